Context: an optimization exercise on an open-source flow, tuned for small area and a short achievable clock period. The choices shown serve that exercise and are no tape-out recipe. Only simulation tests tie the RTL to the original design; equivalence was not proved. Order is by start time. A run may have started before the one above it ended, and the first run may already hold edits. Some runs may be left out. An edit can pass the tests and still lose a function that they never use.

## flow/run.sh

```bash
#!/bin/bash
# synth_recipe.tcl (not shown) runs the flow's synth.tcl, then flattens the netlist and writes it again
# the make line also repeats each setting of config.mk as NAME=value (left out here)
make -C /OpenROAD-flow-scripts/flow DESIGN_CONFIG=/design/flow/config.mk WORK_HOME=/design/flow/orfs CLKGATE_MAP_FILE= SYNTH_SCRIPT=/design/flow/synth_recipe.tcl finish
```

## flow/config.mk

```make
export PLATFORM = sky130hd
export DESIGN_NAME = ex_stage
export DESIGN_NICKNAME = ex_stage
export VERILOG_FILES = /design/flow/design.v
export SDC_FILE = /design/flow/constraint.sdc
export NUM_CORES = 4
export LEC_CHECK = 0
export CAP_MARGIN = 20
export CORE_MARGIN = 2
export CORE_UTILIZATION = 50
export CTS_CLUSTER_DIAMETER = 50
export CTS_CLUSTER_SIZE = 10
export SLEW_MARGIN = 20
```

## flow/constraint.sdc

```tcl
create_clock -name core_clock -period 600.0 [get_ports {clk}]
set_input_delay 120.0000 -clock core_clock [delete_from_list [all_inputs] [get_ports {clk}]]
set_output_delay 120.0000 -clock core_clock [all_outputs]
set_load 0.01 [all_outputs]
```

## flow/design.v

```verilog
module alucontrol(
	input wire [5:0] funct,
	input wire [5:0] opcode,
	input wire aluop_in,
	output reg [4:0] aluop_out
);
localparam [4:0] ALUOP_NONE = 5'h1f;
always @* begin
	aluop_out = ALUOP_NONE;
	if (aluop_in) begin
		case (opcode)
			6'h8: aluop_out = 5'h2;
			6'hc: aluop_out = 5'h0;
			6'hd:  aluop_out = 5'h1;
			6'he: aluop_out = 5'ha;
			6'ha: aluop_out = 5'h7;
			6'h5:  aluop_out = 5'hc;
			6'h4:  aluop_out = 5'hb;
			6'h20:   aluop_out = 5'h2;
			6'h23:   aluop_out = 5'h2;
			6'h28:   aluop_out = 5'h2;
			6'h2b:   aluop_out = 5'h2;
			6'hf:  aluop_out = 5'hd;
			6'h10: aluop_out = 5'h10;
			6'h11: aluop_out = 5'h10;
			default:  aluop_out = ALUOP_NONE;
		endcase
	end else begin
		case (funct)
			6'h0: aluop_out = 5'h4;
			6'h2: aluop_out = 5'h8;
			6'h3: aluop_out = 5'h9;
			6'h20: aluop_out = 5'h2;
			6'h22: aluop_out = 5'h6;
			6'h24: aluop_out = 5'h0;
			6'h25:  aluop_out = 5'h1;
			6'h26: aluop_out = 5'ha;
			6'h27: aluop_out = 5'h3;
			6'h2a: aluop_out = 5'h7;
			6'h18: aluop_out = 5'he;
			6'h1a: aluop_out = 5'hf;
			default: aluop_out = ALUOP_NONE;
		endcase
	end
end
endmodule
module alu(
	input wire [4:0] aluop,
	input wire [N-1:0] s,
	input wire [N-1:0] t,
	input wire [4:0] shamt,
	output reg zero,
	output reg overflow,
	output reg [N-1:0] out
);
parameter N = 32;
reg [63:0] tmp;
always @* begin
	zero = 1'b0;
	overflow = 1'b0;
	out = {N{1'b0}};
	tmp = 64'd0;
	case (aluop)
		5'h4: begin
			out = s << shamt;
		end
		5'h8: begin
			out = s >> shamt;
		end
		5'h9: begin
			out = $signed(s) >>> shamt;
		end
		5'h2: begin
			out = s + t;
			if((s[31] == t[31]) && (out[31] != s[31])) overflow = 1;
		end
		5'h6: begin
			out = s - t;
			if((s[31] != t[31]) && (out[31] != s[31])) overflow = 1;
		end
		5'h0: begin
			out = s & t;
		end
		5'h1:  begin
			out = s | t;
		end
		5'ha: begin
			out = s ^ t;
		end
		5'h3: begin
			out = ~(s | t);
		end
		5'h7: begin
			out = (s[31] != t[31]) ? (s[31] > t[31]) : (s < t);
		end
		5'hb: begin
			if((s - t) == 0) zero = 1;
		end
		5'hc: begin
			if((s - t) != 0) zero = 1;
		end
		5'hd: begin
			out = {t[15:0], 16'h0000};
		end
		5'he: begin
			tmp = s * t;
			out = tmp[31:0];
			if({32{out[31]}} != tmp[63:32]) overflow = 1;
		end
		5'hf: begin
			if(t == 0)  begin
				overflow = 1;
			end else begin
				tmp = s / t;
				out = tmp[31:0];
			end
		end
		5'h10: begin
			out = s;
		end
		default: begin
			out = {N{1'b0}};
		end
	endcase
end
endmodule
module ex_stage (
	input wire clk,
	input wire reset,
	input wire we,
	output wire [4:0] reg_probe,
	output wire [31:0] data_probe,
	output wire write_probe,
	input wire alu_s,
	input wire alu_t,
	input wire alu_op,
	input wire dst_reg,
	input wire is_link,
	input wire is_jump,
	input wire dst_jump,
	input wire [31:0] pc_jump,
	input wire [31:0] pc_next,
	input wire [31:0] data_s,
	input wire [31:0] data_t,
	input wire [31:0] data_c0,
	input wire [5:0] opcode,
	input wire [5:0] funct,
	input wire [4:0] reg_s,
	input wire [4:0] reg_t,
	input wire [4:0] reg_d,
	input wire is_branch,
	input wire mem_read,
	input wire mem_write,
	input wire mem_type,
	input wire mem_to_reg,
	input wire reg_write,
	input wire [31:0] immediate,
	output reg is_branch_out,
	output reg [31:0] pc_branch,
	output reg is_jump_out,
	output reg [31:0] pc_jump_out,
	output reg alu_zero,
	output reg mem_read_out,
	output reg mem_write_out,
	output reg mem_type_out,
	output reg mem_to_reg_out,
	output reg [31:0] alu_out,
	output reg [31:0] data_t_out,
	output reg [4:0] reg_addr,
	output reg reg_write_out
);
wire aluz;
wire [4:0] aluop_out;
wire [31:0] alu_result;
reg [4:0] dst_regid;
reg [4:0] wreg;
reg [31:0] exout;
reg [31:0] data_s_alu;
reg [31:0] data_t_alu;
reg [31:0] expc_branch;
reg [31:0] exdst_jump;
assign reg_probe   = wreg;
assign data_probe  = exout;
assign write_probe = reg_write & ~mem_to_reg;
alucontrol alucontrol(
	.funct(funct),
	.opcode(opcode),
	.aluop_in(alu_op),
	.aluop_out(aluop_out)
);
alu alu(
	.aluop(aluop_out),
	.s(data_s_alu),
	.t(data_t_alu),
	.shamt(immediate[10:6]),
	.zero(aluz),
	.out(alu_result)
);
always @(*) begin
	data_s_alu  = alu_s    ? data_c0   : data_s;
	data_t_alu  = alu_t    ? immediate : data_t;
	exout       = is_link  ? pc_next   : alu_result;
	dst_regid   = dst_reg  ? reg_d     : reg_t;
	wreg        = is_link  ? 5'd31     : dst_regid;
	exdst_jump  = dst_jump ? data_s   : pc_jump;
	expc_branch = pc_next + (immediate << 2);
end
always @(posedge clk) begin
	if (reset) begin
		is_branch_out  <= 0;
		pc_branch      <= 0;
		alu_zero       <= 0;
		mem_read_out   <= 0;
		mem_write_out  <= 0;
		mem_type_out   <= 0;
		mem_to_reg_out <= 0;
		alu_out        <= 0;
		data_t_out     <= 0;
		reg_addr       <= 0;
		reg_write_out  <= 0;
		is_jump_out    <= 0;
		pc_jump_out    <= 0;
	end else if (we) begin
		is_branch_out  <= is_branch;
		pc_branch      <= expc_branch;
		alu_zero       <= aluz;
		mem_read_out   <= mem_read;
		mem_write_out  <= mem_write;
		mem_type_out   <= mem_type;
		mem_to_reg_out <= mem_to_reg;
		alu_out        <= exout;
		data_t_out     <= data_t;
		reg_addr       <= wreg;
		reg_write_out  <= reg_write;
		is_jump_out    <= is_jump;
		pc_jump_out    <= exdst_jump;
	end
end
endmodule
```

==> impl_results.md, run 1 <==
- Critical path type: input pin to primary output
- CTS Buffer Depth: 3
- Setup crit start kind: input pin
- Syn avg cell area: 7.18 µm²
- Largest net degree at the start of global routing: 100
- Worst setup EP type: primary output
- Total clock buffers created by CTS: 25
- CP Depth: 1143
- Pins over their slew limit: 0
- CTS tree: yes
- Via count: around 130k
- Syn Std Cell Area: 125000 µm²
- HP Start: reg_addr[1]
- Initial Util: between 50% and 60%
- DR iter-0 viols: 12700
- Area Growth Syn to Fin: 7.32%
- Setup TNS: 0 ns
- Yosys reg bits: 141
- Worst skew pair latency: 0.63 ns
- Outcome: finished clean
- Clock skew: 0 ns
- Post-CTS Setup Inserts: 0
- Final critical-path required period: 568.82 ns
- # nets final: 20000
- CTS root buf: clkbuf_16
- Post-synth top flop: dfxtp_1
- GPL Wtd Cong: about 1.1
- Final WL: 518000 µm
- Synth top area share: 18.1%
- Launch point of the critical path: alu_t
- Final Hold Fails: 0
- Fmax: between 1.5 and 2 MHz
- Most frequent cells in the layout: nor2_1, ha_1, nand2_1, a21oi_1, inv_1
- Worst Hold End: reg_addr[1]
- Clk slew on worst S/H paths: 0.05 ns
- Die area: roughly 250000 µm²
- Cell family with most CP delay: compound AO/OA/AOI/OAI gates
- R2r setup slk: between 500 and 600 ns
- Port Buffers: 408
- CTS sink cnt: 141
- Worst reg2reg endpoint: pc_branch[16]
- Sequential fraction of the synthesis area: 2.26%
- Cells on worst reg2reg path: 2
- Vias per cell: 6.34
- Required @ worst endpoint: 480.00 ns
- Commonest non-fill, non-tap cell in the layout: nor2_1
- Cts repair resizes: 0
- Drt pass-1 iters: 6
- Synth area leaders: ha_1, fa_1, nor2_1
- Number of global-route vias before repair: 121000
- DIE HEIGHT: between 500 and 600 µm
- Antenna-violating nets left: 0
- DP HPWL: 425000 µm
- Drt wl/cell: about 25 µm
- Die Width: 503 µm
- Final worst-path cycle share: ~95%
- Rows: approximately 180
- Hold path depth: 2
- # setup viols final: 0
- Max cap viols: 0
- Initial antenna violation count: 45
- CP Capture Point: data_probe[0]
- Dpl ws: around 36 ns
- Critical path's most frequent cell: o21a_1
- Slowest stage cell on the critical path: o311ai_0
- First-pass GRT wire length: a little under 800000 µm
- Post-synth ARST share: 0%
- Worst-path fanout max: between 60 and 70
- Slew headroom: 9.98%
- Worst-Margin Slew: 1.33 ns
- Post-CTS Hold Buffers: 0
- Synth warn: 3
- Number of fill cells: roughly 25000
- Final WS setup: 31.18 ns
- Congestion Overflow GR: 0
- Hold Path Class: register to register
- # DRC: 0
- # IOs: approximately 410
- Mapped Cells: between 15000 and 20000
- Distinct cells, synth: 202
- Post-synth EDFFs: 0
- RSZ-0062 raised after global routing: false
- Core Box Area: ~250000 µm²
- CP Buf/Inv Count: about 160
- CTS H-tree depth: 4
- Total GRT Usage: 39.5%
- WP data arrival: 448.82 ns
- Worst r2r src: pc_branch[16]
- Largest area contributor in the netlist: ha_1
- Share of layout cells above drive strength 1: roughly a tenth
- Largest stage delay, worst path: 0.96 ns
per-stage QoR:
stage                     hold slack [ns]  cell area [µm²]  instances  utilization [%]
final                               0.466           134000      20900             53.9
after global placement              0.456           133000      20800             53.6
after CTS                           0.465           134000      20900             53.9
after global routing                0.491           134000      20900             53.9
after detailed placement            0.457           133000      20800             53.6
after floorplan                     0.486           125000      17400                -
cell usage after synthesis, types with 141 or more instances:
cell type and number:
nor2_1 2020, ha_1 1807, nand2_1 1586, a21oi_1 1413, inv_1 999, nor3_1 868, o21a_1 764, o21ai_0 691
xnor2_1 595, xor2_1 497, fa_1 411, clkbuf_1 397, o31ai_1 376, mux2i_1 317, mux2_2 305, or2_2 280
nand3_1 279, a21o_1 266, a211oi_1 176, nor2b_1 164, nand4_1 153, dfxtp_1 141
sequential cells by signal (all words and copies together) (netlist names):
register and count:
data_t_out 32, pc_branch 32, pc_jump_out 32, mem_to_reg_out 1, reg_write_out 1, mem_read_out 1, reg_addr 5, is_branch_out 1
is_jump_out 1, alu_zero 1, mem_type_out 1, alu_out 32, mem_write_out 1
layout make-up:
cell class | count | area [µm²] | area share (%)
Antenna cell | 31 | 77.6 | 0.0580
Clock buffer | 31 | 698 | 0.522
Clock inverter | 2 | 12.5 | 0.00935
Inverter | 1023 | 3850 | 2.88
Multi-Input combinational cell | 15600 | 116000 | 86.4
Sequential cell | 141 | 2820 | 2.11
Tap cell | 3330 | 4170 | 3.11
Timing Repair Buffer | 740 | 6610 | 4.94
per-layer routing:
| layer | routed length (µm) | track usage (%) |
|---|---|---|
| met4 | 39300 | 25.7 |
| met3 | 44600 | 6.66 |
| met2 | 218000 | 60.1 |
| met5 | 335 | 0 |
| met1 | 217000 | 51.4 |
kinds of logic (layout without fill, tap and decap cells):
family          Yosys count  in the layout  share of synthesized area [%]
buf+inv                1660           1796                           5.69
flops                   141            141                           2.26
other cells               1             63                        0.00301
fa+ha+maj              2223           2223                           24.8
xor+xnor               1102           1102                           7.81
compound gates         5075           5075                           27.7
simple gates           6498           6498                           25.7
mux                     667            667                           5.95
Power of run 1 is not shown: the default activity estimate is doubtful for this run.
## Run 2: large edit since run 1, in outline
flow/design.v: 239 -> 2697 lines; modules unchanged: 0
  alucontrol: edited, 46 -> 41 lines
  mdarr: new, 2505 lines, shown in part
  alu: edited, 80 -> 33 lines
  ex_stage: edited, 113 -> 118 lines
==> module alucontrol as of run 2 <==
module alucontrol(
	input wire [5:0] funct,
	input wire [5:0] opcode,
	input wire aluop_in,
	output wire op_add,    
	output wire op_sub,    
	output wire op_slt,    
	output wire op_and,
	output wire op_or,
	output wire op_xor,
	output wire op_nor,
	output wire op_sll,
	output wire op_srl,
	output wire op_sra,
	output wire op_lui,
	output wire op_mov,
	output wire op_mul,
	output wire op_div,
	output wire op_beq,
	output wire op_bne
);
wire i = aluop_in;
wire r = ~aluop_in;
assign op_add = (i & (opcode == 6'h8 || opcode == 6'h20 || opcode == 6'h23 ||
                      opcode == 6'h28 || opcode == 6'h2b)) | (r & funct == 6'h20);
assign op_sub = r & (funct == 6'h22);
assign op_slt = (i & opcode == 6'ha) | (r & funct == 6'h2a);
assign op_and = (i & opcode == 6'hc) | (r & funct == 6'h24);
assign op_or  = (i & opcode == 6'hd)  | (r & funct == 6'h25);
assign op_xor = (i & opcode == 6'he) | (r & funct == 6'h26);
assign op_nor = r & (funct == 6'h27);
assign op_sll = r & (funct == 6'h0);
assign op_srl = r & (funct == 6'h2);
assign op_sra = r & (funct == 6'h3);
assign op_lui = i & (opcode == 6'hf);
assign op_mov = i & (opcode == 6'h10 || opcode == 6'h11);
assign op_mul = r & (funct == 6'h18);
assign op_div = r & (funct == 6'h1a);
assign op_beq = i & (opcode == 6'h4);
assign op_bne = i & (opcode == 6'h5);
endmodule
==> module mdarr as of run 2, first 46 of 2505 lines <==
module mdarr(input wire [31:0] s, input wire [31:0] t, input wire div,
             output wire [31:0] prod, output wire [31:0] quot);
wire [31:0] bv = t ^ {32{div}};
wire [32:1] thigh;
assign thigh[32] = 1'b0;
assign thigh[31] = thigh[32] | t[31];
assign thigh[30] = thigh[31] | t[30];
assign thigh[29] = thigh[30] | t[29];
assign thigh[28] = thigh[29] | t[28];
assign thigh[27] = thigh[28] | t[27];
assign thigh[26] = thigh[27] | t[26];
assign thigh[25] = thigh[26] | t[25];
assign thigh[24] = thigh[25] | t[24];
assign thigh[23] = thigh[24] | t[23];
assign thigh[22] = thigh[23] | t[22];
assign thigh[21] = thigh[22] | t[21];
assign thigh[20] = thigh[21] | t[20];
assign thigh[19] = thigh[20] | t[19];
assign thigh[18] = thigh[19] | t[18];
assign thigh[17] = thigh[18] | t[17];
assign thigh[16] = thigh[17] | t[16];
assign thigh[15] = thigh[16] | t[15];
assign thigh[14] = thigh[15] | t[14];
assign thigh[13] = thigh[14] | t[13];
assign thigh[12] = thigh[13] | t[12];
assign thigh[11] = thigh[12] | t[11];
assign thigh[10] = thigh[11] | t[10];
assign thigh[9] = thigh[10] | t[9];
assign thigh[8] = thigh[9] | t[8];
assign thigh[7] = thigh[8] | t[7];
assign thigh[6] = thigh[7] | t[6];
assign thigh[5] = thigh[6] | t[5];
assign thigh[4] = thigh[5] | t[4];
assign thigh[3] = thigh[4] | t[3];
assign thigh[2] = thigh[3] | t[2];
assign thigh[1] = thigh[2] | t[1];
wire [31:0] q;
wire [0:0] s31_a = s[31] & div;
wire [1:0] s31_g0, s31_p0;
assign s31_g0[0] = div; assign s31_p0[0] = 1'b0;
assign s31_g0[1] = s31_a[0] & bv[0]; assign s31_p0[1] = s31_a[0] ^ bv[0];
wire s31_G1 = s31_g0[1] | (s31_p0[1] & s31_g0[0]); wire s31_P1 = s31_p0[1] & s31_p0[0];
wire [0:0] s31_x;
assign s31_x[0] = s31_p0[1] ^ s31_g0[0];
wire s31_co = s31_G1;
wire s31_cond = div ? (s31_co & ~thigh[1]) : s[31];
==> module alu as of run 2 <==
module alu(
	input wire op_add, op_sub, op_slt, op_and, op_or, op_xor, op_nor,
	input wire op_sll, op_srl, op_sra, op_lui, op_mov, op_mul, op_div,
	input wire op_beq, op_bne,
	input wire [31:0] s,
	input wire [31:0] t,
	input wire [4:0] shamt,
	output wire zero,
	output wire [31:0] out
);
wire sub = op_sub | op_slt;
wire [32:0] sum = {1'b0, s} + {1'b0, t ^ {32{sub}}} + {32'd0, sub};
wire ltu = ~sum[32];
wire lts = (s[31] ^ t[31]) ? s[31] : ltu;
wire eq = (s == t);
assign zero = (op_beq & eq) | (op_bne & ~eq);
wire [31:0] shl = s << shamt;
wire [31:0] shr = $signed({op_sra & s[31], s}) >>> shamt;
wire [31:0] prod, quot;
mdarr md(.s(s), .t(t), .div(op_div), .prod(prod), .quot(quot));
assign out = ({32{op_add | op_sub}} & sum[31:0])
           | ({32{op_slt}} & {31'd0, lts})
           | ({32{op_and}} & (s & t))
           | ({32{op_or}}  & (s | t))
           | ({32{op_xor}} & (s ^ t))
           | ({32{op_nor}} & ~(s | t))
           | ({32{op_sll}} & shl)
           | ({32{op_srl | op_sra}} & shr)
           | ({32{op_lui}} & {t[15:0], 16'h0000})
           | ({32{op_mov}} & s)
           | ({32{op_mul}} & prod)
           | ({32{op_div}} & quot);
endmodule
==> module ex_stage, changes in run 2 <==
@@ -44,8 +44,9 @@
 	output reg reg_write_out
 );
 wire aluz;
-wire [4:0] aluop_out;
 wire [31:0] alu_result;
+wire op_add, op_sub, op_slt, op_and, op_or, op_xor, op_nor;
+wire op_sll, op_srl, op_sra, op_lui, op_mov, op_mul, op_div, op_beq, op_bne;
 reg [4:0] dst_regid;
 reg [4:0] wreg;
 reg [31:0] exout;
@@ -57,13 +58,17 @@
 assign data_probe  = exout;
 assign write_probe = reg_write & ~mem_to_reg;
 alucontrol alucontrol(
-	.funct(funct),
-	.opcode(opcode),
-	.aluop_in(alu_op),
-	.aluop_out(aluop_out)
+	.funct(funct), .opcode(opcode), .aluop_in(alu_op),
+	.op_add(op_add), .op_sub(op_sub), .op_slt(op_slt), .op_and(op_and),
+	.op_or(op_or), .op_xor(op_xor), .op_nor(op_nor), .op_sll(op_sll),
+	.op_srl(op_srl), .op_sra(op_sra), .op_lui(op_lui), .op_mov(op_mov),
+	.op_mul(op_mul), .op_div(op_div), .op_beq(op_beq), .op_bne(op_bne)
 );
 alu alu(
-	.aluop(aluop_out),
+	.op_add(op_add), .op_sub(op_sub), .op_slt(op_slt), .op_and(op_and),
+	.op_or(op_or), .op_xor(op_xor), .op_nor(op_nor), .op_sll(op_sll),
+	.op_srl(op_srl), .op_sra(op_sra), .op_lui(op_lui), .op_mov(op_mov),
+	.op_mul(op_mul), .op_div(op_div), .op_beq(op_beq), .op_bne(op_bne),
 	.s(data_s_alu),
 	.t(data_t_alu),
 	.shamt(immediate[10:6]),
--- a/flow/config.mk
+++ b/flow/config.mk
@@ -5,6 +5,7 @@
 export SDC_FILE = /design/flow/constraint.sdc
 export NUM_CORES = 4
 export LEC_CHECK = 0
+export ABC_AREA = 1
 export CAP_MARGIN = 20
 export CORE_MARGIN = 2
 export CORE_UTILIZATION = 50
==> impl_results.md, run 2 <==
- Slowest stage cell on the critical path: clkinv_1
- Fin util: 57.2% (+3.3 points)
- Worst r2r src: pc_branch[22]
- Syn avg cell area: 6.38 µm² (-11%)
- Worst-Margin Slew: 1.11 ns (-0.226 ns)
- Synth area leaders: ha_1, nand2_1, inv_1
- # IOs: 414 (unchanged)
- Total clock buffers created by CTS: 17 (-32%)
- # setup viols final: 0 (unchanged)
- WP data arrival: 231.64 ns (-217.18 ns)
- Largest stage delay, worst path: 0.75 ns (-0.21 ns)
- CP Capture Point: data_probe[22]
- Count leader, synth: nand2_1
- CTS sink cnt: 141 (unchanged)
- Post-synth ARST share: 0% (unchanged)
- DIE HEIGHT: 294 µm (-42%)
- Number of fill cells: 8424 (-67%)
- CTS H-tree depth: 4 (unchanged)
- HP Start: alu_zero
- Area of the multi-input gates: 34700 µm² (-70%)
- Post-CTS Hold Buffers: 0 (unchanged)
- Syn Std Cell Area: 42100 µm² (-66%)
- Synth top area share: 18.3% (+0.13 points)
- Core Box Area: 83600 µm² (-66%)
- Yosys reg bits: 141 (unchanged)
- Post-synth top flop: dfxtp_1
- Via count: 46100 (-65%)
- Initial antenna violation count: 7 (-84%)
- Synth warn: 1 (-2)
- Worst reg2reg endpoint: pc_branch[22]
- Final worst-path cycle share: 58.6% (-36 points)
- Required @ worst endpoint: 480.00 ns (about the same)
- Pins over their slew limit: 0 (unchanged)
- Sequential Area: 2820 µm² (unchanged)
- Commonest non-fill, non-tap cell in the layout: nand2_1
- Clk slew on worst S/H paths: 0.07 ns (+0.02 ns)
- Die Width: 294 µm (-42%)
- Die area: 86600 µm² (-66%)
- DR iter-0 viols: 3767 (-70%)
- CP Buf/Inv Count: 83 (-49%)
- Max cap viols: 0 (unchanged)
- Vias per cell: 5.75 (-9.3%)
- CTS root buf: clkbuf_16
- Outcome: finished clean
- Final Hold Fails: 0 (unchanged)
- Initial Util: 50.4% (+0.19 points)
- Area Growth Syn to Fin: 13.4%
- Hold Path Class: register to register
- Share of layout cells above drive strength 1: 11.3% (+1.9 points)
- Final critical-path required period: 351.65 ns (-217.18 ns)
- Final WL: 178000 µm (-66%)
- Launch point of the critical path: alu_t
- Setup TNS: 0 ns (unchanged)
- Post-synth EDFFs: 0 (unchanged)
- Critical path type: input pin to primary output
- Slew headroom: 24.3% (+14 points)
- First-pass GRT wire length: 266000 µm (-65%)
- # nets final: 7873 (-61%)
- Cells on worst reg2reg path: 4 (+2)
- Clock skew: 0 ns (unchanged)
- Number of global-route vias before repair: 43300 (-64%)
- Worst Hold End: alu_zero
- Port Buffers: 408 (unchanged)
- Worst-path fanout max: 43 (-35%)
- Hold path depth: 2 (unchanged)
- R2r setup slk: 599.22 ns (+0.34 ns)
- Largest net degree at the start of global routing: 78 (-22%)
- Fmax: 2.84 MHz (+62%)
- DP HPWL: 146000 µm (-66%)
- CP Depth: 1144 (+0.087%)
- Cts repair resizes: 0 (unchanged)
- Setup crit start kind: input pin
- Distinct cells, synth: 83 (-59%)
- Largest area contributor in the netlist: ha_1
- Sequential fraction of the synthesis area: 6.70% (+4.4 points)
- # DRC: 0 (unchanged)
- Post-CTS Setup Inserts: 0 (unchanged)
- Worst skew pair latency: 0.45 ns (-0.18 ns)
- Total GRT Usage: 40.4% (+0.92 points)
- GPL Wtd Cong: 1.08 (+2.7%)
- Cell family with most CP delay: simple AND/OR/NAND/NOR gates
- Rows: 106 (-42%)
- Synth cell count leaders: nand2_1, inv_1, ha_1
- Worst setup EP type: primary output
- Congestion Overflow GR: 0 (unchanged)
- Mapped Cells: 6604 (-62%)
- Drt wl/cell: 22.3 µm (-10%)
- Antenna-violating nets left: 0 (unchanged)
- Most frequent cells in the layout: nand2_1, inv_1, ha_1, nand3_1, clkdlybuf4s50_1
- Critical path's most frequent cell: nand2_1
- CTS Buffer Depth: 2 (-1)
- CTS tree: yes
- RSZ-0062 raised after global routing: false
- Drt pass-1 iters: 6 (unchanged)
-- run 2: per-layer routing --
metal	up-vias	wire (µm)	global-route usage (%)
li1	22400	-	-
met1	21300	73500	51.1
met2	1962	78200	64.5
met3	440	13800	6.00
met4	2	12800	25.4
met5	-	13	0
-- run 2: layout make-up --
type / instances / area share, %
multi-input combinational: 5375 / 72.7
antenna: 4 / 0.0210
clock inverter: 14 / 0.259
inverter: 829 / 6.55
timing repair buffer: 554 / 10.8
tap: 1080 / 2.83
clock buffer: 18 / 0.899
sequential: 141 / 5.91
-- run 2: cells by family (layout without fill, tap and decap cells) --
group | count (synthesis) | count (layout) | synth area share [%]
adders and majority gates | 720 | 720 | 23.3
DFF | 141 | 141 | 6.70
other | 0 | 4 | 0
AOI/OAI and AO/OA | 1250 | 1250 | 18.3
buffers and inverters | 1088 | 1415 | 11.6
xor gates and xnor gates | 373 | 373 | 7.78
muxes | 20 | 20 | 0.475
and+or+nand+nor | 3012 | 3012 | 31.9
-- run 2: per-stage QoR --
step	hold WS (ns)	cells	cell area, µm²	setup WS [ns]
after detailed placement	0.463	7976	47100	250.39
final	0.475	8015	47800	248.36
after CTS	0.479	8008	47700	249.88
after global placement	0.457	7975	47100	252.06
after global routing	0.505	8014	47800	236.05
after floorplan	0.490	6604	42100	272.94
Power of run 2 is not shown: the default activity estimate is doubtful for this run.
==> inputs of run 3 (changes only) <==
--- a/flow/design.v
+++ b/flow/design.v
@@ -2544,6 +2544,24 @@
 assign prod = s0_o;
 assign quot = (thigh[1] | t[0]) ? q : 32'd0;
 endmodule
+module rca #(parameter N = 32) (
+	input wire [N-1:0] a,
+	input wire [N-1:0] b,
+	input wire ci,
+	output wire [N-1:0] y,
+	output wire co
+);
+wire [N:0] c;
+assign c[0] = ci;
+genvar j;
+generate
+	for (j = 0; j < N; j = j + 1) begin : fa
+		assign y[j] = a[j] ^ b[j] ^ c[j];
+		assign c[j+1] = (a[j] & b[j]) | (a[j] & c[j]) | (b[j] & c[j]);
+	end
+endgenerate
+assign co = c[N];
+endmodule
 module alu(
 	input wire op_add, op_sub, op_slt, op_and, op_or, op_xor, op_nor,
 	input wire op_sll, op_srl, op_sra, op_lui, op_mov, op_mul, op_div,
@@ -2554,28 +2572,33 @@
 	output wire zero,
 	output wire [31:0] out
 );
-wire sub = op_sub | op_slt;
-wire [32:0] sum = {1'b0, s} + {1'b0, t ^ {32{sub}}} + {32'd0, sub};
-wire ltu = ~sum[32];
-wire lts = (s[31] ^ t[31]) ? s[31] : ltu;
-wire eq = (s == t);
+wire sub = op_sub | op_slt | op_beq | op_bne;
+wire [31:0] sum;
+wire co;
+rca #(32) add(.a(s), .b(t ^ {32{sub}}), .ci(sub), .y(sum), .co(co));
+wire lts = (s[31] ^ t[31]) ? s[31] : ~co;
+wire eq = ~|sum;
 assign zero = (op_beq & eq) | (op_bne & ~eq);
-wire [31:0] shl = s << shamt;
-wire [31:0] shr = $signed({op_sra & s[31], s}) >>> shamt;
+wire shft = op_sll | op_srl | op_sra;
+wire neg = op_sra & s[31];
+wire [31:0] md_t = shft ? (32'd1 << shamt) : t;
+wire [31:0] md_s = s ^ {32{neg}};
+wire md_div = op_div | op_srl | op_sra;
 wire [31:0] prod, quot;
-mdarr md(.s(s), .t(t), .div(op_div), .prod(prod), .quot(quot));
-assign out = ({32{op_add | op_sub}} & sum[31:0])
-           | ({32{op_slt}} & {31'd0, lts})
-           | ({32{op_and}} & (s & t))
-           | ({32{op_or}}  & (s | t))
-           | ({32{op_xor}} & (s ^ t))
-           | ({32{op_nor}} & ~(s | t))
-           | ({32{op_sll}} & shl)
-           | ({32{op_srl | op_sra}} & shr)
+mdarr md(.s(md_s), .t(md_t), .div(md_div), .prod(prod), .quot(quot));
+wire c11 = op_and | op_or | op_mov;
+wire c10 = op_or | op_xor | op_mov;
+wire c01 = op_or | op_xor;
+wire c00 = op_nor;
+wire [31:0] lg = (s & t & {32{c11}}) | (s & ~t & {32{c10}}) | (~s & t & {32{c01}}) | (~s & ~t & {32{c00}});
+wire sel_q = op_div | op_srl | (op_sra & ~s[31]);
+assign out = ({32{op_add | op_sub}} & sum)
+           | {31'd0, op_slt & lts}
+           | lg
            | ({32{op_lui}} & {t[15:0], 16'h0000})
-           | ({32{op_mov}} & s)
-           | ({32{op_mul}} & prod)
-           | ({32{op_div}} & quot);
+           | ({32{op_mul | op_sll}} & prod)
+           | ({32{sel_q}} & quot)
+           | ({32{neg}} & ~quot);
 endmodule
 module ex_stage (
 	input wire clk,
@@ -2654,15 +2677,17 @@
 	.zero(aluz),
 	.out(alu_result)
 );
+wire [29:0] pcb_hi;
+rca #(30) pcadd(.a(pc_next[31:2]), .b(immediate[29:0]), .ci(1'b0), .y(pcb_hi), .co());
 always @(*) begin
+	expc_branch = {pcb_hi, pc_next[1:0]};
 	data_s_alu  = alu_s    ? data_c0   : data_s;
 	data_t_alu  = alu_t    ? immediate : data_t;
 	exout       = is_link  ? pc_next   : alu_result;
 	dst_regid   = dst_reg  ? reg_d     : reg_t;
 	wreg        = is_link  ? 5'd31     : dst_regid;
 	exdst_jump  = dst_jump ? data_s   : pc_jump;
-	expc_branch = pc_next + (immediate << 2);
-end
+	end
 always @(posedge clk) begin
 	if (reset) begin
 		is_branch_out  <= 0;
==> impl_results.md, run 3 <==
- Outcome: finished clean
- DR iter-0 viols: 2651 (-30%)
- Cts repair resizes: 0 (unchanged)
- Number of global-route vias before repair: 35600 (-18%)
- GPL Wtd Cong: 1.00 (-7.2%)
- Setup crit start kind: input pin
- Clock skew: 0 ns (unchanged)
- Synth warn: 1 (unchanged)
- Final critical-path required period: 351.83 ns (+0.185 ns)
- First-pass GRT wire length: 209000 µm (-21%)
- Congestion Overflow GR: 0 (unchanged)
- Post-CTS Hold Buffers: 0 (unchanged)
- Area of the multi-input gates: 31700 µm² (-8.7%)
- Final WL: 136000 µm (-24%)
- DP HPWL: 111000 µm (-24%)
- Largest net degree at the start of global routing: 129 (+65%)
- Port Buffers: 408 (unchanged)
- R2r setup slk: 599.25 ns (+0.03 ns)
- Launch point of the critical path: alu_t
- Critical path's most frequent cell: nand2_1
- Drt pass-1 iters: 6 (unchanged)
- Distinct cells, synth: 80 (-3.6%)
- Max cap viols: 0 (unchanged)
- Met1 WL: 59900 µm (-19%)
- Sequential Area: 2820 µm² (unchanged)
- Commonest non-fill, non-tap cell in the layout: nand2_1
- Worst r2r src: alu_out[4]
- Worst setup EP type: primary output
- Drt wl/cell: 19.4 µm (-13%)
- Final worst-path cycle share: 58.6% (about the same)
- Final WS setup: 248.17 ns (-0.185 ns)
- CTS sink cnt: 141 (unchanged)
- Worst-Margin Slew: 1.23 ns (+0.127 ns)
- Largest area contributor in the netlist: ha_1
- Clk slew on worst S/H paths: 0.06 ns (about the same)
- Pins over their slew limit: 0 (unchanged)
- Slowest stage cell on the critical path: o21ai_0
- Die area: 79900 µm² (-7.7%)
- RSZ-0062 raised after global routing: false
- Yosys reg bits: 141 (unchanged)
- Number of fill cells: 7737 (-8.2%)
- Synth cell count leaders: nand2_1, inv_1, ha_1
- Worst Hold End: alu_zero
- # DRC: 0 (unchanged)
- Post-synth top flop: dfxtp_1
- Initial antenna violation count: 5 (-2)
- CP Depth: 1146 (+0.17%)
- WP data arrival: 231.83 ns (+0.19 ns)
- DIE HEIGHT: 283 µm (-3.9%)
- Largest stage delay, worst path: 0.90 ns (+0.15 ns)
- Antenna-violating nets left: 0 (unchanged)
- Worst-path fanout max: 64 (+49%)
- # nets final: 6845 (-13%)
- # IOs: 414 (unchanged)
- Cells on worst reg2reg path: 4 (unchanged)
- Hold path depth: 2 (unchanged)
- Most frequent cells in the layout: nand2_1, inv_1, ha_1, clkdlybuf4s50_1, nand3_1
- Mapped Cells: 5655 (-14%)
- Rows: 102 (-3.8%)
- Vias per cell: 5.42 (-5.7%)
- Post-CTS Setup Inserts: 0 (unchanged)
- HP Start: alu_zero
- Area Growth Syn to Fin: 13.1%
- Initial Util: 50.3% (-0.11 points)
- Required @ worst endpoint: 480.00 ns (about the same)
- Sequential fraction of the synthesis area: 7.27% (+0.57 points)
- CP Buf/Inv Count: 88 (+6.0%)
- Final Hold Fails: 0 (unchanged)
- Cell family with most CP delay: compound AO/OA/AOI/OAI gates
- Post-synth ARST share: 0% (unchanged)
- Worst skew pair latency: 0.45 ns (about the same)
- CTS Buffer Depth: 2 (unchanged)
- Synth top area share: 16.0% (-2.3 points)
- Setup TNS: 0 ns (unchanged)
- # setup viols final: 0 (unchanged)
- Fmax: 2.84 MHz (about the same)
- Syn Std Cell Area: 38800 µm² (-7.8%)
- Share of layout cells above drive strength 1: 16.0% (+4.7 points)
- Top layer in use: met5
- CTS tree: yes
- Critical path type: input pin to primary output
- Met3 wire length: 8280 µm (-40%)
- Slew headroom: 17.0% (-7.3 points)
- Worst reg2reg endpoint: alu_out[4]
- CTS H-tree depth: 4 (unchanged)
- Via count: 38000 (-18%)
- Total clock buffers created by CTS: 17 (unchanged)
- Die Width: 283 µm (-3.9%)
- Post-synth EDFFs: 0 (unchanged)
- Dpl ws: 248.26 ns (-2.14 ns)
- Met2 routed WL: 61400 µm (-21%)
- Total GRT Usage: 33.9% (-6.6 points)
- Hold Path Class: register to register
- Count leader, synth: nand2_1
- Synth area leaders: ha_1, nand2_1, fa_1
- Core Box Area: 77200 µm² (-7.6%)
- CP Capture Point: data_probe[13]
- CTS root buf: clkbuf_16
- Syn avg cell area: 6.87 µm² (+7.7%)
run 3: cell types whose count changed in the layout (fill, tap and decap cells not counted), moves of 33 or more:
cell,before,now
buf_4,142,85
a21oi_1,331,245
a21o_1,46,94
nand2_2,92,221
ha_1,615,496
inv_1,766,651
fa_1,105,162
nand2_1,1734,1259
o21ai_2,107,216
o2111ai_1,40,7
nor2_1,352,273
o211ai_1,76,43
o21ai_0,377,262
nand3_1,443,368
run 3: layer usage:
metal  vias to the layer above  track usage, %
met3                       215            5.07
met2                      1003            55.3
li1                      19200               -
met5                         -               0
met4                         6            14.2
met1                     17600            44.5
run 3: final cells by class:
class                      count  area share (%)
multi-input combinational   4581            72.2
timing repair buffer         494            10.8
sequential                   141            6.43
inverter                     717            6.22
tap                         1040            2.96
clock buffer                  18           0.977
clock inverter                14           0.399
antenna                        2          0.0114
run 3: through the flow:
step	cell area [µm²]	instances	util (%)	hold slack [ns]
CTS	43900	7005	56.9	0.472
finish	43900	7007	56.9	0.471
global placement	43300	6972	56.0	0.461
global route	43900	7005	56.9	0.488
detailed placement	43300	6973	56.1	0.462
floorplan	38800	5655	-	0.485
run 3: cells by family (layout without fill, tap and decap cells):
kind of cell	Yosys count	in the layout	synth area share [%]
flip-flops	141	141	7.27
adder cells (fa/ha/maj)	658	658	24.3
buffers and inverters	933	1243	11.9
other	0	2	0
XOR/XNOR	361	361	8.22
AO/OA/AOI/OAI	1103	1103	19.0
AND/OR/NAND/NOR	2458	2458	29.3
multiplexers	1	1	0.0258
Power of run 3 is not shown: the default activity estimate is doubtful for this run.
==> inputs of run 4 (changes only) <==
--- a/flow/design.v
+++ b/flow/design.v
@@ -2569,6 +2569,8 @@
 	input wire [31:0] s,
 	input wire [31:0] t,
 	input wire [4:0] shamt,
+	input wire link,
+	input wire [31:0] pc_next,
 	output wire zero,
 	output wire [31:0] out
 );
@@ -2580,25 +2582,26 @@
 wire eq = ~|sum;
 assign zero = (op_beq & eq) | (op_bne & ~eq);
 wire shft = op_sll | op_srl | op_sra;
-wire neg = op_sra & s[31];
 wire [31:0] md_t = shft ? (32'd1 << shamt) : t;
-wire [31:0] md_s = s ^ {32{neg}};
 wire md_div = op_div | op_srl | op_sra;
 wire [31:0] prod, quot;
-mdarr md(.s(md_s), .t(md_t), .div(md_div), .prod(prod), .quot(quot));
+mdarr md(.s(s), .t(md_t), .div(md_div), .prod(prod), .quot(quot));
+wire neg = op_sra & s[31];
+wire [31:0] sra_fill = ~(32'hffffffff >> shamt);
 wire c11 = op_and | op_or | op_mov;
 wire c10 = op_or | op_xor | op_mov;
 wire c01 = op_or | op_xor;
 wire c00 = op_nor;
 wire [31:0] lg = (s & t & {32{c11}}) | (s & ~t & {32{c10}}) | (~s & t & {32{c01}}) | (~s & ~t & {32{c00}});
-wire sel_q = op_div | op_srl | (op_sra & ~s[31]);
-assign out = ({32{op_add | op_sub}} & sum)
-           | {31'd0, op_slt & lts}
-           | lg
-           | ({32{op_lui}} & {t[15:0], 16'h0000})
-           | ({32{op_mul | op_sll}} & prod)
-           | ({32{sel_q}} & quot)
-           | ({32{neg}} & ~quot);
+wire nl = ~link;
+assign out = ({32{(op_add | op_sub) & nl}} & sum)
+           | {31'd0, op_slt & nl & lts}
+           | ({32{nl}} & lg)
+           | ({32{op_lui & nl}} & {t[15:0], 16'h0000})
+           | ({32{(op_mul | op_sll) & nl}} & prod)
+           | ({32{md_div & nl}} & quot)
+           | ({32{neg & nl}} & sra_fill)
+           | ({32{link}} & pc_next);
 endmodule
 module ex_stage (
 	input wire clk,
@@ -2674,6 +2677,8 @@
 	.s(data_s_alu),
 	.t(data_t_alu),
 	.shamt(immediate[10:6]),
+	.link(is_link),
+	.pc_next(pc_next),
 	.zero(aluz),
 	.out(alu_result)
 );
@@ -2683,7 +2688,7 @@
 	expc_branch = {pcb_hi, pc_next[1:0]};
 	data_s_alu  = alu_s    ? data_c0   : data_s;
 	data_t_alu  = alu_t    ? immediate : data_t;
-	exout       = is_link  ? pc_next   : alu_result;
+	exout       = alu_result;
 	dst_regid   = dst_reg  ? reg_d     : reg_t;
 	wreg        = is_link  ? 5'd31     : dst_regid;
 	exdst_jump  = dst_jump ? data_s   : pc_jump;
--- a/flow/config.mk
+++ b/flow/config.mk
@@ -8,7 +8,8 @@
 export ABC_AREA = 1
 export CAP_MARGIN = 20
 export CORE_MARGIN = 2
-export CORE_UTILIZATION = 50
+export CORE_UTILIZATION = 70
 export CTS_CLUSTER_DIAMETER = 50
 export CTS_CLUSTER_SIZE = 10
+export PLACE_DENSITY = 0.8
 export SLEW_MARGIN = 20
==> impl_results.md, run 4 <==
- Worst-Margin Slew: 1.19 ns (-0.0471 ns)
- Post-CTS Setup Inserts: 0 (unchanged)
- Post-synth EDFFs: 0 (unchanged)
- Largest net degree at the start of global routing: 102 (-21%)
- # setup viols final: 0 (unchanged)
- Cell total after placement: 6466 (-7.3%)
- Worst Hold End: pc_jump_out[30]
- WP data arrival: 235.13 ns (+3.30 ns)
- RSZ-0062 raised after global routing: false
- Post-synth top flop: dfxtp_1
- Drt pass-1 iters: 8 (+2)
- Synth cell count leaders: nand2_1, inv_1, ha_1
- Synth Area in XOR/XNOR: 7.74% (-0.48 points)
- GRT met2 Usage: 71.6% (+16 points)
- Non-filler instance count after layout: 6501 (-7.2%)
- Cells on worst reg2reg path: 2 (-2)
- Syn Std Cell Area: 38600 µm² (-0.63%)
- DIE HEIGHT: 239 µm (-16%)
- Share of layout cells above drive strength 1: 17.3% (+1.3 points)
- Outcome: finished clean
- Worst r2r src: data_t_out[9]
- CP Depth: 1145 (-0.087%)
- Cts repair resizes: 0 (unchanged)
- Synth warn: 1 (unchanged)
- Via count: 39400 (+3.7%)
- Area Growth Syn to Fin: 11.5%
- Syn avg cell area: 7.03 µm² (+2.4%)
- Met1 Use GR: 54.4% (+9.8 points)
- GPL Wtd Cong: 1.07 (+6.4%)
- Total clock buffers created by CTS: 17 (unchanged)
- Largest stage delay, worst path: 0.80 ns (-0.10 ns)
- Number of fill cells: 4143 (-46%)
- Hold Path Class: register to register
- Pins over their slew limit: 0 (unchanged)
- Max cap viols: 0 (unchanged)
- Slowest stage cell on the critical path: o21ai_4
- Critical path type: input pin to primary output
- Worst-path fanout max: 61 (-4.7%)
- Most frequent cells in the layout: nand2_1, inv_1, ha_1, clkdlybuf4s50_1, nand3_1
- Fmax: 2.82 MHz (-0.93%)
- Core Box Area: 54800 µm² (-29%)
- Cell family with most CP delay: compound AO/OA/AOI/OAI gates
- Number of global-route vias before repair: 37500 (+5.1%)
- Antenna-violating nets left: 0 (unchanged)
- Setup TNS: 0 ns (unchanged)
- CTS root buf: clkbuf_16
- Worst setup EP type: primary output
- Sequential fraction of the synthesis area: 7.32% (+0.046 points)
- CTS H-tree depth: 4 (unchanged)
- Hold path depth: 2 (unchanged)
- Synth area leaders: ha_1, nand2_1, fa_1
- Final critical-path required period: 355.13 ns (+3.30 ns)
- DP HPWL: 102000 µm (-8.0%)
- Congestion Overflow GR: 0 (unchanged)
- DR iter-0 viols: 3728 (+41%)
- Worst reg2reg endpoint: data_t_out[9]
- Distinct cells, synth: 80 (unchanged)
- Die Width: 239 µm (-16%)
- Initial antenna violation count: 7 (+2)
- Worst skew pair latency: 0.47 ns (+0.02 ns)
- Clock skew: 0 ns (unchanged)
- Synth Area in Adders: 24.5% (+0.15 points)
- Initial Util: 70.5% (+20 points)
- First-pass GRT wire length: 201000 µm (-4.2%)
- CTS Buffer Depth: 2 (unchanged)
- Post-CTS Hold Buffers: 0 (unchanged)
- Post-synthesis compound-gate area fraction: 21.1% (+2.1 points)
- Drt wl/cell: 19.8 µm (+2.3%)
- Vias per cell: 6.06 (+12%)
- Final Hold Fails: 0 (unchanged)
- R2r setup slk: 599.22 ns (-0.03 ns)
- CTS sink cnt: 141 (unchanged)
- Clk slew on worst S/H paths: 0.07 ns (about the same)
- Critical path's most frequent cell: nand2_1
- Sequential Area: 2820 µm² (unchanged)
- Post-synth ARST share: 0% (unchanged)
- Synth top area share: 16.1% (+0.10 points)
- Most Crowded Layer GR: met2
- CP Buf/Inv Count: 76 (-14%)
- GR Util met3: 11.0% (+6.0 points)
- Total GRT Usage: 44.8% (+11 points)
- Setup crit start kind: input pin
- CTS tree: yes
- Final WL: 129000 µm (-5.0%)
- Commonest non-fill, non-tap cell in the layout: nand2_1
- Largest family of logic cells by synthesized area: simple AND/OR/NAND/NOR gates
- Slew headroom: 20.0% (+3.1 points)
- Die area: 57000 µm² (-29%)
- Area of the multi-input gates: 31600 µm² (-0.49%)
- Yosys reg bits: 141 (unchanged)
- Count leader, synth: nand2_1
- Mapped Cells: 5486 (-3.0%)
- Largest area contributor in the netlist: ha_1
- Launch point of the critical path: alu_op
- Required @ worst endpoint: 480.00 ns (about the same)
- Rows: 86 (-16%)
- Final worst-path cycle share: 59.2% (+0.55 points)
- # IOs: 414 (unchanged)
- # nets final: 6675 (-2.5%)
- Post-synthesis simple-gate area fraction: 27.5% (-1.7 points)
- Port Buffers: 408 (unchanged)
- Post-synthesis mux area share: 0.269% (+0.24 points)
- HP Start: pc_jump_out[30]
- CP Capture Point: data_probe[12]
- # DRC: 0 (unchanged)
## run 4: changes by cell type after synthesis, sizes merged, moves of 15 or more
cell,delta
a221oi,+15
a21o,+18
nand3,-41
o211ai,+27
o21ai,+32
buf,-31
a211oi,+15
nor2,+51
xnor2,+17
inv,-84
xor2,-37
clkbuf,+31
a21oi,-28
nand2,-128
## run 4: cell type report
class / count / share of cell area, %
Antenna cell: 2 / 0.0116
Clock buffer: 18 / 1.02
Clock inverter: 14 / 0.416
Inverter: 643 / 5.74
Multi-Input combinational cell: 4489 / 73.3
Sequential cell: 141 / 6.56
Tap cell: 704 / 2.05
Timing Repair Buffer: 490 / 10.9
## run 4: cell families (layout without fill, tap and decap cells)
| family | count (synthesis) | count (layout) |
|---|---|---|
| AND/OR/NAND/NOR | 2309 | 2309 |
| AO/OA/AOI/OAI | 1171 | 1171 |
| buffers and inverters | 856 | 1165 |
| adder cells (fa/ha/maj) | 658 | 658 |
| XOR/XNOR | 341 | 341 |
| flip-flops | 141 | 141 |
| multiplexers | 10 | 10 |
| other | 0 | 2 |
## run 4: per-layer routing
layer	share of wire, %	vias up
met5	0.043	-
met4	7.2	8
met3	10	530
met2	44	1919
met1	38	18200
li1	-	18800
## run 4: metrics by stage
stage                     area (µm²)  util (%)  hold slack, ns  setup WS, ns
after CTS                      43000      78.5           0.490        246.60
after floorplan                38600         -           0.490        268.56
after detailed placement       42400      77.4           0.467        247.15
after global routing           43000      78.6           0.519        235.35
after global placement         42400      77.4           0.457        249.67
final                          43000      78.6           0.487        244.87
Power of run 4 is not shown: the default activity estimate is doubtful for this run.
==> inputs of run 5 (changes only) <==
==> flow/flow/run.sh (new file) <==
#!/bin/bash
# Standard ORFS layout, but the port buffers that global placement inserts use the
# smallest plain buffer (buf_1) instead of the default choice (a delay-cell buffer).
set -euo pipefail
bash standard.sh 'BUFFER_PORTS_ARGS=-buffer_cell sky130_fd_sc_hd__buf_1' finish > flow_make.log 2>&1
==> flow/standard.sh (new file) <==
#!/bin/bash
# synth_recipe.tcl (not shown) runs the flow's synth.tcl, then flattens the netlist and writes it again
# the make line also repeats each setting of config.mk as NAME=value (left out here)
make -C /OpenROAD-flow-scripts/flow DESIGN_CONFIG=/design/flow/config.mk WORK_HOME=/design/flow/orfs CLKGATE_MAP_FILE= SYNTH_SCRIPT=/design/flow/synth_recipe.tcl "${@:-finish}"
removed: flow/run.sh
==> impl_results.md, run 5 <==
- Outcome: finished clean
- Worst Hold End: alu_zero
- Count leader, synth: nand2_1
- Sequential fraction of the synthesis area: 7.32% (unchanged)
- Area Growth Syn to Fin: 5.01%
- CTS tree: yes
- Die Width: 239 µm (unchanged)
- Congestion Overflow GR: 0 (unchanged)
- Drt pass-1 iters: 8 (unchanged)
- Worst-Margin Slew: 1.24 ns (+0.0551 ns)
- Sequential Area: 2820 µm² (unchanged)
- Met3 wire length: 12500 µm (-6.3%)
- Initial Util: 70.5% (unchanged)
- Initial antenna violation count: 9 (+2)
- Largest net degree at the start of global routing: 103 (+0.98%)
- Port Buffers: 408 (unchanged)
- Share of layout cells above drive strength 1: 17.3% (about the same)
- Fin util: 74.0% (-4.6 points)
- HP Start: alu_zero
- Final critical-path required period: 354.30 ns (-0.835 ns)
- Number of fill cells: 4659 (+12%)
- CP Capture Point: data_probe[14]
- Setup crit start kind: input pin
- CTS root buf: clkbuf_16
- Distinct cells, synth: 80 (unchanged)
- # DRC: 0 (unchanged)
- Post-synth EDFFs: 0 (unchanged)
- Critical path type: input pin to primary output
- Largest stage delay, worst path: 0.96 ns (+0.16 ns)
- Mapped Cells: 5486 (unchanged)
- Core Box Area: 54800 µm² (unchanged)
- Synth area leaders: ha_1, nand2_1, fa_1
- CTS H-tree depth: 4 (unchanged)
- Synth cell count leaders: nand2_1, inv_1, ha_1
- Final worst-path cycle share: 59.0% (-0.14 points)
- Launch point of the critical path: alu_t
- Rows: 86 (unchanged)
- Max cap viols: 0 (unchanged)
- Clk slew on worst S/H paths: 0.07 ns (about the same)
- Clock skew: 0 ns (unchanged)
- Hold path depth: 2 (unchanged)
- Number of global-route vias before repair: 37000 (-1.3%)
- First-pass GRT wire length: 197000 µm (-1.8%)
- R2r setup slk: 599.22 ns (about the same)
- CTS Buffer Depth: 2 (unchanged)
- DR iter-0 viols: 3509 (-5.9%)
- Worst reg2reg endpoint: alu_out[1]
- Via count: 39200 (-0.55%)
- Slew headroom: 16.3% (-3.7 points)
- Slowest stage cell on the critical path: o21ai_0
- Area of the multi-input gates: 31500 µm² (about the same)
- Cell total after placement: 6469 (+0.046%)
- Total GRT Usage: 43.9% (-0.89 points)
- Top layer in use: met5
- Largest area contributor in the netlist: ha_1
- Met1 WL: 49700 µm (+0.14%)
- Required @ worst endpoint: 480.00 ns (about the same)
- RSZ-0062 raised after global routing: false
- DIE HEIGHT: 239 µm (unchanged)
- Met2 routed WL: 55600 µm (-2.1%)
- CP Buf/Inv Count: 79 (+3.9%)
- Cells on worst reg2reg path: 4 (+2)
- Setup TNS: 0 ns (unchanged)
- Synth top area share: 16.1% (unchanged)
- CP Depth: 1145 (unchanged)
- Post-synth ARST share: 0% (unchanged)
- Post-CTS Hold Buffers: 0 (unchanged)
- Final Hold Fails: 0 (unchanged)
- Hold Slack: 0.487 ns (-0.000405 ns)
- # IOs: 414 (unchanged)
- Worst-path fanout max: 58 (-4.9%)
- Post-synth top flop: dfxtp_1
- Most frequent cells in the layout: nand2_1, inv_1, ha_1, buf_1, nand3_1
- Non-filler instance count after layout: 6506 (+0.077%)
- DP HPWL: 100000 µm (-1.7%)
- Final WL: 126000 µm (-2.1%)
- # nets final: 6677 (+0.030%)
- Antenna-violating nets left: 0 (unchanged)
- Die area: 57000 µm² (unchanged)
- Post-CTS Setup Inserts: 0 (unchanged)
- Worst r2r src: alu_out[1]
- Total clock buffers created by CTS: 17 (unchanged)
- CTS sink cnt: 141 (unchanged)
- # setup viols final: 0 (unchanged)
- Critical path's most frequent cell: nand2_1
- Fmax: 2.82 MHz (+0.24%)
- Commonest non-fill, non-tap cell in the layout: nand2_1
- Worst setup EP type: primary output
- Syn Std Cell Area: 38600 µm² (unchanged)
- Worst skew pair latency: 0.47 ns (about the same)
- Synth warn: 1 (unchanged)
- GPL Wtd Cong: 1.05 (-0.99%)
- Cts repair resizes: 0 (unchanged)
- Hold Path Class: register to register
- Pins over their slew limit: 0 (unchanged)
- WP data arrival: 234.30 ns (-0.83 ns)
- Drt wl/cell: 19.4 µm (-2.2%)
- Yosys reg bits: 141 (unchanged)
- Cell family with most CP delay: compound AO/OA/AOI/OAI gates
- Vias per cell: 6.02 (-0.63%)
- Syn avg cell area: 7.03 µm² (unchanged)
-- run 5: cell count changes in the layout (fill, tap and decap cells not counted), sizes merged --
cell / previous run / this run
clkinvlp: 3 / 0
diode: 2 / 5
clkinv: 17 / 15
buf: 86 / 487
clkbuf: 18 / 23
clkdlybuf4s50: 404 / 0
inv: 634 / 639
-- run 5: final cells by class --
type	count	share of cell area [%]
clock buffer	18	1.08
multi-input combinational	4489	77.8
timing repair buffer	492	5.36
inverter	643	6.09
clock inverter	14	0.463
sequential	141	6.97
tap	704	2.17
antenna	5	0.0309
-- run 5: metal layers --
layer / up-vias / track usage [%]
met2: 1805 / 70.0
li1: 18800 / -
met1: 18100 / 54.0
met4: 8 / 25.6
met5: - / 0
met3: 510 / 10.7
-- run 5: kinds of logic after synthesis --
kind of cell               count (synthesis)  share of synthesized area [%]
and+or+nand+nor                         2309                           27.5
AOI/OAI and AO/OA                       1171                           21.1
buffers and inverters                    856                           11.5
adders and majority gates                658                           24.5
xor gates and xnor gates                 341                           7.74
DFF                                      141                           7.32
muxes                                     10                          0.269
-- run 5: metrics by stage --
step           setup WS (ns)  cell area (µm²)
2_1_floorplan         268.56            38600
3_3_place_gp          249.72            39900
3_5_place_dp          247.56            39900
4_1_cts               247.02            40500
5_1_grt               235.81            40500
6_report              245.70            40500
Power of run 5 is not shown: the default activity estimate is doubtful for this run.
==> inputs of run 6 (changes only) <==
--- a/flow/design.v
+++ b/flow/design.v
@@ -71,37 +71,53 @@
 assign thigh[7] = thigh[8] | t[7];
 assign thigh[6] = thigh[7] | t[6];
 assign thigh[5] = thigh[6] | t[5];
-assign thigh[4] = thigh[5] | t[4];
+wire th4_tree = |t[31:4];
+assign thigh[4] = th4_tree;
 assign thigh[3] = thigh[4] | t[3];
 assign thigh[2] = thigh[3] | t[2];
 assign thigh[1] = thigh[2] | t[1];
 wire [31:0] q;
-wire [0:0] s31_a = s[31] & div;
+wire [15:0] g31_o;
+mdgrp31 ug31(.bv(bv), .thigh(thigh), .div(div), .sb(s[31:16]), .gq(q[31:16]), .g_out(g31_o));
+wire [31:0] g15_o;
+mdgrp15 ug15(.g_in(g31_o), .bv(bv), .thigh(thigh), .div(div), .sb(s[15:0]), .gq(q[15:0]), .g_out(g15_o));
+assign prod = g15_o;
+assign quot = (thigh[1] | t[0]) ? q : 32'd0;
+endmodule
+module mdgrp31(input wire [31:0] bv, input wire [32:1] thigh, input wire div, input wire [31:16] sb, output wire [31:16] gq, output wire [15:0] g_out);
+wire [0:0] s31_a = sb[31] & div;
 wire [1:0] s31_g0, s31_p0;
 assign s31_g0[0] = div; assign s31_p0[0] = 1'b0;
 assign s31_g0[1] = s31_a[0] & bv[0]; assign s31_p0[1] = s31_a[0] ^ bv[0];
 wire s31_G1 = s31_g0[1] | (s31_p0[1] & s31_g0[0]); wire s31_P1 = s31_p0[1] & s31_p0[0];
+wire [1:0] s31_c;
+assign s31_c[0] = s31_g0[0];
+assign s31_c[1] = s31_G1;
 wire [0:0] s31_x;
 assign s31_x[0] = s31_p0[1] ^ s31_g0[0];
 wire s31_co = s31_G1;
-wire s31_cond = div ? (s31_co & ~thigh[1]) : s[31];
-assign q[31] = s31_co & ~thigh[1];
+wire s31_cond = div ? (s31_co & ~thigh[1]) : sb[31];
+assign gq[31] = s31_co & ~thigh[1];
 wire [0:0] s31_o = s31_cond ? s31_x : s31_a;
-wire [1:0] s30_a = {s31_o[0:0], s[30] & div};
+wire [1:0] s30_a = {s31_o[0:0], sb[30] & div};
 wire [2:0] s30_g0, s30_p0;
 assign s30_g0[0] = div; assign s30_p0[0] = 1'b0;
 assign s30_g0[1] = s30_a[0] & bv[0]; assign s30_p0[1] = s30_a[0] ^ bv[0];
 assign s30_g0[2] = s30_a[1] & bv[1]; assign s30_p0[2] = s30_a[1] ^ bv[1];
 wire s30_G1 = s30_g0[1] | (s30_p0[1] & s30_g0[0]); wire s30_P1 = s30_p0[1] & s30_p0[0];
 wire s30_G2 = s30_g0[2] | (s30_p0[2] & s30_G1); wire s30_P2 = s30_p0[2] & s30_P1;
+wire [2:0] s30_c;
+assign s30_c[0] = s30_g0[0];
+assign s30_c[1] = s30_G1;
+assign s30_c[2] = s30_G2;
 wire [1:0] s30_x;
 assign s30_x[0] = s30_p0[1] ^ s30_g0[0];
 assign s30_x[1] = s30_p0[2] ^ s30_G1;
 wire s30_co = s30_G2;
-wire s30_cond = div ? (s30_co & ~thigh[2]) : s[30];
-assign q[30] = s30_co & ~thigh[2];
+wire s30_cond = div ? (s30_co & ~thigh[2]) : sb[30];
+assign gq[30] = s30_co & ~thigh[2];
 wire [1:0] s30_o = s30_cond ? s30_x : s30_a;
-wire [2:0] s29_a = {s30_o[1:0], s[29] & div};
+wire [2:0] s29_a = {s30_o[1:0], sb[29] & div};
 wire [3:0] s29_g0, s29_p0;
 assign s29_g0[0] = div; assign s29_p0[0] = 1'b0;
 assign s29_g0[1] = s29_a[0] & bv[0]; assign s29_p0[1] = s29_a[0] ^ bv[0];
@@ -111,15 +127,20 @@
 wire s29_G2 = s29_g0[3] | (s29_p0[3] & s29_g0[2]); wire s29_P2 = s29_p0[3] & s29_p0[2];
 wire s29_G3 = s29_g0[2] | (s29_p0[2] & s29_G1); wire s29_P3 = s29_p0[2] & s29_P1;
 wire s29_G4 = s29_G2 | (s29_P2 & s29_G1); wire s29_P4 = s29_P2 & s29_P1;
+wire [3:0] s29_c;
+assign s29_c[0] = s29_g0[0];
+assign s29_c[1] = s29_G1;
+assign s29_c[2] = s29_G3;
+assign s29_c[3] = s29_G4;
 wire [2:0] s29_x;
 assign s29_x[0] = s29_p0[1] ^ s29_g0[0];
 assign s29_x[1] = s29_p0[2] ^ s29_G1;
 assign s29_x[2] = s29_p0[3] ^ s29_G3;
 wire s29_co = s29_G4;
-wire s29_cond = div ? (s29_co & ~thigh[3]) : s[29];
-assign q[29] = s29_co & ~thigh[3];
+wire s29_cond = div ? (s29_co & ~thigh[3]) : sb[29];
+assign gq[29] = s29_co & ~thigh[3];
 wire [2:0] s29_o = s29_cond ? s29_x : s29_a;
-wire [3:0] s28_a = {s29_o[2:0], s[28] & div};
+wire [3:0] s28_a = {s29_o[2:0], sb[28] & div};
 wire [4:0] s28_g0, s28_p0;
 assign s28_g0[0] = div; assign s28_p0[0] = 1'b0;
 assign s28_g0[1] = s28_a[0] & bv[0]; assign s28_p0[1] = s28_a[0] ^ bv[0];
@@ -131,16 +152,22 @@
 wire s28_G3 = s28_g0[2] | (s28_p0[2] & s28_G1); wire s28_P3 = s28_p0[2] & s28_P1;
 wire s28_G4 = s28_G2 | (s28_P2 & s28_G1); wire s28_P4 = s28_P2 & s28_P1;
 wire s28_G5 = s28_g0[4] | (s28_p0[4] & s28_G4); wire s28_P5 = s28_p0[4] & s28_P4;
+wire [4:0] s28_c;
+assign s28_c[0] = s28_g0[0];
+assign s28_c[1] = s28_G1;
+assign s28_c[2] = s28_G3;
+assign s28_c[3] = s28_G4;
+assign s28_c[4] = s28_G5;
 wire [3:0] s28_x;
 assign s28_x[0] = s28_p0[1] ^ s28_g0[0];
 assign s28_x[1] = s28_p0[2] ^ s28_G1;
 assign s28_x[2] = s28_p0[3] ^ s28_G3;
 assign s28_x[3] = s28_p0[4] ^ s28_G4;
 wire s28_co = s28_G5;
-wire s28_cond = div ? (s28_co & ~thigh[4]) : s[28];
-assign q[28] = s28_co & ~thigh[4];
+wire s28_cond = div ? (s28_co & ~thigh[4]) : sb[28];
+assign gq[28] = s28_co & ~thigh[4];
 wire [3:0] s28_o = s28_cond ? s28_x : s28_a;
-wire [4:0] s27_a = {s28_o[3:0], s[27] & div};
+wire [4:0] s27_a = {s28_o[3:0], sb[27] & div};
 wire [5:0] s27_g0, s27_p0;
 assign s27_g0[0] = div; assign s27_p0[0] = 1'b0;
 assign s27_g0[1] = s27_a[0] & bv[0]; assign s27_p0[1] = s27_a[0] ^ bv[0];
@@ -155,6 +182,13 @@
 wire s27_G5 = s27_G2 | (s27_P2 & s27_G1); wire s27_P5 = s27_P2 & s27_P1;
 wire s27_G6 = s27_g0[4] | (s27_p0[4] & s27_G5); wire s27_P6 = s27_p0[4] & s27_P5;
 wire s27_G7 = s27_G3 | (s27_P3 & s27_G5); wire s27_P7 = s27_P3 & s27_P5;
+wire [5:0] s27_c;
+assign s27_c[0] = s27_g0[0];
+assign s27_c[1] = s27_G1;
+assign s27_c[2] = s27_G4;
+assign s27_c[3] = s27_G5;
+assign s27_c[4] = s27_G6;
+assign s27_c[5] = s27_G7;
 wire [4:0] s27_x;
 assign s27_x[0] = s27_p0[1] ^ s27_g0[0];
 assign s27_x[1] = s27_p0[2] ^ s27_G1;
@@ -162,10 +196,10 @@
 assign s27_x[3] = s27_p0[4] ^ s27_G5;
 assign s27_x[4] = s27_p0[5] ^ s27_G6;
 wire s27_co = s27_G7;
-wire s27_cond = div ? (s27_co & ~thigh[5]) : s[27];
-assign q[27] = s27_co & ~thigh[5];
+wire s27_cond = div ? (s27_co & ~thigh[5]) : sb[27];
+assign gq[27] = s27_co & ~thigh[5];
 wire [4:0] s27_o = s27_cond ? s27_x : s27_a;
-wire [5:0] s26_a = {s27_o[4:0], s[26] & div};
+wire [5:0] s26_a = {s27_o[4:0], sb[26] & div};
 wire [6:0] s26_g0, s26_p0;
 assign s26_g0[0] = div; assign s26_p0[0] = 1'b0;
 assign s26_g0[1] = s26_a[0] & bv[0]; assign s26_p0[1] = s26_a[0] ^ bv[0];
@@ -183,6 +217,14 @@
 wire s26_G7 = s26_g0[4] | (s26_p0[4] & s26_G5); wire s26_P7 = s26_p0[4] & s26_P5;
 wire s26_G8 = s26_G3 | (s26_P3 & s26_G5); wire s26_P8 = s26_P3 & s26_P5;
 wire s26_G9 = s26_G6 | (s26_P6 & s26_G5); wire s26_P9 = s26_P6 & s26_P5;
+wire [6:0] s26_c;
+assign s26_c[0] = s26_g0[0];
+assign s26_c[1] = s26_G1;
+assign s26_c[2] = s26_G4;
+assign s26_c[3] = s26_G5;
+assign s26_c[4] = s26_G7;
+assign s26_c[5] = s26_G8;
+assign s26_c[6] = s26_G9;
 wire [5:0] s26_x;
 assign s26_x[0] = s26_p0[1] ^ s26_g0[0];
 assign s26_x[1] = s26_p0[2] ^ s26_G1;
@@ -191,10 +233,10 @@
 assign s26_x[4] = s26_p0[5] ^ s26_G7;
 assign s26_x[5] = s26_p0[6] ^ s26_G8;
 wire s26_co = s26_G9;
-wire s26_cond = div ? (s26_co & ~thigh[6]) : s[26];
-assign q[26] = s26_co & ~thigh[6];
+wire s26_cond = div ? (s26_co & ~thigh[6]) : sb[26];
+assign gq[26] = s26_co & ~thigh[6];
 wire [5:0] s26_o = s26_cond ? s26_x : s26_a;
-wire [6:0] s25_a = {s26_o[5:0], s[25] & div};
+wire [6:0] s25_a = {s26_o[5:0], sb[25] & div};
 wire [7:0] s25_g0, s25_p0;
 assign s25_g0[0] = div; assign s25_p0[0] = 1'b0;
 assign s25_g0[1] = s25_a[0] & bv[0]; assign s25_p0[1] = s25_a[0] ^ bv[0];
@@ -216,6 +258,15 @@
 wire s25_G10 = s25_G3 | (s25_P3 & s25_G6); wire s25_P10 = s25_P3 & s25_P6;
 wire s25_G11 = s25_G7 | (s25_P7 & s25_G6); wire s25_P11 = s25_P7 & s25_P6;
 wire s25_G12 = s25_G8 | (s25_P8 & s25_G6); wire s25_P12 = s25_P8 & s25_P6;
+wire [7:0] s25_c;
+assign s25_c[0] = s25_g0[0];
+assign s25_c[1] = s25_G1;
+assign s25_c[2] = s25_G5;
+assign s25_c[3] = s25_G6;
+assign s25_c[4] = s25_G9;
+assign s25_c[5] = s25_G10;
+assign s25_c[6] = s25_G11;
+assign s25_c[7] = s25_G12;
 wire [6:0] s25_x;
 assign s25_x[0] = s25_p0[1] ^ s25_g0[0];
 assign s25_x[1] = s25_p0[2] ^ s25_G1;
@@ -225,10 +276,10 @@
 assign s25_x[5] = s25_p0[6] ^ s25_G10;
 assign s25_x[6] = s25_p0[7] ^ s25_G11;
 wire s25_co = s25_G12;
-wire s25_cond = div ? (s25_co & ~thigh[7]) : s[25];
-assign q[25] = s25_co & ~thigh[7];
+wire s25_cond = div ? (s25_co & ~thigh[7]) : sb[25];
+assign gq[25] = s25_co & ~thigh[7];
 wire [6:0] s25_o = s25_cond ? s25_x : s25_a;
-wire [7:0] s24_a = {s25_o[6:0], s[24] & div};
+wire [7:0] s24_a = {s25_o[6:0], sb[24] & div};
 wire [8:0] s24_g0, s24_p0;
 assign s24_g0[0] = div; assign s24_p0[0] = 1'b0;
 assign s24_g0[1] = s24_a[0] & bv[0]; assign s24_p0[1] = s24_a[0] ^ bv[0];
@@ -252,6 +303,16 @@
 wire s24_G11 = s24_G7 | (s24_P7 & s24_G6); wire s24_P11 = s24_P7 & s24_P6;
 wire s24_G12 = s24_G8 | (s24_P8 & s24_G6); wire s24_P12 = s24_P8 & s24_P6;
 wire s24_G13 = s24_g0[8] | (s24_p0[8] & s24_G12); wire s24_P13 = s24_p0[8] & s24_P12;
+wire [8:0] s24_c;
+assign s24_c[0] = s24_g0[0];
+assign s24_c[1] = s24_G1;
+assign s24_c[2] = s24_G5;
+assign s24_c[3] = s24_G6;
+assign s24_c[4] = s24_G9;
+assign s24_c[5] = s24_G10;
+assign s24_c[6] = s24_G11;
+assign s24_c[7] = s24_G12;
+assign s24_c[8] = s24_G13;
 wire [7:0] s24_x;
 assign s24_x[0] = s24_p0[1] ^ s24_g0[0];
 assign s24_x[1] = s24_p0[2] ^ s24_G1;
@@ -262,10 +323,10 @@
 assign s24_x[6] = s24_p0[7] ^ s24_G11;
 assign s24_x[7] = s24_p0[8] ^ s24_G12;
 wire s24_co = s24_G13;
-wire s24_cond = div ? (s24_co & ~thigh[8]) : s[24];
-assign q[24] = s24_co & ~thigh[8];
+wire s24_cond = div ? (s24_co & ~thigh[8]) : sb[24];
+assign gq[24] = s24_co & ~thigh[8];
 wire [7:0] s24_o = s24_cond ? s24_x : s24_a;
-wire [8:0] s23_a = {s24_o[7:0], s[23] & div};
+wire [8:0] s23_a = {s24_o[7:0], sb[23] & div};
 wire [9:0] s23_g0, s23_p0;
 assign s23_g0[0] = div; assign s23_p0[0] = 1'b0;
 assign s23_g0[1] = s23_a[0] & bv[0]; assign s23_p0[1] = s23_a[0] ^ bv[0];
@@ -292,6 +353,17 @@
 wire s23_G13 = s23_G9 | (s23_P9 & s23_G7); wire s23_P13 = s23_P9 & s23_P7;
 wire s23_G14 = s23_g0[8] | (s23_p0[8] & s23_G13); wire s23_P14 = s23_p0[8] & s23_P13;
 wire s23_G15 = s23_G5 | (s23_P5 & s23_G13); wire s23_P15 = s23_P5 & s23_P13;
+wire [9:0] s23_c;
+assign s23_c[0] = s23_g0[0];
+assign s23_c[1] = s23_G1;
+assign s23_c[2] = s23_G6;
+assign s23_c[3] = s23_G7;
+assign s23_c[4] = s23_G10;
+assign s23_c[5] = s23_G11;
+assign s23_c[6] = s23_G12;
+assign s23_c[7] = s23_G13;
+assign s23_c[8] = s23_G14;
+assign s23_c[9] = s23_G15;
 wire [8:0] s23_x;
 assign s23_x[0] = s23_p0[1] ^ s23_g0[0];
 assign s23_x[1] = s23_p0[2] ^ s23_G1;
@@ -303,10 +375,10 @@
 assign s23_x[7] = s23_p0[8] ^ s23_G13;
 assign s23_x[8] = s23_p0[9] ^ s23_G14;
 wire s23_co = s23_G15;
-wire s23_cond = div ? (s23_co & ~thigh[9]) : s[23];
-assign q[23] = s23_co & ~thigh[9];
+wire s23_cond = div ? (s23_co & ~thigh[9]) : sb[23];
+assign gq[23] = s23_co & ~thigh[9];
 wire [8:0] s23_o = s23_cond ? s23_x : s23_a;
-wire [9:0] s22_a = {s23_o[8:0], s[22] & div};
+wire [9:0] s22_a = {s23_o[8:0], sb[22] & div};
 wire [10:0] s22_g0, s22_p0;
 assign s22_g0[0] = div; assign s22_p0[0] = 1'b0;
 assign s22_g0[1] = s22_a[0] & bv[0]; assign s22_p0[1] = s22_a[0] ^ bv[0];
@@ -336,6 +408,18 @@
 wire s22_G15 = s22_g0[8] | (s22_p0[8] & s22_G14); wire s22_P15 = s22_p0[8] & s22_P14;
 wire s22_G16 = s22_G5 | (s22_P5 & s22_G14); wire s22_P16 = s22_P5 & s22_P14;
 wire s22_G17 = s22_G10 | (s22_P10 & s22_G14); wire s22_P17 = s22_P10 & s22_P14;
+wire [10:0] s22_c;
+assign s22_c[0] = s22_g0[0];
+assign s22_c[1] = s22_G1;
+assign s22_c[2] = s22_G6;
+assign s22_c[3] = s22_G7;
+assign s22_c[4] = s22_G11;
+assign s22_c[5] = s22_G12;
+assign s22_c[6] = s22_G13;
+assign s22_c[7] = s22_G14;
+assign s22_c[8] = s22_G15;
+assign s22_c[9] = s22_G16;
+assign s22_c[10] = s22_G17;
 wire [9:0] s22_x;
 assign s22_x[0] = s22_p0[1] ^ s22_g0[0];
 assign s22_x[1] = s22_p0[2] ^ s22_G1;
@@ -348,10 +432,10 @@
 assign s22_x[8] = s22_p0[9] ^ s22_G15;
 assign s22_x[9] = s22_p0[10] ^ s22_G16;
 wire s22_co = s22_G17;
-wire s22_cond = div ? (s22_co & ~thigh[10]) : s[22];
-assign q[22] = s22_co & ~thigh[10];
+wire s22_cond = div ? (s22_co & ~thigh[10]) : sb[22];
+assign gq[22] = s22_co & ~thigh[10];
 wire [9:0] s22_o = s22_cond ? s22_x : s22_a;
-wire [10:0] s21_a = {s22_o[9:0], s[21] & div};
+wire [10:0] s21_a = {s22_o[9:0], sb[21] & div};
 wire [11:0] s21_g0, s21_p0;
 assign s21_g0[0] = div; assign s21_p0[0] = 1'b0;
 assign s21_g0[1] = s21_a[0] & bv[0]; assign s21_p0[1] = s21_a[0] ^ bv[0];
@@ -385,6 +469,19 @@
 wire s21_G18 = s21_G5 | (s21_P5 & s21_G16); wire s21_P18 = s21_P5 & s21_P16;
 wire s21_G19 = s21_G11 | (s21_P11 & s21_G16); wire s21_P19 = s21_P11 & s21_P16;
 wire s21_G20 = s21_G12 | (s21_P12 & s21_G16); wire s21_P20 = s21_P12 & s21_P16;
+wire [11:0] s21_c;
+assign s21_c[0] = s21_g0[0];
+assign s21_c[1] = s21_G1;
+assign s21_c[2] = s21_G7;
+assign s21_c[3] = s21_G8;
+assign s21_c[4] = s21_G13;
+assign s21_c[5] = s21_G14;
+assign s21_c[6] = s21_G15;
+assign s21_c[7] = s21_G16;
+assign s21_c[8] = s21_G17;
+assign s21_c[9] = s21_G18;
+assign s21_c[10] = s21_G19;
+assign s21_c[11] = s21_G20;
 wire [10:0] s21_x;
 assign s21_x[0] = s21_p0[1] ^ s21_g0[0];
 assign s21_x[1] = s21_p0[2] ^ s21_G1;
@@ -398,10 +495,10 @@
 assign s21_x[9] = s21_p0[10] ^ s21_G18;
 assign s21_x[10] = s21_p0[11] ^ s21_G19;
 wire s21_co = s21_G20;
-wire s21_cond = div ? (s21_co & ~thigh[11]) : s[21];
-assign q[21] = s21_co & ~thigh[11];
+wire s21_cond = div ? (s21_co & ~thigh[11]) : sb[21];
+assign gq[21] = s21_co & ~thigh[11];
 wire [10:0] s21_o = s21_cond ? s21_x : s21_a;
-wire [11:0] s20_a = {s21_o[10:0], s[20] & div};
+wire [11:0] s20_a = {s21_o[10:0], sb[20] & div};
 wire [12:0] s20_g0, s20_p0;
 assign s20_g0[0] = div; assign s20_p0[0] = 1'b0;
 assign s20_g0[1] = s20_a[0] & bv[0]; assign s20_p0[1] = s20_a[0] ^ bv[0];
@@ -438,6 +535,20 @@
 wire s20_G20 = s20_G11 | (s20_P11 & s20_G16); wire s20_P20 = s20_P11 & s20_P16;
 wire s20_G21 = s20_G12 | (s20_P12 & s20_G16); wire s20_P21 = s20_P12 & s20_P16;
 wire s20_G22 = s20_G17 | (s20_P17 & s20_G16); wire s20_P22 = s20_P17 & s20_P16;
+wire [12:0] s20_c;
+assign s20_c[0] = s20_g0[0];
+assign s20_c[1] = s20_G1;
+assign s20_c[2] = s20_G7;
+assign s20_c[3] = s20_G8;
+assign s20_c[4] = s20_G13;
+assign s20_c[5] = s20_G14;
+assign s20_c[6] = s20_G15;
+assign s20_c[7] = s20_G16;
+assign s20_c[8] = s20_G18;
+assign s20_c[9] = s20_G19;
+assign s20_c[10] = s20_G20;
+assign s20_c[11] = s20_G21;
+assign s20_c[12] = s20_G22;
 wire [11:0] s20_x;
 assign s20_x[0] = s20_p0[1] ^ s20_g0[0];
 assign s20_x[1] = s20_p0[2] ^ s20_G1;
@@ -452,10 +563,10 @@
 assign s20_x[10] = s20_p0[11] ^ s20_G20;
 assign s20_x[11] = s20_p0[12] ^ s20_G21;
 wire s20_co = s20_G22;
-wire s20_cond = div ? (s20_co & ~thigh[12]) : s[20];
-assign q[20] = s20_co & ~thigh[12];
+wire s20_cond = div ? (s20_co & ~thigh[12]) : sb[20];
+assign gq[20] = s20_co & ~thigh[12];
 wire [11:0] s20_o = s20_cond ? s20_x : s20_a;
-wire [12:0] s19_a = {s20_o[11:0], s[19] & div};
+wire [12:0] s19_a = {s20_o[11:0], sb[19] & div};
 wire [13:0] s19_g0, s19_p0;
 assign s19_g0[0] = div; assign s19_p0[0] = 1'b0;
 assign s19_g0[1] = s19_a[0] & bv[0]; assign s19_p0[1] = s19_a[0] ^ bv[0];
@@ -496,6 +607,21 @@
 wire s19_G23 = s19_G13 | (s19_P13 & s19_G17); wire s19_P23 = s19_P13 & s19_P17;
 wire s19_G24 = s19_G18 | (s19_P18 & s19_G17); wire s19_P24 = s19_P18 & s19_P17;
 wire s19_G25 = s19_G19 | (s19_P19 & s19_G17); wire s19_P25 = s19_P19 & s19_P17;
+wire [13:0] s19_c;
+assign s19_c[0] = s19_g0[0];
+assign s19_c[1] = s19_G1;
+assign s19_c[2] = s19_G8;
+assign s19_c[3] = s19_G9;
+assign s19_c[4] = s19_G14;
+assign s19_c[5] = s19_G15;
+assign s19_c[6] = s19_G16;
+assign s19_c[7] = s19_G17;
+assign s19_c[8] = s19_G20;
+assign s19_c[9] = s19_G21;
+assign s19_c[10] = s19_G22;
+assign s19_c[11] = s19_G23;
+assign s19_c[12] = s19_G24;
+assign s19_c[13] = s19_G25;
 wire [12:0] s19_x;
 assign s19_x[0] = s19_p0[1] ^ s19_g0[0];
 assign s19_x[1] = s19_p0[2] ^ s19_G1;
@@ -511,10 +637,10 @@
 assign s19_x[11] = s19_p0[12] ^ s19_G23;
 assign s19_x[12] = s19_p0[13] ^ s19_G24;
 wire s19_co = s19_G25;
-wire s19_cond = div ? (s19_co & ~thigh[13]) : s[19];
-assign q[19] = s19_co & ~thigh[13];
+wire s19_cond = div ? (s19_co & ~thigh[13]) : sb[19];
+assign gq[19] = s19_co & ~thigh[13];
 wire [12:0] s19_o = s19_cond ? s19_x : s19_a;
-wire [13:0] s18_a = {s19_o[12:0], s[18] & div};
+wire [13:0] s18_a = {s19_o[12:0], sb[18] & div};
 wire [14:0] s18_g0, s18_p0;
 assign s18_g0[0] = div; assign s18_p0[0] = 1'b0;
 assign s18_g0[1] = s18_a[0] & bv[0]; assign s18_p0[1] = s18_a[0] ^ bv[0];
@@ -559,6 +685,22 @@
 wire s18_G26 = s18_G19 | (s18_P19 & s18_G18); wire s18_P26 = s18_P19 & s18_P18;
 wire s18_G27 = s18_G20 | (s18_P20 & s18_G18); wire s18_P27 = s18_P20 & s18_P18;
 wire s18_G28 = s18_G21 | (s18_P21 & s18_G18); wire s18_P28 = s18_P21 & s18_P18;
+wire [14:0] s18_c;
+assign s18_c[0] = s18_g0[0];
+assign s18_c[1] = s18_G1;
+assign s18_c[2] = s18_G8;
+assign s18_c[3] = s18_G9;
+assign s18_c[4] = s18_G15;
+assign s18_c[5] = s18_G16;
+assign s18_c[6] = s18_G17;
+assign s18_c[7] = s18_G18;
+assign s18_c[8] = s18_G22;
+assign s18_c[9] = s18_G23;
+assign s18_c[10] = s18_G24;
+assign s18_c[11] = s18_G25;
+assign s18_c[12] = s18_G26;
+assign s18_c[13] = s18_G27;
+assign s18_c[14] = s18_G28;
 wire [13:0] s18_x;
 assign s18_x[0] = s18_p0[1] ^ s18_g0[0];
 assign s18_x[1] = s18_p0[2] ^ s18_G1;
@@ -575,10 +717,10 @@
 assign s18_x[12] = s18_p0[13] ^ s18_G26;
 assign s18_x[13] = s18_p0[14] ^ s18_G27;
 wire s18_co = s18_G28;
-wire s18_cond = div ? (s18_co & ~thigh[14]) : s[18];
-assign q[18] = s18_co & ~thigh[14];
+wire s18_cond = div ? (s18_co & ~thigh[14]) : sb[18];
+assign gq[18] = s18_co & ~thigh[14];
 wire [13:0] s18_o = s18_cond ? s18_x : s18_a;
-wire [14:0] s17_a = {s18_o[13:0], s[17] & div};
+wire [14:0] s17_a = {s18_o[13:0], sb[17] & div};
 wire [15:0] s17_g0, s17_p0;
 assign s17_g0[0] = div; assign s17_p0[0] = 1'b0;
 assign s17_g0[1] = s17_a[0] & bv[0]; assign s17_p0[1] = s17_a[0] ^ bv[0];
@@ -628,6 +770,23 @@
 wire s17_G30 = s17_G22 | (s17_P22 & s17_G20); wire s17_P30 = s17_P22 & s17_P20;
 wire s17_G31 = s17_G23 | (s17_P23 & s17_G20); wire s17_P31 = s17_P23 & s17_P20;
 wire s17_G32 = s17_G24 | (s17_P24 & s17_G20); wire s17_P32 = s17_P24 & s17_P20;
+wire [15:0] s17_c;
+assign s17_c[0] = s17_g0[0];
+assign s17_c[1] = s17_G1;
+assign s17_c[2] = s17_G9;
+assign s17_c[3] = s17_G10;
+assign s17_c[4] = s17_G17;
+assign s17_c[5] = s17_G18;
+assign s17_c[6] = s17_G19;
+assign s17_c[7] = s17_G20;
+assign s17_c[8] = s17_G25;
+assign s17_c[9] = s17_G26;
+assign s17_c[10] = s17_G27;
+assign s17_c[11] = s17_G28;
+assign s17_c[12] = s17_G29;
+assign s17_c[13] = s17_G30;
+assign s17_c[14] = s17_G31;
+assign s17_c[15] = s17_G32;
 wire [14:0] s17_x;
 assign s17_x[0] = s17_p0[1] ^ s17_g0[0];
 assign s17_x[1] = s17_p0[2] ^ s17_G1;
@@ -645,10 +804,10 @@
 assign s17_x[13] = s17_p0[14] ^ s17_G30;
 assign s17_x[14] = s17_p0[15] ^ s17_G31;
 wire s17_co = s17_G32;
-wire s17_cond = div ? (s17_co & ~thigh[15]) : s[17];
-assign q[17] = s17_co & ~thigh[15];
+wire s17_cond = div ? (s17_co & ~thigh[15]) : sb[17];
+assign gq[17] = s17_co & ~thigh[15];
 wire [14:0] s17_o = s17_cond ? s17_x : s17_a;
-wire [15:0] s16_a = {s17_o[14:0], s[16] & div};
+wire [15:0] s16_a = {s17_o[14:0], sb[16] & div};
 wire [16:0] s16_g0, s16_p0;
 assign s16_g0[0] = div; assign s16_p0[0] = 1'b0;
 assign s16_g0[1] = s16_a[0] & bv[0]; assign s16_p0[1] = s16_a[0] ^ bv[0];
@@ -700,6 +859,24 @@
 wire s16_G31 = s16_G23 | (s16_P23 & s16_G20); wire s16_P31 = s16_P23 & s16_P20;
 wire s16_G32 = s16_G24 | (s16_P24 & s16_G20); wire s16_P32 = s16_P24 & s16_P20;
 wire s16_G33 = s16_g0[16] | (s16_p0[16] & s16_G32); wire s16_P33 = s16_p0[16] & s16_P32;
+wire [16:0] s16_c;
+assign s16_c[0] = s16_g0[0];
+assign s16_c[1] = s16_G1;
+assign s16_c[2] = s16_G9;
+assign s16_c[3] = s16_G10;
+assign s16_c[4] = s16_G17;
+assign s16_c[5] = s16_G18;
+assign s16_c[6] = s16_G19;
+assign s16_c[7] = s16_G20;
+assign s16_c[8] = s16_G25;
+assign s16_c[9] = s16_G26;
+assign s16_c[10] = s16_G27;
+assign s16_c[11] = s16_G28;
+assign s16_c[12] = s16_G29;
+assign s16_c[13] = s16_G30;
+assign s16_c[14] = s16_G31;
+assign s16_c[15] = s16_G32;
+assign s16_c[16] = s16_G33;
 wire [15:0] s16_x;
 assign s16_x[0] = s16_p0[1] ^ s16_g0[0];
 assign s16_x[1] = s16_p0[2] ^ s16_G1;
@@ -718,10 +895,13 @@
 assign s16_x[14] = s16_p0[15] ^ s16_G31;
 assign s16_x[15] = s16_p0[16] ^ s16_G32;
 wire s16_co = s16_G33;
-wire s16_cond = div ? (s16_co & ~thigh[16]) : s[16];
-assign q[16] = s16_co & ~thigh[16];
+wire s16_cond = div ? (s16_co & ~thigh[16]) : sb[16];
+assign gq[16] = s16_co & ~thigh[16];
 wire [15:0] s16_o = s16_cond ? s16_x : s16_a;
-wire [16:0] s15_a = {s16_o[15:0], s[15] & div};
+assign g_out = s16_o;
+endmodule
+module mdgrp15(input wire [15:0] g_in, input wire [31:0] bv, input wire [32:1] thigh, input wire div, input wire [15:0] sb, output wire [15:0] gq, output wire [31:0] g_out);
+wire [16:0] s15_a = {g_in[15:0], sb[15] & div};
 wire [17:0] s15_g0, s15_p0;
 assign s15_g0[0] = div; assign s15_p0[0] = 1'b0;
 assign s15_g0[1] = s15_a[0] & bv[0]; assign s15_p0[1] = s15_a[0] ^ bv[0];
@@ -776,6 +956,25 @@
 wire s15_G33 = s15_G25 | (s15_P25 & s15_G21); wire s15_P33 = s15_P25 & s15_P21;
 wire s15_G34 = s15_g0[16] | (s15_p0[16] & s15_G33); wire s15_P34 = s15_p0[16] & s15_P33;
 wire s15_G35 = s15_G9 | (s15_P9 & s15_G33); wire s15_P35 = s15_P9 & s15_P33;
+wire [17:0] s15_c;
+assign s15_c[0] = s15_g0[0];
+assign s15_c[1] = s15_G1;
+assign s15_c[2] = s15_G10;
+assign s15_c[3] = s15_G11;
+assign s15_c[4] = s15_G18;
+assign s15_c[5] = s15_G19;
+assign s15_c[6] = s15_G20;
+assign s15_c[7] = s15_G21;
+assign s15_c[8] = s15_G26;
+assign s15_c[9] = s15_G27;
+assign s15_c[10] = s15_G28;
+assign s15_c[11] = s15_G29;
+assign s15_c[12] = s15_G30;
+assign s15_c[13] = s15_G31;
+assign s15_c[14] = s15_G32;
+assign s15_c[15] = s15_G33;
+assign s15_c[16] = s15_G34;
+assign s15_c[17] = s15_G35;
 wire [16:0] s15_x;
 assign s15_x[0] = s15_p0[1] ^ s15_g0[0];
 assign s15_x[1] = s15_p0[2] ^ s15_G1;
@@ -795,10 +994,10 @@
 assign s15_x[15] = s15_p0[16] ^ s15_G33;
 assign s15_x[16] = s15_p0[17] ^ s15_G34;
 wire s15_co = s15_G35;
-wire s15_cond = div ? (s15_co & ~thigh[17]) : s[15];
-assign q[15] = s15_co & ~thigh[17];
+wire s15_cond = div ? (s15_co & ~thigh[17]) : sb[15];
+assign gq[15] = s15_co & ~thigh[17];
 wire [16:0] s15_o = s15_cond ? s15_x : s15_a;
-wire [17:0] s14_a = {s15_o[16:0], s[14] & div};
+wire [17:0] s14_a = {s15_o[16:0], sb[14] & div};
 wire [18:0] s14_g0, s14_p0;
 assign s14_g0[0] = div; assign s14_p0[0] = 1'b0;
 assign s14_g0[1] = s14_a[0] & bv[0]; assign s14_p0[1] = s14_a[0] ^ bv[0];
@@ -856,6 +1055,26 @@
 wire s14_G35 = s14_g0[16] | (s14_p0[16] & s14_G34); wire s14_P35 = s14_p0[16] & s14_P34;
 wire s14_G36 = s14_G9 | (s14_P9 & s14_G34); wire s14_P36 = s14_P9 & s14_P34;
 wire s14_G37 = s14_G18 | (s14_P18 & s14_G34); wire s14_P37 = s14_P18 & s14_P34;
+wire [18:0] s14_c;
+assign s14_c[0] = s14_g0[0];
+assign s14_c[1] = s14_G1;
+assign s14_c[2] = s14_G10;
+assign s14_c[3] = s14_G11;
+assign s14_c[4] = s14_G19;
+assign s14_c[5] = s14_G20;
+assign s14_c[6] = s14_G21;
+assign s14_c[7] = s14_G22;
+assign s14_c[8] = s14_G27;
+assign s14_c[9] = s14_G28;
+assign s14_c[10] = s14_G29;
+assign s14_c[11] = s14_G30;
+assign s14_c[12] = s14_G31;
+assign s14_c[13] = s14_G32;
+assign s14_c[14] = s14_G33;
+assign s14_c[15] = s14_G34;
+assign s14_c[16] = s14_G35;
+assign s14_c[17] = s14_G36;
+assign s14_c[18] = s14_G37;
 wire [17:0] s14_x;
 assign s14_x[0] = s14_p0[1] ^ s14_g0[0];
 assign s14_x[1] = s14_p0[2] ^ s14_G1;
@@ -876,10 +1095,10 @@
 assign s14_x[16] = s14_p0[17] ^ s14_G35;
 assign s14_x[17] = s14_p0[18] ^ s14_G36;
 wire s14_co = s14_G37;
-wire s14_cond = div ? (s14_co & ~thigh[18]) : s[14];
-assign q[14] = s14_co & ~thigh[18];
+wire s14_cond = div ? (s14_co & ~thigh[18]) : sb[14];
+assign gq[14] = s14_co & ~thigh[18];
 wire [17:0] s14_o = s14_cond ? s14_x : s14_a;
-wire [18:0] s13_a = {s14_o[17:0], s[13] & div};
+wire [18:0] s13_a = {s14_o[17:0], sb[13] & div};
 wire [19:0] s13_g0, s13_p0;
 assign s13_g0[0] = div; assign s13_p0[0] = 1'b0;
 assign s13_g0[1] = s13_a[0] & bv[0]; assign s13_p0[1] = s13_a[0] ^ bv[0];
@@ -941,6 +1160,27 @@
 wire s13_G38 = s13_G9 | (s13_P9 & s13_G36); wire s13_P38 = s13_P9 & s13_P36;
 wire s13_G39 = s13_G19 | (s13_P19 & s13_G36); wire s13_P39 = s13_P19 & s13_P36;
 wire s13_G40 = s13_G20 | (s13_P20 & s13_G36); wire s13_P40 = s13_P20 & s13_P36;
+wire [19:0] s13_c;
+assign s13_c[0] = s13_g0[0];
+assign s13_c[1] = s13_G1;
+assign s13_c[2] = s13_G11;
+assign s13_c[3] = s13_G12;
+assign s13_c[4] = s13_G21;
+assign s13_c[5] = s13_G22;
+assign s13_c[6] = s13_G23;
+assign s13_c[7] = s13_G24;
+assign s13_c[8] = s13_G29;
+assign s13_c[9] = s13_G30;
+assign s13_c[10] = s13_G31;
+assign s13_c[11] = s13_G32;
+assign s13_c[12] = s13_G33;
+assign s13_c[13] = s13_G34;
+assign s13_c[14] = s13_G35;
+assign s13_c[15] = s13_G36;
+assign s13_c[16] = s13_G37;
+assign s13_c[17] = s13_G38;
+assign s13_c[18] = s13_G39;
+assign s13_c[19] = s13_G40;
 wire [18:0] s13_x;
 assign s13_x[0] = s13_p0[1] ^ s13_g0[0];
 assign s13_x[1] = s13_p0[2] ^ s13_G1;
@@ -962,10 +1202,10 @@
 assign s13_x[17] = s13_p0[18] ^ s13_G38;
 assign s13_x[18] = s13_p0[19] ^ s13_G39;
 wire s13_co = s13_G40;
-wire s13_cond = div ? (s13_co & ~thigh[19]) : s[13];
-assign q[13] = s13_co & ~thigh[19];
+wire s13_cond = div ? (s13_co & ~thigh[19]) : sb[13];
+assign gq[13] = s13_co & ~thigh[19];
 wire [18:0] s13_o = s13_cond ? s13_x : s13_a;
-wire [19:0] s12_a = {s13_o[18:0], s[12] & div};
+wire [19:0] s12_a = {s13_o[18:0], sb[12] & div};
 wire [20:0] s12_g0, s12_p0;
 assign s12_g0[0] = div; assign s12_p0[0] = 1'b0;
 assign s12_g0[1] = s12_a[0] & bv[0]; assign s12_p0[1] = s12_a[0] ^ bv[0];
@@ -1030,6 +1270,28 @@
 wire s12_G40 = s12_G19 | (s12_P19 & s12_G37); wire s12_P40 = s12_P19 & s12_P37;
 wire s12_G41 = s12_G20 | (s12_P20 & s12_G37); wire s12_P41 = s12_P20 & s12_P37;
 wire s12_G42 = s12_G29 | (s12_P29 & s12_G37); wire s12_P42 = s12_P29 & s12_P37;
+wire [20:0] s12_c;
+assign s12_c[0] = s12_g0[0];
+assign s12_c[1] = s12_G1;
+assign s12_c[2] = s12_G11;
+assign s12_c[3] = s12_G12;
+assign s12_c[4] = s12_G21;
+assign s12_c[5] = s12_G22;
+assign s12_c[6] = s12_G23;
+assign s12_c[7] = s12_G24;
+assign s12_c[8] = s12_G30;
+assign s12_c[9] = s12_G31;
+assign s12_c[10] = s12_G32;
+assign s12_c[11] = s12_G33;
+assign s12_c[12] = s12_G34;
+assign s12_c[13] = s12_G35;
+assign s12_c[14] = s12_G36;
+assign s12_c[15] = s12_G37;
+assign s12_c[16] = s12_G38;
+assign s12_c[17] = s12_G39;
+assign s12_c[18] = s12_G40;
+assign s12_c[19] = s12_G41;
+assign s12_c[20] = s12_G42;
 wire [19:0] s12_x;
 assign s12_x[0] = s12_p0[1] ^ s12_g0[0];
 assign s12_x[1] = s12_p0[2] ^ s12_G1;
@@ -1052,10 +1314,10 @@
 assign s12_x[18] = s12_p0[19] ^ s12_G40;
 assign s12_x[19] = s12_p0[20] ^ s12_G41;
 wire s12_co = s12_G42;
-wire s12_cond = div ? (s12_co & ~thigh[20]) : s[12];
-assign q[12] = s12_co & ~thigh[20];
+wire s12_cond = div ? (s12_co & ~thigh[20]) : sb[12];
+assign gq[12] = s12_co & ~thigh[20];
 wire [19:0] s12_o = s12_cond ? s12_x : s12_a;
-wire [20:0] s11_a = {s12_o[19:0], s[11] & div};
+wire [20:0] s11_a = {s12_o[19:0], sb[11] & div};
 wire [21:0] s11_g0, s11_p0;
 assign s11_g0[0] = div; assign s11_p0[0] = 1'b0;
 assign s11_g0[1] = s11_a[0] & bv[0]; assign s11_p0[1] = s11_a[0] ^ bv[0];
@@ -1124,6 +1386,29 @@
 wire s11_G43 = s11_G21 | (s11_P21 & s11_G39); wire s11_P43 = s11_P21 & s11_P39;
 wire s11_G44 = s11_G30 | (s11_P30 & s11_G39); wire s11_P44 = s11_P30 & s11_P39;
 wire s11_G45 = s11_G31 | (s11_P31 & s11_G39); wire s11_P45 = s11_P31 & s11_P39;
+wire [21:0] s11_c;
+assign s11_c[0] = s11_g0[0];
+assign s11_c[1] = s11_G1;
+assign s11_c[2] = s11_G12;
+assign s11_c[3] = s11_G13;
+assign s11_c[4] = s11_G22;
+assign s11_c[5] = s11_G23;
+assign s11_c[6] = s11_G24;
+assign s11_c[7] = s11_G25;
+assign s11_c[8] = s11_G32;
+assign s11_c[9] = s11_G33;
+assign s11_c[10] = s11_G34;
+assign s11_c[11] = s11_G35;
+assign s11_c[12] = s11_G36;
+assign s11_c[13] = s11_G37;
+assign s11_c[14] = s11_G38;
+assign s11_c[15] = s11_G39;
+assign s11_c[16] = s11_G40;
+assign s11_c[17] = s11_G41;
+assign s11_c[18] = s11_G42;
+assign s11_c[19] = s11_G43;
+assign s11_c[20] = s11_G44;
+assign s11_c[21] = s11_G45;
 wire [20:0] s11_x;
 assign s11_x[0] = s11_p0[1] ^ s11_g0[0];
 assign s11_x[1] = s11_p0[2] ^ s11_G1;
@@ -1147,10 +1432,10 @@
 assign s11_x[19] = s11_p0[20] ^ s11_G43;
 assign s11_x[20] = s11_p0[21] ^ s11_G44;
 wire s11_co = s11_G45;
-wire s11_cond = div ? (s11_co & ~thigh[21]) : s[11];
-assign q[11] = s11_co & ~thigh[21];
+wire s11_cond = div ? (s11_co & ~thigh[21]) : sb[11];
+assign gq[11] = s11_co & ~thigh[21];
 wire [20:0] s11_o = s11_cond ? s11_x : s11_a;
-wire [21:0] s10_a = {s11_o[20:0], s[10] & div};
+wire [21:0] s10_a = {s11_o[20:0], sb[10] & div};
 wire [22:0] s10_g0, s10_p0;
 assign s10_g0[0] = div; assign s10_p0[0] = 1'b0;
 assign s10_g0[1] = s10_a[0] & bv[0]; assign s10_p0[1] = s10_a[0] ^ bv[0];
@@ -1223,6 +1508,30 @@
 wire s10_G46 = s10_G31 | (s10_P31 & s10_G41); wire s10_P46 = s10_P31 & s10_P41;
 wire s10_G47 = s10_G32 | (s10_P32 & s10_G41); wire s10_P47 = s10_P32 & s10_P41;
 wire s10_G48 = s10_G33 | (s10_P33 & s10_G41); wire s10_P48 = s10_P33 & s10_P41;
+wire [22:0] s10_c;
+assign s10_c[0] = s10_g0[0];
+assign s10_c[1] = s10_G1;
+assign s10_c[2] = s10_G12;
+assign s10_c[3] = s10_G13;
+assign s10_c[4] = s10_G23;
+assign s10_c[5] = s10_G24;
+assign s10_c[6] = s10_G25;
+assign s10_c[7] = s10_G26;
+assign s10_c[8] = s10_G34;
+assign s10_c[9] = s10_G35;
+assign s10_c[10] = s10_G36;
+assign s10_c[11] = s10_G37;
+assign s10_c[12] = s10_G38;
+assign s10_c[13] = s10_G39;
+assign s10_c[14] = s10_G40;
+assign s10_c[15] = s10_G41;
+assign s10_c[16] = s10_G42;
+assign s10_c[17] = s10_G43;
+assign s10_c[18] = s10_G44;
+assign s10_c[19] = s10_G45;
+assign s10_c[20] = s10_G46;
+assign s10_c[21] = s10_G47;
+assign s10_c[22] = s10_G48;
 wire [21:0] s10_x;
 assign s10_x[0] = s10_p0[1] ^ s10_g0[0];
 assign s10_x[1] = s10_p0[2] ^ s10_G1;
@@ -1247,10 +1556,10 @@
 assign s10_x[20] = s10_p0[21] ^ s10_G46;
 assign s10_x[21] = s10_p0[22] ^ s10_G47;
 wire s10_co = s10_G48;
-wire s10_cond = div ? (s10_co & ~thigh[22]) : s[10];
-assign q[10] = s10_co & ~thigh[22];
+wire s10_cond = div ? (s10_co & ~thigh[22]) : sb[10];
+assign gq[10] = s10_co & ~thigh[22];
 wire [21:0] s10_o = s10_cond ? s10_x : s10_a;
-wire [22:0] s9_a = {s10_o[21:0], s[9] & div};
+wire [22:0] s9_a = {s10_o[21:0], sb[9] & div};
 wire [23:0] s9_g0, s9_p0;
 assign s9_g0[0] = div; assign s9_p0[0] = 1'b0;
 assign s9_g0[1] = s9_a[0] & bv[0]; assign s9_p0[1] = s9_a[0] ^ bv[0];
@@ -1328,6 +1637,31 @@
 wire s9_G50 = s9_G34 | (s9_P34 & s9_G44); wire s9_P50 = s9_P34 & s9_P44;
 wire s9_G51 = s9_G35 | (s9_P35 & s9_G44); wire s9_P51 = s9_P35 & s9_P44;
 wire s9_G52 = s9_G36 | (s9_P36 & s9_G44); wire s9_P52 = s9_P36 & s9_P44;
+wire [23:0] s9_c;
+assign s9_c[0] = s9_g0[0];
+assign s9_c[1] = s9_G1;
+assign s9_c[2] = s9_G13;
+assign s9_c[3] = s9_G14;
+assign s9_c[4] = s9_G25;
+assign s9_c[5] = s9_G26;
+assign s9_c[6] = s9_G27;
+assign s9_c[7] = s9_G28;
+assign s9_c[8] = s9_G37;
+assign s9_c[9] = s9_G38;
+assign s9_c[10] = s9_G39;
+assign s9_c[11] = s9_G40;
+assign s9_c[12] = s9_G41;
+assign s9_c[13] = s9_G42;
+assign s9_c[14] = s9_G43;
+assign s9_c[15] = s9_G44;
+assign s9_c[16] = s9_G45;
+assign s9_c[17] = s9_G46;
+assign s9_c[18] = s9_G47;
+assign s9_c[19] = s9_G48;
+assign s9_c[20] = s9_G49;
+assign s9_c[21] = s9_G50;
+assign s9_c[22] = s9_G51;
+assign s9_c[23] = s9_G52;
 wire [22:0] s9_x;
 assign s9_x[0] = s9_p0[1] ^ s9_g0[0];
 assign s9_x[1] = s9_p0[2] ^ s9_G1;
@@ -1353,10 +1687,10 @@
 assign s9_x[21] = s9_p0[22] ^ s9_G50;
 assign s9_x[22] = s9_p0[23] ^ s9_G51;
 wire s9_co = s9_G52;
-wire s9_cond = div ? (s9_co & ~thigh[23]) : s[9];
-assign q[9] = s9_co & ~thigh[23];
+wire s9_cond = div ? (s9_co & ~thigh[23]) : sb[9];
+assign gq[9] = s9_co & ~thigh[23];
 wire [22:0] s9_o = s9_cond ? s9_x : s9_a;
-wire [23:0] s8_a = {s9_o[22:0], s[8] & div};
+wire [23:0] s8_a = {s9_o[22:0], sb[8] & div};
 wire [24:0] s8_g0, s8_p0;
 assign s8_g0[0] = div; assign s8_p0[0] = 1'b0;
 assign s8_g0[1] = s8_a[0] & bv[0]; assign s8_p0[1] = s8_a[0] ^ bv[0];
@@ -1437,6 +1771,32 @@
 wire s8_G52 = s8_G35 | (s8_P35 & s8_G44); wire s8_P52 = s8_P35 & s8_P44;
 wire s8_G53 = s8_G36 | (s8_P36 & s8_G44); wire s8_P53 = s8_P36 & s8_P44;
 wire s8_G54 = s8_G45 | (s8_P45 & s8_G44); wire s8_P54 = s8_P45 & s8_P44;
+wire [24:0] s8_c;
+assign s8_c[0] = s8_g0[0];
+assign s8_c[1] = s8_G1;
+assign s8_c[2] = s8_G13;
+assign s8_c[3] = s8_G14;
+assign s8_c[4] = s8_G25;
+assign s8_c[5] = s8_G26;
+assign s8_c[6] = s8_G27;
+assign s8_c[7] = s8_G28;
+assign s8_c[8] = s8_G37;
+assign s8_c[9] = s8_G38;
+assign s8_c[10] = s8_G39;
+assign s8_c[11] = s8_G40;
+assign s8_c[12] = s8_G41;
+assign s8_c[13] = s8_G42;
+assign s8_c[14] = s8_G43;
+assign s8_c[15] = s8_G44;
+assign s8_c[16] = s8_G46;
+assign s8_c[17] = s8_G47;
+assign s8_c[18] = s8_G48;
+assign s8_c[19] = s8_G49;
+assign s8_c[20] = s8_G50;
+assign s8_c[21] = s8_G51;
+assign s8_c[22] = s8_G52;
+assign s8_c[23] = s8_G53;
+assign s8_c[24] = s8_G54;
 wire [23:0] s8_x;
 assign s8_x[0] = s8_p0[1] ^ s8_g0[0];
 assign s8_x[1] = s8_p0[2] ^ s8_G1;
@@ -1463,10 +1823,10 @@
 assign s8_x[22] = s8_p0[23] ^ s8_G52;
 assign s8_x[23] = s8_p0[24] ^ s8_G53;
 wire s8_co = s8_G54;
-wire s8_cond = div ? (s8_co & ~thigh[24]) : s[8];
-assign q[8] = s8_co & ~thigh[24];
+wire s8_cond = div ? (s8_co & ~thigh[24]) : sb[8];
+assign gq[8] = s8_co & ~thigh[24];
 wire [23:0] s8_o = s8_cond ? s8_x : s8_a;
-wire [24:0] s7_a = {s8_o[23:0], s[7] & div};
+wire [24:0] s7_a = {s8_o[23:0], sb[7] & div};
 wire [25:0] s7_g0, s7_p0;
 assign s7_g0[0] = div; assign s7_p0[0] = 1'b0;
 assign s7_g0[1] = s7_a[0] & bv[0]; assign s7_p0[1] = s7_a[0] ^ bv[0];
@@ -1551,6 +1911,33 @@
 wire s7_G55 = s7_G37 | (s7_P37 & s7_G45); wire s7_P55 = s7_P37 & s7_P45;
 wire s7_G56 = s7_G46 | (s7_P46 & s7_G45); wire s7_P56 = s7_P46 & s7_P45;
 wire s7_G57 = s7_G47 | (s7_P47 & s7_G45); wire s7_P57 = s7_P47 & s7_P45;
+wire [25:0] s7_c;
+assign s7_c[0] = s7_g0[0];
+assign s7_c[1] = s7_G1;
+assign s7_c[2] = s7_G14;
+assign s7_c[3] = s7_G15;
+assign s7_c[4] = s7_G26;
+assign s7_c[5] = s7_G27;
+assign s7_c[6] = s7_G28;
+assign s7_c[7] = s7_G29;
+assign s7_c[8] = s7_G38;
+assign s7_c[9] = s7_G39;
+assign s7_c[10] = s7_G40;
+assign s7_c[11] = s7_G41;
+assign s7_c[12] = s7_G42;
+assign s7_c[13] = s7_G43;
+assign s7_c[14] = s7_G44;
+assign s7_c[15] = s7_G45;
+assign s7_c[16] = s7_G48;
+assign s7_c[17] = s7_G49;
+assign s7_c[18] = s7_G50;
+assign s7_c[19] = s7_G51;
+assign s7_c[20] = s7_G52;
+assign s7_c[21] = s7_G53;
+assign s7_c[22] = s7_G54;
+assign s7_c[23] = s7_G55;
+assign s7_c[24] = s7_G56;
+assign s7_c[25] = s7_G57;
 wire [24:0] s7_x;
 assign s7_x[0] = s7_p0[1] ^ s7_g0[0];
 assign s7_x[1] = s7_p0[2] ^ s7_G1;
@@ -1578,10 +1965,10 @@
 assign s7_x[23] = s7_p0[24] ^ s7_G55;
 assign s7_x[24] = s7_p0[25] ^ s7_G56;
 wire s7_co = s7_G57;
-wire s7_cond = div ? (s7_co & ~thigh[25]) : s[7];
-assign q[7] = s7_co & ~thigh[25];
+wire s7_cond = div ? (s7_co & ~thigh[25]) : sb[7];
+assign gq[7] = s7_co & ~thigh[25];
 wire [24:0] s7_o = s7_cond ? s7_x : s7_a;
-wire [25:0] s6_a = {s7_o[24:0], s[6] & div};
+wire [25:0] s6_a = {s7_o[24:0], sb[6] & div};
 wire [26:0] s6_g0, s6_p0;
 assign s6_g0[0] = div; assign s6_p0[0] = 1'b0;
 assign s6_g0[1] = s6_a[0] & bv[0]; assign s6_p0[1] = s6_a[0] ^ bv[0];
@@ -1670,6 +2057,34 @@
 wire s6_G58 = s6_G47 | (s6_P47 & s6_G46); wire s6_P58 = s6_P47 & s6_P46;
 wire s6_G59 = s6_G48 | (s6_P48 & s6_G46); wire s6_P59 = s6_P48 & s6_P46;
 wire s6_G60 = s6_G49 | (s6_P49 & s6_G46); wire s6_P60 = s6_P49 & s6_P46;
+wire [26:0] s6_c;
+assign s6_c[0] = s6_g0[0];
+assign s6_c[1] = s6_G1;
+assign s6_c[2] = s6_G14;
+assign s6_c[3] = s6_G15;
+assign s6_c[4] = s6_G27;
+assign s6_c[5] = s6_G28;
+assign s6_c[6] = s6_G29;
+assign s6_c[7] = s6_G30;
+assign s6_c[8] = s6_G39;
+assign s6_c[9] = s6_G40;
+assign s6_c[10] = s6_G41;
+assign s6_c[11] = s6_G42;
+assign s6_c[12] = s6_G43;
+assign s6_c[13] = s6_G44;
+assign s6_c[14] = s6_G45;
+assign s6_c[15] = s6_G46;
+assign s6_c[16] = s6_G50;
+assign s6_c[17] = s6_G51;
+assign s6_c[18] = s6_G52;
+assign s6_c[19] = s6_G53;
+assign s6_c[20] = s6_G54;
+assign s6_c[21] = s6_G55;
+assign s6_c[22] = s6_G56;
+assign s6_c[23] = s6_G57;
+assign s6_c[24] = s6_G58;
+assign s6_c[25] = s6_G59;
+assign s6_c[26] = s6_G60;
 wire [25:0] s6_x;
 assign s6_x[0] = s6_p0[1] ^ s6_g0[0];
 assign s6_x[1] = s6_p0[2] ^ s6_G1;
@@ -1698,10 +2113,10 @@
 assign s6_x[24] = s6_p0[25] ^ s6_G58;
 assign s6_x[25] = s6_p0[26] ^ s6_G59;
 wire s6_co = s6_G60;
-wire s6_cond = div ? (s6_co & ~thigh[26]) : s[6];
-assign q[6] = s6_co & ~thigh[26];
+wire s6_cond = div ? (s6_co & ~thigh[26]) : sb[6];
+assign gq[6] = s6_co & ~thigh[26];
 wire [25:0] s6_o = s6_cond ? s6_x : s6_a;
-wire [26:0] s5_a = {s6_o[25:0], s[5] & div};
+wire [26:0] s5_a = {s6_o[25:0], sb[5] & div};
 wire [27:0] s5_g0, s5_p0;
 assign s5_g0[0] = div; assign s5_p0[0] = 1'b0;
 assign s5_g0[1] = s5_a[0] & bv[0]; assign s5_p0[1] = s5_a[0] ^ bv[0];
@@ -1795,6 +2210,35 @@
 wire s5_G62 = s5_G50 | (s5_P50 & s5_G48); wire s5_P62 = s5_P50 & s5_P48;
 wire s5_G63 = s5_G51 | (s5_P51 & s5_G48); wire s5_P63 = s5_P51 & s5_P48;
 wire s5_G64 = s5_G52 | (s5_P52 & s5_G48); wire s5_P64 = s5_P52 & s5_P48;
+wire [27:0] s5_c;
+assign s5_c[0] = s5_g0[0];
+assign s5_c[1] = s5_G1;
+assign s5_c[2] = s5_G15;
+assign s5_c[3] = s5_G16;
+assign s5_c[4] = s5_G29;
+assign s5_c[5] = s5_G30;
+assign s5_c[6] = s5_G31;
+assign s5_c[7] = s5_G32;
+assign s5_c[8] = s5_G41;
+assign s5_c[9] = s5_G42;
+assign s5_c[10] = s5_G43;
+assign s5_c[11] = s5_G44;
+assign s5_c[12] = s5_G45;
+assign s5_c[13] = s5_G46;
+assign s5_c[14] = s5_G47;
+assign s5_c[15] = s5_G48;
+assign s5_c[16] = s5_G53;
+assign s5_c[17] = s5_G54;
+assign s5_c[18] = s5_G55;
+assign s5_c[19] = s5_G56;
+assign s5_c[20] = s5_G57;
+assign s5_c[21] = s5_G58;
+assign s5_c[22] = s5_G59;
+assign s5_c[23] = s5_G60;
+assign s5_c[24] = s5_G61;
+assign s5_c[25] = s5_G62;
+assign s5_c[26] = s5_G63;
+assign s5_c[27] = s5_G64;
 wire [26:0] s5_x;
 assign s5_x[0] = s5_p0[1] ^ s5_g0[0];
 assign s5_x[1] = s5_p0[2] ^ s5_G1;
@@ -1824,10 +2268,10 @@
 assign s5_x[25] = s5_p0[26] ^ s5_G62;
 assign s5_x[26] = s5_p0[27] ^ s5_G63;
 wire s5_co = s5_G64;
-wire s5_cond = div ? (s5_co & ~thigh[27]) : s[5];
-assign q[5] = s5_co & ~thigh[27];
+wire s5_cond = div ? (s5_co & ~thigh[27]) : sb[5];
+assign gq[5] = s5_co & ~thigh[27];
 wire [26:0] s5_o = s5_cond ? s5_x : s5_a;
-wire [27:0] s4_a = {s5_o[26:0], s[4] & div};
+wire [27:0] s4_a = {s5_o[26:0], sb[4] & div};
 wire [28:0] s4_g0, s4_p0;
 assign s4_g0[0] = div; assign s4_p0[0] = 1'b0;
 assign s4_g0[1] = s4_a[0] & bv[0]; assign s4_p0[1] = s4_a[0] ^ bv[0];
@@ -1925,6 +2369,36 @@
 wire s4_G65 = s4_G52 | (s4_P52 & s4_G49); wire s4_P65 = s4_P52 & s4_P49;
 wire s4_G66 = s4_G53 | (s4_P53 & s4_G49); wire s4_P66 = s4_P53 & s4_P49;
 wire s4_G67 = s4_G54 | (s4_P54 & s4_G49); wire s4_P67 = s4_P54 & s4_P49;
+wire [28:0] s4_c;
+assign s4_c[0] = s4_g0[0];
+assign s4_c[1] = s4_G1;
+assign s4_c[2] = s4_G15;
+assign s4_c[3] = s4_G16;
+assign s4_c[4] = s4_G29;
+assign s4_c[5] = s4_G30;
+assign s4_c[6] = s4_G31;
+assign s4_c[7] = s4_G32;
+assign s4_c[8] = s4_G42;
+assign s4_c[9] = s4_G43;
+assign s4_c[10] = s4_G44;
+assign s4_c[11] = s4_G45;
+assign s4_c[12] = s4_G46;
+assign s4_c[13] = s4_G47;
+assign s4_c[14] = s4_G48;
+assign s4_c[15] = s4_G49;
+assign s4_c[16] = s4_G55;
+assign s4_c[17] = s4_G56;
+assign s4_c[18] = s4_G57;
+assign s4_c[19] = s4_G58;
+assign s4_c[20] = s4_G59;
+assign s4_c[21] = s4_G60;
+assign s4_c[22] = s4_G61;
+assign s4_c[23] = s4_G62;
+assign s4_c[24] = s4_G63;
+assign s4_c[25] = s4_G64;
+assign s4_c[26] = s4_G65;
+assign s4_c[27] = s4_G66;
+assign s4_c[28] = s4_G67;
 wire [27:0] s4_x;
 assign s4_x[0] = s4_p0[1] ^ s4_g0[0];
 assign s4_x[1] = s4_p0[2] ^ s4_G1;
@@ -1955,10 +2429,10 @@
 assign s4_x[26] = s4_p0[27] ^ s4_G65;
 assign s4_x[27] = s4_p0[28] ^ s4_G66;
 wire s4_co = s4_G67;
-wire s4_cond = div ? (s4_co & ~thigh[28]) : s[4];
-assign q[4] = s4_co & ~thigh[28];
+wire s4_cond = div ? (s4_co & ~thigh[28]) : sb[4];
+assign gq[4] = s4_co & ~thigh[28];
 wire [27:0] s4_o = s4_cond ? s4_x : s4_a;
-wire [28:0] s3_a = {s4_o[27:0], s[3] & div};
+wire [28:0] s3_a = {s4_o[27:0], sb[3] & div};
 wire [29:0] s3_g0, s3_p0;
 assign s3_g0[0] = div; assign s3_p0[0] = 1'b0;
 assign s3_g0[1] = s3_a[0] & bv[0]; assign s3_p0[1] = s3_a[0] ^ bv[0];
@@ -2061,6 +2535,37 @@
 wire s3_G69 = s3_G55 | (s3_P55 & s3_G51); wire s3_P69 = s3_P55 & s3_P51;
 wire s3_G70 = s3_G56 | (s3_P56 & s3_G51); wire s3_P70 = s3_P56 & s3_P51;
 wire s3_G71 = s3_G57 | (s3_P57 & s3_G51); wire s3_P71 = s3_P57 & s3_P51;
+wire [29:0] s3_c;
+assign s3_c[0] = s3_g0[0];
+assign s3_c[1] = s3_G1;
+assign s3_c[2] = s3_G16;
+assign s3_c[3] = s3_G17;
+assign s3_c[4] = s3_G30;
+assign s3_c[5] = s3_G31;
+assign s3_c[6] = s3_G32;
+assign s3_c[7] = s3_G33;
+assign s3_c[8] = s3_G44;
+assign s3_c[9] = s3_G45;
+assign s3_c[10] = s3_G46;
+assign s3_c[11] = s3_G47;
+assign s3_c[12] = s3_G48;
+assign s3_c[13] = s3_G49;
+assign s3_c[14] = s3_G50;
+assign s3_c[15] = s3_G51;
+assign s3_c[16] = s3_G58;
+assign s3_c[17] = s3_G59;
+assign s3_c[18] = s3_G60;
+assign s3_c[19] = s3_G61;
+assign s3_c[20] = s3_G62;
+assign s3_c[21] = s3_G63;
+assign s3_c[22] = s3_G64;
+assign s3_c[23] = s3_G65;
+assign s3_c[24] = s3_G66;
+assign s3_c[25] = s3_G67;
+assign s3_c[26] = s3_G68;
+assign s3_c[27] = s3_G69;
+assign s3_c[28] = s3_G70;
+assign s3_c[29] = s3_G71;
 wire [28:0] s3_x;
 assign s3_x[0] = s3_p0[1] ^ s3_g0[0];
 assign s3_x[1] = s3_p0[2] ^ s3_G1;
@@ -2092,10 +2597,10 @@
 assign s3_x[27] = s3_p0[28] ^ s3_G69;
 assign s3_x[28] = s3_p0[29] ^ s3_G70;
 wire s3_co = s3_G71;
-wire s3_cond = div ? (s3_co & ~thigh[29]) : s[3];
-assign q[3] = s3_co & ~thigh[29];
+wire s3_cond = div ? (s3_co & ~thigh[29]) : sb[3];
+assign gq[3] = s3_co & ~thigh[29];
 wire [28:0] s3_o = s3_cond ? s3_x : s3_a;
-wire [29:0] s2_a = {s3_o[28:0], s[2] & div};
+wire [29:0] s2_a = {s3_o[28:0], sb[2] & div};
 wire [30:0] s2_g0, s2_p0;
 assign s2_g0[0] = div; assign s2_p0[0] = 1'b0;
 assign s2_g0[1] = s2_a[0] & bv[0]; assign s2_p0[1] = s2_a[0] ^ bv[0];
@@ -2203,6 +2708,38 @@
 wire s2_G73 = s2_G58 | (s2_P58 & s2_G53); wire s2_P73 = s2_P58 & s2_P53;
 wire s2_G74 = s2_G59 | (s2_P59 & s2_G53); wire s2_P74 = s2_P59 & s2_P53;
 wire s2_G75 = s2_G60 | (s2_P60 & s2_G53); wire s2_P75 = s2_P60 & s2_P53;
+wire [30:0] s2_c;
+assign s2_c[0] = s2_g0[0];
+assign s2_c[1] = s2_G1;
+assign s2_c[2] = s2_G16;
+assign s2_c[3] = s2_G17;
+assign s2_c[4] = s2_G31;
+assign s2_c[5] = s2_G32;
+assign s2_c[6] = s2_G33;
+assign s2_c[7] = s2_G34;
+assign s2_c[8] = s2_G46;
+assign s2_c[9] = s2_G47;
+assign s2_c[10] = s2_G48;
+assign s2_c[11] = s2_G49;
+assign s2_c[12] = s2_G50;
+assign s2_c[13] = s2_G51;
+assign s2_c[14] = s2_G52;
+assign s2_c[15] = s2_G53;
+assign s2_c[16] = s2_G61;
+assign s2_c[17] = s2_G62;
+assign s2_c[18] = s2_G63;
+assign s2_c[19] = s2_G64;
+assign s2_c[20] = s2_G65;
+assign s2_c[21] = s2_G66;
+assign s2_c[22] = s2_G67;
+assign s2_c[23] = s2_G68;
+assign s2_c[24] = s2_G69;
+assign s2_c[25] = s2_G70;
+assign s2_c[26] = s2_G71;
+assign s2_c[27] = s2_G72;
+assign s2_c[28] = s2_G73;
+assign s2_c[29] = s2_G74;
+assign s2_c[30] = s2_G75;
 wire [29:0] s2_x;
 assign s2_x[0] = s2_p0[1] ^ s2_g0[0];
 assign s2_x[1] = s2_p0[2] ^ s2_G1;
@@ -2235,10 +2772,10 @@
 assign s2_x[28] = s2_p0[29] ^ s2_G73;
 assign s2_x[29] = s2_p0[30] ^ s2_G74;
 wire s2_co = s2_G75;
-wire s2_cond = div ? (s2_co & ~thigh[30]) : s[2];
-assign q[2] = s2_co & ~thigh[30];
+wire s2_cond = div ? (s2_co & ~thigh[30]) : sb[2];
+assign gq[2] = s2_co & ~thigh[30];
 wire [29:0] s2_o = s2_cond ? s2_x : s2_a;
-wire [30:0] s1_a = {s2_o[29:0], s[1] & div};
+wire [30:0] s1_a = {s2_o[29:0], sb[1] & div};
 wire [31:0] s1_g0, s1_p0;
 assign s1_g0[0] = div; assign s1_p0[0] = 1'b0;
 assign s1_g0[1] = s1_a[0] & bv[0]; assign s1_p0[1] = s1_a[0] ^ bv[0];
@@ -2352,6 +2889,39 @@
 wire s1_G78 = s1_G62 | (s1_P62 & s1_G56); wire s1_P78 = s1_P62 & s1_P56;
 wire s1_G79 = s1_G63 | (s1_P63 & s1_G56); wire s1_P79 = s1_P63 & s1_P56;
 wire s1_G80 = s1_G64 | (s1_P64 & s1_G56); wire s1_P80 = s1_P64 & s1_P56;
+wire [31:0] s1_c;
+assign s1_c[0] = s1_g0[0];
+assign s1_c[1] = s1_G1;
+assign s1_c[2] = s1_G17;
+assign s1_c[3] = s1_G18;
+assign s1_c[4] = s1_G33;
+assign s1_c[5] = s1_G34;
+assign s1_c[6] = s1_G35;
+assign s1_c[7] = s1_G36;
+assign s1_c[8] = s1_G49;
+assign s1_c[9] = s1_G50;
+assign s1_c[10] = s1_G51;
+assign s1_c[11] = s1_G52;
+assign s1_c[12] = s1_G53;
+assign s1_c[13] = s1_G54;
+assign s1_c[14] = s1_G55;
+assign s1_c[15] = s1_G56;
+assign s1_c[16] = s1_G65;
+assign s1_c[17] = s1_G66;
+assign s1_c[18] = s1_G67;
+assign s1_c[19] = s1_G68;
+assign s1_c[20] = s1_G69;
+assign s1_c[21] = s1_G70;
+assign s1_c[22] = s1_G71;
+assign s1_c[23] = s1_G72;
+assign s1_c[24] = s1_G73;
+assign s1_c[25] = s1_G74;
+assign s1_c[26] = s1_G75;
+assign s1_c[27] = s1_G76;
+assign s1_c[28] = s1_G77;
+assign s1_c[29] = s1_G78;
+assign s1_c[30] = s1_G79;
+assign s1_c[31] = s1_G80;
 wire [30:0] s1_x;
 assign s1_x[0] = s1_p0[1] ^ s1_g0[0];
 assign s1_x[1] = s1_p0[2] ^ s1_G1;
@@ -2385,10 +2955,10 @@
 assign s1_x[29] = s1_p0[30] ^ s1_G78;
 assign s1_x[30] = s1_p0[31] ^ s1_G79;
 wire s1_co = s1_G80;
-wire s1_cond = div ? (s1_co & ~thigh[31]) : s[1];
-assign q[1] = s1_co & ~thigh[31];
+wire s1_cond = div ? (s1_co & ~thigh[31]) : sb[1];
+assign gq[1] = s1_co & ~thigh[31];
 wire [30:0] s1_o = s1_cond ? s1_x : s1_a;
-wire [31:0] s0_a = {s1_o[30:0], s[0] & div};
+wire [31:0] s0_a = {s1_o[30:0], sb[0] & div};
 wire [32:0] s0_g0, s0_p0;
 assign s0_g0[0] = div; assign s0_p0[0] = 1'b0;
 assign s0_g0[1] = s0_a[0] & bv[0]; assign s0_p0[1] = s0_a[0] ^ bv[0];
@@ -2504,6 +3074,40 @@
 wire s0_G79 = s0_G63 | (s0_P63 & s0_G56); wire s0_P79 = s0_P63 & s0_P56;
 wire s0_G80 = s0_G64 | (s0_P64 & s0_G56); wire s0_P80 = s0_P64 & s0_P56;
 wire s0_G81 = s0_g0[32] | (s0_p0[32] & s0_G80); wire s0_P81 = s0_p0[32] & s0_P80;
+wire [32:0] s0_c;
+assign s0_c[0] = s0_g0[0];
+assign s0_c[1] = s0_G1;
+assign s0_c[2] = s0_G17;
+assign s0_c[3] = s0_G18;
+assign s0_c[4] = s0_G33;
+assign s0_c[5] = s0_G34;
+assign s0_c[6] = s0_G35;
+assign s0_c[7] = s0_G36;
+assign s0_c[8] = s0_G49;
+assign s0_c[9] = s0_G50;
+assign s0_c[10] = s0_G51;
+assign s0_c[11] = s0_G52;
+assign s0_c[12] = s0_G53;
+assign s0_c[13] = s0_G54;
+assign s0_c[14] = s0_G55;
+assign s0_c[15] = s0_G56;
+assign s0_c[16] = s0_G65;
+assign s0_c[17] = s0_G66;
+assign s0_c[18] = s0_G67;
+assign s0_c[19] = s0_G68;
+assign s0_c[20] = s0_G69;
+assign s0_c[21] = s0_G70;
+assign s0_c[22] = s0_G71;
+assign s0_c[23] = s0_G72;
+assign s0_c[24] = s0_G73;
+assign s0_c[25] = s0_G74;
+assign s0_c[26] = s0_G75;
+assign s0_c[27] = s0_G76;
+assign s0_c[28] = s0_G77;
+assign s0_c[29] = s0_G78;
+assign s0_c[30] = s0_G79;
+assign s0_c[31] = s0_G80;
+assign s0_c[32] = s0_G81;
 wire [31:0] s0_x;
 assign s0_x[0] = s0_p0[1] ^ s0_g0[0];
 assign s0_x[1] = s0_p0[2] ^ s0_G1;
@@ -2538,11 +3142,10 @@
 assign s0_x[30] = s0_p0[31] ^ s0_G79;
 assign s0_x[31] = s0_p0[32] ^ s0_G80;
 wire s0_co = s0_G81;
-wire s0_cond = div ? (s0_co & ~1'b0) : s[0];
-assign q[0] = s0_co & ~1'b0;
+wire s0_cond = div ? (s0_co & ~1'b0) : sb[0];
+assign gq[0] = s0_co & ~1'b0;
 wire [31:0] s0_o = s0_cond ? s0_x : s0_a;
-assign prod = s0_o;
-assign quot = (thigh[1] | t[0]) ? q : 32'd0;
+assign g_out = s0_o;
 endmodule
 module rca #(parameter N = 32) (
 	input wire [N-1:0] a,
--- a/flow/config.mk
+++ b/flow/config.mk
@@ -13,3 +13,5 @@
 export CTS_CLUSTER_SIZE = 10
 export PLACE_DENSITY = 0.8
 export SLEW_MARGIN = 20
+export SYNTH_HIERARCHICAL = 1
+export SYNTH_MINIMUM_KEEP_SIZE = 0
==> impl_results.md, run 6 <==
- Critical path's most frequent cell: nand2_1
- Total GRT Usage: 46.9% (+3.0 points)
- Pins over their slew limit: 0 (unchanged)
- RSZ-0062 raised after global routing: false
- Outcome: finished clean
- Setup crit start kind: input pin
- Hold Slack: 0.461 ns (-0.0260 ns)
- Drt pass-1 iters: 7 (-1)
- Initial antenna violation count: 8 (-1)
- Cell total after placement: 7819 (+21%)
- Final Hold Fails: 0 (unchanged)
- Slowest stage cell on the critical path: o21ai_0
- Syn avg cell area: 6.28 µm² (-11%)
- Vias per cell: 5.95 (-1.2%)
- Worst-Margin Slew: 1.09 ns (-0.154 ns)
- Slew headroom: 26.7% (+10 points)
- # nets final: 7984 (+20%)
- DP HPWL: 122000 µm (+21%)
- DR iter-0 viols: 4752 (+35%)
- CTS H-tree depth: 4 (unchanged)
- Synth warn: 7 (+6)
- Total clock buffers created by CTS: 17 (unchanged)
- # setup viols final: 0 (unchanged)
- Die Width: 250 µm (+4.9%)
- Fmax: 3.11 MHz (+10%)
- Via count: 46700 (+19%)
- Drt wl/cell: 19.2 µm (-1.1%)
- First-pass GRT wire length: 231000 µm (+17%)
- Port Buffers: 408 (unchanged)
- Most frequent cells in the layout: nand2_1, inv_1, nand3_1, ha_1, nor2_1
- Die area: 62700 µm² (+10%)
- Post-CTS Hold Buffers: 0 (unchanged)
- Setup TNS: 0 ns (unchanged)
- Worst skew pair latency: 0.47 ns (about the same)
- Final critical-path required period: 321.68 ns (-32.62 ns)
- Core Box Area: 60100 µm² (+9.8%)
- Mapped Cells: 6762 (+23%)
- Post-CTS Setup Inserts: 0 (unchanged)
- Rows: 90 (+4.7%)
- # DRC: 0 (unchanged)
- R2r setup slk: 599.23 ns (about the same)
- Largest net degree at the start of global routing: 78 (-24%)
- Clk slew on worst S/H paths: 0.07 ns (about the same)
- Share of layout cells above drive strength 1: 9.17% (-8.1 points)
- Antenna-violating nets left: 0 (unchanged)
- Cts repair resizes: 0 (unchanged)
- Congestion Overflow GR: 0 (unchanged)
- Non-filler instance count after layout: 7859 (+21%)
- CTS sink cnt: 141 (unchanged)
- Clock skew: 0 ns (unchanged)
- Commonest non-fill, non-tap cell in the layout: nand2_1
- DIE HEIGHT: 250 µm (+4.9%)
- Syn Std Cell Area: 42500 µm² (+10%)
- Max cap viols: 0 (unchanged)
- Final WL: 151000 µm (+20%)
- Area Growth Syn to Fin: 5.65%
- Number of global-route vias before repair: 42600 (+15%)
- CTS Buffer Depth: 2 (unchanged)
- Worst-path fanout max: 35 (-40%)
- Initial Util: 70.7% (+0.22 points)
- Largest stage delay, worst path: 0.88 ns (-0.08 ns)
- GPL Wtd Cong: 1.06 (+0.68%)
- Hold Path Class: register to register
- Required @ worst endpoint: 480.00 ns (about the same)
- # IOs: 414 (unchanged)
- WP data arrival: 201.68 ns (-32.62 ns)
- Critical path type: input pin to primary output
- Worst setup EP type: primary output
- CTS tree: yes
- Final worst-path cycle share: 53.6% (-5.4 points)
- CTS root buf: clkbuf_16
-- run 6: metal layers --
metal	vias up	wire length [µm]	global-route usage, %
li1	22400	-	-
met5	-	51	0
met4	6	12300	32.2
met1	21300	57700	58.7
met2	2483	63300	71.7
met3	600	17600	11.0
-- run 6: worst paths after layout --
kind,from,end,depth (start not counted)
worst max register to register,pc_jump_out[23],pc_jump_out[23],4
worst max-delay path,funct[4],data_probe[23],563
worst min-delay path,alu_out[31],alu_out[31],2
worst min register to register,alu_out[31],alu_out[31],2
-- run 6: layout make-up --
cell class	count	area (µm²)
antenna	7	17.5
sequential	141	2820
clock buffer	17	425
multi-input combinational	5526	35000
clock inverter	15	176
timing repair buffer	481	2100
fill	5119	15200
tap	782	978
inverter	890	3360
-- run 6: worst max-delay path: cells and delay by family --
kind,cells,cell delay [ns]
buf+inv,54,10.72
xor+xnor,1,0.20
fa+ha+maj,36,11.10
simple gates,372,40.13
compound gates,100,18.87
-- run 6: metrics by stage --
stage / utilization [%] / setup WS, ns / area (µm²)
2_1_floorplan: - / 297.28 / 42500
3_3_place_gp: 73.6 / 282.21 / 44300
6_report: 74.7 / 278.32 / 44900
3_5_place_dp: 73.6 / 280.30 / 44300
5_1_grt: 74.6 / 270.98 / 44900
4_1_cts: 74.6 / 280.04 / 44900
Power of run 6 is not shown: the default activity estimate is doubtful for this run.
==> inputs of run 7 (changes only) <==
--- a/flow/design.v
+++ b/flow/design.v
@@ -39,9 +39,10 @@
 assign op_beq = i & (opcode == 6'h4);
 assign op_bne = i & (opcode == 6'h5);
 endmodule
-module mdarr(input wire [31:0] s, input wire [31:0] t, input wire div,
-             output wire [31:0] prod, output wire [31:0] quot);
-wire [31:0] bv = t ^ {32{div}};
+module mdarr(input wire [31:0] s, input wire [31:0] t, input wire div, input wire sub, input wire add,
+             output wire [31:0] prod, output wire [31:0] quot, output wire cout);
+wire [31:0] bv = t ^ {32{sub}};
+wire cin = sub;
 wire [32:1] thigh;
 assign thigh[32] = 1'b0;
 assign thigh[31] = thigh[32] | t[31];
@@ -77,17 +78,9 @@
 assign thigh[2] = thigh[3] | t[2];
 assign thigh[1] = thigh[2] | t[1];
 wire [31:0] q;
-wire [15:0] g31_o;
-mdgrp31 ug31(.bv(bv), .thigh(thigh), .div(div), .sb(s[31:16]), .gq(q[31:16]), .g_out(g31_o));
-wire [31:0] g15_o;
-mdgrp15 ug15(.g_in(g31_o), .bv(bv), .thigh(thigh), .div(div), .sb(s[15:0]), .gq(q[15:0]), .g_out(g15_o));
-assign prod = g15_o;
-assign quot = (thigh[1] | t[0]) ? q : 32'd0;
-endmodule
-module mdgrp31(input wire [31:0] bv, input wire [32:1] thigh, input wire div, input wire [31:16] sb, output wire [31:16] gq, output wire [15:0] g_out);
-wire [0:0] s31_a = sb[31] & div;
+wire [0:0] s31_a = s[31] & div;
 wire [1:0] s31_g0, s31_p0;
-assign s31_g0[0] = div; assign s31_p0[0] = 1'b0;
+assign s31_g0[0] = cin; assign s31_p0[0] = 1'b0;
 assign s31_g0[1] = s31_a[0] & bv[0]; assign s31_p0[1] = s31_a[0] ^ bv[0];
 wire s31_G1 = s31_g0[1] | (s31_p0[1] & s31_g0[0]); wire s31_P1 = s31_p0[1] & s31_p0[0];
 wire [1:0] s31_c;
@@ -96,12 +89,12 @@
 wire [0:0] s31_x;
 assign s31_x[0] = s31_p0[1] ^ s31_g0[0];
 wire s31_co = s31_G1;
-wire s31_cond = div ? (s31_co & ~thigh[1]) : sb[31];
-assign gq[31] = s31_co & ~thigh[1];
+wire s31_cond = div ? (s31_co & ~thigh[1]) : s[31];
+assign q[31] = s31_co & ~thigh[1];
 wire [0:0] s31_o = s31_cond ? s31_x : s31_a;
-wire [1:0] s30_a = {s31_o[0:0], sb[30] & div};
+wire [1:0] s30_a = {s31_o[0:0], s[30] & div};
 wire [2:0] s30_g0, s30_p0;
-assign s30_g0[0] = div; assign s30_p0[0] = 1'b0;
+assign s30_g0[0] = cin; assign s30_p0[0] = 1'b0;
 assign s30_g0[1] = s30_a[0] & bv[0]; assign s30_p0[1] = s30_a[0] ^ bv[0];
 assign s30_g0[2] = s30_a[1] & bv[1]; assign s30_p0[2] = s30_a[1] ^ bv[1];
 wire s30_G1 = s30_g0[1] | (s30_p0[1] & s30_g0[0]); wire s30_P1 = s30_p0[1] & s30_p0[0];
@@ -114,12 +107,12 @@
 assign s30_x[0] = s30_p0[1] ^ s30_g0[0];
 assign s30_x[1] = s30_p0[2] ^ s30_G1;
 wire s30_co = s30_G2;
-wire s30_cond = div ? (s30_co & ~thigh[2]) : sb[30];
-assign gq[30] = s30_co & ~thigh[2];
+wire s30_cond = div ? (s30_co & ~thigh[2]) : s[30];
+assign q[30] = s30_co & ~thigh[2];
 wire [1:0] s30_o = s30_cond ? s30_x : s30_a;
-wire [2:0] s29_a = {s30_o[1:0], sb[29] & div};
+wire [2:0] s29_a = {s30_o[1:0], s[29] & div};
 wire [3:0] s29_g0, s29_p0;
-assign s29_g0[0] = div; assign s29_p0[0] = 1'b0;
+assign s29_g0[0] = cin; assign s29_p0[0] = 1'b0;
 assign s29_g0[1] = s29_a[0] & bv[0]; assign s29_p0[1] = s29_a[0] ^ bv[0];
 assign s29_g0[2] = s29_a[1] & bv[1]; assign s29_p0[2] = s29_a[1] ^ bv[1];
 assign s29_g0[3] = s29_a[2] & bv[2]; assign s29_p0[3] = s29_a[2] ^ bv[2];
@@ -137,12 +130,12 @@
 assign s29_x[1] = s29_p0[2] ^ s29_G1;
 assign s29_x[2] = s29_p0[3] ^ s29_G3;
 wire s29_co = s29_G4;
-wire s29_cond = div ? (s29_co & ~thigh[3]) : sb[29];
-assign gq[29] = s29_co & ~thigh[3];
+wire s29_cond = div ? (s29_co & ~thigh[3]) : s[29];
+assign q[29] = s29_co & ~thigh[3];
 wire [2:0] s29_o = s29_cond ? s29_x : s29_a;
-wire [3:0] s28_a = {s29_o[2:0], sb[28] & div};
+wire [3:0] s28_a = {s29_o[2:0], s[28] & div};
 wire [4:0] s28_g0, s28_p0;
-assign s28_g0[0] = div; assign s28_p0[0] = 1'b0;
+assign s28_g0[0] = cin; assign s28_p0[0] = 1'b0;
 assign s28_g0[1] = s28_a[0] & bv[0]; assign s28_p0[1] = s28_a[0] ^ bv[0];
 assign s28_g0[2] = s28_a[1] & bv[1]; assign s28_p0[2] = s28_a[1] ^ bv[1];
 assign s28_g0[3] = s28_a[2] & bv[2]; assign s28_p0[3] = s28_a[2] ^ bv[2];
@@ -164,12 +157,12 @@
 assign s28_x[2] = s28_p0[3] ^ s28_G3;
 assign s28_x[3] = s28_p0[4] ^ s28_G4;
 wire s28_co = s28_G5;
-wire s28_cond = div ? (s28_co & ~thigh[4]) : sb[28];
-assign gq[28] = s28_co & ~thigh[4];
+wire s28_cond = div ? (s28_co & ~thigh[4]) : s[28];
+assign q[28] = s28_co & ~thigh[4];
 wire [3:0] s28_o = s28_cond ? s28_x : s28_a;
-wire [4:0] s27_a = {s28_o[3:0], sb[27] & div};
+wire [4:0] s27_a = {s28_o[3:0], s[27] & div};
 wire [5:0] s27_g0, s27_p0;
-assign s27_g0[0] = div; assign s27_p0[0] = 1'b0;
+assign s27_g0[0] = cin; assign s27_p0[0] = 1'b0;
 assign s27_g0[1] = s27_a[0] & bv[0]; assign s27_p0[1] = s27_a[0] ^ bv[0];
 assign s27_g0[2] = s27_a[1] & bv[1]; assign s27_p0[2] = s27_a[1] ^ bv[1];
 assign s27_g0[3] = s27_a[2] & bv[2]; assign s27_p0[3] = s27_a[2] ^ bv[2];
@@ -196,12 +189,12 @@
 assign s27_x[3] = s27_p0[4] ^ s27_G5;
 assign s27_x[4] = s27_p0[5] ^ s27_G6;
 wire s27_co = s27_G7;
-wire s27_cond = div ? (s27_co & ~thigh[5]) : sb[27];
-assign gq[27] = s27_co & ~thigh[5];
+wire s27_cond = div ? (s27_co & ~thigh[5]) : s[27];
+assign q[27] = s27_co & ~thigh[5];
 wire [4:0] s27_o = s27_cond ? s27_x : s27_a;
-wire [5:0] s26_a = {s27_o[4:0], sb[26] & div};
+wire [5:0] s26_a = {s27_o[4:0], s[26] & div};
 wire [6:0] s26_g0, s26_p0;
-assign s26_g0[0] = div; assign s26_p0[0] = 1'b0;
+assign s26_g0[0] = cin; assign s26_p0[0] = 1'b0;
 assign s26_g0[1] = s26_a[0] & bv[0]; assign s26_p0[1] = s26_a[0] ^ bv[0];
 assign s26_g0[2] = s26_a[1] & bv[1]; assign s26_p0[2] = s26_a[1] ^ bv[1];
 assign s26_g0[3] = s26_a[2] & bv[2]; assign s26_p0[3] = s26_a[2] ^ bv[2];
@@ -233,12 +226,12 @@
 assign s26_x[4] = s26_p0[5] ^ s26_G7;
 assign s26_x[5] = s26_p0[6] ^ s26_G8;
 wire s26_co = s26_G9;
-wire s26_cond = div ? (s26_co & ~thigh[6]) : sb[26];
-assign gq[26] = s26_co & ~thigh[6];
+wire s26_cond = div ? (s26_co & ~thigh[6]) : s[26];
+assign q[26] = s26_co & ~thigh[6];
 wire [5:0] s26_o = s26_cond ? s26_x : s26_a;
-wire [6:0] s25_a = {s26_o[5:0], sb[25] & div};
+wire [6:0] s25_a = {s26_o[5:0], s[25] & div};
 wire [7:0] s25_g0, s25_p0;
-assign s25_g0[0] = div; assign s25_p0[0] = 1'b0;
+assign s25_g0[0] = cin; assign s25_p0[0] = 1'b0;
 assign s25_g0[1] = s25_a[0] & bv[0]; assign s25_p0[1] = s25_a[0] ^ bv[0];
 assign s25_g0[2] = s25_a[1] & bv[1]; assign s25_p0[2] = s25_a[1] ^ bv[1];
 assign s25_g0[3] = s25_a[2] & bv[2]; assign s25_p0[3] = s25_a[2] ^ bv[2];
@@ -276,12 +269,12 @@
 assign s25_x[5] = s25_p0[6] ^ s25_G10;
 assign s25_x[6] = s25_p0[7] ^ s25_G11;
 wire s25_co = s25_G12;
-wire s25_cond = div ? (s25_co & ~thigh[7]) : sb[25];
-assign gq[25] = s25_co & ~thigh[7];
+wire s25_cond = div ? (s25_co & ~thigh[7]) : s[25];
+assign q[25] = s25_co & ~thigh[7];
 wire [6:0] s25_o = s25_cond ? s25_x : s25_a;
-wire [7:0] s24_a = {s25_o[6:0], sb[24] & div};
+wire [7:0] s24_a = {s25_o[6:0], s[24] & div};
 wire [8:0] s24_g0, s24_p0;
-assign s24_g0[0] = div; assign s24_p0[0] = 1'b0;
+assign s24_g0[0] = cin; assign s24_p0[0] = 1'b0;
 assign s24_g0[1] = s24_a[0] & bv[0]; assign s24_p0[1] = s24_a[0] ^ bv[0];
 assign s24_g0[2] = s24_a[1] & bv[1]; assign s24_p0[2] = s24_a[1] ^ bv[1];
 assign s24_g0[3] = s24_a[2] & bv[2]; assign s24_p0[3] = s24_a[2] ^ bv[2];
@@ -323,12 +316,12 @@
 assign s24_x[6] = s24_p0[7] ^ s24_G11;
 assign s24_x[7] = s24_p0[8] ^ s24_G12;
 wire s24_co = s24_G13;
-wire s24_cond = div ? (s24_co & ~thigh[8]) : sb[24];
-assign gq[24] = s24_co & ~thigh[8];
+wire s24_cond = div ? (s24_co & ~thigh[8]) : s[24];
+assign q[24] = s24_co & ~thigh[8];
 wire [7:0] s24_o = s24_cond ? s24_x : s24_a;
-wire [8:0] s23_a = {s24_o[7:0], sb[23] & div};
+wire [8:0] s23_a = {s24_o[7:0], s[23] & div};
 wire [9:0] s23_g0, s23_p0;
-assign s23_g0[0] = div; assign s23_p0[0] = 1'b0;
+assign s23_g0[0] = cin; assign s23_p0[0] = 1'b0;
 assign s23_g0[1] = s23_a[0] & bv[0]; assign s23_p0[1] = s23_a[0] ^ bv[0];
 assign s23_g0[2] = s23_a[1] & bv[1]; assign s23_p0[2] = s23_a[1] ^ bv[1];
 assign s23_g0[3] = s23_a[2] & bv[2]; assign s23_p0[3] = s23_a[2] ^ bv[2];
@@ -375,12 +368,12 @@
 assign s23_x[7] = s23_p0[8] ^ s23_G13;
 assign s23_x[8] = s23_p0[9] ^ s23_G14;
 wire s23_co = s23_G15;
-wire s23_cond = div ? (s23_co & ~thigh[9]) : sb[23];
-assign gq[23] = s23_co & ~thigh[9];
+wire s23_cond = div ? (s23_co & ~thigh[9]) : s[23];
+assign q[23] = s23_co & ~thigh[9];
 wire [8:0] s23_o = s23_cond ? s23_x : s23_a;
-wire [9:0] s22_a = {s23_o[8:0], sb[22] & div};
+wire [9:0] s22_a = {s23_o[8:0], s[22] & div};
 wire [10:0] s22_g0, s22_p0;
-assign s22_g0[0] = div; assign s22_p0[0] = 1'b0;
+assign s22_g0[0] = cin; assign s22_p0[0] = 1'b0;
 assign s22_g0[1] = s22_a[0] & bv[0]; assign s22_p0[1] = s22_a[0] ^ bv[0];
 assign s22_g0[2] = s22_a[1] & bv[1]; assign s22_p0[2] = s22_a[1] ^ bv[1];
 assign s22_g0[3] = s22_a[2] & bv[2]; assign s22_p0[3] = s22_a[2] ^ bv[2];
@@ -432,12 +425,12 @@
 assign s22_x[8] = s22_p0[9] ^ s22_G15;
 assign s22_x[9] = s22_p0[10] ^ s22_G16;
 wire s22_co = s22_G17;
-wire s22_cond = div ? (s22_co & ~thigh[10]) : sb[22];
-assign gq[22] = s22_co & ~thigh[10];
+wire s22_cond = div ? (s22_co & ~thigh[10]) : s[22];
+assign q[22] = s22_co & ~thigh[10];
 wire [9:0] s22_o = s22_cond ? s22_x : s22_a;
-wire [10:0] s21_a = {s22_o[9:0], sb[21] & div};
+wire [10:0] s21_a = {s22_o[9:0], s[21] & div};
 wire [11:0] s21_g0, s21_p0;
-assign s21_g0[0] = div; assign s21_p0[0] = 1'b0;
+assign s21_g0[0] = cin; assign s21_p0[0] = 1'b0;
 assign s21_g0[1] = s21_a[0] & bv[0]; assign s21_p0[1] = s21_a[0] ^ bv[0];
 assign s21_g0[2] = s21_a[1] & bv[1]; assign s21_p0[2] = s21_a[1] ^ bv[1];
 assign s21_g0[3] = s21_a[2] & bv[2]; assign s21_p0[3] = s21_a[2] ^ bv[2];
@@ -495,12 +488,12 @@
 assign s21_x[9] = s21_p0[10] ^ s21_G18;
 assign s21_x[10] = s21_p0[11] ^ s21_G19;
 wire s21_co = s21_G20;
-wire s21_cond = div ? (s21_co & ~thigh[11]) : sb[21];
-assign gq[21] = s21_co & ~thigh[11];
+wire s21_cond = div ? (s21_co & ~thigh[11]) : s[21];
+assign q[21] = s21_co & ~thigh[11];
 wire [10:0] s21_o = s21_cond ? s21_x : s21_a;
-wire [11:0] s20_a = {s21_o[10:0], sb[20] & div};
+wire [11:0] s20_a = {s21_o[10:0], s[20] & div};
 wire [12:0] s20_g0, s20_p0;
-assign s20_g0[0] = div; assign s20_p0[0] = 1'b0;
+assign s20_g0[0] = cin; assign s20_p0[0] = 1'b0;
 assign s20_g0[1] = s20_a[0] & bv[0]; assign s20_p0[1] = s20_a[0] ^ bv[0];
 assign s20_g0[2] = s20_a[1] & bv[1]; assign s20_p0[2] = s20_a[1] ^ bv[1];
 assign s20_g0[3] = s20_a[2] & bv[2]; assign s20_p0[3] = s20_a[2] ^ bv[2];
@@ -563,12 +556,12 @@
 assign s20_x[10] = s20_p0[11] ^ s20_G20;
 assign s20_x[11] = s20_p0[12] ^ s20_G21;
 wire s20_co = s20_G22;
-wire s20_cond = div ? (s20_co & ~thigh[12]) : sb[20];
-assign gq[20] = s20_co & ~thigh[12];
+wire s20_cond = div ? (s20_co & ~thigh[12]) : s[20];
+assign q[20] = s20_co & ~thigh[12];
 wire [11:0] s20_o = s20_cond ? s20_x : s20_a;
-wire [12:0] s19_a = {s20_o[11:0], sb[19] & div};
+wire [12:0] s19_a = {s20_o[11:0], s[19] & div};
 wire [13:0] s19_g0, s19_p0;
-assign s19_g0[0] = div; assign s19_p0[0] = 1'b0;
+assign s19_g0[0] = cin; assign s19_p0[0] = 1'b0;
 assign s19_g0[1] = s19_a[0] & bv[0]; assign s19_p0[1] = s19_a[0] ^ bv[0];
 assign s19_g0[2] = s19_a[1] & bv[1]; assign s19_p0[2] = s19_a[1] ^ bv[1];
 assign s19_g0[3] = s19_a[2] & bv[2]; assign s19_p0[3] = s19_a[2] ^ bv[2];
@@ -637,12 +630,12 @@
 assign s19_x[11] = s19_p0[12] ^ s19_G23;
 assign s19_x[12] = s19_p0[13] ^ s19_G24;
 wire s19_co = s19_G25;
-wire s19_cond = div ? (s19_co & ~thigh[13]) : sb[19];
-assign gq[19] = s19_co & ~thigh[13];
+wire s19_cond = div ? (s19_co & ~thigh[13]) : s[19];
+assign q[19] = s19_co & ~thigh[13];
 wire [12:0] s19_o = s19_cond ? s19_x : s19_a;
-wire [13:0] s18_a = {s19_o[12:0], sb[18] & div};
+wire [13:0] s18_a = {s19_o[12:0], s[18] & div};
 wire [14:0] s18_g0, s18_p0;
-assign s18_g0[0] = div; assign s18_p0[0] = 1'b0;
+assign s18_g0[0] = cin; assign s18_p0[0] = 1'b0;
 assign s18_g0[1] = s18_a[0] & bv[0]; assign s18_p0[1] = s18_a[0] ^ bv[0];
 assign s18_g0[2] = s18_a[1] & bv[1]; assign s18_p0[2] = s18_a[1] ^ bv[1];
 assign s18_g0[3] = s18_a[2] & bv[2]; assign s18_p0[3] = s18_a[2] ^ bv[2];
@@ -717,12 +710,12 @@
 assign s18_x[12] = s18_p0[13] ^ s18_G26;
 assign s18_x[13] = s18_p0[14] ^ s18_G27;
 wire s18_co = s18_G28;
-wire s18_cond = div ? (s18_co & ~thigh[14]) : sb[18];
-assign gq[18] = s18_co & ~thigh[14];
+wire s18_cond = div ? (s18_co & ~thigh[14]) : s[18];
+assign q[18] = s18_co & ~thigh[14];
 wire [13:0] s18_o = s18_cond ? s18_x : s18_a;
-wire [14:0] s17_a = {s18_o[13:0], sb[17] & div};
+wire [14:0] s17_a = {s18_o[13:0], s[17] & div};
 wire [15:0] s17_g0, s17_p0;
-assign s17_g0[0] = div; assign s17_p0[0] = 1'b0;
+assign s17_g0[0] = cin; assign s17_p0[0] = 1'b0;
 assign s17_g0[1] = s17_a[0] & bv[0]; assign s17_p0[1] = s17_a[0] ^ bv[0];
 assign s17_g0[2] = s17_a[1] & bv[1]; assign s17_p0[2] = s17_a[1] ^ bv[1];
 assign s17_g0[3] = s17_a[2] & bv[2]; assign s17_p0[3] = s17_a[2] ^ bv[2];
@@ -804,12 +797,12 @@
 assign s17_x[13] = s17_p0[14] ^ s17_G30;
 assign s17_x[14] = s17_p0[15] ^ s17_G31;
 wire s17_co = s17_G32;
-wire s17_cond = div ? (s17_co & ~thigh[15]) : sb[17];
-assign gq[17] = s17_co & ~thigh[15];
+wire s17_cond = div ? (s17_co & ~thigh[15]) : s[17];
+assign q[17] = s17_co & ~thigh[15];
 wire [14:0] s17_o = s17_cond ? s17_x : s17_a;
-wire [15:0] s16_a = {s17_o[14:0], sb[16] & div};
+wire [15:0] s16_a = {s17_o[14:0], s[16] & div};
 wire [16:0] s16_g0, s16_p0;
-assign s16_g0[0] = div; assign s16_p0[0] = 1'b0;
+assign s16_g0[0] = cin; assign s16_p0[0] = 1'b0;
 assign s16_g0[1] = s16_a[0] & bv[0]; assign s16_p0[1] = s16_a[0] ^ bv[0];
 assign s16_g0[2] = s16_a[1] & bv[1]; assign s16_p0[2] = s16_a[1] ^ bv[1];
 assign s16_g0[3] = s16_a[2] & bv[2]; assign s16_p0[3] = s16_a[2] ^ bv[2];
@@ -895,15 +888,12 @@
 assign s16_x[14] = s16_p0[15] ^ s16_G31;
 assign s16_x[15] = s16_p0[16] ^ s16_G32;
 wire s16_co = s16_G33;
-wire s16_cond = div ? (s16_co & ~thigh[16]) : sb[16];
-assign gq[16] = s16_co & ~thigh[16];
+wire s16_cond = div ? (s16_co & ~thigh[16]) : s[16];
+assign q[16] = s16_co & ~thigh[16];
 wire [15:0] s16_o = s16_cond ? s16_x : s16_a;
-assign g_out = s16_o;
-endmodule
-module mdgrp15(input wire [15:0] g_in, input wire [31:0] bv, input wire [32:1] thigh, input wire div, input wire [15:0] sb, output wire [15:0] gq, output wire [31:0] g_out);
-wire [16:0] s15_a = {g_in[15:0], sb[15] & div};
+wire [16:0] s15_a = {s16_o[15:0], s[15] & div};
 wire [17:0] s15_g0, s15_p0;
-assign s15_g0[0] = div; assign s15_p0[0] = 1'b0;
+assign s15_g0[0] = cin; assign s15_p0[0] = 1'b0;
 assign s15_g0[1] = s15_a[0] & bv[0]; assign s15_p0[1] = s15_a[0] ^ bv[0];
 assign s15_g0[2] = s15_a[1] & bv[1]; assign s15_p0[2] = s15_a[1] ^ bv[1];
 assign s15_g0[3] = s15_a[2] & bv[2]; assign s15_p0[3] = s15_a[2] ^ bv[2];
@@ -994,12 +984,12 @@
 assign s15_x[15] = s15_p0[16] ^ s15_G33;
 assign s15_x[16] = s15_p0[17] ^ s15_G34;
 wire s15_co = s15_G35;
-wire s15_cond = div ? (s15_co & ~thigh[17]) : sb[15];
-assign gq[15] = s15_co & ~thigh[17];
+wire s15_cond = div ? (s15_co & ~thigh[17]) : s[15];
+assign q[15] = s15_co & ~thigh[17];
 wire [16:0] s15_o = s15_cond ? s15_x : s15_a;
-wire [17:0] s14_a = {s15_o[16:0], sb[14] & div};
+wire [17:0] s14_a = {s15_o[16:0], s[14] & div};
 wire [18:0] s14_g0, s14_p0;
-assign s14_g0[0] = div; assign s14_p0[0] = 1'b0;
+assign s14_g0[0] = cin; assign s14_p0[0] = 1'b0;
 assign s14_g0[1] = s14_a[0] & bv[0]; assign s14_p0[1] = s14_a[0] ^ bv[0];
 assign s14_g0[2] = s14_a[1] & bv[1]; assign s14_p0[2] = s14_a[1] ^ bv[1];
 assign s14_g0[3] = s14_a[2] & bv[2]; assign s14_p0[3] = s14_a[2] ^ bv[2];
@@ -1095,12 +1085,12 @@
 assign s14_x[16] = s14_p0[17] ^ s14_G35;
 assign s14_x[17] = s14_p0[18] ^ s14_G36;
 wire s14_co = s14_G37;
-wire s14_cond = div ? (s14_co & ~thigh[18]) : sb[14];
-assign gq[14] = s14_co & ~thigh[18];
+wire s14_cond = div ? (s14_co & ~thigh[18]) : s[14];
+assign q[14] = s14_co & ~thigh[18];
 wire [17:0] s14_o = s14_cond ? s14_x : s14_a;
-wire [18:0] s13_a = {s14_o[17:0], sb[13] & div};
+wire [18:0] s13_a = {s14_o[17:0], s[13] & div};
 wire [19:0] s13_g0, s13_p0;
-assign s13_g0[0] = div; assign s13_p0[0] = 1'b0;
+assign s13_g0[0] = cin; assign s13_p0[0] = 1'b0;
 assign s13_g0[1] = s13_a[0] & bv[0]; assign s13_p0[1] = s13_a[0] ^ bv[0];
 assign s13_g0[2] = s13_a[1] & bv[1]; assign s13_p0[2] = s13_a[1] ^ bv[1];
 assign s13_g0[3] = s13_a[2] & bv[2]; assign s13_p0[3] = s13_a[2] ^ bv[2];
@@ -1202,12 +1192,12 @@
 assign s13_x[17] = s13_p0[18] ^ s13_G38;
 assign s13_x[18] = s13_p0[19] ^ s13_G39;
 wire s13_co = s13_G40;
-wire s13_cond = div ? (s13_co & ~thigh[19]) : sb[13];
-assign gq[13] = s13_co & ~thigh[19];
+wire s13_cond = div ? (s13_co & ~thigh[19]) : s[13];
+assign q[13] = s13_co & ~thigh[19];
 wire [18:0] s13_o = s13_cond ? s13_x : s13_a;
-wire [19:0] s12_a = {s13_o[18:0], sb[12] & div};
+wire [19:0] s12_a = {s13_o[18:0], s[12] & div};
 wire [20:0] s12_g0, s12_p0;
-assign s12_g0[0] = div; assign s12_p0[0] = 1'b0;
+assign s12_g0[0] = cin; assign s12_p0[0] = 1'b0;
 assign s12_g0[1] = s12_a[0] & bv[0]; assign s12_p0[1] = s12_a[0] ^ bv[0];
 assign s12_g0[2] = s12_a[1] & bv[1]; assign s12_p0[2] = s12_a[1] ^ bv[1];
 assign s12_g0[3] = s12_a[2] & bv[2]; assign s12_p0[3] = s12_a[2] ^ bv[2];
@@ -1314,12 +1304,12 @@
 assign s12_x[18] = s12_p0[19] ^ s12_G40;
 assign s12_x[19] = s12_p0[20] ^ s12_G41;
 wire s12_co = s12_G42;
-wire s12_cond = div ? (s12_co & ~thigh[20]) : sb[12];
-assign gq[12] = s12_co & ~thigh[20];
+wire s12_cond = div ? (s12_co & ~thigh[20]) : s[12];
+assign q[12] = s12_co & ~thigh[20];
 wire [19:0] s12_o = s12_cond ? s12_x : s12_a;
-wire [20:0] s11_a = {s12_o[19:0], sb[11] & div};
+wire [20:0] s11_a = {s12_o[19:0], s[11] & div};
 wire [21:0] s11_g0, s11_p0;
-assign s11_g0[0] = div; assign s11_p0[0] = 1'b0;
+assign s11_g0[0] = cin; assign s11_p0[0] = 1'b0;
 assign s11_g0[1] = s11_a[0] & bv[0]; assign s11_p0[1] = s11_a[0] ^ bv[0];
 assign s11_g0[2] = s11_a[1] & bv[1]; assign s11_p0[2] = s11_a[1] ^ bv[1];
 assign s11_g0[3] = s11_a[2] & bv[2]; assign s11_p0[3] = s11_a[2] ^ bv[2];
@@ -1432,12 +1422,12 @@
 assign s11_x[19] = s11_p0[20] ^ s11_G43;
 assign s11_x[20] = s11_p0[21] ^ s11_G44;
 wire s11_co = s11_G45;
-wire s11_cond = div ? (s11_co & ~thigh[21]) : sb[11];
-assign gq[11] = s11_co & ~thigh[21];
+wire s11_cond = div ? (s11_co & ~thigh[21]) : s[11];
+assign q[11] = s11_co & ~thigh[21];
 wire [20:0] s11_o = s11_cond ? s11_x : s11_a;
-wire [21:0] s10_a = {s11_o[20:0], sb[10] & div};
+wire [21:0] s10_a = {s11_o[20:0], s[10] & div};
 wire [22:0] s10_g0, s10_p0;
-assign s10_g0[0] = div; assign s10_p0[0] = 1'b0;
+assign s10_g0[0] = cin; assign s10_p0[0] = 1'b0;
 assign s10_g0[1] = s10_a[0] & bv[0]; assign s10_p0[1] = s10_a[0] ^ bv[0];
 assign s10_g0[2] = s10_a[1] & bv[1]; assign s10_p0[2] = s10_a[1] ^ bv[1];
 assign s10_g0[3] = s10_a[2] & bv[2]; assign s10_p0[3] = s10_a[2] ^ bv[2];
@@ -1556,12 +1546,12 @@
 assign s10_x[20] = s10_p0[21] ^ s10_G46;
 assign s10_x[21] = s10_p0[22] ^ s10_G47;
 wire s10_co = s10_G48;
-wire s10_cond = div ? (s10_co & ~thigh[22]) : sb[10];
-assign gq[10] = s10_co & ~thigh[22];
+wire s10_cond = div ? (s10_co & ~thigh[22]) : s[10];
+assign q[10] = s10_co & ~thigh[22];
 wire [21:0] s10_o = s10_cond ? s10_x : s10_a;
-wire [22:0] s9_a = {s10_o[21:0], sb[9] & div};
+wire [22:0] s9_a = {s10_o[21:0], s[9] & div};
 wire [23:0] s9_g0, s9_p0;
-assign s9_g0[0] = div; assign s9_p0[0] = 1'b0;
+assign s9_g0[0] = cin; assign s9_p0[0] = 1'b0;
 assign s9_g0[1] = s9_a[0] & bv[0]; assign s9_p0[1] = s9_a[0] ^ bv[0];
 assign s9_g0[2] = s9_a[1] & bv[1]; assign s9_p0[2] = s9_a[1] ^ bv[1];
 assign s9_g0[3] = s9_a[2] & bv[2]; assign s9_p0[3] = s9_a[2] ^ bv[2];
@@ -1687,12 +1677,12 @@
 assign s9_x[21] = s9_p0[22] ^ s9_G50;
 assign s9_x[22] = s9_p0[23] ^ s9_G51;
 wire s9_co = s9_G52;
-wire s9_cond = div ? (s9_co & ~thigh[23]) : sb[9];
-assign gq[9] = s9_co & ~thigh[23];
+wire s9_cond = div ? (s9_co & ~thigh[23]) : s[9];
+assign q[9] = s9_co & ~thigh[23];
 wire [22:0] s9_o = s9_cond ? s9_x : s9_a;
-wire [23:0] s8_a = {s9_o[22:0], sb[8] & div};
+wire [23:0] s8_a = {s9_o[22:0], s[8] & div};
 wire [24:0] s8_g0, s8_p0;
-assign s8_g0[0] = div; assign s8_p0[0] = 1'b0;
+assign s8_g0[0] = cin; assign s8_p0[0] = 1'b0;
 assign s8_g0[1] = s8_a[0] & bv[0]; assign s8_p0[1] = s8_a[0] ^ bv[0];
 assign s8_g0[2] = s8_a[1] & bv[1]; assign s8_p0[2] = s8_a[1] ^ bv[1];
 assign s8_g0[3] = s8_a[2] & bv[2]; assign s8_p0[3] = s8_a[2] ^ bv[2];
@@ -1823,12 +1813,12 @@
 assign s8_x[22] = s8_p0[23] ^ s8_G52;
 assign s8_x[23] = s8_p0[24] ^ s8_G53;
 wire s8_co = s8_G54;
-wire s8_cond = div ? (s8_co & ~thigh[24]) : sb[8];
-assign gq[8] = s8_co & ~thigh[24];
+wire s8_cond = div ? (s8_co & ~thigh[24]) : s[8];
+assign q[8] = s8_co & ~thigh[24];
 wire [23:0] s8_o = s8_cond ? s8_x : s8_a;
-wire [24:0] s7_a = {s8_o[23:0], sb[7] & div};
+wire [24:0] s7_a = {s8_o[23:0], s[7] & div};
 wire [25:0] s7_g0, s7_p0;
-assign s7_g0[0] = div; assign s7_p0[0] = 1'b0;
+assign s7_g0[0] = cin; assign s7_p0[0] = 1'b0;
 assign s7_g0[1] = s7_a[0] & bv[0]; assign s7_p0[1] = s7_a[0] ^ bv[0];
 assign s7_g0[2] = s7_a[1] & bv[1]; assign s7_p0[2] = s7_a[1] ^ bv[1];
 assign s7_g0[3] = s7_a[2] & bv[2]; assign s7_p0[3] = s7_a[2] ^ bv[2];
@@ -1965,12 +1955,12 @@
 assign s7_x[23] = s7_p0[24] ^ s7_G55;
 assign s7_x[24] = s7_p0[25] ^ s7_G56;
 wire s7_co = s7_G57;
-wire s7_cond = div ? (s7_co & ~thigh[25]) : sb[7];
-assign gq[7] = s7_co & ~thigh[25];
+wire s7_cond = div ? (s7_co & ~thigh[25]) : s[7];
+assign q[7] = s7_co & ~thigh[25];
 wire [24:0] s7_o = s7_cond ? s7_x : s7_a;
-wire [25:0] s6_a = {s7_o[24:0], sb[6] & div};
+wire [25:0] s6_a = {s7_o[24:0], s[6] & div};
 wire [26:0] s6_g0, s6_p0;
-assign s6_g0[0] = div; assign s6_p0[0] = 1'b0;
+assign s6_g0[0] = cin; assign s6_p0[0] = 1'b0;
 assign s6_g0[1] = s6_a[0] & bv[0]; assign s6_p0[1] = s6_a[0] ^ bv[0];
 assign s6_g0[2] = s6_a[1] & bv[1]; assign s6_p0[2] = s6_a[1] ^ bv[1];
 assign s6_g0[3] = s6_a[2] & bv[2]; assign s6_p0[3] = s6_a[2] ^ bv[2];
@@ -2113,12 +2103,12 @@
 assign s6_x[24] = s6_p0[25] ^ s6_G58;
 assign s6_x[25] = s6_p0[26] ^ s6_G59;
 wire s6_co = s6_G60;
-wire s6_cond = div ? (s6_co & ~thigh[26]) : sb[6];
-assign gq[6] = s6_co & ~thigh[26];
+wire s6_cond = div ? (s6_co & ~thigh[26]) : s[6];
+assign q[6] = s6_co & ~thigh[26];
 wire [25:0] s6_o = s6_cond ? s6_x : s6_a;
-wire [26:0] s5_a = {s6_o[25:0], sb[5] & div};
+wire [26:0] s5_a = {s6_o[25:0], s[5] & div};
 wire [27:0] s5_g0, s5_p0;
-assign s5_g0[0] = div; assign s5_p0[0] = 1'b0;
+assign s5_g0[0] = cin; assign s5_p0[0] = 1'b0;
 assign s5_g0[1] = s5_a[0] & bv[0]; assign s5_p0[1] = s5_a[0] ^ bv[0];
 assign s5_g0[2] = s5_a[1] & bv[1]; assign s5_p0[2] = s5_a[1] ^ bv[1];
 assign s5_g0[3] = s5_a[2] & bv[2]; assign s5_p0[3] = s5_a[2] ^ bv[2];
@@ -2268,12 +2258,12 @@
 assign s5_x[25] = s5_p0[26] ^ s5_G62;
 assign s5_x[26] = s5_p0[27] ^ s5_G63;
 wire s5_co = s5_G64;
-wire s5_cond = div ? (s5_co & ~thigh[27]) : sb[5];
-assign gq[5] = s5_co & ~thigh[27];
+wire s5_cond = div ? (s5_co & ~thigh[27]) : s[5];
+assign q[5] = s5_co & ~thigh[27];
 wire [26:0] s5_o = s5_cond ? s5_x : s5_a;
-wire [27:0] s4_a = {s5_o[26:0], sb[4] & div};
+wire [27:0] s4_a = {s5_o[26:0], s[4] & div};
 wire [28:0] s4_g0, s4_p0;
-assign s4_g0[0] = div; assign s4_p0[0] = 1'b0;
+assign s4_g0[0] = cin; assign s4_p0[0] = 1'b0;
 assign s4_g0[1] = s4_a[0] & bv[0]; assign s4_p0[1] = s4_a[0] ^ bv[0];
 assign s4_g0[2] = s4_a[1] & bv[1]; assign s4_p0[2] = s4_a[1] ^ bv[1];
 assign s4_g0[3] = s4_a[2] & bv[2]; assign s4_p0[3] = s4_a[2] ^ bv[2];
@@ -2429,12 +2419,12 @@
 assign s4_x[26] = s4_p0[27] ^ s4_G65;
 assign s4_x[27] = s4_p0[28] ^ s4_G66;
 wire s4_co = s4_G67;
-wire s4_cond = div ? (s4_co & ~thigh[28]) : sb[4];
-assign gq[4] = s4_co & ~thigh[28];
+wire s4_cond = div ? (s4_co & ~thigh[28]) : s[4];
+assign q[4] = s4_co & ~thigh[28];
 wire [27:0] s4_o = s4_cond ? s4_x : s4_a;
-wire [28:0] s3_a = {s4_o[27:0], sb[3] & div};
+wire [28:0] s3_a = {s4_o[27:0], s[3] & div};
 wire [29:0] s3_g0, s3_p0;
-assign s3_g0[0] = div; assign s3_p0[0] = 1'b0;
+assign s3_g0[0] = cin; assign s3_p0[0] = 1'b0;
 assign s3_g0[1] = s3_a[0] & bv[0]; assign s3_p0[1] = s3_a[0] ^ bv[0];
 assign s3_g0[2] = s3_a[1] & bv[1]; assign s3_p0[2] = s3_a[1] ^ bv[1];
 assign s3_g0[3] = s3_a[2] & bv[2]; assign s3_p0[3] = s3_a[2] ^ bv[2];
@@ -2597,12 +2587,12 @@
 assign s3_x[27] = s3_p0[28] ^ s3_G69;
 assign s3_x[28] = s3_p0[29] ^ s3_G70;
 wire s3_co = s3_G71;
-wire s3_cond = div ? (s3_co & ~thigh[29]) : sb[3];
-assign gq[3] = s3_co & ~thigh[29];
+wire s3_cond = div ? (s3_co & ~thigh[29]) : s[3];
+assign q[3] = s3_co & ~thigh[29];
 wire [28:0] s3_o = s3_cond ? s3_x : s3_a;
-wire [29:0] s2_a = {s3_o[28:0], sb[2] & div};
+wire [29:0] s2_a = {s3_o[28:0], s[2] & div};
 wire [30:0] s2_g0, s2_p0;
-assign s2_g0[0] = div; assign s2_p0[0] = 1'b0;
+assign s2_g0[0] = cin; assign s2_p0[0] = 1'b0;
 assign s2_g0[1] = s2_a[0] & bv[0]; assign s2_p0[1] = s2_a[0] ^ bv[0];
 assign s2_g0[2] = s2_a[1] & bv[1]; assign s2_p0[2] = s2_a[1] ^ bv[1];
 assign s2_g0[3] = s2_a[2] & bv[2]; assign s2_p0[3] = s2_a[2] ^ bv[2];
@@ -2772,12 +2762,12 @@
 assign s2_x[28] = s2_p0[29] ^ s2_G73;
 assign s2_x[29] = s2_p0[30] ^ s2_G74;
 wire s2_co = s2_G75;
-wire s2_cond = div ? (s2_co & ~thigh[30]) : sb[2];
-assign gq[2] = s2_co & ~thigh[30];
+wire s2_cond = div ? (s2_co & ~thigh[30]) : s[2];
+assign q[2] = s2_co & ~thigh[30];
 wire [29:0] s2_o = s2_cond ? s2_x : s2_a;
-wire [30:0] s1_a = {s2_o[29:0], sb[1] & div};
+wire [30:0] s1_a = {s2_o[29:0], s[1] & div};
 wire [31:0] s1_g0, s1_p0;
-assign s1_g0[0] = div; assign s1_p0[0] = 1'b0;
+assign s1_g0[0] = cin; assign s1_p0[0] = 1'b0;
 assign s1_g0[1] = s1_a[0] & bv[0]; assign s1_p0[1] = s1_a[0] ^ bv[0];
 assign s1_g0[2] = s1_a[1] & bv[1]; assign s1_p0[2] = s1_a[1] ^ bv[1];
 assign s1_g0[3] = s1_a[2] & bv[2]; assign s1_p0[3] = s1_a[2] ^ bv[2];
@@ -2955,12 +2945,12 @@
 assign s1_x[29] = s1_p0[30] ^ s1_G78;
 assign s1_x[30] = s1_p0[31] ^ s1_G79;
 wire s1_co = s1_G80;
-wire s1_cond = div ? (s1_co & ~thigh[31]) : sb[1];
-assign gq[1] = s1_co & ~thigh[31];
+wire s1_cond = div ? (s1_co & ~thigh[31]) : s[1];
+assign q[1] = s1_co & ~thigh[31];
 wire [30:0] s1_o = s1_cond ? s1_x : s1_a;
-wire [31:0] s0_a = {s1_o[30:0], sb[0] & div};
+wire [31:0] s0_a = add ? s : {s1_o[30:0], s[0] & div};
 wire [32:0] s0_g0, s0_p0;
-assign s0_g0[0] = div; assign s0_p0[0] = 1'b0;
+assign s0_g0[0] = cin; assign s0_p0[0] = 1'b0;
 assign s0_g0[1] = s0_a[0] & bv[0]; assign s0_p0[1] = s0_a[0] ^ bv[0];
 assign s0_g0[2] = s0_a[1] & bv[1]; assign s0_p0[2] = s0_a[1] ^ bv[1];
 assign s0_g0[3] = s0_a[2] & bv[2]; assign s0_p0[3] = s0_a[2] ^ bv[2];
@@ -3142,10 +3132,12 @@
 assign s0_x[30] = s0_p0[31] ^ s0_G79;
 assign s0_x[31] = s0_p0[32] ^ s0_G80;
 wire s0_co = s0_G81;
-wire s0_cond = div ? (s0_co & ~1'b0) : sb[0];
-assign gq[0] = s0_co & ~1'b0;
+wire s0_cond = add | (div ? s0_co : s[0]);
+assign cout = s0_co;
+assign q[0] = s0_co & ~1'b0;
 wire [31:0] s0_o = s0_cond ? s0_x : s0_a;
-assign g_out = s0_o;
+assign prod = s0_o;
+assign quot = (thigh[1] | t[0]) ? q : 32'd0;
 endmodule
 module rca #(parameter N = 32) (
 	input wire [N-1:0] a,
@@ -3177,18 +3169,19 @@
 	output wire zero,
 	output wire [31:0] out
 );
-wire sub = op_sub | op_slt | op_beq | op_bne;
-wire [31:0] sum;
-wire co;
-rca #(32) add(.a(s), .b(t ^ {32{sub}}), .ci(sub), .y(sum), .co(co));
-wire lts = (s[31] ^ t[31]) ? s[31] : ~co;
-wire eq = ~|sum;
-assign zero = (op_beq & eq) | (op_bne & ~eq);
 wire shft = op_sll | op_srl | op_sra;
 wire [31:0] md_t = shft ? (32'd1 << shamt) : t;
 wire md_div = op_div | op_srl | op_sra;
+wire cmp = op_slt | op_beq | op_bne;
+wire md_add = op_add | op_sub | cmp;
+wire md_sub = op_sub | cmp | md_div;
 wire [31:0] prod, quot;
-mdarr md(.s(s), .t(md_t), .div(md_div), .prod(prod), .quot(quot));
+wire co;
+mdarr md(.s(s), .t(md_t), .div(md_div), .sub(md_sub), .add(md_add),
+         .prod(prod), .quot(quot), .cout(co));
+wire lts = (s[31] ^ t[31]) ? s[31] : ~co;
+wire eq = ~|prod;
+assign zero = (op_beq & eq) | (op_bne & ~eq);
 wire neg = op_sra & s[31];
 wire [31:0] sra_fill = ~(32'hffffffff >> shamt);
 wire c11 = op_and | op_or | op_mov;
@@ -3197,11 +3190,10 @@
 wire c00 = op_nor;
 wire [31:0] lg = (s & t & {32{c11}}) | (s & ~t & {32{c10}}) | (~s & t & {32{c01}}) | (~s & ~t & {32{c00}});
 wire nl = ~link;
-assign out = ({32{(op_add | op_sub) & nl}} & sum)
+assign out = ({32{(op_add | op_sub | op_mul | op_sll) & nl}} & prod)
            | {31'd0, op_slt & nl & lts}
            | ({32{nl}} & lg)
            | ({32{op_lui & nl}} & {t[15:0], 16'h0000})
-           | ({32{(op_mul | op_sll) & nl}} & prod)
            | ({32{md_div & nl}} & quot)
            | ({32{neg & nl}} & sra_fill)
            | ({32{link}} & pc_next);
==> flow/flow/run.sh (replaced) <==
#!/bin/bash
# Standard ORFS layout with two changes:
#  - synthesis is the standard flow's own script (synth_recipe.tcl), but ABC maps the logic with
#    flow/abc.script, which gives ABC a delay target so that it recovers area instead
#    of sizing every path for minimum delay;
#  - the port buffers that global placement inserts use buf_1 instead of a delay-cell buffer.
set -euo pipefail
W=$PWD
cat > "$W/flow_synth.tcl" <<EOT
proc abc {args} {
  set i [lsearch -exact \$args -script]
  if {\$i >= 0} { lset args [expr {\$i+1}] {$W/flow/abc.script} }
  yosys abc {*}\$args
}
source {$W/synth_recipe.tcl}
EOT
sed "s#SYNTH_SCRIPT=[^ ]*#SYNTH_SCRIPT=$W/flow_synth.tcl#" standard.sh > standard_abc.sh
grep -q "SYNTH_SCRIPT=$W/flow_synth.tcl" standard_abc.sh
bash standard_abc.sh 'BUFFER_PORTS_ARGS=-buffer_cell sky130_fd_sc_hd__buf_1' finish > flow_make.log 2>&1
==> flow/flow/abc.script (new file) <==
strash
dch
map -D 10000
topo
stime -c
buffer -c
upsize -c -D 10000
dnsize -c -D 10000
--- a/flow/config.mk
+++ b/flow/config.mk
@@ -9,9 +9,8 @@
 export CAP_MARGIN = 20
 export CORE_MARGIN = 2
 export CORE_UTILIZATION = 70
+export CTS_BUF_LIST = sky130_fd_sc_hd__clkbuf_8
 export CTS_CLUSTER_DIAMETER = 50
 export CTS_CLUSTER_SIZE = 10
 export PLACE_DENSITY = 0.8
 export SLEW_MARGIN = 20
-export SYNTH_HIERARCHICAL = 1
-export SYNTH_MINIMUM_KEEP_SIZE = 0
==> impl_results.md, run 7 <==
- Syn avg cell area: 6.45 µm² (+2.6%)
- Clk slew on worst S/H paths: 0.09 ns (+0.02 ns)
- Synth area leaders: ha_1, nand2_1, o21ai_0
- Die area: 49000 µm² (-22%)
- Post-synth EDFFs: 0
- DIE HEIGHT: 221 µm (-12%)
- DR iter-0 viols: 3805 (-20%)
- Worst setup EP type: primary output
- Setup crit start kind: input pin
- Worst reg2reg endpoint: pc_jump_out[27]
- RSZ-0062 raised after global routing: false
- Share of layout cells above drive strength 1: 4.29% (-4.9 points)
- Cell family with most CP delay: compound AO/OA/AOI/OAI gates
- R2r setup slk: 599.06 ns (-0.17 ns)
- Fin util: 77.3% (+2.6 points)
- Required @ worst endpoint: 480.00 ns (about the same)
- Outcome: finished clean
- Final worst-path cycle share: 60.8% (+7.2 points)
- CTS tree: yes
- Critical path type: input pin to primary output
- # setup viols final: 0 (unchanged)
- # nets final: 6306 (-21%)
- CP Buf/Inv Count: 213 (+290%)
- Total clock buffers created by CTS: 17 (unchanged)
- Syn Std Cell Area: 33000 µm² (-22%)
- Distinct cells, synth: 51
- Area Growth Syn to Fin: 8.94%
- Slowest stage cell on the critical path: o21ai_2
- Count leader, synth: nand2_1
- Via count: 37900 (-19%)
- Mapped Cells: 5124 (-24%)
- CP Depth: 1148 (+100%)
- Clock skew: 0 ns (unchanged)
- Most frequent cells in the layout: nand2_1, o21ai_0, nor2_1, inv_1, ha_1
- Post-CTS Setup Inserts: 0 (unchanged)
- Die Width: 221 µm (-12%)
- GPL Wtd Cong: 1.12 (+5.8%)
- HP Start: alu_zero
- Initial Util: 71.0% (+0.30 points)
- CTS root buf: clkbuf_8
- Drt pass-1 iters: 8 (+1)
- Total GRT Usage: 48.7% (+1.8 points)
- Final Hold Fails: 0 (unchanged)
- Slew headroom: 15.8% (-11 points)
- CP Capture Point: data_probe[25]
- Synth cell count leaders: nand2_1, o21ai_0, nor2_1
- Rows: 79 (-12%)
- Synth top area share: 18.8%
- Port Buffers: 408 (unchanged)
- CTS H-tree depth: 4 (unchanged)
- Core Box Area: 46600 µm² (-23%)
- First-pass GRT wire length: 189000 µm (-18%)
- Antenna-violating nets left: 0 (unchanged)
- Post-CTS Hold Buffers: 0 (unchanged)
- WP data arrival: 245.07 ns (+43.39 ns)
- CTS Buffer Depth: 2 (unchanged)
- Yosys reg bits: approximately 140
- Post-synth ARST share: 0%
- Cts repair resizes: 0 (unchanged)
- # IOs: 414 (unchanged)
- Post-synth top flop: dfxtp_1
- Critical path's most frequent cell: nand2_1
- Sequential fraction of the synthesis area: 8.54%
- DP HPWL: 97400 µm (-20%)
- Worst-Margin Slew: 1.25 ns (+0.167 ns)
- Final WL: 123000 µm (-18%)
- Worst skew pair latency: 0.54 ns (+0.07 ns)
- Largest stage delay, worst path: 0.79 ns (-0.09 ns)
- # DRC: 0 (unchanged)
- Max cap viols: 0 (unchanged)
- Cells on worst reg2reg path: 2 (-2)
- Hold Path Class: register to register
- Fmax: 2.74 MHz (-12%)
- Synth warn: 1 (-6)
- Final critical-path required period: 365.07 ns (+43.38 ns)
- Largest area contributor in the netlist: ha_1
- Worst r2r src: pc_jump_out[27]
- Drt wl/cell: 20.3 µm (+5.8%)
- Worst Hold End: alu_zero
- Hold path depth: 2 (unchanged)
- Launch point of the critical path: immediate[8]
- Worst-path fanout max: 45 (+29%)
- Vias per cell: 6.25 (+5.0%)
- Initial antenna violation count: 12 (+4)
- Number of global-route vias before repair: 35400 (-17%)
- Congestion Overflow GR: 0 (unchanged)
- Pins over their slew limit: 0 (unchanged)
- Commonest non-fill, non-tap cell in the layout: nand2_1
- Largest net degree at the start of global routing: 93 (+19%)
- Setup TNS: 0 ns (unchanged)
- CTS sink cnt: 141 (unchanged)
## run 7: cell types whose count changed in the layout (fill, tap and decap cells not counted), moves of 66 or more
cell,change
a31oi_1,+66
and2_1,-95
fa_1,-66
inv_1,-333
nand2_1,-1020
nand2_2,-129
nand3_1,-666
nand3_2,-82
nor2_1,+176
o21ai_0,+492
## run 7: per-stage QoR
stage / hold slack (ns) / cells / area [µm²] / setup slack, ns
3_3_place_gp: 0.456 / 6031 / 35600 / 241.17
5_1_grt: 0.516 / 6069 / 36000 / 223.20
3_5_place_dp: 0.463 / 6031 / 35600 / 237.98
4_1_cts: 0.482 / 6062 / 35900 / 237.58
6_report: 0.491 / 6073 / 36000 / 234.94
2_1_floorplan: 0.484 / 5124 / 33000 / 258.78
## run 7: kinds of logic after synthesis
| kind of cell | after synthesis | share of synthesized area, % |
|---|---|---|
| compound gates | 1486 | 25.3 |
| xor+xnor | 334 | 8.85 |
| fa+ha+maj | 627 | 26.7 |
| buf+inv | 737 | 8.38 |
| flops | 141 | 8.54 |
| mux | 25 | 0.765 |
| simple gates | 1774 | 21.4 |
## run 7: area by class of cell
cell class | count | area, µm²
tap | 607 | 759
clock buffer | 17 | 234
timing repair buffer | 508 | 2290
sequential | 141 | 2820
inverter | 530 | 1990
fill | 3737 | 10600
antenna | 10 | 25.0
clock inverter | 14 | 128
multi-input combinational | 4246 | 27700
## run 7: per-layer routing
layer  track usage [%]  vias up  part of all wire (%)
li1                  -    18000                     -
met1              57.9    17300                    38
met2              73.8     2082                    42
met3              16.8      587                    12
met4              33.4       12                   8.1
met5                 0        -                 0.080
Power of run 7 is not shown: the default activity estimate is doubtful for this run.
==> inputs of run 8 (changes only) <==
==> flow/flow/run.sh (replaced) <==
#!/bin/bash
# Standard ORFS layout (standard.sh, unchanged synthesis) with two changes:
#  - after synthesis, every combinational cell is swapped to the smallest-area cell of
#    its own family (same function and pins, e.g. nand2_4 -> nand2_1); the placer's
#    repair_design still sizes up what slew or load limits need;
#  - the port buffers that global placement inserts use buf_1 instead of a delay-cell buffer.
set -euo pipefail
W=$PWD
R=$W/orfs/results/$FLOW_PLATFORM/ex_stage/base
bash standard.sh synth > flow_synth.log 2>&1
cat > "$W/downsize_run.tcl" <<EOT
read_db $R/1_synth.odb
source $W/flow/downsize.tcl
downsize_all
write_db $R/1_synth.odb
EOT
openroad -no_init -exit "$W/downsize_run.tcl" > downsize.log 2>&1
bash standard.sh 'BUFFER_PORTS_ARGS=-buffer_cell sky130_fd_sc_hd__buf_1' finish > flow_make.log 2>&1
==> flow/flow/downsize.tcl (new file) <==
# Swap every combinational cell to the smallest-area cell of the same family (same function,
# same pins): sky130_fd_sc_hd__<base>_<N> -> the <base>_<M> with least area. Flip-flops stay.
proc downsize_all {} {
  set db [ord::get_db]
  set masters {}
  foreach lib [$db getLibs] {
    foreach m [$lib getMasters] { lappend masters $m }
  }
  array set best {}
  foreach m $masters {
    set n [$m getName]
    if {![regexp {^(sky130_fd_sc_hd__[a-z0-9]+)_([0-9]+)$} $n -> base sz]} { continue }
    set a [expr {[$m getWidth] * [$m getHeight]}]
    if {![info exists best($base)] || $a < [lindex $best($base) 1]} { set best($base) [list $m $a] }
  }
  set n 0
  foreach inst [[ord::get_db_block] getInsts] {
    set m [$inst getMaster]
    set name [$m getName]
    if {![regexp {^(sky130_fd_sc_hd__[a-z0-9]+)_([0-9]+)$} $name -> base sz]} { continue }
    if {[regexp {df|dl|edf|sdf|tap|fill|decap|conb|clkdly|dlygate|dlymetal} $base]} { continue }
    if {![info exists best($base)]} { continue }
    set bm [lindex $best($base) 0]
    if {[$bm getName] ne $name} {
      if {[$inst swapMaster $bm]} { incr n }
    }
  }
  puts "downsize_all: swapped $n instances"
}
--- a/flow/config.mk
+++ b/flow/config.mk
@@ -12,5 +12,6 @@
 export CTS_BUF_LIST = sky130_fd_sc_hd__clkbuf_8
 export CTS_CLUSTER_DIAMETER = 50
 export CTS_CLUSTER_SIZE = 10
+export GPL_TIMING_DRIVEN = 0
 export PLACE_DENSITY = 0.8
 export SLEW_MARGIN = 20
removed: flow/flow/abc.script
==> impl_results.md, run 8 <==
- DP HPWL: 132000 µm (+35%)
- Worst setup EP type: primary output
- Final worst-path cycle share: 57.2% (-3.6 points)
- Worst skew pair latency: 0.50 ns (-0.04 ns)
- Synth warn: 1 (unchanged)
- Share of layout cells above drive strength 1: 1.87% (-2.4 points)
- Pins over their slew limit: 0 (unchanged)
- Drt wl/cell: 21.2 µm (+4.5%)
- Cells on worst reg2reg path: 4 (+2)
- # IOs: 414 (unchanged)
- Die Width: 237 µm (+7.3%)
- Clock skew: 0 ns (unchanged)
- Congestion Overflow GR: 0 (unchanged)
- Most Crowded Layer GR: met2
- Number of global-route vias before repair: 44700 (+27%)
- Port Buffers: 404 (-0.98%)
- Fmax: 2.91 MHz (+6.3%)
- Worst-Margin Slew: 1.41 ns (+0.156 ns)
- Syn Std Cell Area: 38100 µm² (+15%)
- Mapped Cells: 6378 (+24%)
- GPL Wtd Cong: 1.24 (+11%)
- Slew headroom: 3.28% (-13 points)
- Post-CTS Hold Buffers: 0 (unchanged)
- Largest net degree at the start of global routing: 29 (-69%)
- # DRC: 0 (unchanged)
- # nets final: 7706 (+22%)
- Required @ worst endpoint: 480.00 ns (about the same)
- Outcome: finished clean
- Antenna-violating nets left: 0 (unchanged)
- Most frequent cells in the layout: nand2_1, nand3_1, inv_1, buf_1, ha_1
- # setup viols final: 0 (unchanged)
- Cell total after placement: 7521 (+25%)
- Critical path type: input pin to primary output
- Cts repair resizes: 0 (unchanged)
- Initial antenna violation count: 22 (+10)
- Total GRT Usage: 55.7% (+7.0 points)
- Hold Path Class: register to register
- Critical path's most frequent cell: nand2_1
- Hold path depth: 2 (unchanged)
- First-pass GRT wire length: 245000 µm (+29%)
- Final WL: 161000 µm (+30%)
- CTS tree: yes
- CTS sink cnt: 141 (unchanged)
- Die area: 56300 µm² (+15%)
- Via count: 48400 (+27%)
- Commonest non-fill, non-tap cell in the layout: nand2_1
- Clk slew on worst S/H paths: 0.09 ns (about the same)
- DR iter-0 viols: 6301 (+66%)
- Rows: 85 (+7.6%)
- Area Growth Syn to Fin: 10.5%
- Setup TNS: 0 ns (unchanged)
- Worst-path fanout max: 28 (-38%)
- Syn avg cell area: 5.98 µm² (-7.3%)
- CTS Buffer Depth: 2 (unchanged)
- Final critical-path required period: 343.29 ns (-21.78 ns)
- Setup crit start kind: input pin
- Post-CTS Setup Inserts: 0 (unchanged)
- GRT met2 Usage: 81.5% (+7.7 points)
- RSZ-0062 raised after global routing: false
- Non-filler instance count after layout: 7570 (+25%)
- Max cap viols: 0 (unchanged)
- Final Hold Fails: 0 (unchanged)
- Total clock buffers created by CTS: 17 (unchanged)
- Drt pass-1 iters: 11 (+3)
- CTS H-tree depth: 4 (unchanged)
- GR Util met3: 23.5% (+6.7 points)
- Vias per cell: 6.39 (+2.3%)
- CTS root buf: clkbuf_8
- Slowest stage cell on the critical path: a21boi_0
- WP data arrival: 223.28 ns (-21.79 ns)
- Core Box Area: 53800 µm² (+16%)
- Number of fill cells: 4234 (+13%)
- DIE HEIGHT: 237 µm (+7.3%)
- Met1 Use GR: 61.7% (+3.7 points)
- Initial Util: 70.8% (-0.14 points)
- Largest stage delay, worst path: 0.99 ns (+0.20 ns)
## run 8: layout make-up
type | count | area [µm²] | share of cell area (%)
clock inverters | 15 | 171 | 0.407
inverters | 739 | 2780 | 6.59
well taps | 696 | 871 | 2.07
multi-input cells | 5282 | 32200 | 76.4
repair buffers | 447 | 2210 | 5.24
clock buffers | 17 | 234 | 0.556
diodes | 17 | 42.5 | 0.101
plain buffers | 216 | 815 | 1.93
flip-flops and latches | 141 | 2820 | 6.70
## run 8: worst paths after layout
kind                        from        endpoint  slack [ns]
setup / recovery          alu_op  data_probe[18]      256.72
hold / removal    pc_jump_out[4]  pc_jump_out[4]        0.49
hold reg to reg   pc_jump_out[4]  pc_jump_out[4]        0.49
setup reg to reg     reg_addr[4]     reg_addr[4]      599.06
## run 8: per-layer routing
layer  vias up  wire (µm)
met5         -        164
met4        14      18000
met3      1213      24000
met2      3545      63800
met1     21600      54800
li1      22000          -
## run 8: worst max-delay path, delay by kind of cell
family	cells	cell delay, ns
AO/OA/AOI/OAI	121	32.00
XOR/XNOR	3	1.33
adder cells (fa/ha/maj)	35	11.01
buffers and inverters	79	19.14
AND/OR/NAND/NOR	300	39.47
## run 8: per-stage QoR
stage	area, µm²	utilization, %	hold WS [ns]	setup slack, ns
CTS	42000	78.1	0.491	262.79
detailed placement	41600	77.4	0.467	263.10
floorplan	38100	-	0.490	289.36
global route	42100	78.2	0.518	251.03
global placement	40500	75.3	0.454	259.73
finish	42100	78.3	0.489	256.72
Power of run 8 is left out: the tool's default activity adds up to more than one toggle a clock period on the data nets, which glitch-free logic cannot reach.
==> inputs of run 9 (changes only) <==
--- a/flow/config.mk
+++ b/flow/config.mk
@@ -9,9 +9,7 @@
 export CAP_MARGIN = 20
 export CORE_MARGIN = 2
 export CORE_UTILIZATION = 70
-export CTS_BUF_LIST = sky130_fd_sc_hd__clkbuf_8
 export CTS_CLUSTER_DIAMETER = 50
 export CTS_CLUSTER_SIZE = 10
-export GPL_TIMING_DRIVEN = 0
 export PLACE_DENSITY = 0.8
 export SLEW_MARGIN = 20
==> impl_results.md, run 9 <==
- Worst r2r src: alu_out[23]
- Area Growth Syn to Fin: 8.73%
- WP data arrival: 216.78 ns (-6.50 ns)
- GPL Wtd Cong: 1.11 (-11%)
- CP Buf/Inv Count: 73 (-7.6%)
- Via count: 46400 (-4.0%)
- Dpl ws: 267.70 ns (+4.60 ns)
- Cts repair resizes: 0 (unchanged)
- # setup viols final: 0 (unchanged)
- Initial antenna violation count: 8 (-64%)
- Mapped Cells: 6378 (unchanged)
- CTS sink cnt: 141 (unchanged)
- Placed Area: 40800 µm² (-2.0%)
- DP HPWL: 117000 µm (-11%)
- Post-CTS Hold Buffers: 0 (unchanged)
- Hold path depth: 2 (unchanged)
- Die area: 56300 µm² (unchanged)
- DIE HEIGHT: 237 µm (unchanged)
- Final WL: 150000 µm (-7.0%)
- Final instance area: 41400 µm² (-1.6%)
- Slew headroom: 13.1% (+9.8 points)
- Most frequent cells in the layout: nand2_1, nand3_1, inv_1, ha_1, nor2_1
- Cell family with most CP delay: simple AND/OR/NAND/NOR gates
- Worst-path fanout max: 37 (+32%)
- Number of global-route vias before repair: 43400 (-3.0%)
- Required @ worst endpoint: 480.00 ns (about the same)
- # nets final: 7561 (-1.9%)
- Setup crit start kind: input pin
- First-pass GRT wire length: 230000 µm (-5.9%)
- Final Hold Fails: 0 (unchanged)
- Hold Path Class: register to register
- Worst skew pair latency: 0.46 ns (-0.04 ns)
- Worst-Margin Slew: 1.29 ns (-0.120 ns)
- Max cap viols: 0 (unchanged)
- Syn avg cell area: 5.98 µm² (unchanged)
- Critical path's most frequent cell: nand2_1
- Setup TNS: 0 ns (unchanged)
- DR iter-0 viols: 5253 (-17%)
- Total GRT Usage: 51.8% (-3.9 points)
- Final WS setup: 263.22 ns (+6.50 ns)
- Final critical-path required period: 336.78 ns (-6.50 ns)
- Pins over their slew limit: 0 (unchanged)
- Worst setup EP type: primary output
- Rows: 85 (unchanged)
- # IOs: 414 (unchanged)
- Port Buffers: 408 (+0.99%)
- Antenna-violating nets left: 0 (unchanged)
- Worst Hold End: alu_zero
- # DRC: 0 (unchanged)
- Final worst-path cycle share: 56.1% (-1.1 points)
- Vias per cell: 6.26 (-2.0%)
- Initial Util: 70.8% (unchanged)
- Worst reg2reg endpoint: alu_out[23]
- Clk slew on worst S/H paths: 0.06 ns (-0.03 ns)
- Fmax: 2.97 MHz (+1.9%)
- CTS root buf: clkbuf_16
- Total clock buffers created by CTS: 17 (unchanged)
- Post-CTS Setup Inserts: 0 (unchanged)
- CTS H-tree depth: 4 (unchanged)
- Commonest non-fill, non-tap cell in the layout: nand2_1
- Syn Std Cell Area: 38100 µm² (unchanged)
- Slowest stage cell on the critical path: o21ai_0
- Largest net degree at the start of global routing: 107 (+270%)
- Drt wl/cell: 20.2 µm (-5.0%)
- CTS tree: yes
- Cells on worst reg2reg path: 4 (unchanged)
- Largest stage delay, worst path: 0.85 ns (-0.14 ns)
- Synth warn: 1 (unchanged)
- Number of fill cells: 4285 (+1.2%)
- Congestion Overflow GR: 0 (unchanged)
- Critical path type: input pin to primary output
- Clock skew: 0 ns (unchanged)
- Drt pass-1 iters: 13 (+2)
- CTS Buffer Depth: 2 (unchanged)
- Hold Slack: 0.471 ns (-0.0185 ns)
- R2r setup slk: 599.19 ns (+0.13 ns)
- Share of layout cells above drive strength 1: 2.67% (+0.80 points)
- Outcome: finished clean
- Die Width: 237 µm (unchanged)
- RSZ-0062 raised after global routing: false
- HP Start: alu_zero
- Core Box Area: 53800 µm² (unchanged)
run 9: area by class of cell:
class                           count  area [µm²]  area share [%]
Tap cell                          696         871            2.10
Timing Repair Buffer              518        2360            5.70
Multi-Input combinational cell   5282       32000            77.1
Clock buffer                       17         425            1.03
Sequential cell                   141        2820            6.81
Clock inverter                     15         200           0.483
Inverter                          739        2770            6.69
Antenna cell                        7        17.5          0.0423
run 9: metal layers:
metal  up-vias  global-route usage [%]  routed length (µm)  share of wire [%]
li1      21700                       -                   -                  -
met1     20800                    60.6               52500                 35
met2      3005                    78.6               61800                 41
met3       935                    14.8               19900                 13
met4        10                    43.0               15300                 10
met5         -                       0                  70              0.047
run 9: worst max-delay path by stage:
stage	from	end	slack, ns	depth (start not counted)
after floorplan	alu_op	data_probe[18]	289.36	535
after global placement	alu_op	data_probe[18]	269.78	548
after detailed placement	alu_op	data_probe[18]	267.70	550
after CTS	alu_op	data_probe[18]	267.41	551
after global routing	alu_t	data_probe[18]	256.27	546
final	alu_op	data_probe[11]	263.22	553
run 9: tightest hold or removal path, stage by stage, from the launching register on:
cell	delay (ns)
dfxtp_1	0.31
nand2_1	0.06
a21oi_1	0.05
run 9: per-stage QoR:
step,instances,utilization [%]
finish,7415,77.0
detailed placement,7376,75.8
global route,7411,77.0
floorplan,6378,-
global placement,7375,75.8
CTS,7408,77.0
Power of run 9 is left out for the same reason.
==> run 10: too many edits to list; what changed since run 9 <==
flow/design.v: 3322 -> 3210 lines; modules unchanged: 3
  mdarr: edited, 3100 -> 2988 lines, shown in part
  alu: edited, 41 -> 41 lines
==> module mdarr, changes in run 10, first 41 of 5050 lines <==
@@ -1,5 +1,5 @@
 module mdarr(input wire [31:0] s, input wire [31:0] t, input wire div, input wire sub, input wire add,
-             output wire [31:0] prod, output wire [31:0] quot, output wire cout);
+             output wire [31:0] prod, output wire [31:0] quot, output wire cout, output wire tnz);
 wire [31:0] bv = t ^ {32{sub}};
 wire cin = sub;
 wire [32:1] thigh;
@@ -38,210 +38,198 @@
 assign thigh[1] = thigh[2] | t[1];
 wire [31:0] q;
 wire [0:0] s31_a = s[31] & div;
-wire [1:0] s31_g0, s31_p0;
-assign s31_g0[0] = cin; assign s31_p0[0] = 1'b0;
-assign s31_g0[1] = s31_a[0] & bv[0]; assign s31_p0[1] = s31_a[0] ^ bv[0];
-wire s31_G1 = s31_g0[1] | (s31_p0[1] & s31_g0[0]); wire s31_P1 = s31_p0[1] & s31_p0[0];
+wire [0:0] s31_g0, s31_p0;
+assign s31_p0[0] = s31_a[0] ^ bv[0];
+assign s31_g0[0] = (s31_a[0] & bv[0]) | (s31_p0[0] & cin);
 wire [1:0] s31_c;
-assign s31_c[0] = s31_g0[0];
-assign s31_c[1] = s31_G1;
-wire [0:0] s31_x;
-assign s31_x[0] = s31_p0[1] ^ s31_g0[0];
-wire s31_co = s31_G1;
+assign s31_c[0] = cin;
+assign s31_c[1] = s31_g0[0];
+wire [0:0] s31_x = s31_p0 ^ s31_c[0:0];
+wire s31_co = s31_c[1];
 wire s31_cond = div ? (s31_co & ~thigh[1]) : s[31];
 assign q[31] = s31_co & ~thigh[1];
 wire [0:0] s31_o = s31_cond ? s31_x : s31_a;
 wire [1:0] s30_a = {s31_o[0:0], s[30] & div};
-wire [2:0] s30_g0, s30_p0;
-assign s30_g0[0] = cin; assign s30_p0[0] = 1'b0;
-assign s30_g0[1] = s30_a[0] & bv[0]; assign s30_p0[1] = s30_a[0] ^ bv[0];
-assign s30_g0[2] = s30_a[1] & bv[1]; assign s30_p0[2] = s30_a[1] ^ bv[1];
+wire [1:0] s30_g0, s30_p0;
+assign s30_p0[0] = s30_a[0] ^ bv[0];
+assign s30_g0[0] = (s30_a[0] & bv[0]) | (s30_p0[0] & cin);
+assign s30_p0[1] = s30_a[1] ^ bv[1];
+assign s30_g0[1] = s30_a[1] & bv[1];
==> module alu, changes in run 10 <==
@@ -17,9 +17,9 @@
 wire md_add = op_add | op_sub | cmp;
 wire md_sub = op_sub | cmp | md_div;
 wire [31:0] prod, quot;
-wire co;
+wire co, tnz;
 mdarr md(.s(s), .t(md_t), .div(md_div), .sub(md_sub), .add(md_add),
-         .prod(prod), .quot(quot), .cout(co));
+         .prod(prod), .quot(quot), .cout(co), .tnz(tnz));
 wire lts = (s[31] ^ t[31]) ? s[31] : ~co;
 wire eq = ~|prod;
 assign zero = (op_beq & eq) | (op_bne & ~eq);
@@ -35,7 +35,7 @@
            | {31'd0, op_slt & nl & lts}
            | ({32{nl}} & lg)
            | ({32{op_lui & nl}} & {t[15:0], 16'h0000})
-           | ({32{md_div & nl}} & quot)
+           | ({32{md_div & tnz & nl}} & quot)
            | ({32{neg & nl}} & sra_fill)
            | ({32{link}} & pc_next);
 endmodule
==> impl_results.md, run 10 <==
- Outcome: finished clean
- Critical path type: input pin to primary output
- DR iter-0 viols: 5236 (-0.32%)
- R2r setup slk: 599.17 ns (-0.02 ns)
- Clk slew on worst S/H paths: 0.08 ns (+0.02 ns)
- Share of layout cells above drive strength 1: 2.92% (+0.26 points)
- Hold Path Class: register to register
- Pins over their slew limit: 0 (unchanged)
- Most frequent cells in the layout: nand2_1, inv_1, nand3_1, ha_1, nor2_1
- DP HPWL: 114000 µm (-2.6%)
- CTS sink cnt: 141 (unchanged)
- Port Buffers: 408 (unchanged)
- Core Box Area: 52300 µm² (-2.7%)
- Worst reg2reg endpoint: alu_out[23]
- Cells on worst reg2reg path: 4 (unchanged)
- Met3 wire length: 19500 µm (-1.8%)
- CTS root buf: clkbuf_16
- Die Width: 233 µm (-1.6%)
- WP data arrival: 222.63 ns (+5.85 ns)
- Final critical-path required period: 342.63 ns (+5.85 ns)
- Largest stage delay, worst path: 0.82 ns (-0.03 ns)
- DIE HEIGHT: 233 µm (-1.6%)
- Commonest non-fill, non-tap cell in the layout: nand2_1
- Hold path depth: 2 (unchanged)
- Worst r2r src: alu_out[23]
- Final worst-path cycle share: 57.1% (+0.97 points)
- Total GRT Usage: 51.8% (about the same)
- First-pass GRT wire length: 219000 µm (-5.0%)
- Post-CTS Setup Inserts: 0 (unchanged)
- Max cap viols: 0 (unchanged)
- Setup crit start kind: input pin
- # DRC: 0 (unchanged)
- Drt wl/cell: 20.2 µm (+0.12%)
- Via count: 44500 (-4.2%)
- Met2 routed WL: 60000 µm (-2.9%)
- CP Depth: 624 (+13%)
- Initial antenna violation count: 9 (+1)
- CTS Buffer Depth: 2 (unchanged)
- Top layer in use: met5
- Number of global-route vias before repair: 41100 (-5.5%)
- RSZ-0062 raised after global routing: false
- Congestion Overflow GR: 0 (unchanged)
- Worst setup EP type: primary output
- Synth warn: 1 (unchanged)
- GPL Wtd Cong: 1.11 (+0.48%)
- Critical path's most frequent cell: nand2_1
- Final Hold Fails: 0 (unchanged)
- # IOs: 414 (unchanged)
- Total clock buffers created by CTS: 17 (unchanged)
- Worst skew pair latency: 0.48 ns (+0.02 ns)
- Initial Util: 70.4% (-0.41 points)
- Slowest stage cell on the critical path: o21ai_0
- Met1 WL: 51000 µm (-2.9%)
- Syn avg cell area: 6.06 µm² (+1.4%)
- Worst Hold End: alu_zero
- CP Capture Point: data_probe[30]
- Worst-path fanout max: 37 (unchanged)
- Largest net degree at the start of global routing: 104 (-2.8%)
- Slew headroom: 16.1% (+3.0 points)
- Worst-Margin Slew: 1.25 ns (-0.0448 ns)
- Clock skew: 0 ns (unchanged)
- Syn Std Cell Area: 36900 µm² (-3.3%)
- Drt pass-1 iters: 10 (-3)
- # setup viols final: 0 (unchanged)
- Rows: 84 (-1.2%)
- CP Buf/Inv Count: 67 (-8.2%)
- Die area: 54500 µm² (-3.2%)
- HP Start: alu_zero
- Mapped Cells: 6080 (-4.7%)
- Fin util: 76.8% (-0.21 points)
- Cts repair resizes: 0 (unchanged)
- CTS H-tree depth: 4 (unchanged)
- Area Growth Syn to Fin: 9.06%
- # nets final: 7273 (-3.8%)
- Fmax: 2.92 MHz (-1.7%)
- Final WL: 144000 µm (-3.8%)
- Cell family with most CP delay: simple AND/OR/NAND/NOR gates
- Required @ worst endpoint: 480.00 ns (about the same)
- Antenna-violating nets left: 0 (unchanged)
- CTS tree: yes
- Post-CTS Hold Buffers: 0 (unchanged)
- Vias per cell: 6.24 (-0.37%)
- Setup TNS: 0 ns (unchanged)
- Launch point of the critical path: alu_op
## run 10: metrics by stage
| step | area, µm² | cells | hold WS (ns) | worst slack [ns] |
|---|---|---|---|---|
| after CTS | 40200 | 7115 | 0.487 | 260.67 |
| after floorplan | 36900 | 6080 | 0.490 | 283.98 |
| final | 40200 | 7127 | 0.486 | 257.37 |
| after global placement | 39500 | 7083 | 0.456 | 263.93 |
| after global routing | 40200 | 7118 | 0.503 | 248.95 |
| after detailed placement | 39500 | 7083 | 0.468 | 261.14 |
## run 10: layout make-up
type,count,area (µm²)
timing repair buffer,523,2400
clock inverter,15,193
clock buffer,17,425
tap,688,861
inverter,727,2730
antenna,11,27.5
fill,4125,12100
multi-input combinational,5005,30700
sequential,141,2820
## run 10: routing by layer
metal / GRT usage (%) / vias to the layer above
met2: 77.7 / 2867
met1: 59.9 / 20000
met4: 38.1 / 14
li1: - / 20700
met3: 19.3 / 906
met5: 4.96 / -
Power of run 10 is not shown: the default activity estimate is doubtful for this run.
==> inputs of run 11 (changes only) <==
--- a/flow/config.mk
+++ b/flow/config.mk
@@ -8,8 +8,8 @@
 export ABC_AREA = 1
 export CAP_MARGIN = 20
 export CORE_MARGIN = 2
-export CORE_UTILIZATION = 70
+export CORE_UTILIZATION = 60
 export CTS_CLUSTER_DIAMETER = 50
 export CTS_CLUSTER_SIZE = 10
-export PLACE_DENSITY = 0.8
+export PLACE_DENSITY = 0.7
 export SLEW_MARGIN = 20
==> impl_results.md, run 11 <==
- R2r setup slk: 599.27 ns (+0.10 ns)
- Worst-Margin Slew: 1.27 ns (+0.0284 ns)
- Launch point of the critical path: alu_op
- HP Start: alu_zero
- Worst-path fanout max: 39 (+5.4%)
- Die Width: 252 µm (+7.9%)
- Clock skew: 0 ns (unchanged)
- Largest net degree at the start of global routing: 103 (-0.96%)
- Cts repair resizes: 0 (unchanged)
- RSZ-0062 raised after global routing: false
- Mapped Cells: 6080 (unchanged)
- Pins over their slew limit: 0 (unchanged)
- Drt wl/cell: 19.5 µm (-3.5%)
- Total GRT Usage: 43.7% (-8.1 points)
- CTS H-tree depth: 4 (unchanged)
- CTS tree: yes
- Worst reg2reg endpoint: alu_out[9]
- Syn avg cell area: 6.06 µm² (unchanged)
- Critical path's most frequent cell: nand2_1
- Worst r2r src: alu_out[9]
- Die area: 63400 µm² (+16%)
- CP Depth: 624 (unchanged)
- Area Growth Syn to Fin: 9.54%
- Final WL: 141000 µm (-2.2%)
- Clk slew on worst S/H paths: 0.08 ns (about the same)
- CTS sink cnt: 141 (unchanged)
- Hold path depth: 2 (unchanged)
- Vias per cell: 5.88 (-5.8%)
- Top layer in use: met5
- Congestion Overflow GR: 0 (unchanged)
- Post-CTS Setup Inserts: 0 (unchanged)
- Setup TNS: 0 ns (unchanged)
- WP data arrival: 221.88 ns (-0.75 ns)
- Rows: 90 (+7.1%)
- Worst Hold End: alu_zero
- CTS Buffer Depth: 2 (unchanged)
- Dpl ws: 260.50 ns (-0.646 ns)
- Total clock buffers created by CTS: 17 (unchanged)
- Met3 wire length: 13700 µm (-30%)
- Final WS setup: 258.12 ns (+0.752 ns)
- Cells on worst reg2reg path: 4 (unchanged)
- Via count: 42400 (-4.5%)
- Final Hold Fails: 0 (unchanged)
- # IOs: 414 (unchanged)
- Antenna-violating nets left: 0 (unchanged)
- Required @ worst endpoint: 480.00 ns (about the same)
- Core Box Area: 60600 µm² (+16%)
- # nets final: 7281 (+0.11%)
- First-pass GRT wire length: 216000 µm (-0.97%)
- Critical path type: input pin to primary output
- Worst setup EP type: primary output
- Syn Std Cell Area: 36900 µm² (unchanged)
- Met2 routed WL: 61000 µm (+1.6%)
- Share of layout cells above drive strength 1: 3.06% (+0.14 points)
- Hold Path Class: register to register
- Synth warn: 1 (unchanged)
- GPL Wtd Cong: 1.08 (-2.4%)
- Commonest non-fill, non-tap cell in the layout: nand2_1
- Drt pass-1 iters: 9 (-1)
- Cell family with most CP delay: simple AND/OR/NAND/NOR gates
- Initial Util: 60.8% (-9.6 points)
- Slowest stage cell on the critical path: o21ai_0
- Initial antenna violation count: 10 (+1)
- Fmax: 2.93 MHz (+0.22%)
- Final worst-path cycle share: 57.0% (-0.13 points)
- Number of fill cells: 5806 (+41%)
- Number of global-route vias before repair: 39300 (-4.3%)
- Port Buffers: 408 (unchanged)
- Most frequent cells in the layout: nand2_1, inv_1, nand3_1, ha_1, nor2_1
- CP Capture Point: data_probe[16]
- # DRC: 0 (unchanged)
- Worst skew pair latency: 0.48 ns (about the same)
- Hold Slack: 0.473 ns (-0.0124 ns)
- Post-CTS Hold Buffers: 0 (unchanged)
- Setup crit start kind: input pin
- CTS root buf: clkbuf_16
- DR iter-0 viols: 4076 (-22%)
- Outcome: finished clean
- CP Buf/Inv Count: 71 (+6.0%)
- # setup viols final: 0 (unchanged)
- DIE HEIGHT: 252 µm (+7.9%)
- Met1 WL: 55400 µm (+8.7%)
- Largest stage delay, worst path: 0.76 ns (-0.06 ns)
- Slew headroom: 14.2% (-1.9 points)
- DP HPWL: 114000 µm (-0.35%)
- Max cap viols: 0 (unchanged)
- Final critical-path required period: 341.88 ns (-0.752 ns)
run 11: changes by cell type in the layout (fill, tap and decap cells not counted), moves of 3 or more:
cell      delta
o21ai_1      -3
diode_2      -5
o21ai_0      +4
inv_6        -3
buf_4        +9
clkinv_8     +3
run 11: metrics by stage:
stage | area (µm²) | instances | util (%)
floorplan | 36900 | 6080 | -
global placement | 39700 | 7186 | 65.6
detailed placement | 39700 | 7186 | 65.6
CTS | 40300 | 7218 | 66.6
global route | 40400 | 7222 | 66.6
finish | 40400 | 7224 | 66.6
run 11: area by class of cell:
type / instances / area, µm² / area share, %
Multi-Input combinational cell: 5005 / 30800 / 76.2
Sequential cell: 141 / 2820 / 6.99
Inverter: 727 / 2730 / 6.76
Timing Repair Buffer: 531 / 2460 / 6.10
Tap cell: 782 / 978 / 2.42
Clock buffer: 17 / 425 / 1.05
Clock inverter: 15 / 181 / 0.449
Antenna cell: 6 / 15.0 / 0.0372
run 11: routing by layer:
layer | GRT usage [%] | vias up
met5 | 0 | -
met4 | 26.8 | 12
met2 | 70.0 | 1978
met1 | 53.4 | 19200
li1 | - | 20700
met3 | 9.87 | 550
Power of run 11 is not shown: the default activity estimate is doubtful for this run.
==> inputs of run 12 (changes only) <==
--- a/flow/config.mk
+++ b/flow/config.mk
@@ -8,8 +8,9 @@
 export ABC_AREA = 1
 export CAP_MARGIN = 20
 export CORE_MARGIN = 2
-export CORE_UTILIZATION = 60
-export CTS_CLUSTER_DIAMETER = 50
-export CTS_CLUSTER_SIZE = 10
-export PLACE_DENSITY = 0.7
+export CORE_UTILIZATION = 70
+export CTS_BUF_LIST = sky130_fd_sc_hd__clkbuf_8
+export CTS_CLUSTER_DIAMETER = 40
+export CTS_CLUSTER_SIZE = 8
+export PLACE_DENSITY = 0.8
 export SLEW_MARGIN = 20
==> impl_results.md, run 12 <==
- WP data arrival: 222.52 ns (+0.64 ns)
- Final Hold Fails: 0 (unchanged)
- Cell family with most CP delay: simple AND/OR/NAND/NOR gates
- # DRC: 0 (unchanged)
- Core Box Area: 52300 µm² (-14%)
- Final instance area: 40000 µm² (-0.95%)
- Commonest non-fill, non-tap cell in the layout: nand2_1
- Rows: 84 (-6.7%)
- Drt pass-1 iters: 9 (unchanged)
- Slew headroom: 14.3% (+0.11 points)
- # nets final: 7272 (-0.12%)
- Post-CTS Hold Buffers: 0 (unchanged)
- Total GRT Usage: 51.6% (+8.0 points)
- Placed Area: 39500 µm² (-0.51%)
- Clock skew: 0 ns (unchanged)
- Congestion Overflow GR: 0 (unchanged)
- CP Buf/Inv Count: 67 (-5.6%)
- Most frequent cells in the layout: nand2_1, inv_1, nand3_1, ha_1, nor2_1
- CP Capture Point: data_probe[31]
- Worst reg2reg endpoint: alu_out[23]
- Synth warn: 1 (unchanged)
- First-pass GRT wire length: 218000 µm (+0.67%)
- Setup crit start kind: input pin
- Clk slew on worst S/H paths: 0.11 ns (+0.03 ns)
- Initial Util: 70.4% (+9.6 points)
- CTS tree: yes
- Worst Hold End: alu_zero
- Area Growth Syn to Fin: 8.50%
- Max cap viols: 0 (unchanged)
- DR iter-0 viols: 5335 (+31%)
- Worst skew pair latency: 0.54 ns (+0.06 ns)
- Dpl ws: 261.14 ns (+0.646 ns)
- Syn avg cell area: 6.06 µm² (unchanged)
- Vias per cell: 6.21 (+5.7%)
- Critical path's most frequent cell: nand2_1
- Number of fill cells: 4167 (-28%)
- Slowest stage cell on the critical path: o21ai_0
- RSZ-0062 raised after global routing: false
- Final critical-path required period: 342.52 ns (+0.634 ns)
- Final WL: 144000 µm (+1.9%)
- R2r setup slk: 599.15 ns (-0.12 ns)
- Cells on worst reg2reg path: 4 (unchanged)
- GPL Wtd Cong: 1.11 (+2.4%)
- Die area: 54500 µm² (-14%)
- Hold path depth: 2 (unchanged)
- Largest net degree at the start of global routing: 104 (+0.97%)
- Total clock buffers created by CTS: 17 (unchanged)
- Post-CTS Setup Inserts: 0 (unchanged)
- Die Width: 233 µm (-7.3%)
- Drt wl/cell: 20.2 µm (+3.4%)
- Pins over their slew limit: 0 (unchanged)
- Worst-Margin Slew: 1.27 ns (-0.00161 ns)
- Worst r2r src: alu_out[23]
- HP Start: alu_zero
- Port Buffers: 408 (unchanged)
- Final worst-path cycle share: 57.1% (+0.11 points)
- # IOs: 414 (unchanged)
- Required @ worst endpoint: 480.00 ns (about the same)
- Fmax: 2.92 MHz (-0.19%)
- CP Depth: 626 (+0.32%)
- # setup viols final: 0 (unchanged)
- Outcome: finished clean
- Syn Std Cell Area: 36900 µm² (unchanged)
- Worst-path fanout max: 37 (-5.1%)
- Antenna-violating nets left: 0 (unchanged)
- CTS Buffer Depth: 2 (unchanged)
- CTS sink cnt: 141 (unchanged)
- Hold Path Class: register to register
- Largest stage delay, worst path: 0.82 ns (+0.06 ns)
- Share of layout cells above drive strength 1: 2.91% (-0.15 points)
- Mapped Cells: 6080 (unchanged)
- CTS H-tree depth: 4 (unchanged)
- Final WS setup: 257.49 ns (-0.634 ns)
- Cts repair resizes: 0 (unchanged)
- DIE HEIGHT: 233 µm (-7.3%)
- Via count: 44200 (+4.2%)
- Number of global-route vias before repair: 40800 (+3.9%)
- Critical path type: input pin to primary output
- DP HPWL: 114000 µm (+0.35%)
- Launch point of the critical path: alu_op
- Initial antenna violation count: 11 (+1)
- Setup TNS: 0 ns (unchanged)
- Worst setup EP type: primary output
- CTS root buf: clkbuf_8
[run 12: metal layers]
metal,track usage (%),vias up,wire length (µm)
li1,-,20700,-
met1,60.0,20000,50900
met2,77.1,2769,59800
met3,19.2,802,19600
met4,38.3,16,12800
met5,4.23,-,400
[run 12: layout make-up]
| cell class | instances | area [µm²] | share of cell area, % |
|---|---|---|---|
| clock buffers | 17 | 234 | 0.585 |
| multi-input cells | 5005 | 30700 | 76.9 |
| repair buffers | 522 | 2390 | 5.99 |
| flip-flops and latches | 141 | 2820 | 7.06 |
| clock inverters | 15 | 193 | 0.482 |
| diodes | 6 | 15.0 | 0.0375 |
| inverters | 727 | 2730 | 6.82 |
| well taps | 688 | 861 | 2.15 |
[run 12: metrics by stage]
step / hold WS [ns] / cells / util [%]
after global placement: 0.456 / 7083 / 75.5
after detailed placement: 0.468 / 7083 / 75.5
after global routing: 0.516 / 7118 / 76.4
final: 0.485 / 7121 / 76.4
after floorplan: 0.490 / 6080 / -
after CTS: 0.491 / 7115 / 76.3
Power of run 12 is not shown: the default activity estimate is doubtful for this run.
==> inputs of run 13 (changes only) <==
--- a/flow/config.mk
+++ b/flow/config.mk
@@ -8,9 +8,9 @@
 export ABC_AREA = 1
 export CAP_MARGIN = 20
 export CORE_MARGIN = 2
-export CORE_UTILIZATION = 70
+export CORE_UTILIZATION = 60
 export CTS_BUF_LIST = sky130_fd_sc_hd__clkbuf_8
 export CTS_CLUSTER_DIAMETER = 40
 export CTS_CLUSTER_SIZE = 8
-export PLACE_DENSITY = 0.8
+export PLACE_DENSITY = 0.7
 export SLEW_MARGIN = 20
==> impl_results.md, run 13 <==
- Placed Area: 39700 µm² (+0.51%)
- Worst skew pair latency: 0.54 ns (about the same)
- Cell family with most CP delay: simple AND/OR/NAND/NOR gates
- # IOs: 414 (unchanged)
- Drt wl/cell: 19.4 µm (-3.5%)
- Die Width: 252 µm (+7.9%)
- Worst r2r src: alu_out[9]
- Hold path depth: 2 (unchanged)
- Mapped Cells: 6080 (unchanged)
- Fmax: 2.93 MHz (+0.19%)
- CTS sink cnt: 141 (unchanged)
- Commonest non-fill, non-tap cell in the layout: nand2_1
- Total GRT Usage: 43.6% (-8.1 points)
- Cells on worst reg2reg path: 4 (unchanged)
- Critical path's most frequent cell: nand2_1
- # DRC: 0 (unchanged)
- Drt pass-1 iters: 7 (-2)
- GPL Wtd Cong: 1.08 (-2.4%)
- Slowest stage cell on the critical path: o31ai_1
- Post-CTS Hold Buffers: 0 (unchanged)
- RSZ-0062 raised after global routing: false
- CTS Buffer Depth: 2 (unchanged)
- Largest net degree at the start of global routing: 103 (-0.96%)
- Number of fill cells: 5845 (+40%)
- CP Buf/Inv Count: 71 (+6.0%)
- Syn avg cell area: 6.06 µm² (unchanged)
- Worst setup EP type: primary output
- Vias per cell: 5.88 (-5.4%)
- Final worst-path cycle share: 57.0% (-0.11 points)
- Largest stage delay, worst path: 0.77 ns (-0.05 ns)
- CP Depth: 624 (-0.32%)
- HP Start: alu_zero
- Final WL: 140000 µm (-2.1%)
- Antenna-violating nets left: 0 (unchanged)
- Pins over their slew limit: 0 (unchanged)
- Cts repair resizes: 0 (unchanged)
- Post-CTS Setup Inserts: 0 (unchanged)
- CTS root buf: clkbuf_8
- R2r setup slk: 599.24 ns (+0.09 ns)
- CP Capture Point: data_probe[21]
- Clock skew: 0 ns (unchanged)
- Outcome: finished clean
- Hold Path Class: register to register
- CTS H-tree depth: 4 (unchanged)
- Setup TNS: 0 ns (unchanged)
- DIE HEIGHT: 252 µm (+7.9%)
- DP HPWL: 114000 µm (-0.35%)
- Port Buffers: 408 (unchanged)
- Hold Slack: 0.487 ns (+0.00198 ns)
- First-pass GRT wire length: 216000 µm (-0.87%)
- Congestion Overflow GR: 0 (unchanged)
- Most frequent cells in the layout: nand2_1, inv_1, nand3_1, ha_1, nor2_1
- Die area: 63400 µm² (+16%)
- Share of layout cells above drive strength 1: 3.06% (+0.15 points)
- # nets final: 7281 (+0.12%)
- Via count: 42500 (-4.0%)
- Required @ worst endpoint: 480.00 ns (about the same)
- Launch point of the critical path: alu_op
- Syn Std Cell Area: 36900 µm² (unchanged)
- WP data arrival: 221.86 ns (-0.66 ns)
- Worst Hold End: alu_zero
- Initial antenna violation count: 13 (+2)
- # setup viols final: 0 (unchanged)
- Clk slew on worst S/H paths: 0.11 ns (about the same)
- Slew headroom: 16.7% (+2.4 points)
- Critical path type: input pin to primary output
- Final critical-path required period: 341.86 ns (-0.660 ns)
- Worst-path fanout max: 39 (+5.4%)
- Max cap viols: 0 (unchanged)
- Total clock buffers created by CTS: 17 (unchanged)
- DR iter-0 viols: 4179 (-22%)
- CTS tree: yes
- Core Box Area: 60600 µm² (+16%)
- Synth warn: 1 (unchanged)
- Worst reg2reg endpoint: alu_out[9]
- Area Growth Syn to Fin: 9.03%
- Initial Util: 60.8% (-9.6 points)
- Final instance area: 40200 µm² (+0.49%)
- Number of global-route vias before repair: 39100 (-4.1%)
- Final Hold Fails: 0 (unchanged)
- Setup crit start kind: input pin
- Rows: 90 (+7.1%)
- Worst-Margin Slew: 1.24 ns (-0.0357 ns)
## run 13: layout make-up
class / count / area [µm²] / share of cell area, %
Tap cell: 782 / 978 / 2.43
Antenna cell: 8 / 20.0 / 0.0498
Inverter: 727 / 2730 / 6.79
Clock buffer: 17 / 234 / 0.582
Clock inverter: 15 / 181 / 0.451
Multi-Input combinational cell: 5005 / 30800 / 76.5
Timing Repair Buffer: 531 / 2460 / 6.13
Sequential cell: 141 / 2820 / 7.02
## run 13: per-layer routing
metal  vias up  share of wire (%)  global-route usage [%]
met5         -              0.070                       0
met4        14                7.2                    26.9
li1      20700                  -                       -
met1     19300                 39                    53.5
met3       504                9.6                    9.18
met2      2005                 44                    69.9
## run 13: through the flow
step | utilization (%) | instances | setup slack [ns]
floorplan | - | 6080 | 283.98
global placement | 65.6 | 7186 | 262.00
detailed placement | 65.6 | 7186 | 260.50
CTS | 66.3 | 7218 | 260.11
global route | 66.3 | 7223 | 248.89
finish | 66.3 | 7226 | 258.15
Power of run 13 is not shown: the default activity estimate is doubtful for this run.

separate check: timing with driven ports:
How much do the figures lean on ideal ports? The routed layouts below were timed once more, with nothing changed but the port constraints. Step 1: set_driving_cell puts a clkbuf_16 on clk and a buf_2 on each other input, an assumption about the parent block. Step 2 also shifts input and output timing later by t, the mid clock arrival at the registers, as if the neighbouring blocks saw the same clock. Three values: no drivers, after step 1, after step 2; two values: the first two.
run	t (ns)	slack for setup (ns)	worst setup path at the end	slew at the worst register clock pin (ns)	worst slew at a driven data input, ns
run 1	0.668	31.177 / 31.054 / 31.054	input to output	0.14 / 0.14	0.19
run 2	0.514	248.355 / 248.325 / 248.325	input to output	0.08 / 0.08	0.11
run 3	0.517	248.170 / 248.138 / 248.138	input to output	0.08 / 0.08	0.13
run 4	0.538	244.867 / 244.843 / 244.843	input to output	0.08 / 0.08	0.23
run 5	0.546	245.702 / 245.674 / 245.674	input to output	0.09 / 0.09	0.24
run 6	0.512	278.320 / 278.282 / 278.282	input to output	0.08 / 0.08	0.14
run 7	0.611	234.935 / 234.866 / 234.865	input to output	0.11 / 0.11	0.18
run 8	0.553	256.715 / 256.694 / 256.694	input to output	0.12 / 0.12	0.16
run 9	0.502	263.216 / 263.190 / 263.190	input to output	0.09 / 0.09	0.10
run 10	0.543	257.367 / 257.341 / 257.341	input to output	0.08 / 0.08	0.22
run 11	0.540	258.119 / 258.080 / 258.080	input to output	0.08 / 0.08	0.19
run 12	0.601	257.485 / 257.456 / 257.456	input to output	0.11 / 0.11	0.22
run 13	0.585	258.145 / 258.107 / 258.107	input to output	0.11 / 0.11	0.19
After both steps setup and hold are still met in every run listed. For run 1, which loses most, drivers alone change the setup slack by -0.123 ns; drivers and shift together by -0.123 ns.
